This design comes from an exercise in tuning for small area on the open sky130 flow, not from production work.
RTL that was checked went through simulation tests only; none was proved equivalent to the original.
Runs are listed by start time; runs that overlapped did not see each other's results, and the first one shown may already differ from the original design.
Some runs may be left out. An edit can pass the tests and still lose a function that they never use.
Function not checked in run 1: the RTL went through the layout flow alone.
The clock cells of runs 11 and 13 to 16 come from the design's own scripts or RTL, not from TritonCTS.
The clock port is modelled as an ideal driver, which makes a skipped or thinned clock tree look cheaper than it is; a real chip needs a root buffer or a tree.

### design/flow/design.v
module controller (clk, reset, b0, b1, tc_sec, tc_min, en_sec, en_min, en_hour, 
state,stop_enable_sec,stop_enable_min,stopwatch_tc,stopwatch,add_hour,add_min);
	input clk, reset, b0, b1, tc_sec, tc_min,stopwatch_tc;
	output en_sec, en_min, en_hour,stop_enable_sec,stop_enable_min,stopwatch,add_hour,add_min;
	output [5:0] state;
	reg [5:0] state;
	integer a;
	parameter s0 = 1, s10 = 4, s11 = 6, s12 = 5, s20 = 8, s21 = 10, s22 = 9, s30 = 16, s31 = 18, s32 = 17;
	always @(posedge clk or posedge reset) begin
		if (reset) begin
			state <= s0;
			a <= 0;
		end
		else begin
			if(a == 400) begin
				a <= 0;
				case (state)
					s0: if(!b0) state <= s10; 		 
						else if(!b1) state <= s30;
					s10: if(!b0) state <=s0; 		 
						else if(!b1) state <= s11;
					s11: if(!b1) state <= s12;		 
					s12: if(!b1) state <= s10;		 
					s30: if(!b0) state <= s31;		 
						else if(!b1) state <= s0;
					s31: if(!b0) state <= s32;		 
					s32: if(!b0) state <= s30;		 
						else if(!b1) state <= s0;
				default : state <= s0;
			endcase
			end
			else
				a <= a + 1;
		end
	end 
	assign en_sec = ((state == 4) | (state == 6) | (state == 5)) ? 0 : 1;
	assign en_min = (state == 5) ? 0 : tc_sec;
	assign en_hour = (state == 6) ? 0: tc_min;
	assign add_hour = ((state==6)&(!b0))? 1:0;
	assign add_min = ((state==5)&(!b0))? 1:0;
	assign stopwatch = ((state==16)|(state==17)|(state==18)) ? 1: 0;
	assign stop_enable_sec = ((state==18)& (state!=17)) ? 1 : 0;
	assign stop_enable_min = stopwatch_tc;
endmodule
module count_display_sec(clk, reset, set_outside, set_inside, enable, display, display10, tc, stop_enable_sec, stopwatch_tc,stopwatch);
	parameter N=60, M=6;
	input clk, reset, enable, set_outside, set_inside,stop_enable_sec,stopwatch;
	output [6:0] display, display10;
	output tc,stopwatch_tc;
	reg [M-1:0] bcd,stop_bcd;
	reg [6:0] display, display10;
	integer a,sr, sr10,stop_a,stop_sr,stop_sr10,check,check_return;
	assign tc = (bcd == N-1) & enable;
	assign stopwatch_tc = (stop_bcd == N-1) & stop_enable_sec;
	reg [M-1:0] bcd_v, stop_bcd_v;
	reg [6:0] display_v, display10_v;
	integer a_v, sr_v, sr10_v, stop_a_v, stop_sr_v, stop_sr10_v, check_v, check_return_v;
	always @(posedge clk or posedge reset) begin
		if (reset) begin
			bcd <= 0;
			stop_bcd <= 0;
			a <= 0;
			sr <= 0;
			sr10 <= 0;
			stop_a <= 0;
			stop_sr <= 0;
			stop_sr10 <= 0;
			check <= 0;
			check_return <= 0;
			display <= 7'b000_0001;
			display10 <= 7'b000_0001;
		end
		else begin
			bcd_v = bcd;
			stop_bcd_v = stop_bcd;
			display_v = display;
			display10_v = display10;
			a_v = a;
			sr_v = sr;
			sr10_v = sr10;
			stop_a_v = stop_a;
			stop_sr_v = stop_sr;
			stop_sr10_v = stop_sr10;
			check_v = check;
			check_return_v = check_return;
			if(stopwatch & (check_v==0) &(check_return_v==0))begin
					display_v = 7'b000_0001;
					display10_v = 7'b000_0001;
					check_v=1;
			end
			else if(stopwatch & (check_v==0)&(check_return_v==1))begin
				case (stop_sr_v)
							0:display_v = 7'b000_0001;
							1:display_v = 7'b100_1111;
							2:display_v = 7'b001_0010;
							3:display_v = 7'b000_0110;
							4:display_v = 7'b100_1100;
							5:display_v=  7'b010_0100;
							6:display_v = 7'b010_0000;
							7:display_v = 7'b000_1111;
							8:display_v = 7'b000_0000;
							9:display_v = 7'b000_0100;
							default: display_v = 7'b100_1111;
						endcase
						case (stop_sr10_v)
							0:display10_v = 7'b000_0001;
							1:display10_v = 7'b100_1111;
							2:display10_v = 7'b001_0010;
							3:display10_v = 7'b000_0110;
							4:display10_v = 7'b100_1100;
							5:display10_v = 7'b010_0100;
							default: display10_v = 7'b100_1111;
						endcase
					check_v=1;
			end
			else if((check_v==1) & !stopwatch & !enable)begin
				display_v = 7'b000_0001;
				display10_v = 7'b000_0001;
				check_v=0;
			end
			else if(enable) begin
				if(a_v == 999) begin
					a_v=0;
					if(bcd_v == N-1) begin bcd_v = 0; sr10_v = 0; sr_v = 0; end
					else begin 
						bcd_v = bcd_v + 1;
						if(bcd_v <10) begin sr10_v = 0; sr_v = bcd_v; end
						else if(bcd_v <20) begin sr10_v = 1; sr_v = bcd_v-10; end
						else if(bcd_v <30) begin sr10_v = 2; sr_v = bcd_v-20; end
						else if(bcd_v <40) begin sr10_v = 3; sr_v = bcd_v-30; end
						else if(bcd_v <50) begin sr10_v = 4; sr_v = bcd_v-40; end
						else begin sr10_v = 5; sr_v = bcd_v-50; end
					end
					if(!stopwatch) begin
						case (sr_v)
							0:display_v = 7'b000_0001;
							1:display_v = 7'b100_1111;
							2:display_v = 7'b001_0010;
							3:display_v = 7'b000_0110;
							4:display_v = 7'b100_1100;
							5:display_v=  7'b010_0100;
							6:display_v = 7'b010_0000;
							7:display_v = 7'b000_1111;
							8:display_v = 7'b000_0000;
							9:display_v = 7'b000_0100;
							default: display_v = 7'b100_1111;
						endcase
						case (sr10_v)
							0:display10_v = 7'b000_0001;
							1:display10_v = 7'b100_1111;
							2:display10_v = 7'b001_0010;
							3:display10_v = 7'b000_0110;
							4:display10_v = 7'b100_1100;
							5:display10_v = 7'b010_0100;
							default: display10_v = 7'b100_1111;
						endcase
					end 
				end
				else begin
					a_v= a_v+1;
				end
				if(stop_enable_sec) begin	 
					check_return_v=1;
					if(stop_a_v == 9) begin
						stop_a_v=0;
						if(stop_bcd_v == N-1) begin stop_bcd_v = 0; stop_sr10_v = 0; stop_sr_v = 0; end
						else begin 
							stop_bcd_v = stop_bcd_v + 1;
							if(stop_bcd_v <10) begin stop_sr10_v = 0; stop_sr_v = stop_bcd_v; end
							else if(stop_bcd_v <20) begin stop_sr10_v = 1; stop_sr_v = stop_bcd_v-10; end
							else if(stop_bcd_v <30) begin stop_sr10_v = 2; stop_sr_v = stop_bcd_v-20; end
							else if(stop_bcd_v <40) begin stop_sr10_v = 3; stop_sr_v = stop_bcd_v-30; end
							else if(stop_bcd_v <50) begin stop_sr10_v = 4; stop_sr_v = stop_bcd_v-40; end
							else begin stop_sr10_v = 5; stop_sr_v = stop_bcd_v-50; end
						end
						case (stop_sr_v)
							0:display_v = 7'b000_0001;
							1:display_v = 7'b100_1111;
							2:display_v = 7'b001_0010;
							3:display_v = 7'b000_0110;
							4:display_v = 7'b100_1100;
							5:display_v=  7'b010_0100;
							6:display_v = 7'b010_0000;
							7:display_v = 7'b000_1111;
							8:display_v = 7'b000_0000;
							9:display_v = 7'b000_0100;
							default: display_v = 7'b100_1111;
						endcase
						case (stop_sr10_v)
							0:display10_v = 7'b000_0001;
							1:display10_v = 7'b100_1111;
							2:display10_v = 7'b001_0010;
							3:display10_v = 7'b000_0110;
							4:display10_v = 7'b100_1100;
							5:display10_v = 7'b010_0100;
							default: display10_v = 7'b100_1111;
						endcase
					end else stop_a_v =stop_a_v + 1;	
				end
			end
			bcd <= bcd_v;
			stop_bcd <= stop_bcd_v;
			display <= display_v;
			display10 <= display10_v;
			a <= a_v;
			sr <= sr_v;
			sr10 <= sr10_v;
			stop_a <= stop_a_v;
			stop_sr <= stop_sr_v;
			stop_sr10 <= stop_sr10_v;
			check <= check_v;
			check_return <= check_return_v;
		end
	end
endmodule
module count_display_min (clk, reset, enable ,display, display10, tc,stop_enable_sec,stop_enable_min,stopwatch,add_min);
	parameter N=60, M=6;
	input clk, reset, enable;
	input stop_enable_min,stop_enable_sec,stopwatch,add_min;
	output [6:0] display, display10;
	output tc;
	reg [M-1:0] bcd,stop_bcd;
	reg [6:0] display, display10;
	integer a,mr, mr10, stop_a,stop_mr,stop_mr10,check,check_return;
	assign tc = (bcd == N-1) & enable;
	reg [M-1:0] bcd_v, stop_bcd_v;
	reg [6:0] display_v, display10_v;
	integer a_v, mr_v, mr10_v, stop_a_v, stop_mr_v, stop_mr10_v, check_v, check_return_v;
	always @(posedge clk or posedge reset) begin
		if (reset) begin
			bcd <= 0;
			stop_bcd <= 0;
			a <= 0;
			mr <= 0;
			mr10 <= 0;
			stop_a <= 0;
			stop_mr <= 0;
			stop_mr10 <= 0;
			check <= 0;
			check_return <= 0;
			display <= 7'b000_0001;
			display10 <= 7'b000_0001;
		end
		else begin
			bcd_v = bcd;
			stop_bcd_v = stop_bcd;
			display_v = display;
			display10_v = display10;
			a_v = a;
			mr_v = mr;
			mr10_v = mr10;
			stop_a_v = stop_a;
			stop_mr_v = stop_mr;
			stop_mr10_v = stop_mr10;
			check_v = check;
			check_return_v = check_return;
			if(add_min) begin 
			if(a_v == 999) begin
				a_v=0;
				if(bcd_v == N-1) begin bcd_v = 0; mr10_v = 0; mr_v = 0; end
				else begin 
					bcd_v = bcd_v + 1;
					if(bcd_v <10) begin mr10_v = 0; mr_v = bcd_v; end
					else if(bcd_v <20) begin mr10_v = 1; mr_v = bcd_v-10; end
					else if(bcd_v <30) begin mr10_v = 2; mr_v = bcd_v-20; end
					else if(bcd_v <40) begin mr10_v = 3; mr_v = bcd_v-30; end
					else if(bcd_v <50) begin mr10_v = 4; mr_v = bcd_v-40; end
					else begin mr10_v = 5; mr_v = bcd_v-50; end
				end
				check_v=0;
				case (mr_v)
					0:display_v = 7'b000_0001;
					1:display_v = 7'b100_1111;
					2:display_v = 7'b001_0010;
					3:display_v = 7'b000_0110;
					4:display_v = 7'b100_1100;
					5:display_v=  7'b010_0100;
					6:display_v = 7'b010_0000;
					7:display_v = 7'b000_1111;
					8:display_v = 7'b000_0000;
					9:display_v = 7'b000_0100;
					default: display_v = 7'b100_1111;
				endcase
				case (mr10_v)
					0:display10_v = 7'b000_0001;
					1:display10_v = 7'b100_1111;
					2:display10_v = 7'b001_0010;
					3:display10_v = 7'b000_0110;
					4:display10_v = 7'b100_1100;
					5:display10_v = 7'b010_0100;
					default: display10_v = 7'b100_1111;
				endcase
			end
			else begin
				a_v= a_v+1;
			end
			end
			else if(stopwatch & (check_v==0) & (check_return_v==0))begin
					display_v = 7'b000_0001;
					display10_v = 7'b000_0001;
					check_v=1;
			end
			else if(stopwatch & (check_v==0)&(check_return_v==1))begin
				case (stop_mr_v)
							0:display_v = 7'b000_0001;
							1:display_v = 7'b100_1111;
							2:display_v = 7'b001_0010;
							3:display_v = 7'b000_0110;
							4:display_v = 7'b100_1100;
							5:display_v=  7'b010_0100;
							6:display_v = 7'b010_0000;
							7:display_v = 7'b000_1111;
							8:display_v = 7'b000_0000;
							9:display_v = 7'b000_0100;
							default: display_v = 7'b100_1111;
						endcase
						case (stop_mr10_v)
							0:display10_v = 7'b000_0001;
							1:display10_v = 7'b100_1111;
							2:display10_v = 7'b001_0010;
							3:display10_v = 7'b000_0110;
							4:display10_v = 7'b100_1100;
							5:display10_v = 7'b010_0100;
							default: display10_v = 7'b100_1111;
						endcase
					check_v=1;
			end
			else if((check_v==1) & !stopwatch & !enable)begin
					display_v = 7'b000_0001;
					display10_v = 7'b000_0001;
					check_v=0;
			end
			else if(enable | stop_enable_min) begin
				if(enable) begin
					if(a_v == 999) begin
						a_v=0;
						if(bcd_v == N-1) begin bcd_v = 0; mr10_v = 0; mr_v = 0; end
						else begin 
							bcd_v = bcd_v + 1;
							if(bcd_v <10) begin mr10_v = 0; mr_v = bcd_v; end
							else if(bcd_v <20) begin mr10_v = 1; mr_v = bcd_v-10; end
							else if(bcd_v <30) begin mr10_v = 2; mr_v = bcd_v-20; end
							else if(bcd_v <40) begin mr10_v = 3; mr_v = bcd_v-30; end
							else if(bcd_v <50) begin mr10_v = 4; mr_v = bcd_v-40; end
							else begin mr10_v = 5; mr_v = bcd_v-50; end
						end
						if(!stopwatch) begin
							check_v=0;
							case (mr_v)
								0:display_v = 7'b000_0001;
								1:display_v = 7'b100_1111;
								2:display_v = 7'b001_0010;
								3:display_v = 7'b000_0110;
								4:display_v = 7'b100_1100;
								5:display_v=  7'b010_0100;
								6:display_v = 7'b010_0000;
								7:display_v = 7'b000_1111;
								8:display_v = 7'b000_0000;
								9:display_v = 7'b000_0100;
								default: display_v = 7'b100_1111;
							endcase
							case (mr10_v)
								0:display10_v = 7'b000_0001;
								1:display10_v = 7'b100_1111;
								2:display10_v = 7'b001_0010;
								3:display10_v = 7'b000_0110;
								4:display10_v = 7'b100_1100;
								5:display10_v = 7'b010_0100;
								default: display10_v = 7'b100_1111;
							endcase
						end 
					end
					else begin
						a_v= a_v+1;
					end
				end 
				if(stop_enable_min) begin	 
					check_return_v=1;
					if(stop_a_v == 9) begin
						stop_a_v=0;
						if(stop_bcd_v == N-1) begin stop_bcd_v = 0; stop_mr10_v = 0; stop_mr_v = 0; end
						else begin 
							stop_bcd_v = stop_bcd_v + 1;
							if(stop_bcd_v <10) begin stop_mr10_v = 0; stop_mr_v = stop_bcd_v; end
							else if(stop_bcd_v <20) begin stop_mr10_v = 1; stop_mr_v = stop_bcd_v-10; end
							else if(stop_bcd_v <30) begin stop_mr10_v = 2; stop_mr_v = stop_bcd_v-20; end
							else if(stop_bcd_v <40) begin stop_mr10_v = 3; stop_mr_v = stop_bcd_v-30; end
							else if(stop_bcd_v <50) begin stop_mr10_v = 4; stop_mr_v = stop_bcd_v-40; end
							else begin stop_mr10_v = 5; stop_mr_v = stop_bcd_v-50; end
						end
						case (stop_mr_v)
							0:display_v = 7'b000_0001;
							1:display_v = 7'b100_1111;
							2:display_v = 7'b001_0010;
							3:display_v = 7'b000_0110;
							4:display_v = 7'b100_1100;
							5:display_v=  7'b010_0100;
							6:display_v = 7'b010_0000;
							7:display_v = 7'b000_1111;
							8:display_v = 7'b000_0000;
							9:display_v = 7'b000_0100;
							default: display_v = 7'b100_1111;
						endcase
						case (stop_mr10_v)
							0:display10_v = 7'b000_0001;
							1:display10_v = 7'b100_1111;
							2:display10_v = 7'b001_0010;
							3:display10_v = 7'b000_0110;
							4:display10_v = 7'b100_1100;
							5:display10_v = 7'b010_0100;
							default: display10_v = 7'b100_1111;
						endcase
					end else stop_a_v =stop_a_v + 1;	
				end
			end 
			bcd <= bcd_v;
			stop_bcd <= stop_bcd_v;
			display <= display_v;
			display10 <= display10_v;
			a <= a_v;
			mr <= mr_v;
			mr10 <= mr10_v;
			stop_a <= stop_a_v;
			stop_mr <= stop_mr_v;
			stop_mr10 <= stop_mr10_v;
			check <= check_v;
			check_return <= check_return_v;
		end
	end
endmodule
module count_display_hour (clk, reset, enable, display, display10,stop_enable_sec,stopwatch,add_hour);
	parameter N=24, M=5;
	input clk, reset, enable,stop_enable_sec,add_hour,stopwatch;
	output [6:0] display, display10;
	reg [M-1:0] bcd;
	reg [6:0] display, display10;
	integer a,hr,hr10,check;
	reg [M-1:0] bcd_v;
	reg [6:0] display_v, display10_v;
	integer a_v, hr_v, hr10_v, check_v;
	always @(posedge clk or posedge reset) begin
		if (reset) begin
			bcd <= 0;
			a <= 0;
			hr <= 0;
			hr10 <= 0;
			check <= 0;
			display <= 7'b000_0001;
			display10 <= 7'b000_0001;
		end
		else begin
			bcd_v = bcd;
			display_v = display;
			display10_v = display10;
			a_v = a;
			hr_v = hr;
			hr10_v = hr10;
			check_v = check;
			if(stopwatch & (check_v==0))begin
					display_v = 7'b000_0001;
					display10_v = 7'b000_0001;
					check_v=1;
			end
			else if(add_hour) begin 
			if(a_v == 999) begin
					a_v=0;
					if(bcd_v == N-1) begin bcd_v = 0; hr10_v = 0; hr_v = 0; end
					else begin 
						bcd_v = bcd_v + 1;
						if(bcd_v < 10) begin hr10_v = 0; hr_v = bcd_v; end
						else if(bcd_v < 20) begin hr10_v = 1; hr_v = bcd_v - 10; end
						else begin hr10_v = 2; hr_v = bcd_v - 20; end
					end
					if(!stop_enable_sec)begin
						case (hr_v)
							0:display_v = 7'b000_0001;
							1:display_v = 7'b100_1111;
							2:display_v = 7'b001_0010;
							3:display_v = 7'b000_0110;
							4:display_v = 7'b100_1100;
							5:display_v=  7'b010_0100;
							6:display_v = 7'b010_0000;
							7:display_v = 7'b000_1111;
							8:display_v = 7'b000_0000;
							9:display_v = 7'b000_0100;
							default: display_v = 7'b100_1111;
						endcase
						case (hr10_v)
							0:display10_v = 7'b000_0001;
							1:display10_v = 7'b100_1111;
							2:display10_v = 7'b001_0010;
							default: display10_v = 7'b100_1111;
						endcase
					end
				end
				else
					a_v = a_v + 1;
			end
			else if(enable) begin
				if(a_v == 999) begin
					a_v=0;
					if(bcd_v == N-1) begin bcd_v = 0; hr10_v = 0; hr_v = 0; end
					else begin 
						bcd_v = bcd_v + 1;
						if(bcd_v < 10) begin hr10_v = 0; hr_v = bcd_v; end
						else if(bcd_v < 20) begin hr10_v = 1; hr_v = bcd_v - 10; end
						else begin hr10_v = 2; hr_v = bcd_v - 20; end
					end
					if(!stop_enable_sec)begin
						case (hr_v)
							0:display_v = 7'b000_0001;
							1:display_v = 7'b100_1111;
							2:display_v = 7'b001_0010;
							3:display_v = 7'b000_0110;
							4:display_v = 7'b100_1100;
							5:display_v=  7'b010_0100;
							6:display_v = 7'b010_0000;
							7:display_v = 7'b000_1111;
							8:display_v = 7'b000_0000;
							9:display_v = 7'b000_0100;
							default: display_v = 7'b100_1111;
						endcase
						case (hr10_v)
							0:display10_v = 7'b000_0001;
							1:display10_v = 7'b100_1111;
							2:display10_v = 7'b001_0010;
							default: display10_v = 7'b100_1111;
						endcase
					end
				end
				else
					a_v = a_v + 1;
				if(stop_enable_sec)begin display_v =7'b000_0001; display10_v = 7'b000_0001;end
			end
			bcd <= bcd_v;
			display <= display_v;
			display10 <= display10_v;
			a <= a_v;
			hr <= hr_v;
			hr10 <= hr10_v;
			check <= check_v;
		end
	end
endmodule
module watch_project (clk, reset, set_outside, set_inside, display_sec, display_sec10, display_min, display_min10, display_hour, display_hour10, state );
	input clk, reset, set_outside, set_inside;
	output [6:0] display_sec, display_sec10, display_min, display_min10, display_hour, display_hour10;
	output [5:0] state;
	wire en_sec, en_sec10, en_min, en_min10, en_hour, en_hour10,stop_enable_sec,stopwatch_tc,stopwatch,add_hour,add_min;
	wire tc_sec, tc_min, stop_enable_min;
	count_display_sec #(60,6) u1 (clk, reset, set_outside, set_inside, en_sec, display_sec, display_sec10, tc_sec,stop_enable_sec, stopwatch_tc,stopwatch);
	count_display_min #(60,6) u2 (clk, reset, en_min, display_min, display_min10, tc_min,stop_enable_sec,stopwatch_tc,stopwatch,add_min);
	count_display_hour #(24,5) u3 (clk, reset, en_hour, display_hour, display_hour10,stop_enable_sec,stopwatch,add_hour);
	controller u6 (clk, reset, set_outside, set_inside, tc_sec, tc_min, en_sec, en_min, 
	en_hour, state, stop_enable_sec,stop_enable_min,stopwatch_tc,stopwatch,add_hour,add_min);
endmodule
### design/flow/run.sh
#!/bin/bash
# synth_recipe.tcl (not shown) runs the flow's synth.tcl, then flattens the netlist and writes it again
# the make line also repeats each setting of config.mk as NAME=value (left out here)
make -C /OpenROAD-flow-scripts/flow DESIGN_CONFIG=/design/flow/config.mk WORK_HOME=/design/flow/orfs CLKGATE_MAP_FILE= SYNTH_SCRIPT=/design/flow/synth_recipe.tcl finish
### design/flow/config.mk
export PLATFORM = sky130hd
export DESIGN_NAME = watch_project
export DESIGN_NICKNAME = watch_project
export VERILOG_FILES = /design/flow/design.v
export SDC_FILE = /design/flow/constraint.sdc
export NUM_CORES = 4
export LEC_CHECK = 0
export CAP_MARGIN = 20
export CORE_MARGIN = 2
export CORE_UTILIZATION = 40
export SLEW_MARGIN = 20
### design/flow/constraint.sdc
create_clock -name core_clock -period 20.0 [get_ports {clk}]
set_input_delay 4.0000 -clock core_clock [delete_from_list [all_inputs] [get_ports {clk}]]
set_output_delay 4.0000 -clock core_clock [all_outputs]
set_load 0.01 [all_outputs]
==> flow_summary.json, run 1 <==
{
  "die_w_um": 220,
  "fin_util": 0.452,
  "ctsHoldBuffers": 0,
  "cts_sinks": 289,
  "path_delay_family": "simple AND/OR/NAND/NOR gates",
  "fillers": 4525,
  "finalClockSkew_ns": 0.0211,
  "layout-drive-gt1-share": 0.0527,
  "place.gp.congestion": 0.896,
  "period_share": 0.333,
  "yosys_warnings": 4,
  "clkTransAtPathRegs_ns": 0.06,
  "syn_area_mm2": 0.0186,
  "setup_slack_ns": 13.33,
  "worst_path_max_delay_cell": "clkdlybuf4s50_1",
  "slew_viol_final": 0,
  "cp_cell_sequence": "clkdlybuf4s50_1 > nor2_1 > nand3_1 > nor2_2 > a21oi_2 > nor2_1 > nand2_1 > a2111oi_0 > or3_1 > a221o_1",
  "antenna_found_initial": 0,
  "final_common_cell": "dfrtp_1",
  "worstPathMaxFanout": 18,
  "numCtsBuffers": 37,
  "synth_ff_type": "dfrtp_1",
  "post_drt_wl_per_cell_um": 16.6,
  "layout.cells.non_filler": 2772,
  "dieArea_mm2": 0.0482,
  "grt_max_degree": 138,
  "tritoncts": "built",
  "r2r_setup_slack_ns": 14.86,
  "final_hold_viol_count": 0,
  "start_kind": "input port",
  "ys_seq_elements": 289,
  "synth_edf_count": 0,
  "synth_cells": 2110,
  "place_hpwl_mm": 33.2,
  "die_h_um": 220,
  "cts_buffer_depth": 3,
  "postRouteAntennaNets": 0,
  "io_pins": 52,
  "cpMostUsedCell": "nor2_1",
  "dp.cells": 2704,
  "async_flop_share": 1.00,
  "htreeDepth": 2,
  "rsz0062_at_grt": "no",
  "slew_headroom": 0.287,
  "drv_cap": 0,
  "routed_wirelength_mm": 46.1,
  "cts.repair.resized": 0,
  "grt_usage": 0.195,
  "drt_iter0_drc": 985,
  "synth_cell_types": 97,
  "ys_seq_area_frac": 0.389,
  "status": "no timing/DRC/antenna violations",
  "setup_viol_count_final": 0,
  "avgSynthCellArea_um2": 8.81,
  "tightest_slew_ns": 1.07,
  "firstDrtPassIters": 5,
  "crit_path_end_kind": "register",
  "initial_core_util": 0.402,
  "grt_pass1_wl_mm": 77.5,
  "post_cts_buffers": 0,
  "clock_latency_ns": 0.55,
  "gr-total-overflow": 0,
  "area_growth_pct": 12.4,
  "nets": 2233,
  "final_cell_mix": "dfrtp_1 (282), nand2_1 (266), nor2_1 (152)",
  "critPathKind": "in -> reg",
  "grt_pass1_vias": 15311,
  "rows": 79,
  "worstPathArrival_ns": 7.10,
  "drc": 0,
  "finalCriticalPeriod_ns": 6.67,
  "cts_root_buf": "clkbuf_16",
  "diodes": 0,
  "fp.coreArea_mm2": 0.0463,
  "vias_per_cell": 5.68,
  "tns_ns": 0,
  "clock.fmax_mhz": 150,
  "io_buffer_count": 50,
  "cpPeakStageDelay_ns": 0.65,
  "hold_class": "reg -> reg",
  "preCtsSetupSlack_ns": 12.87,
  "cp_num_buf_inv": 1,
  "vias": 15738,
  "critPathRequiredTime_ns": 20.43
}
-- final cells by class --
type | count | area [µm²] | share of cell area
inverter | 92 | 353 | 0.0169
sequential | 289 | 7240 | 0.346
clock inverter | 13 | 196 | 0.00940
clock buffer | 55 | 1090 | 0.0520
timing repair buffer | 54 | 534 | 0.0256
multi-input combinational | 1662 | 10700 | 0.513
tap | 607 | 759 | 0.0363
-- synth_stat cells (8+ instances only) --
master | number | area, µm²
xor2_1 | 63 | 552
nor3_1 | 47 | 235
o31ai_1 | 19 | 143
a221oi_1 | 9 | 78.8
xnor2_1 | 150 | 1310
and3_1 | 55 | 344
a22o_1 | 10 | 87.6
and2_1 | 17 | 106
o211ai_1 | 15 | 113
ha_1 | 93 | 1160
buf_2 | 8 | 40.0
inv_1 | 86 | 323
dfrtp_1 | 282 | 7060
a31oi_1 | 20 | 125
and4_1 | 19 | 166
o21ai_0 | 131 | 656
nand3_1 | 102 | 510
nand2_1 | 266 | 998
or3_1 | 27 | 169
o2111ai_1 | 11 | 96.3
a21o_1 | 15 | 113
nor2b_1 | 23 | 144
clkbuf_1 | 52 | 195
o22ai_1 | 21 | 131
mux2_2 | 9 | 101
nand2b_1 | 17 | 106
nor4_1 | 49 | 307
mux2i_1 | 15 | 150
a21oi_1 | 88 | 440
a211oi_1 | 16 | 120
nor2_1 | 152 | 571
nand4_1 | 59 | 369
nor3b_1 | 8 | 60.1
-- sequential cells by signal, indices dropped and copies added (netlist names), 32 cells and up --
register and count:
u2.stop_a 32, u3.a 32, u2.a 32, u1.stop_a 32, u6.a 32, u1.a 32
-- worst paths after layout --
kind | start | end | cells after the start
max in group asynchronous | reset | u1.a[12] | 3
setup / recovery | set_outside | u2.display[1] | 10
setup reg to reg | u2.stop_mr[0] | u2.display[1] | 15
hold / removal | u1.stop_a[31] | u1.stop_a[31] | 1
min in group asynchronous | reset | u2.stop_a[7] | 2
hold reg to reg | u1.stop_a[31] | u1.stop_a[31] | 1
-- per-stage QoR --
stage / area [µm²] / hold WS, ns
2_1_floorplan: 18600 / 0.443
4_1_cts: 20900 / 0.470
6_report: 20900 / 0.467
3_5_place_dp: 19600 / 0.459
5_1_grt: 20900 / 0.486
3_3_place_gp: 19600 / 0.459
-- worst reg2reg max path, stage by stage, from the launching register on --
cell	delay, ns
dfrtp_1	0.59
nand3_4	0.17
xnor2_1	0.56
inv_1	0.31
ha_1	0.29
a21oi_1	0.66
o21ai_0	0.19
a21oi_1	0.27
nor4_1	0.12
o21ai_0	0.63
inv_1	0.15
ha_1	0.22
nor2_1	0.15
a2111oi_0	0.09
or3_1	0.34
a221o_1	0.29
-- logic make-up after synthesis --
family                     count (synthesis)  share of synthesized area
adders and majority gates                 94                     0.0631
AOI/OAI and AO/OA                        439                      0.153
and+or+nand+nor                          888                      0.243
xor gates and xnor gates                 216                      0.104
other                                      1                   0.000202
DFF                                      289                      0.389
muxes                                     24                     0.0135
buffers and inverters                    159                     0.0338
-- routing by layer --
| layer | global-route usage | part of all wire |
|---|---|---|
| met2 | 0.316 | 0.46 |
| met3 | 0.0320 | 0.053 |
| met5 | 0 | 0 |
| met1 | 0.266 | 0.46 |
| met4 | 0.0635 | 0.024 |
Power of run 1 is not shown: the default activity estimate is doubtful for this run.
==> run 2, diff against run 1 <==
==> design/flow/design.v (replaced) <==
module watch_project (clk, reset, set_outside, set_inside, display_sec, display_sec10,
                      display_min, display_min10, display_hour, display_hour10, state);
	input clk, reset, set_outside, set_inside;
	output [6:0] display_sec, display_sec10, display_min, display_min10, display_hour, display_hour10;
	output [5:0] state;
	parameter CT = 400;	 
	parameter PT = 999;	 
	parameter ST = 9;	 
	function [6:0] seg;
		input [3:0] d;
		case (d)
			4'd0: seg = 7'b000_0001;
			4'd1: seg = 7'b100_1111;
			4'd2: seg = 7'b001_0010;
			4'd3: seg = 7'b000_0110;
			4'd4: seg = 7'b100_1100;
			4'd5: seg = 7'b010_0100;
			4'd6: seg = 7'b010_0000;
			4'd7: seg = 7'b000_1111;
			4'd8: seg = 7'b000_0000;
			4'd9: seg = 7'b000_0100;
			default: seg = 7'b100_1111;
		endcase
	endfunction
	wire b0 = set_outside, b1 = set_inside;
	reg [8:0] ca;
	reg q4, q2, q1, q0;	 
	assign state = {1'b0, q4, 1'b0, q2, q1, q0};
	wire samp = (ca == CT);
	always @(posedge clk or posedge reset) begin
		if (reset) begin
			ca <= 0;
			{q4, q2, q1, q0} <= 4'b0001;
		end else if (samp) begin
			ca <= 0;
			case ({q4, q2, q1, q0})
				4'b0001: if (!b0) {q4, q2, q1, q0} <= 4'b0100; else if (!b1) {q4, q2, q1, q0} <= 4'b1000;
				4'b0100: if (!b0) {q4, q2, q1, q0} <= 4'b0001; else if (!b1) {q4, q2, q1, q0} <= 4'b0110;
				4'b0110: if (!b1) {q4, q2, q1, q0} <= 4'b0101;
				4'b0101: if (!b1) {q4, q2, q1, q0} <= 4'b0100;
				4'b1000: if (!b0) {q4, q2, q1, q0} <= 4'b1010; else if (!b1) {q4, q2, q1, q0} <= 4'b0001;
				4'b1010: if (!b0) {q4, q2, q1, q0} <= 4'b1001;
				4'b1001: if (!b0) {q4, q2, q1, q0} <= 4'b1000; else if (!b1) {q4, q2, q1, q0} <= 4'b0001;
				default: {q4, q2, q1, q0} <= 4'b0001;
			endcase
		end else
			ca <= ca + 1'b1;
	end
	wire sw = q4;			 
	wire set = q2;			 
	wire run = q4 & q1;		 
	wire st5 = q2 & q0;		 
	wire st6 = q2 & q1;		 
	wire add_min = st5 & !b0;
	wire add_hour = st6 & !b0;
	reg [9:0] as;			 
	reg [3:0] su; reg [2:0] st;	 
	reg [3:0] sa;			 
	reg [3:0] ssu; reg [2:0] sst;	 
	reg cs;
	reg [3:0] dsu; reg [2:0] dst;	 
	wire as_t = (as == PT);
	wire sa_t = (sa == ST);
	wire s59 = (st == 5) & (su == 9);
	wire ss59 = (sst == 5) & (ssu == 9);
	wire [3:0] su_n = (su == 9) ? 4'd0 : su + 1'b1;
	wire [2:0] st_n = (su == 9) ? ((st == 5) ? 3'd0 : st + 1'b1) : st;
	wire [3:0] ssu_n = (ssu == 9) ? 4'd0 : ssu + 1'b1;
	wire [2:0] sst_n = (ssu == 9) ? ((sst == 5) ? 3'd0 : sst + 1'b1) : sst;
	always @(posedge clk or posedge reset) begin
		if (reset) begin
			as <= 0; su <= 0; st <= 0; sa <= 0; ssu <= 0; sst <= 0; cs <= 0; dsu <= 0; dst <= 0;
		end else if (sw & !cs) begin
			cs <= 1'b1;
			dsu <= ssu; dst <= sst;
		end else if (cs & !sw & set) begin
			cs <= 1'b0;
			dsu <= 0; dst <= 0;
		end else if (!set) begin
			if (as_t) begin
				as <= 0;
				su <= su_n; st <= st_n;
				if (!sw) begin dsu <= su_n; dst <= st_n; end
			end else
				as <= as + 1'b1;
			if (run) begin
				if (sa_t) begin
					sa <= 0;
					ssu <= ssu_n; sst <= sst_n;
					dsu <= ssu_n; dst <= sst_n;
				end else
					sa <= sa + 1'b1;
			end
		end
	end
	wire en_min = s59 & !set;
	wire stc = ss59 & run;		 
	wire sm_step = stc & sa_t;	 
	reg [9:0] am;
	reg [3:0] mu; reg [2:0] mt;
	reg [3:0] smu; reg [2:0] smt;
	reg cm;
	reg [3:0] dmu; reg [2:0] dmt;
	wire am_t = (am == PT);
	wire m59 = (mt == 5) & (mu == 9);
	wire [3:0] mu_n = (mu == 9) ? 4'd0 : mu + 1'b1;
	wire [2:0] mt_n = (mu == 9) ? ((mt == 5) ? 3'd0 : mt + 1'b1) : mt;
	wire [3:0] smu_n = (smu == 9) ? 4'd0 : smu + 1'b1;
	wire [2:0] smt_n = (smu == 9) ? ((smt == 5) ? 3'd0 : smt + 1'b1) : smt;
	always @(posedge clk or posedge reset) begin
		if (reset) begin
			am <= 0; mu <= 0; mt <= 0; smu <= 0; smt <= 0; cm <= 0; dmu <= 0; dmt <= 0;
		end else if (add_min) begin
			if (am_t) begin
				am <= 0;
				mu <= mu_n; mt <= mt_n;
				cm <= 1'b0;
				dmu <= mu_n; dmt <= mt_n;
			end else
				am <= am + 1'b1;
		end else if (sw & !cm) begin
			cm <= 1'b1;
			dmu <= smu; dmt <= smt;
		end else if (cm & !sw & !en_min) begin
			cm <= 1'b0;
			dmu <= 0; dmt <= 0;
		end else begin
			if (en_min) begin
				if (am_t) begin
					am <= 0;
					mu <= mu_n; mt <= mt_n;
					if (!sw) begin cm <= 1'b0; dmu <= mu_n; dmt <= mt_n; end
				end else
					am <= am + 1'b1;
			end
			if (sm_step) begin
				smu <= smu_n; smt <= smt_n;
				dmu <= smu_n; dmt <= smt_n;
			end
		end
	end
	wire en_hour = m59 & en_min & !st6;
	reg [9:0] ah;
	reg [3:0] hu; reg [1:0] ht;
	reg ch, zf;			 
	wire ah_t = (ah == PT);
	wire h23 = (ht == 2) & (hu == 3);
	wire [3:0] hu_n = (h23 | (hu == 9)) ? 4'd0 : hu + 1'b1;
	wire [1:0] ht_n = h23 ? 2'd0 : (hu == 9) ? ht + 1'b1 : ht;
	always @(posedge clk or posedge reset) begin
		if (reset) begin
			ah <= 0; hu <= 0; ht <= 0; ch <= 0; zf <= 0;
		end else if (sw & !ch) begin
			ch <= 1'b1;
			zf <= 1'b1;
		end else if (add_hour) begin
			if (ah_t) begin
				ah <= 0;
				hu <= hu_n; ht <= ht_n;
				zf <= 1'b0;
			end else
				ah <= ah + 1'b1;
		end else if (en_hour) begin
			if (ah_t) begin
				ah <= 0;
				hu <= hu_n; ht <= ht_n;
				if (!run) zf <= 1'b0;
			end else
				ah <= ah + 1'b1;
			if (run) zf <= 1'b1;
		end
	end
	assign display_sec = seg(dsu);
	assign display_sec10 = seg({1'b0, dst});
	assign display_min = seg(dmu);
	assign display_min10 = seg({1'b0, dmt});
	assign display_hour = seg(zf ? 4'd0 : hu);
	assign display_hour10 = seg(zf ? 4'd0 : {2'b00, ht});
endmodule
==> flow_summary.json, run 2 <==
{
  "status": "no timing/DRC/antenna violations",
  "finalClockSkew_ns": 0.0107,
  "slew_headroom": 0.342,
  "synth_cell_types": 74,
  "worst_path_max_delay_cell": "clkdlybuf4s50_1",
  "die_h_um": 132,
  "worstPathMaxFanout": 8,
  "r2r_setup_slack_ns": 17.24,
  "ctsHoldBuffers": 0,
  "routed_wirelength_mm": 13.8,
  "layout-drive-gt1-share": 0.0696,
  "diodes": 0,
  "vias": 5178,
  "slew_viol_final": 0,
  "drv_cap": 0,
  "final_common_cell": "dfrtp_1",
  "cpPeakStageDelay_ns": 0.54,
  "ys_top_cells_by_area": "dfrtp_1 (38%), ha_1 (7.7%), nand2_1 (4.6%), nor2_1 (4.5%), o21ai_0 (4.0%)",
  "avgSynthCellArea_um2": 8.92,
  "crit_start": "zf",
  "clock.fmax_mhz": 154,
  "numCtsBuffers": 9,
  "grt_pass1_wl_mm": 23.6,
  "area_growth_pct": 13.4,
  "tritoncts": "built",
  "synth_ff_type": "dfrtp_1",
  "place.gp.congestion": 0.827,
  "cts_root_buf": "clkbuf_16",
  "yosysTopAreaCell": "dfrtp_1",
  "firstDrtPassIters": 4,
  "yosys_warnings": 1,
  "post_cts_buffers": 0,
  "cts_sinks": 99,
  "yosys-top-cells-count": "dfrtp_1 (98), nand2_1 (80), nor2_1 (79)",
  "period_share": 0.325,
  "critPathRequiredTime_ns": 16.00,
  "critPathKind": "reg -> out",
  "final_cell_mix": "dfrtp_1 (98), nand2_1 (80), nor2_1 (79)",
  "synth_cells": 732,
  "clock_latency_ns": 0.36,
  "postRouteAntennaNets": 0,
  "crit_end": "display_hour[6]",
  "crit_path_end_kind": "primary output",
  "clkTransAtPathRegs_ns": 0.07,
  "htreeDepth": 3,
  "rsz0062_at_grt": "no",
  "drc": 0,
  "gr-total-overflow": 0,
  "synth.most_common_cell": "dfrtp_1",
  "io_pins": 52,
  "hold_class": "reg -> reg",
  "final_hold_viol_count": 0,
  "drt_iter0_drc": 277,
  "start_kind": "register",
  "synth_edf_count": 0,
  "setup_viol_count_final": 0,
  "finalCriticalPeriod_ns": 6.51,
  "grt_max_degree": 65,
  "async_flop_share": 1.00,
  "yosysTopAreaCellShare": 0.375,
  "reg2reg_to": "su[0]",
  "dieArea_mm2": 0.0174,
  "rows": 46,
  "ys_seq_elements": 99,
  "cts_buffer_depth": 2,
  "ys_seq_area_frac": 0.380,
  "place_hpwl_mm": 9.97,
  "die_w_um": 132,
  "initial_core_util": 0.410,
  "nets": 801,
  "r2r.worst_path.cells": 4,
  "tns_ns": 0,
  "syn_area_mm2": 0.00653,
  "tightest_slew_ns": 0.983,
  "grt_usage": 0.164,
  "io_buffer_count": 48,
  "fp.coreArea_mm2": 0.0159,
  "vias_per_cell": 5.29,
  "cp_cell_sequence": "inv_1 > nand2_1 > inv_1 > ha_1 > nor2_1 > a21oi_1 > o22ai_1 > nor2_1 > clkdlybuf4s50_1",
  "post_drt_wl_per_cell_um": 14.1,
  "top_regs": "ah (10), am (10), as (10)",
  "timing.rr.start": "q2",
  "cts.repair.resized": 0,
  "antenna_found_initial": 0,
  "grt_pass1_vias": 4931,
  "worstPathArrival_ns": 2.51
}
[run 2: cell count changes after synthesis, sizes merged, moves of 46 or more]
| cell | change |
|---|---|
| nor2 | -74 |
| xnor2 | -126 |
| dfrtp | -184 |
| nand2 | -186 |
| xor2 | -48 |
| nand4 | -49 |
| nor4 | -46 |
| a21oi | -55 |
| and3 | -55 |
| ha | -53 |
| nand3 | -81 |
| inv | -56 |
| o21ai | -81 |
[run 2: layer usage]
metal | wire (µm) | track usage
met1 | 6560 | 0.211
met2 | 6670 | 0.279
met3 | 445 | 0.0365
met4 | 150 | 0.0435
met5 | 0 | 0
[run 2: worst min-delay path by stage]
stage	start	endpoint	cells after the start
2_1_floorplan	ah[9]	ah[9]	1
3_3_place_gp	ah[9]	ah[9]	1
3_5_place_dp	ca[5]	ca[5]	1
4_1_cts	ca[5]	ca[5]	1
5_1_grt	am[8]	am[8]	1
6_report	ca[5]	ca[5]	1
[run 2: logic make-up (layout without fill, tap and decap cells)]
group	after synthesis	count (layout)	share of synthesized area
AOI/OAI and AO/OA	159	159	0.158
xor gates and xnor gates	41	41	0.0550
adders and majority gates	42	42	0.0797
buffers and inverters	74	102	0.0498
DFF	99	99	0.380
muxes	27	27	0.0448
other	1	3	0.000574
and+or+nand+nor	289	289	0.233
[run 2: cell type report]
type | instances | area, µm²
inverters | 36 | 138
well taps | 216 | 270
multi-input cells | 561 | 3730
fillers | 1527 | 8530
flip-flops and latches | 99 | 2480
clock buffers | 9 | 225
repair buffers | 50 | 495
clock inverters | 7 | 67.6
[run 2: critical path, delay by kind of cell, from the launching register on]
kind / cells / cell delay, ns
adder cells (fa/ha/maj): 1 / 0.18
AND/OR/NAND/NOR: 3 / 0.35
flip-flops: 1 / 0.47
buffers and inverters: 3 / 0.90
AO/OA/AOI/OAI: 2 / 0.24
[run 2: stage by stage]
step | std cells | utilization | setup WS (ns) | hold WS (ns) | cell area (µm²)
after floorplan | 734 | - | 13.41 | 0.445 | 6540
after global placement | 962 | 0.446 | 13.81 | 0.474 | 7120
after detailed placement | 962 | 0.446 | 13.77 | 0.479 | 7120
after CTS | 978 | 0.465 | 13.46 | 0.491 | 7410
after global routing | 978 | 0.465 | 13.27 | 0.505 | 7410
final | 978 | 0.465 | 13.49 | 0.490 | 7410
Power of run 2 is not shown: the default activity estimate is doubtful for this run.
==> run 3, diff against run 2 <==
==> design/flow/design.v (replaced) <==
module watch_project (clk, reset, set_outside, set_inside, display_sec, display_sec10,
                      display_min, display_min10, display_hour, display_hour10, state);
	input clk, reset, set_outside, set_inside;
	output [6:0] display_sec, display_sec10, display_min, display_min10, display_hour, display_hour10;
	output [5:0] state;
	parameter [8:0] CA0 = 9'd111;	 
	parameter [9:0] PA0 = 10'd24;	 
	parameter [3:0] SA0 = 4'd6;	 
	localparam [3:0] U0 = 4'd6;	 
	localparam [2:0] T0 = 3'd2;	 
	localparam [1:0] H0 = 2'd1;	 
	function [6:0] segu;		 
		input [3:0] d;
		segu = {(~d[3] & d[0]) | (~d[2] & d[1] & ~d[0]),
			(~d[2] & d[1] & d[0]) | (d[2] & ~d[1] & ~d[0]),
			(~d[2] & ~d[1] & ~d[0]),
			~((d[3] & d[1] & d[0]) | (~d[2] & ~d[1]) | (d[2] & ~d[0])),
			(~d[2] & d[1]) | d[0],
			~((d[3] & d[1]) | (d[2] & ~d[0])),
			~d[3] | (d[2] & ~d[1] & d[0])};
	endfunction
	function [6:0] segt;		 
		input [2:0] d;
		segt = {(~d[2] & d[0]) | (d[2] & d[1] & ~d[0]),
			(d[2] & d[1] & d[0]),
			(~d[1] & ~d[0]),
			(~d[2] & d[0]) | (d[2] & d[1] & ~d[0]),
			(d[2] & d[1]) | d[0],
			(~d[2] & d[0]) | ~d[1],
			~d[2]};
	endfunction
	function [6:0] segh;		 
		input [1:0] d;
		segh = {~d[0], 1'b0, d[1] & d[0], ~d[0], ~d[0], d[1], ~(d[1] & d[0])};
	endfunction
	wire b0 = set_outside, b1 = set_inside;
	reg [8:0] ca;
	reg q4, q2, q1, q0;	 
	assign state = {1'b0, q4, 1'b0, q2, q1, q0};
	wire samp;
	wire [8:0] ca_i;
	assign {samp, ca_i} = ca + 1'b1;
	always @(posedge clk or posedge reset) begin
		if (reset) begin
			ca <= CA0;
			{q4, q2, q1, q0} <= 4'b0001;
		end else begin
			ca <= ca_i | (samp ? CA0 : 9'd0);
			if (samp)
				case ({q4, q2, q1, q0})
					4'b0001: if (!b0) {q4, q2, q1, q0} <= 4'b0100; else if (!b1) {q4, q2, q1, q0} <= 4'b1000;
					4'b0100: if (!b0) {q4, q2, q1, q0} <= 4'b0001; else if (!b1) {q4, q2, q1, q0} <= 4'b0110;
					4'b0110: if (!b1) {q4, q2, q1, q0} <= 4'b0101;
					4'b0101: if (!b1) {q4, q2, q1, q0} <= 4'b0100;
					4'b1000: if (!b0) {q4, q2, q1, q0} <= 4'b1010; else if (!b1) {q4, q2, q1, q0} <= 4'b0001;
					4'b1010: if (!b0) {q4, q2, q1, q0} <= 4'b1001;
					4'b1001: if (!b0) {q4, q2, q1, q0} <= 4'b1000; else if (!b1) {q4, q2, q1, q0} <= 4'b0001;
					default: {q4, q2, q1, q0} <= 4'b0001;
				endcase
		end
	end
	wire sw = q4;			 
	wire set = q2;			 
	wire run = q4 & q1;		 
	wire st5 = q2 & q0;		 
	wire st6 = q2 & q1;		 
	wire add_min = st5 & !b0;
	wire add_hour = st6 & !b0;
	reg cs;
	reg [9:0] as;			 
	reg [3:0] su; reg [2:0] st;	 
	reg [3:0] sa;			 
	reg [3:0] ssu; reg [2:0] sst;	 
	reg [3:0] dsu; reg [2:0] dst;	 
	wire s_first = sw & !cs;	 
	wire s_blank = cs & !sw & set;	 
	wire [9:0] as_i; wire s_tick;
	assign {s_tick, as_i} = as + (!set & !s_first);
	wire [3:0] su_i; wire su_c;
	assign {su_c, su_i} = su + s_tick;
	wire [2:0] st_i; wire st_c;
	assign {st_c, st_i} = st + su_c;
	wire [3:0] su_n = su_i | (su_c ? U0 : 4'd0);
	wire [2:0] st_n = st_i | (st_c ? T0 : 3'd0);
	wire s59 = &{st, su};
	wire [3:0] sa_i; wire sa_c;
	assign {sa_c, sa_i} = sa + run;
	wire [3:0] ssu_i; wire ssu_c;
	assign {ssu_c, ssu_i} = ssu + sa_c;
	wire [2:0] sst_i; wire sst_c;
	assign {sst_c, sst_i} = sst + ssu_c;
	wire [3:0] ssu_n = ssu_i | (ssu_c ? U0 : 4'd0);
	wire [2:0] sst_n = sst_i | (sst_c ? T0 : 3'd0);
	wire ss59 = &{sst, ssu};
	always @(posedge clk or posedge reset) begin
		if (reset) begin
			cs <= 0; as <= PA0; su <= U0; st <= T0; sa <= SA0; ssu <= U0; sst <= T0; dsu <= U0; dst <= T0;
		end else begin
			as <= as_i | (s_tick ? PA0 : 10'd0);
			su <= su_n; st <= st_n;
			sa <= sa_i | (sa_c ? SA0 : 4'd0);
			ssu <= ssu_n; sst <= sst_n;
			if (s_first) begin
				cs <= 1'b1;
				dsu <= ssu; dst <= sst;
			end else if (s_blank) begin
				cs <= 1'b0;
				dsu <= U0; dst <= T0;
			end else if (sa_c) begin
				dsu <= ssu_n; dst <= sst_n;
			end else if (s_tick & !sw) begin
				dsu <= su_n; dst <= st_n;
			end
		end
	end
	wire en_min = s59 & !set;	 
	reg cm;
	reg [9:0] am;
	reg [3:0] mu; reg [2:0] mt;
	reg [3:0] smu; reg [2:0] smt;
	reg [3:0] dmu; reg [2:0] dmt;
	wire m_first = sw & !cm;
	wire m_blank = cm & !sw & !en_min;
	wire [9:0] am_i; wire m_tick;
	assign {m_tick, am_i} = am + (add_min | (en_min & !m_first));
	wire [3:0] mu_i; wire mu_c;
	assign {mu_c, mu_i} = mu + m_tick;
	wire [2:0] mt_i; wire mt_c;
	assign {mt_c, mt_i} = mt + mu_c;
	wire [3:0] mu_n = mu_i | (mu_c ? U0 : 4'd0);
	wire [2:0] mt_n = mt_i | (mt_c ? T0 : 3'd0);
	wire m59 = &{mt, mu};
	wire sm_step = ss59 & sa_c;
	wire [3:0] smu_i; wire smu_c;
	assign {smu_c, smu_i} = smu + sm_step;
	wire [2:0] smt_i; wire smt_c;
	assign {smt_c, smt_i} = smt + smu_c;
	wire [3:0] smu_n = smu_i | (smu_c ? U0 : 4'd0);
	wire [2:0] smt_n = smt_i | (smt_c ? T0 : 3'd0);
	always @(posedge clk or posedge reset) begin
		if (reset) begin
			cm <= 0; am <= PA0; mu <= U0; mt <= T0; smu <= U0; smt <= T0; dmu <= U0; dmt <= T0;
		end else begin
			am <= am_i | (m_tick ? PA0 : 10'd0);
			mu <= mu_n; mt <= mt_n;
			smu <= smu_n; smt <= smt_n;
			if (add_min) begin
				if (m_tick) begin
					cm <= 1'b0;
					dmu <= mu_n; dmt <= mt_n;
				end
			end else if (m_first) begin
				cm <= 1'b1;
				dmu <= smu; dmt <= smt;
			end else if (m_blank) begin
				cm <= 1'b0;
				dmu <= U0; dmt <= T0;
			end else if (sm_step) begin
				dmu <= smu_n; dmt <= smt_n;
			end else if (m_tick & !sw) begin
				cm <= 1'b0;
				dmu <= mu_n; dmt <= mt_n;
			end
		end
	end
	reg ch, zf;			 
	reg [9:0] ah;
	reg [3:0] hu; reg [1:0] ht;
	wire en_hour = m59 & en_min;	 
	wire h_first = sw & !ch;
	wire [9:0] ah_i; wire h_tick;
	assign {h_tick, ah_i} = ah + ((add_hour | en_hour) & !h_first);
	wire [3:0] hu_i; wire hu_c;
	assign {hu_c, hu_i} = hu + h_tick;
	wire h23 = (ht == 2'd3) & (hu == 4'd9);
	always @(posedge clk or posedge reset) begin
		if (reset) begin
			ch <= 0; zf <= 0; ah <= PA0; hu <= U0; ht <= H0;
		end else begin
			ah <= ah_i | (h_tick ? PA0 : 10'd0);
			if (h_tick & h23) begin
				hu <= U0; ht <= H0;
			end else begin
				hu <= hu_i | (hu_c ? U0 : 4'd0);
				ht <= ht + hu_c;
			end
			if (h_first) begin
				ch <= 1'b1;
				zf <= 1'b1;
			end else if (en_hour & run)
				zf <= 1'b1;
			else if (h_tick)
				zf <= 1'b0;
		end
	end
	assign display_sec = segu(dsu);
	assign display_sec10 = segt(dst);
	assign display_min = segu(dmu);
	assign display_min10 = segt(dmt);
	assign display_hour = segu(zf ? U0 : hu);
	assign display_hour10 = segh(zf ? H0 : ht);
endmodule
==> flow_summary.json, run 3 <==
{
  "finalCriticalPeriod_ns": 7.50,
  "async_flop_share": 1.00,
  "drt_iter0_drc": 219,
  "tightest_slew_ns": 0.959,
  "worstPathMaxFanout": 9,
  "critPathRequiredTime_ns": 20.27,
  "clock_latency_ns": 0.35,
  "vias_per_cell": 5.27,
  "routed_wirelength_mm": 10.9,
  "initial_core_util": 0.406,
  "finalClockSkew_ns": 0.00701,
  "htreeDepth": 3,
  "post_drt_wl_per_cell_um": 14.6,
  "die_h_um": 120,
  "fp.coreArea_mm2": 0.0131,
  "hold_class": "reg -> reg",
  "grt_pass1_vias": 3810,
  "drv_cap": 0,
  "gr-total-overflow": 0,
  "top_regs": "ah (10), am (10), as (10)",
  "setup_viol_count_final": 0,
  "critPathKind": "in -> reg",
  "final_hold_viol_count": 0,
  "cpMostUsedCell": "ha_1",
  "nets": 596,
  "cts_root_buf": "clkbuf_16",
  "io_pins": 52,
  "crit_path_end_kind": "register",
  "firstDrtPassIters": 4,
  "cts_sinks": 99,
  "worst_path_max_delay_cell": "clkdlybuf4s50_1",
  "drc": 0,
  "diodes": 0,
  "cts.repair.resized": 0,
  "die_w_um": 120,
  "antenna_found_initial": 0,
  "period_share": 0.375,
  "place_hpwl_mm": 7.68,
  "fin_util": 0.469,
  "cp_cell_sequence": "clkdlybuf4s50_1 > nand3b_1 > o21ai_0 > ha_1 > ha_1 > and4_1 > nand3_1 > inv_1 > ha_1 > ha_1 > and3_1 > ha_1 > ha_1 > xor2_1 > nand2b_1 > o2111ai_1 > a41oi_2",
  "yosysTopAreaCellShare": 0.295,
  "vias": 3923,
  "avgSynthCellArea_um2": 10.1,
  "cts_buffer_depth": 2,
  "yosys-top-cells-count": "dfrtp_1 (63), nand2_1 (43), dfstp_2 (36)",
  "ys_seq_area_frac": 0.472,
  "status": "no timing/DRC/antenna violations",
  "layout-drive-gt1-share": 0.134,
  "slew_viol_final": 0,
  "io_buffer_count": 48,
  "ys_top_cells_by_area": "dfrtp_1 (30%), dfstp_2 (18%), ha_1 (6.6%), xnor2_1 (3.4%), nand2_1 (3.0%)",
  "ctsHoldBuffers": 0,
  "start_kind": "input port",
  "postRouteAntennaNets": 0,
  "synth.most_common_cell": "dfrtp_1",
  "slew_headroom": 0.358,
  "grt_usage": 0.163,
  "area_growth_pct": 15.4,
  "syn_area_mm2": 0.00534,
  "setup_slack_ns": 12.50,
  "final_common_cell": "dfrtp_1",
  "synth_ff_type": "dfrtp_1",
  "synth_cells": 530,
  "fillers": 1247,
  "tritoncts": "built",
  "ys_seq_elements": 99,
  "synth_edf_count": 0,
  "dpl_cell_area_mm2": 0.00590,
  "rows": 42,
  "rsz0062_at_grt": "no",
  "numCtsBuffers": 9,
  "grt_max_degree": 65,
  "final_cell_mix": "dfrtp_1 (63), clkdlybuf4s50_1 (48), nand2_1 (43)",
  "yosys_warnings": 1,
  "yosysTopAreaCell": "dfrtp_1",
  "preCtsSetupSlack_ns": 12.12,
  "post_cts_buffers": 0,
  "clkTransAtPathRegs_ns": 0.07,
  "grt_pass1_wl_mm": 18.8,
  "dieArea_mm2": 0.0143,
  "cpPeakStageDelay_ns": 0.64,
  "clock.fmax_mhz": 133,
  "tns_ns": 0,
  "synth_cell_types": 65,
  "final_area_mm2": 0.00616,
  "place.gp.congestion": 0.827,
  "worstPathArrival_ns": 7.76
}
## run 3: cell count changes after synthesis, sizes merged, moves of 10 or more
| cell | change |
|---|---|
| a21oi | -12 |
| and3 | +15 |
| dfrtp | -35 |
| dfstp | +35 |
| ha | -12 |
| mux2 | -11 |
| nand2 | -38 |
| nor2 | -47 |
| nor3 | -12 |
| nor3b | -10 |
| o21ai | -30 |
| o31ai | -10 |
## run 3: kinds of logic after synthesis
family,after synthesis,synth area share
XOR/XNOR,38,0.0623
other,1,0.000702
AO/OA/AOI/OAI,103,0.134
flip-flops,99,0.472
AND/OR/NAND/NOR,188,0.186
buffers and inverters,59,0.0522
adder cells (fa/ha/maj),28,0.0656
multiplexers,14,0.0272
## run 3: cell type report
cell class / instances / area [µm²] / area share
Sequential cell: 99 / 2520 / 0.409
Tap cell: 176 / 220 / 0.0357
Timing Repair Buffer: 49 / 488 / 0.0792
Multi-Input combinational cell: 374 / 2550 / 0.413
Inverter: 31 / 120 / 0.0195
Clock buffer: 13 / 250 / 0.0406
Clock inverter: 3 / 15.0 / 0.00244
## run 3: critical path: cells and delay by family
| kind | cells | cell delay, ns |
|---|---|---|
| fa+ha+maj | 6 | 1.24 |
| compound gates | 3 | 0.53 |
| buf+inv | 2 | 0.69 |
| simple gates | 5 | 1.09 |
| xor+xnor | 1 | 0.19 |
## run 3: worst paths after layout
check	slack [ns]	cells past startpoint	from	end
min in group asynchronous	4.04	2	reset	ht[1]
worst max-delay path	12.50	17	set_outside	dmt[2]
worst max register to register	15.80	16	q4	dmt[2]
max in group asynchronous	14.75	3	reset	dsu[3]
worst min register to register	0.47	1	ch	ch
worst min-delay path	0.47	1	ch	ch
## run 3: through the flow
step | cells | hold slack, ns
floorplan | 532 | 0.434
global placement | 729 | 0.448
detailed placement | 729 | 0.452
CTS | 745 | 0.472
global route | 745 | 0.489
finish | 745 | 0.467
## run 3: per-layer routing
layer | vias to the layer above | global-route usage | share of wire
met5 | - | 0 | 0
met4 | 0 | 0.0375 | 0.0086
met3 | 8 | 0.0466 | 0.034
met2 | 60 | 0.260 | 0.48
met1 | 1932 | 0.221 | 0.47
li1 | 1923 | - | -
Power of run 3 is not shown: the default activity estimate is doubtful for this run.
==> run 4, diff against run 3 <==
--- a/design/flow/config.mk
+++ b/design/flow/config.mk
@@ -8,4 +8,5 @@
 export CAP_MARGIN = 20
 export CORE_MARGIN = 2
 export CORE_UTILIZATION = 40
+export CTS_BUF_LIST = sky130_fd_sc_hd__clkbuf_4 sky130_fd_sc_hd__clkbuf_8
 export SLEW_MARGIN = 20
==> flow_summary.json, run 4 <==
{
  "tightest_slew_ns": 0.954,
  "avgSynthCellArea_um2": 10.1,
  "numCtsBuffers": 9,
  "grt_pass1_vias": 3818,
  "finalClockSkew_ns": 0.0118,
  "initial_core_util": 0.406,
  "ys_seq_area_frac": 0.472,
  "grt_usage": 0.162,
  "hold_class": "reg -> reg",
  "synth_cell_types": 65,
  "top_regs": "ah (10), am (10), as (10)",
  "synth.most_common_cell": "dfrtp_1",
  "tns_ns": 0,
  "cts_sinks": 99,
  "hold_path.startpoint": "ch",
  "die_h_um": 120,
  "tritoncts": "built",
  "clkTransAtPathRegs_ns": 0.09,
  "fp.coreArea_mm2": 0.0131,
  "status": "no timing/DRC/antenna violations",
  "ctsHoldBuffers": 0,
  "synth_ff_type": "dfrtp_1",
  "place.gp.congestion": 0.827,
  "yosysTopAreaCellShare": 0.295,
  "timing.rr.start": "q4",
  "layout-drive-gt1-share": 0.139,
  "drc": 0,
  "synth_edf_count": 0,
  "slew_headroom": 0.361,
  "final_cell_mix": "dfrtp_1 (63), clkdlybuf4s50_1 (48), nand2_1 (43)",
  "worst_path_max_delay_cell": "clkdlybuf4s50_1",
  "setup_viol_count_final": 0,
  "setup_slack_ns": 12.53,
  "htreeDepth": 3,
  "area_growth_pct": 13.7,
  "cts_buffer_depth": 2,
  "grt_max_degree": 65,
  "rows": 42,
  "drt_iter0_drc": 247,
  "slew_viol_final": 0,
  "routed_wirelength_mm": 10.8,
  "ys_top_cells_by_area": "dfrtp_1 (30%), dfstp_2 (18%), ha_1 (6.6%), xnor2_1 (3.4%), nand2_1 (3.0%)",
  "grt_pass1_wl_mm": 18.6,
  "final_hold_viol_count": 0,
  "io_buffer_count": 48,
  "syn_area_mm2": 0.00534,
  "post_cts_buffers": 0,
  "clock.fmax_mhz": 134,
  "final_common_cell": "dfrtp_1",
  "cts_root_buf": "clkbuf_8",
  "cpPeakStageDelay_ns": 0.63,
  "diodes": 0,
  "nets": 596,
  "ys_seq_elements": 99,
  "antenna_found_initial": 0,
  "preCtsSetupSlack_ns": 12.12,
  "synth_cells": 530,
  "period_share": 0.373,
  "postRouteAntennaNets": 0,
  "yosysTopAreaCell": "dfrtp_1",
  "firstDrtPassIters": 4,
  "cpMostUsedCell": "ha_1",
  "dieArea_mm2": 0.0143,
  "async_flop_share": 1.00,
  "drv_cap": 0,
  "place_hpwl_mm": 7.68,
  "clock_latency_ns": 0.37,
  "vias_per_cell": 5.25,
  "finalCriticalPeriod_ns": 7.47,
  "yosys_warnings": 1,
  "critPathKind": "in -> reg",
  "die_w_um": 120,
  "crit_path_end_kind": "register",
  "post_drt_wl_per_cell_um": 14.5,
  "worstPathMaxFanout": 9,
  "vias": 3911,
  "rsz0062_at_grt": "no",
  "gr-total-overflow": 0,
  "worstPathArrival_ns": 7.77,
  "cts.repair.resized": 0,
  "cp_cell_sequence": "clkdlybuf4s50_1 > nand3b_1 > o21ai_0 > ha_1 > ha_1 > and4_1 > nand3_1 > inv_1 > ha_1 > ha_1 > and3_1 > ha_1 > ha_1 > xor2_1 > nand2b_1 > o2111ai_1 > a41oi_2",
  "crit_start": "set_outside",
  "io_pins": 52,
  "yosys-top-cells-count": "dfrtp_1 (63), nand2_1 (43), dfstp_2 (36)",
  "critPathRequiredTime_ns": 20.30,
  "start_kind": "input port"
}
## run 4: changes by cell type in the layout (fill, tap and decap cells not counted)
cell | before | now
clkbuf_4 | 0 | 3
clkbuf_1 | 3 | 0
clkbuf_16 | 9 | 0
clkbuf_8 | 1 | 10
## run 4: kinds of logic (layout without fill, tap and decap cells)
logic type / Yosys count / count (layout) / share of synthesized area
XOR/XNOR: 38 / 38 / 0.0623
adder cells (fa/ha/maj): 28 / 28 / 0.0656
flip-flops: 99 / 99 / 0.472
AO/OA/AOI/OAI: 103 / 103 / 0.134
multiplexers: 14 / 14 / 0.0272
other: 1 / 3 / 0.000702
AND/OR/NAND/NOR: 188 / 188 / 0.186
buffers and inverters: 59 / 96 / 0.0522
## run 4: area by class of cell
type	instances	area [µm²]
Clock buffer	13	160
Clock inverter	3	15.0
Fill cell	1252	7070
Inverter	31	120
Multi-Input combinational cell	374	2550
Sequential cell	99	2520
Tap cell	176	220
Timing Repair Buffer	49	488
## run 4: final timing paths
kind                                to  slack, ns  depth (start not counted)
worst max register to register  dmt[2]      15.78                         16
worst min register to register      ch       0.47                          1
max in group asynchronous       smu[3]      14.77                          3
worst max-delay path            dmt[2]      12.53                         17
min in group asynchronous        ht[1]       4.01                          2
worst min-delay path                ch       0.47                          1
## run 4: critical path: cells and delay by family
kind	cells	cell delay, ns
compound gates	3	0.53
simple gates	5	1.09
fa+ha+maj	6	1.24
xor+xnor	1	0.20
buf+inv	2	0.68
## run 4: through the flow
stage,utilization,area (µm²),cells,hold slack [ns]
floorplan,-,5350,532,0.434
global placement,0.449,5900,729,0.448
detailed placement,0.449,5900,729,0.452
CTS,0.462,6070,745,0.476
global route,0.462,6070,745,0.494
finish,0.462,6070,745,0.473
## run 4: metal layers
layer  global-route usage  part of all wire
met3               0.0452             0.035
met1                0.218              0.47
met5                    0                 0
met2                0.260              0.48
met4               0.0419             0.011
Power of run 4 is not shown: the default activity estimate is doubtful for this run.
==> run 5, diff against run 4 <==
--- a/design/flow/config.mk
+++ b/design/flow/config.mk
@@ -8,5 +8,5 @@
 export CAP_MARGIN = 20
 export CORE_MARGIN = 2
 export CORE_UTILIZATION = 40
-export CTS_BUF_LIST = sky130_fd_sc_hd__clkbuf_4 sky130_fd_sc_hd__clkbuf_8
+export CTS_BUF_LIST = sky130_fd_sc_hd__clkbuf_8
 export SLEW_MARGIN = 20
==> flow_summary.json, run 5 <==
{
  "status": "no timing/DRC/antenna violations",
  "grt_pass1_vias": 3798,
  "top_regs": "ah (10), am (10), as (10)",
  "fillers": 1251,
  "final_cell_mix": "dfrtp_1 (63), clkdlybuf4s50_1 (48), nand2_1 (43)",
  "period_share": 0.374,
  "clock.fmax_mhz": 134,
  "crit_end": "dmt[2]",
  "path_delay_family": "adder cells",
  "timing.rr.start": "q4",
  "setup_viol_count_final": 0,
  "ctsHoldBuffers": 0,
  "yosysTopAreaCell": "dfrtp_1",
  "ys_top_cells_by_area": "dfrtp_1 (30%), dfstp_2 (18%), ha_1 (6.6%), xnor2_1 (3.4%), nand2_1 (3.0%)",
  "post_cts_buffers": 0,
  "io_buffer_count": 48,
  "tns_ns": 0,
  "preCtsSetupSlack_ns": 12.12,
  "yosys-top-cells-count": "dfrtp_1 (63), nand2_1 (43), dfstp_2 (36)",
  "hold_class": "reg -> reg",
  "firstDrtPassIters": 4,
  "reg2reg_to": "dmt[2]",
  "drv_cap": 0,
  "layout-drive-gt1-share": 0.134,
  "crit_path_end_kind": "register",
  "start_kind": "input port",
  "diodes": 0,
  "cpPeakStageDelay_ns": 0.63,
  "synth_cell_types": 65,
  "routed_wirelength_mm": 10.8,
  "io_pins": 52,
  "sequential_cell_area_mm2": 0.00252,
  "critPathRequiredTime_ns": 20.30,
  "finalCriticalPeriod_ns": 7.49,
  "clock_latency_ns": 0.37,
  "grt_max_degree": 65,
  "rsz0062_at_grt": "no",
  "rows": 42,
  "drt_iter0_drc": 277,
  "antenna_found_initial": 0,
  "worstPathMaxFanout": 9,
  "grt_usage": 0.162,
  "grt_pass1_wl_mm": 18.6,
  "critPathKind": "in -> reg",
  "initial_core_util": 0.406,
  "synth.most_common_cell": "dfrtp_1",
  "dieArea_mm2": 0.0143,
  "numCtsBuffers": 9,
  "cpMostUsedCell": "ha_1",
  "finalClockSkew_ns": 0.0120,
  "die_h_um": 120,
  "vias_per_cell": 5.24,
  "r2r.worst_path.cells": 16,
  "cp_num_buf_inv": 2,
  "r2r_setup_slack_ns": 15.77,
  "place_hpwl_mm": 7.68,
  "final_common_cell": "dfrtp_1",
  "cts.repair.resized": 0,
  "critical_path_depth": 17,
  "setup_slack_ns": 12.51,
  "cp_cell_sequence": "clkdlybuf4s50_1 > nand3b_1 > o21ai_0 > ha_1 > ha_1 > and4_1 > nand3_1 > inv_1 > ha_1 > ha_1 > and3_1 > ha_1 > ha_1 > xor2_1 > nand2b_1 > o2111ai_1 > a41oi_2",
  "post_drt_wl_per_cell_um": 14.5,
  "place.gp.congestion": 0.827,
  "vias": 3907,
  "avgSynthCellArea_um2": 10.1,
  "slew_viol_final": 0,
  "syn_area_mm2": 0.00534,
  "multiInputGateArea_mm2": 0.00255,
  "crit_start": "set_outside",
  "postRouteAntennaNets": 0,
  "final_hold_viol_count": 0,
  "cts_sinks": 99,
  "yosys_warnings": 1,
  "async_flop_share": 1.00,
  "ys_seq_area_frac": 0.472,
  "fp.coreArea_mm2": 0.0131,
  "cts_root_buf": "clkbuf_8",
  "tritoncts": "built",
  "synth_edf_count": 0,
  "clkTransAtPathRegs_ns": 0.09,
  "area_growth_pct": 13.5,
  "synth_cells": 530,
  "gr-total-overflow": 0,
  "yosysTopAreaCellShare": 0.295,
  "worstPathArrival_ns": 7.78,
  "die_w_um": 120,
  "cts_buffer_depth": 2,
  "worst_path_max_delay_cell": "clkdlybuf4s50_1",
  "ys_seq_elements": 99,
  "slew_headroom": 0.362,
  "tightest_slew_ns": 0.954,
  "nets": 596,
  "hold_ws_ns": 0.473,
  "synth_ff_type": "dfrtp_1",
  "htreeDepth": 3,
  "drc": 0
}
[run 5: cell counts after synthesis]
Identical to the previous run, type by type.
[run 5: final cells by class]
cell class | count | share of cell area
sequential | 99 | 0.416
tap | 176 | 0.0363
clock inverter | 6 | 0.00434
multi-input combinational | 374 | 0.420
inverter | 31 | 0.0198
clock buffer | 10 | 0.0227
timing repair buffer | 49 | 0.0805
[run 5: how the worst min path moves through the flow]
| stage | start | to | slack (ns) | cells past startpoint |
|---|---|---|---|---|
| floorplan | as[6] | as[6] | 0.43 | 1 |
| global placement | as[6] | as[6] | 0.45 | 1 |
| detailed placement | ch | ch | 0.45 | 1 |
| CTS | ca[8] | ca[8] | 0.48 | 1 |
| global route | ah[8] | ah[8] | 0.49 | 1 |
| finish | ch | ch | 0.47 | 1 |
[run 5: per-layer routing]
layer	vias to the layer above	global-route usage	wire length [µm]
met4	0	0.0419	120
li1	1922	-	-
met1	1920	0.219	5140
met3	8	0.0452	361
met2	57	0.258	5140
met5	-	0	0
[run 5: kinds of logic after synthesis]
kind of cell	synth area share
compound gates	0.134
xor+xnor	0.0623
fa+ha+maj	0.0656
buf+inv	0.0522
flops	0.472
mux	0.0272
other cells	0.000702
simple gates	0.186
[run 5: metrics by stage]
stage / cells / area, µm² / util
after floorplan: 532 / 5350 / -
after global placement: 729 / 5900 / 0.449
after detailed placement: 729 / 5900 / 0.449
after CTS: 745 / 6060 / 0.461
after global routing: 745 / 6060 / 0.461
final: 745 / 6060 / 0.461
Power of run 5 is not shown: the default activity estimate is doubtful for this run.
==> run 6, diff against run 5 <==
==> design/flow/flow/run.sh (new file) <==
#!/bin/bash
# Own layout flow: the standard ORFS flow (standard.sh) with
#  - an area-oriented ABC script for the synthesis's logic mapping
#    (registers are mapped before ABC, so they are the standard synthesis's)
#  - port buffers of the smallest buffer cell
#  - clock tree of clkbuf_8 without dummy loads
set -euo pipefail
W=$(pwd)
rm -rf "$W/myscripts"
cp -r "$FLOW_HOME/scripts" "$W/myscripts"
cp "$W/flow/abc_area.script" "$W/myscripts/abc_area.script"
export BUFFER_PORTS_ARGS="-buffer_cell sky130_fd_sc_hd__buf_1"
export CTS_ARGS="-sink_clustering_enable -repair_clock_nets -dont_use_dummy_load -buf_list sky130_fd_sc_hd__clkbuf_8"
bash "$W/standard.sh" SCRIPTS_DIR="$W/myscripts" ABC_AREA=1 finish > "$W/flow_make.log" 2>&1
==> design/flow/flow/abc_area.script (new file) <==
strash
&get -n
&deepsyn -T 60
&put
dch -f
amap
topo
==> design/flow/standard.sh (new file) <==
#!/bin/bash
# synth_recipe.tcl (not shown) runs the flow's synth.tcl, then flattens the netlist and writes it again
# the make line also repeats each setting of config.mk as NAME=value (left out here)
make -C /OpenROAD-flow-scripts/flow DESIGN_CONFIG=/design/flow/config.mk WORK_HOME=/design/flow/orfs CLKGATE_MAP_FILE= SYNTH_SCRIPT=/design/flow/synth_recipe.tcl "${@:-finish}"
--- a/design/flow/config.mk
+++ b/design/flow/config.mk
@@ -8,5 +8,4 @@
 export CAP_MARGIN = 20
 export CORE_MARGIN = 2
 export CORE_UTILIZATION = 40
-export CTS_BUF_LIST = sky130_fd_sc_hd__clkbuf_8
 export SLEW_MARGIN = 20
removed: design/flow/run.sh
==> flow_summary.json, run 6 <==
{
  "grt_pass1_vias": 3500,
  "status": "no timing/DRC/antenna violations",
  "yosys-top-cells-count": "clkinv_1 (85), dfrtp_1 (63), nor2_1 (59)",
  "top_regs": "ah (10), am (10), as (10)",
  "synth_cell_types": 35,
  "final_common_cell": "clkinv_1",
  "post_cts_buffers": 0,
  "routed_wirelength_mm": 9.23,
  "rsz0062_at_grt": "no",
  "yosys_warnings": 1,
  "final_cell_mix": "clkinv_1 (84), dfrtp_1 (63), nor2_1 (59)",
  "place.gp.congestion": 0.829,
  "tns_ns": 0,
  "slew_viol_final": 0,
  "finalCriticalPeriod_ns": 8.20,
  "setup_viol_count_final": 0,
  "grt_pass1_wl_mm": 16.0,
  "drv_cap": 0,
  "layout-drive-gt1-share": 0.0825,
  "io_pins": 52,
  "syn_area_mm2": 0.00486,
  "slew_headroom": 0.456,
  "clkTransAtPathRegs_ns": 0.08,
  "initial_core_util": 0.406,
  "htreeDepth": 3,
  "drt_iter0_drc": 233,
  "synth_ff_type": "dfrtp_1",
  "multiInputGateArea_mm2": 0.00195,
  "start_kind": "input port",
  "synth_cells": 521,
  "nets": 604,
  "firstDrtPassIters": 4,
  "critPathRequiredTime_ns": 20.31,
  "fin_util": 0.442,
  "critPathKind": "in -> reg",
  "ys_top_cells_by_area": "dfrtp_1 (32%), dfstp_2 (19%), ha_1 (7.2%), clkinv_1 (6.6%), nor2_1 (4.6%)",
  "vias_per_cell": 5.12,
  "grt_usage": 0.154,
  "worstPathMaxFanout": 8,
  "clock_latency_ns": 0.38,
  "drc": 0,
  "cts_root_buf": "clkbuf_8",
  "place_hpwl_mm": 7.05,
  "sequential_cell_area_mm2": 0.00252,
  "period_share": 0.410,
  "ys_seq_area_frac": 0.519,
  "yosysTopAreaCell": "dfrtp_1",
  "dieArea_mm2": 0.0131,
  "ctsHoldBuffers": 0,
  "die_w_um": 114,
  "worstPathArrival_ns": 8.50,
  "post_drt_wl_per_cell_um": 12.9,
  "synth.most_common_cell": "clkinv_1",
  "crit_path_end_kind": "register",
  "area_growth_pct": 8.67,
  "final_hold_viol_count": 0,
  "cts_buffer_depth": 2,
  "async_flop_share": 1.00,
  "grt_max_degree": 68,
  "tritoncts": "built",
  "postRouteAntennaNets": 0,
  "fp.coreArea_mm2": 0.0120,
  "die_h_um": 114,
  "io_buffer_count": 48,
  "cts.repair.resized": 0,
  "cts_sinks": 99,
  "clock.fmax_mhz": 122,
  "avgSynthCellArea_um2": 9.33,
  "synth_edf_count": 0,
  "diodes": 0,
  "fillers": 1188,
  "tightest_slew_ns": 0.817,
  "gr-total-overflow": 0,
  "vias": 3671,
  "rows": 40,
  "hold_class": "reg -> reg",
  "antenna_found_initial": 0,
  "finalClockSkew_ns": 0.0155,
  "yosysTopAreaCellShare": 0.324,
  "numCtsBuffers": 9,
  "ys_seq_elements": 99
}
## run 6: changes by cell type after synthesis, moves of 15 or more
cell | before | now
a22oi_1 | 1 | 16
and3_1 | 17 | 1
clkinv_1 | 0 | 85
inv_1 | 29 | 0
nand3_1 | 30 | 15
nor2_1 | 32 | 59
nor3_1 | 5 | 26
or2_0 | 0 | 17
xnor2_1 | 21 | 0
xor2_1 | 17 | 0
## run 6: area by class of cell
type	count	share of cell area
inverters	85	0.0606
flip-flops and latches	99	0.477
clock buffers	9	0.0234
well taps	147	0.0348
repair buffers	49	0.0355
multi-input cells	328	0.368
## run 6: metal layers
metal,up-vias,global-route usage,wire length [µm]
met5,-,0,0
met4,0,0.0496,117
met3,9,0.0450,323
met2,55,0.256,4440
met1,1712,0.195,4350
li1,1895,-,-
## run 6: path summary, 6_finish.rpt
kind	from	end	slack [ns]	cells after the start
max	set_outside	dmt[1]	11.80	22
min	am[8]	am[8]	0.46	1
max reg2reg	q2	dmt[1]	14.81	22
min reg2reg	am[8]	am[8]	0.46	1
max in group asynchronous	reset	mu[3]	15.17	3
min in group asynchronous	reset	q1	3.63	2
## run 6: cell families after synthesis
group | Yosys count | share of synthesized area
buffers and inverters | 96 | 0.0826
adder cells (fa/ha/maj) | 28 | 0.0721
AND/OR/NAND/NOR | 171 | 0.158
other | 1 | 0.000771
flip-flops | 99 | 0.519
AO/OA/AOI/OAI | 126 | 0.168
## run 6: per-stage QoR
step / worst slack (ns) / hold WS (ns) / area [µm²] / cells
after detailed placement: 11.37 / 0.453 / 5160 / 708
final: 11.80 / 0.462 / 5280 / 717
after global placement: 11.55 / 0.439 / 5160 / 708
after floorplan: 12.30 / 0.431 / 4870 / 523
after CTS: 11.77 / 0.465 / 5280 / 717
after global routing: 11.05 / 0.481 / 5280 / 717
## run 6: worst max-delay path, cell delays in order
cell and delay, ns:
buf_1 0.17, nor3_1 0.47, nor3_1 0.24, nor2_1 0.22, ha_1 0.21, ha_1 0.18
clkinv_1 0.08, nor3_1 0.25, clkinv_1 0.13, nor3_1 0.26, clkinv_1 0.12, nor3_1 0.25
clkinv_1 0.12, nor3_1 0.35, ha_1 0.24, ha_1 0.18, and3_1 0.17, ha_1 0.18
ha_1 0.24, a31o_1 0.21, o22ai_1 0.17, a21oi_1 0.09
Power of run 6 is not shown: the default activity estimate is doubtful for this run.
==> run 7, diff against run 6 <==
--- a/design/flow/design.v
+++ b/design/flow/design.v
@@ -3,7 +3,8 @@
 	input clk, reset, set_outside, set_inside;
 	output [6:0] display_sec, display_sec10, display_min, display_min10, display_hour, display_hour10;
 	output [5:0] state;
-	parameter [8:0] CA0 = 9'd111;	 
+	parameter [8:0] CA0 = 9'd324;	 
+	parameter [8:0] CA_S = 9'd162;	 
 	parameter [9:0] PA0 = 10'd24;	 
 	parameter [3:0] SA0 = 4'd6;	 
 	localparam [3:0] U0 = 4'd6;	 
@@ -33,19 +34,60 @@
 		input [1:0] d;
 		segh = {~d[0], 1'b0, d[1] & d[0], ~d[0], ~d[0], d[1], ~(d[1] & d[0])};
 	endfunction
+	function [10:0] inc10;
+		input [9:0] a; input ci;
+		integer i; reg c;
+		begin
+			c = ci;
+			for (i = 0; i < 10; i = i + 1) begin inc10[i] = a[i] ^ c; c = c & a[i]; end
+			inc10[10] = c;
+		end
+	endfunction
+	function [9:0] inc9;
+		input [8:0] a; input ci;
+		integer i; reg c;
+		begin
+			c = ci;
+			for (i = 0; i < 9; i = i + 1) begin inc9[i] = a[i] ^ c; c = c & a[i]; end
+			inc9[9] = c;
+		end
+	endfunction
+	function [4:0] inc4;
+		input [3:0] a; input ci;
+		integer i; reg c;
+		begin
+			c = ci;
+			for (i = 0; i < 4; i = i + 1) begin inc4[i] = a[i] ^ c; c = c & a[i]; end
+			inc4[4] = c;
+		end
+	endfunction
+	function [3:0] inc3;
+		input [2:0] a; input ci;
+		integer i; reg c;
+		begin
+			c = ci;
+			for (i = 0; i < 3; i = i + 1) begin inc3[i] = a[i] ^ c; c = c & a[i]; end
+			inc3[3] = c;
+		end
+	endfunction
+	function [1:0] inc2;
+		input [1:0] a; input ci;
+		begin
+			inc2 = {a[1] ^ (ci & a[0]), a[0] ^ ci};
+		end
+	endfunction
 	wire b0 = set_outside, b1 = set_inside;
 	reg [8:0] ca;
 	reg q4, q2, q1, q0;	 
 	assign state = {1'b0, q4, 1'b0, q2, q1, q0};
-	wire samp;
-	wire [8:0] ca_i;
-	assign {samp, ca_i} = ca + 1'b1;
+	wire samp = (ca[6:0] == CA_S[6:0]);	 
+	wire [8:0] ca_i = {ca[7:0], ~(ca[8] ^ ca[3]) ^ samp};
 	always @(posedge clk or posedge reset) begin
 		if (reset) begin
 			ca <= CA0;
 			{q4, q2, q1, q0} <= 4'b0001;
 		end else begin
-			ca <= ca_i | (samp ? CA0 : 9'd0);
+			ca <= ca_i;
 			if (samp)
 				case ({q4, q2, q1, q0})
 					4'b0001: if (!b0) {q4, q2, q1, q0} <= 4'b0100; else if (!b1) {q4, q2, q1, q0} <= 4'b1000;
@@ -75,20 +117,20 @@
 	wire s_first = sw & !cs;	 
 	wire s_blank = cs & !sw & set;	 
 	wire [9:0] as_i; wire s_tick;
-	assign {s_tick, as_i} = as + (!set & !s_first);
+	assign {s_tick, as_i} = inc10(as, (!set & !s_first));
 	wire [3:0] su_i; wire su_c;
-	assign {su_c, su_i} = su + s_tick;
+	assign {su_c, su_i} = inc4(su, s_tick);
 	wire [2:0] st_i; wire st_c;
-	assign {st_c, st_i} = st + su_c;
+	assign {st_c, st_i} = inc3(st, su_c);
 	wire [3:0] su_n = su_i | (su_c ? U0 : 4'd0);
 	wire [2:0] st_n = st_i | (st_c ? T0 : 3'd0);
 	wire s59 = &{st, su};
 	wire [3:0] sa_i; wire sa_c;
-	assign {sa_c, sa_i} = sa + run;
+	assign {sa_c, sa_i} = inc4(sa, run);
 	wire [3:0] ssu_i; wire ssu_c;
-	assign {ssu_c, ssu_i} = ssu + sa_c;
+	assign {ssu_c, ssu_i} = inc4(ssu, sa_c);
 	wire [2:0] sst_i; wire sst_c;
-	assign {sst_c, sst_i} = sst + ssu_c;
+	assign {sst_c, sst_i} = inc3(sst, ssu_c);
 	wire [3:0] ssu_n = ssu_i | (ssu_c ? U0 : 4'd0);
 	wire [2:0] sst_n = sst_i | (sst_c ? T0 : 3'd0);
 	wire ss59 = &{sst, ssu};
@@ -122,19 +164,19 @@
 	wire m_first = sw & !cm;
 	wire m_blank = cm & !sw & !en_min;
 	wire [9:0] am_i; wire m_tick;
-	assign {m_tick, am_i} = am + (add_min | (en_min & !m_first));
+	assign {m_tick, am_i} = inc10(am, (add_min | (en_min & !m_first)));
 	wire [3:0] mu_i; wire mu_c;
-	assign {mu_c, mu_i} = mu + m_tick;
+	assign {mu_c, mu_i} = inc4(mu, m_tick);
 	wire [2:0] mt_i; wire mt_c;
-	assign {mt_c, mt_i} = mt + mu_c;
+	assign {mt_c, mt_i} = inc3(mt, mu_c);
 	wire [3:0] mu_n = mu_i | (mu_c ? U0 : 4'd0);
 	wire [2:0] mt_n = mt_i | (mt_c ? T0 : 3'd0);
 	wire m59 = &{mt, mu};
 	wire sm_step = ss59 & sa_c;
 	wire [3:0] smu_i; wire smu_c;
-	assign {smu_c, smu_i} = smu + sm_step;
+	assign {smu_c, smu_i} = inc4(smu, sm_step);
 	wire [2:0] smt_i; wire smt_c;
-	assign {smt_c, smt_i} = smt + smu_c;
+	assign {smt_c, smt_i} = inc3(smt, smu_c);
 	wire [3:0] smu_n = smu_i | (smu_c ? U0 : 4'd0);
 	wire [2:0] smt_n = smt_i | (smt_c ? T0 : 3'd0);
 	always @(posedge clk or posedge reset) begin
@@ -169,9 +211,9 @@
 	wire en_hour = m59 & en_min;	 
 	wire h_first = sw & !ch;
 	wire [9:0] ah_i; wire h_tick;
-	assign {h_tick, ah_i} = ah + ((add_hour | en_hour) & !h_first);
+	assign {h_tick, ah_i} = inc10(ah, ((add_hour | en_hour) & !h_first));
 	wire [3:0] hu_i; wire hu_c;
-	assign {hu_c, hu_i} = hu + h_tick;
+	assign {hu_c, hu_i} = inc4(hu, h_tick);
 	wire h23 = (ht == 2'd3) & (hu == 4'd9);
 	always @(posedge clk or posedge reset) begin
 		if (reset) begin
@@ -182,7 +224,7 @@
 				hu <= U0; ht <= H0;
 			end else begin
 				hu <= hu_i | (hu_c ? U0 : 4'd0);
-				ht <= ht + hu_c;
+				ht <= inc2(ht, hu_c);
 			end
 			if (h_first) begin
 				ch <= 1'b1;
==> design/flow/flow/abc_area.script (replaced) <==
strash
&get -n
&deepsyn -T 60
&put
dch -f
amap -m
topo
==> flow_summary.json, run 7 <==
{
  "r2r.worst_path.cells": 22,
  "drv_cap": 0,
  "yosys-top-cells-count": "ha_1 (67), dfrtp_1 (66), nor2_1 (45)",
  "die_w_um": 111,
  "wl_met2_mm": 3.93,
  "multiInputGateArea_mm2": 0.00185,
  "avgSynthCellArea_um2": 11.6,
  "nets": 519,
  "finalCriticalPeriod_ns": 8.35,
  "rsz0062_at_grt": "no",
  "yosysTopAreaCell": "dfrtp_1",
  "place_hpwl_mm": 6.21,
  "die_h_um": 111,
  "top_regs": "ah (10), am (10), as (10)",
  "crit_start": "set_outside",
  "gr-total-overflow": 0,
  "crit_end": "dmt[2]",
  "slew_viol_final": 0,
  "critPathKind": "in -> reg",
  "cts_root_buf": "clkbuf_8",
  "clock.fmax_mhz": 120,
  "ys_seq_elements": 99,
  "layout-drive-gt1-share": 0.0987,
  "syn_area_mm2": 0.00459,
  "fp.coreArea_mm2": 0.0113,
  "yosys_warnings": 1,
  "vias": 3027,
  "status": "no timing/DRC/antenna violations",
  "period_share": 0.418,
  "dieArea_mm2": 0.0123,
  "post_drt_wl_per_cell_um": 13.8,
  "ys_seq_area_frac": 0.549,
  "firstDrtPassIters": 4,
  "clock_latency_ns": 0.37,
  "numCtsBuffers": 9,
  "tightest_slew_ns": 0.793,
  "synth_cell_types": 33,
  "async_flop_share": 1.00,
  "worstPathMaxFanout": 5,
  "clkTransAtPathRegs_ns": 0.10,
  "ys_top_cells_by_area": "dfrtp_1 (36%), dfstp_2 (19%), ha_1 (18%), nor2_1 (3.7%), or2_0 (3.3%)",
  "grt_pass1_vias": 3048,
  "initial_core_util": 0.405,
  "critPathRequiredTime_ns": 20.27,
  "final_common_cell": "ha_1",
  "start_kind": "input port",
  "synth_edf_count": 0,
  "htreeDepth": 3,
  "synth.most_common_cell": "ha_1",
  "reg2reg_to": "dst[2]",
  "final_cell_mix": "ha_1 (67), dfrtp_1 (66), buf_1 (48)",
  "tns_ns": 0,
  "post_cts_buffers": 0,
  "rows": 39,
  "routed_wirelength_mm": 8.11,
  "timing.rr.start": "q4",
  "drc": 0,
  "synth_ff_type": "dfrtp_1",
  "slew_headroom": 0.466,
  "antenna_found_initial": 0,
  "vias_per_cell": 5.14,
  "place.gp.congestion": 0.812,
  "sequential_cell_area_mm2": 0.00252,
  "finalClockSkew_ns": 0.0352,
  "grt_max_degree": 55,
  "synth_cells": 397,
  "postRouteAntennaNets": 0,
  "yosysTopAreaCellShare": 0.360,
  "route.met3.wl_um": 310,
  "drt-met1-wl_mm": 3.71,
  "io_pins": 52,
  "r2r_setup_slack_ns": 14.73,
  "diodes": 0,
  "setup_viol_count_final": 0,
  "tritoncts": "built",
  "cts_buffer_depth": 2,
  "final_hold_viol_count": 0,
  "worstPathArrival_ns": 8.62,
  "grt_pass1_wl_mm": 14.0,
  "ctsHoldBuffers": 0,
  "fillers": 1072,
  "drt_iter0_drc": 124,
  "grt_usage": 0.142,
  "cts.repair.resized": 0,
  "io_buffer_count": 48,
  "crit_path_end_kind": "register",
  "highest_layer": "met4",
  "hold_class": "reg -> reg",
  "area_growth_pct": 9.08,
  "cts_sinks": 99
}
-- run 7: changes by cell type after synthesis, moves of 14 or more --
| cell | before | now |
|---|---|---|
| clkinv_1 | 85 | 39 |
| ha_1 | 28 | 67 |
| a21oi_1 | 30 | 6 |
| nand2_1 | 41 | 19 |
| nor3_1 | 26 | 8 |
| nor2_1 | 59 | 45 |
| o21ai_0 | 31 | 17 |
-- run 7: logic make-up after synthesis --
family / after synthesis / share of synthesized area
flops: 99 / 0.549
compound gates: 61 / 0.0922
simple gates: 119 / 0.126
fa+ha+maj: 67 / 0.183
buf+inv: 50 / 0.0499
other cells: 1 / 0.000817
-- run 7: worst max-delay path, cell delays in order --
cell and delay, ns:
buf_1 0.17, nor2b_1 0.09, nand2_1 0.09, clkinv_1 0.09, nor2_1 0.14, clkinv_1 0.12, nor2_1 0.30, nor2_1 0.10
ha_1 0.19, ha_1 0.18, ha_1 0.18, ha_1 0.18, ha_1 0.18, ha_1 0.18, ha_1 0.18, ha_1 0.18
ha_1 0.18, ha_1 0.23, ha_1 0.20, ha_1 0.18, ha_1 0.18, ha_1 0.21, ha_1 0.19, ha_1 0.18
ha_1 0.28, a221o_1 0.29
-- run 7: worst min path at each step --
stage	startpoint	end	slack [ns]	cells past startpoint
3_3_place_gp	ca[7]	ca[8]	0.34	0
5_1_grt	ca[7]	ca[8]	0.39	0
3_5_place_dp	ca[7]	ca[8]	0.34	0
2_1_floorplan	ca[7]	ca[8]	0.33	0
6_report	ca[7]	ca[8]	0.37	0
4_1_cts	ca[7]	ca[8]	0.37	0
-- run 7: layout make-up --
cell class | instances | area share
clock buffers | 9 | 0.0247
inverters | 39 | 0.0295
multi-input cells | 250 | 0.369
flip-flops and latches | 99 | 0.503
well taps | 143 | 0.0357
repair buffers | 49 | 0.0375
-- run 7: stage by stage --
stage	setup slack (ns)	utilization	hold WS (ns)	area (µm²)	std cells
after floorplan	11.80	-	0.333	4600	399
after global placement	11.30	0.431	0.337	4880	580
after detailed placement	11.20	0.431	0.343	4880	580
after CTS	11.62	0.442	0.373	5010	589
after global routing	11.29	0.442	0.389	5010	589
final	11.65	0.442	0.367	5010	589
-- run 7: metal layers --
layer	track usage	up-vias
met4	0.0486	0
met2	0.231	51
met3	0.0470	16
met5	0	-
met1	0.178	1483
li1	-	1477
Power of run 7 is not shown: the default activity estimate is doubtful for this run.
==> run 8, diff against run 7 <==
--- a/design/flow/flow/run.sh
+++ b/design/flow/flow/run.sh
@@ -10,5 +10,5 @@
 cp -r "$FLOW_HOME/scripts" "$W/myscripts"
 cp "$W/flow/abc_area.script" "$W/myscripts/abc_area.script"
 export BUFFER_PORTS_ARGS="-buffer_cell sky130_fd_sc_hd__buf_1"
-export CTS_ARGS="-sink_clustering_enable -repair_clock_nets -dont_use_dummy_load -buf_list sky130_fd_sc_hd__clkbuf_8"
+export CTS_ARGS="-sink_clustering_enable -repair_clock_nets -dont_use_dummy_load -buf_list sky130_fd_sc_hd__clkbuf_16 -sink_clustering_size 50 -sink_clustering_max_diameter 200"
 bash "$W/standard.sh" SCRIPTS_DIR="$W/myscripts" ABC_AREA=1 finish > "$W/flow_make.log" 2>&1
==> flow_summary.json, run 8 <==
{
  "initial_core_util": 0.405,
  "die_w_um": 111,
  "place.gp.congestion": 0.812,
  "drc": 0,
  "hold_path.startpoint": "ca[7]",
  "die_h_um": 111,
  "setup_viol_count_final": 0,
  "yosys-top-cells-count": "ha_1 (67), dfrtp_1 (66), nor2_1 (45)",
  "crit_path_end_kind": "register",
  "post_cts_buffers": 0,
  "diodes": 0,
  "cts.repair.resized": 0,
  "fp.coreArea_mm2": 0.0113,
  "grt_pass1_wl_mm": 14.1,
  "final_cell_mix": "ha_1 (67), dfrtp_1 (66), buf_1 (48)",
  "avgSynthCellArea_um2": 11.6,
  "holdPathEnd": "ca[8]",
  "tritoncts": "built",
  "drt_iter0_drc": 127,
  "timing.rr.start": "q4",
  "area_growth_pct": 11.3,
  "cts_sinks": 99,
  "synth_ff_type": "dfrtp_1",
  "top_regs": "ah (10), am (10), as (10)",
  "critPathKind": "in -> reg",
  "cts_root_buf": "clkbuf_16",
  "drv_cap": 0,
  "final_common_cell": "ha_1",
  "slew_headroom": 0.465,
  "preCtsSetupSlack_ns": 11.20,
  "worst_path_max_delay_cell": "nor2_1",
  "cpMostUsedCell": "ha_1",
  "slew_viol_final": 0,
  "cp_num_buf_inv": 3,
  "setup_slack_ns": 11.62,
  "rsz0062_at_grt": "no",
  "grt_usage": 0.143,
  "fillers": 1064,
  "antenna_found_initial": 0,
  "sequential_cell_area_mm2": 0.00252,
  "dieArea_mm2": 0.0123,
  "io_pins": 52,
  "critPathRequiredTime_ns": 20.23,
  "syn_area_mm2": 0.00459,
  "grt_pass1_vias": 3055,
  "ctsHoldBuffers": 0,
  "path_delay_family": "adder cells",
  "clock_latency_ns": 0.34,
  "numCtsBuffers": 9,
  "synth.most_common_cell": "ha_1",
  "r2r.worst_path.cells": 22,
  "clock.fmax_mhz": 119,
  "grt_max_degree": 55,
  "postRouteAntennaNets": 0,
  "tightest_slew_ns": 0.795,
  "period_share": 0.419,
  "vias": 3022,
  "yosys_warnings": 1,
  "synth_cell_types": 33,
  "yosysTopAreaCell": "dfrtp_1",
  "ys_seq_area_frac": 0.549,
  "async_flop_share": 1.00,
  "nets": 519,
  "cpPeakStageDelay_ns": 0.30,
  "routed_wirelength_mm": 8.16,
  "htreeDepth": 3,
  "synth_edf_count": 0,
  "yosysTopAreaCellShare": 0.360,
  "status": "no timing/DRC/antenna violations",
  "rows": 39,
  "worstPathMaxFanout": 5,
  "layout-drive-gt1-share": 0.0987,
  "final_hold_viol_count": 0,
  "ys_seq_elements": 99,
  "io_buffer_count": 48,
  "firstDrtPassIters": 4,
  "place_hpwl_mm": 6.21,
  "hold_class": "reg -> reg",
  "synth_cells": 397,
  "finalCriticalPeriod_ns": 8.38,
  "worstPathArrival_ns": 8.62,
  "finalClockSkew_ns": 0.0237,
  "post_drt_wl_per_cell_um": 13.9,
  "ys_top_cells_by_area": "dfrtp_1 (36%), dfstp_2 (19%), ha_1 (18%), nor2_1 (3.7%), or2_0 (3.3%)",
  "reg2reg_to": "dst[2]",
  "holdPathStages": 0,
  "multiInputGateArea_mm2": 0.00185,
  "tns_ns": 0,
  "vias_per_cell": 5.13,
  "cts_buffer_depth": 2,
  "clkTransAtPathRegs_ns": 0.07,
  "start_kind": "input port",
  "gr-total-overflow": 0,
  "r2r_setup_slack_ns": 14.74
}
run 8: cell count changes in the layout (fill, tap and decap cells not counted):
cell       previous run  this run
clkbuf_16             0         9
clkbuf_8              9         0
run 8: layout make-up:
class,count,share of cell area
Inverter,39,0.0289
Timing Repair Buffer,49,0.0367
Clock buffer,9,0.0441
Multi-Input combinational cell,250,0.362
Tap cell,143,0.0350
Sequential cell,99,0.493
run 8: worst max-delay path by stage:
stage	start	endpoint	slack [ns]	cells past startpoint
floorplan	set_outside	dmt[2]	11.80	25
global placement	set_outside	dmt[2]	11.30	26
detailed placement	set_outside	dmt[2]	11.20	26
CTS	set_outside	dmt[2]	11.57	26
global route	set_outside	dmt[2]	11.25	26
finish	set_outside	dmt[2]	11.62	26
run 8: cells by family (layout without fill, tap and decap cells):
family          after synthesis  count (layout)  synth area share
flops                        99              99             0.549
buf+inv                      50              97            0.0499
other cells                   1               3          0.000817
compound gates               61              61            0.0922
simple gates                119             119             0.126
fa+ha+maj                    67              67             0.183
run 8: worst reg2reg max path, delay by kind of cell, from the launching register on:
family                   cells  cell delay, ns
adder cells (fa/ha/maj)     17            3.35
AND/OR/NAND/NOR              2            0.64
flip-flops                   1            0.53
AO/OA/AOI/OAI                2            0.31
buffers and inverters        1            0.28
run 8: metrics by stage:
stage / cell area (µm²) / std cells / hold WS, ns / util
after global placement: 4880 / 580 / 0.337 / 0.431
after CTS: 5110 / 589 / 0.367 / 0.451
after detailed placement: 4880 / 580 / 0.343 / 0.431
final: 5110 / 589 / 0.362 / 0.451
after global routing: 5110 / 589 / 0.381 / 0.451
after floorplan: 4600 / 399 / 0.333 / -
run 8: routing by layer:
metal | share of wire | wire length, µm | up-vias | track usage
met3 | 0.037 | 305 | 17 | 0.0454
met5 | 0 | 0 | - | 0
met1 | 0.46 | 3760 | 1478 | 0.178
li1 | - | - | 1477 | -
met4 | 0.022 | 177 | 0 | 0.0510
met2 | 0.48 | 3920 | 50 | 0.234
Power of run 8 is not shown: the default activity estimate is doubtful for this run.
==> run 9, diff against run 8 <==
==> design/flow/design.v (replaced) <==
module watch_project (clk, reset, set_outside, set_inside, display_sec, display_sec10,
                      display_min, display_min10, display_hour, display_hour10, state);
	input clk, reset, set_outside, set_inside;
	output [6:0] display_sec, display_sec10, display_min, display_min10, display_hour, display_hour10;
	output [5:0] state;
	parameter [8:0] CA0 = 9'd324;	 
	parameter [8:0] CA_S = 9'd162;	 
	parameter [9:0] PA0 = 10'd24;	 
	parameter [3:0] SA0 = 4'd6;	 
	localparam [3:0] U0 = 4'd6;	 
	localparam [2:0] T0 = 3'b000;	 
	localparam [1:0] H0 = 2'b00;	 
	function [6:0] segu;		 
		input [3:0] d;
		segu = {(~d[3] & d[0]) | (~d[2] & d[1] & ~d[0]),
			(~d[2] & d[1] & d[0]) | (d[2] & ~d[1] & ~d[0]),
			(~d[2] & ~d[1] & ~d[0]),
			~((d[3] & d[1] & d[0]) | (~d[2] & ~d[1]) | (d[2] & ~d[0])),
			(~d[2] & d[1]) | d[0],
			~((d[3] & d[1]) | (d[2] & ~d[0])),
			~d[3] | (d[2] & ~d[1] & d[0])};
	endfunction
	function [6:0] segt;		 
		input [2:0] d;
		segt = {d[1] ^ d[0],
			d[2] & ~d[1],
			~d[2] & d[1],
			d[1] ^ d[0],
			d[2] | (~d[1] & d[0]),
			d[0],
			~d[2] & ~d[1]};
	endfunction
	function [6:0] segh;		 
		input [1:0] d;
		segh = {~d[1] & d[0], 1'b0, d[1], ~d[1] & d[0], ~d[1] & d[0], d[0], ~d[1]};
	endfunction
	function [10:0] inc10;
		input [9:0] a; input ci;
		integer i; reg c;
		begin
			c = ci;
			for (i = 0; i < 10; i = i + 1) begin inc10[i] = a[i] ^ c; c = c & a[i]; end
			inc10[10] = c;
		end
	endfunction
	function [4:0] inc4;
		input [3:0] a; input ci;
		integer i; reg c;
		begin
			c = ci;
			for (i = 0; i < 4; i = i + 1) begin inc4[i] = a[i] ^ c; c = c & a[i]; end
			inc4[4] = c;
		end
	endfunction
	function [2:0] jstep;
		input [2:0] q; input en;
		jstep = en ? {q[1:0], ~q[2]} : q;
	endfunction
	wire b0 = set_outside, b1 = set_inside;
	reg [8:0] ca;
	reg q4, q2, q1, q0;	 
	assign state = {1'b0, q4, 1'b0, q2, q1, q0};
	wire samp = (ca[6:0] == CA_S[6:0]);	 
	always @(posedge clk or posedge reset) begin
		if (reset) begin
			ca <= CA0;
			{q4, q2, q1, q0} <= 4'b0001;
		end else begin
			ca <= {ca[7:0], ~(ca[8] ^ ca[3]) ^ samp};
			if (samp)
				case ({q4, q2, q1, q0})
					4'b0001: if (!b0) {q4, q2, q1, q0} <= 4'b0100; else if (!b1) {q4, q2, q1, q0} <= 4'b1000;
					4'b0100: if (!b0) {q4, q2, q1, q0} <= 4'b0001; else if (!b1) {q4, q2, q1, q0} <= 4'b0110;
					4'b0110: if (!b1) {q4, q2, q1, q0} <= 4'b0101;
					4'b0101: if (!b1) {q4, q2, q1, q0} <= 4'b0100;
					4'b1000: if (!b0) {q4, q2, q1, q0} <= 4'b1010; else if (!b1) {q4, q2, q1, q0} <= 4'b0001;
					4'b1010: if (!b0) {q4, q2, q1, q0} <= 4'b1001;
					4'b1001: if (!b0) {q4, q2, q1, q0} <= 4'b1000; else if (!b1) {q4, q2, q1, q0} <= 4'b0001;
					default: {q4, q2, q1, q0} <= 4'b0001;
				endcase
		end
	end
	wire sw = q4;			 
	wire set = q2;			 
	wire run = q4 & q1;		 
	wire add_min = q2 & q0 & !b0;	 
	wire add_hour = q2 & q1 & !b0;	 
	reg cs;
	reg [9:0] as;			 
	reg [3:0] su; reg [2:0] st;	 
	reg [3:0] sa;			 
	reg [3:0] ssu; reg [2:0] sst;	 
	reg [3:0] dsu; reg [2:0] dst;	 
	wire s_first = sw & !cs;	 
	wire s_blank = cs & !sw & set;	 
	wire [9:0] as_i; wire s_tick;
	assign {s_tick, as_i} = inc10(as, !set & !s_first);
	wire [3:0] su_i; wire su_c;
	assign {su_c, su_i} = inc4(su, s_tick);
	wire [3:0] su_n = su_i | (su_c ? U0 : 4'd0);
	wire st_c = su_c & st[2] & !st[1];
	wire [2:0] st_n = jstep(st, su_c);
	wire s59 = (&su) & st[2] & !st[1];
	wire [3:0] sa_i; wire sa_c;
	assign {sa_c, sa_i} = inc4(sa, run);
	wire [3:0] ssu_i; wire ssu_c;
	assign {ssu_c, ssu_i} = inc4(ssu, sa_c);
	wire [3:0] ssu_n = ssu_i | (ssu_c ? U0 : 4'd0);
	wire [2:0] sst_n = jstep(sst, ssu_c);
	wire ss59 = (&ssu) & sst[2] & !sst[1];
	always @(posedge clk or posedge reset) begin
		if (reset) begin
			cs <= 0; as <= PA0; su <= U0; st <= T0; sa <= SA0; ssu <= U0; sst <= T0; dsu <= U0; dst <= T0;
		end else begin
			as <= as_i | (s_tick ? PA0 : 10'd0);
			su <= su_n; st <= st_n;
			sa <= sa_i | (sa_c ? SA0 : 4'd0);
			ssu <= ssu_n; sst <= sst_n;
			if (s_first)
				cs <= 1'b1;
			else if (s_blank)
				cs <= 1'b0;
			if (s_blank) begin
				dsu <= U0; dst <= T0;
			end else if (s_first | sa_c) begin
				dsu <= ssu_n; dst <= sst_n;
			end else if (s_tick & !sw) begin
				dsu <= su_n; dst <= st_n;
			end
		end
	end
	wire en_min = s59 & !set;	 
	reg cm;
	reg [9:0] am;
	reg [3:0] mu; reg [2:0] mt;
	reg [3:0] smu; reg [2:0] smt;
	reg [3:0] dmu; reg [2:0] dmt;
	wire m_first = sw & !cm;
	wire m_blank = cm & !sw & !en_min & !add_min;
	wire [9:0] am_i; wire m_tick;
	assign {m_tick, am_i} = inc10(am, add_min | (en_min & !m_first));
	wire [3:0] mu_i; wire mu_c;
	assign {mu_c, mu_i} = inc4(mu, m_tick);
	wire [3:0] mu_n = mu_i | (mu_c ? U0 : 4'd0);
	wire [2:0] mt_n = jstep(mt, mu_c);
	wire m59 = (&mu) & mt[2] & !mt[1];
	wire sm_step = ss59 & sa_c;
	wire [3:0] smu_i; wire smu_c;
	assign {smu_c, smu_i} = inc4(smu, sm_step);
	wire [3:0] smu_n = smu_i | (smu_c ? U0 : 4'd0);
	wire [2:0] smt_n = jstep(smt, smu_c);
	always @(posedge clk or posedge reset) begin
		if (reset) begin
			cm <= 0; am <= PA0; mu <= U0; mt <= T0; smu <= U0; smt <= T0; dmu <= U0; dmt <= T0;
		end else begin
			am <= am_i | (m_tick ? PA0 : 10'd0);
			mu <= mu_n; mt <= mt_n;
			smu <= smu_n; smt <= smt_n;
			if (m_tick & !sw) begin
				cm <= 1'b0;
				dmu <= mu_n; dmt <= mt_n;
			end else if (m_first) begin
				cm <= 1'b1;
				dmu <= smu_n; dmt <= smt_n;
			end else if (m_blank) begin
				cm <= 1'b0;
				dmu <= U0; dmt <= T0;
			end else if (sm_step) begin
				dmu <= smu_n; dmt <= smt_n;
			end
		end
	end
	reg ch, zf;			 
	reg [9:0] ah;
	reg [3:0] hu; reg [1:0] ht;
	wire en_hour = m59 & en_min;	 
	wire h_first = sw & !ch;
	wire [9:0] ah_i; wire h_tick;
	assign {h_tick, ah_i} = inc10(ah, (add_hour | en_hour) & !h_first);
	wire [3:0] hu_i; wire hu_c;
	assign {hu_c, hu_i} = inc4(hu, h_tick);
	wire h23 = ht[1] & (hu == 4'd9);	 
	always @(posedge clk or posedge reset) begin
		if (reset) begin
			ch <= 0; zf <= 0; ah <= PA0; hu <= U0; ht <= H0;
		end else begin
			ah <= ah_i | (h_tick ? PA0 : 10'd0);
			if (h_tick & h23) begin
				hu <= U0; ht <= H0;
			end else begin
				hu <= hu_i | (hu_c ? U0 : 4'd0);
				if (hu_c) ht <= {ht[0], 1'b1};
			end
			if (h_first) begin
				ch <= 1'b1;
				zf <= 1'b1;
			end else if (en_hour & run)
				zf <= 1'b1;
			else if (h_tick)
				zf <= 1'b0;
		end
	end
	assign display_sec = segu(dsu);
	assign display_sec10 = segt(dst);
	assign display_min = segu(dmu);
	assign display_min10 = segt(dmt);
	assign display_hour = segu(zf ? U0 : hu);
	assign display_hour10 = segh(zf ? H0 : ht);
endmodule
--- a/design/flow/flow/run.sh
+++ b/design/flow/flow/run.sh
@@ -10,5 +10,5 @@
 cp -r "$FLOW_HOME/scripts" "$W/myscripts"
 cp "$W/flow/abc_area.script" "$W/myscripts/abc_area.script"
 export BUFFER_PORTS_ARGS="-buffer_cell sky130_fd_sc_hd__buf_1"
-export CTS_ARGS="-sink_clustering_enable -repair_clock_nets -dont_use_dummy_load -buf_list sky130_fd_sc_hd__clkbuf_16 -sink_clustering_size 50 -sink_clustering_max_diameter 200"
+export CTS_ARGS="-sink_clustering_enable -repair_clock_nets -dont_use_dummy_load -buf_list sky130_fd_sc_hd__clkbuf_8"
 bash "$W/standard.sh" SCRIPTS_DIR="$W/myscripts" ABC_AREA=1 finish > "$W/flow_make.log" 2>&1
==> flow_summary.json, run 9 <==
{
  "status": "no timing/DRC/antenna violations",
  "synthXorXnorAreaFrac": 0,
  "syn_area_mm2": 0.00444,
  "hold_class": "reg -> reg",
  "die_h_um": 109,
  "cts_root_buf": "clkbuf_8",
  "final_cell_mix": "dfrtp_1 (73), ha_1 (57), clkinv_1 (49)",
  "finalClockSkew_ns": 0.0239,
  "place.gp.congestion": 0.745,
  "cts_sinks": 99,
  "ctsHoldBuffers": 0,
  "grt_usage": 0.140,
  "worstPathMaxFanout": 7,
  "initial_core_util": 0.410,
  "finalCriticalPeriod_ns": 7.29,
  "route.met3.wl_um": 292,
  "synth_cells": 387,
  "drc": 0,
  "final_hold_viol_count": 0,
  "grt_pass1_vias": 2876,
  "r2r.worst_path.cells": 20,
  "synth_mux_area_frac": 0,
  "clock_latency_ns": 0.35,
  "synthSimpleGateAreaFrac": 0.113,
  "period_share": 0.365,
  "worstPathArrival_ns": 7.51,
  "slew_headroom": 0.376,
  "htreeDepth": 3,
  "avgSynthCellArea_um2": 11.5,
  "highest_layer": "met4",
  "rows": 38,
  "wl_met2_mm": 3.69,
  "crit_path_end_kind": "register",
  "multiInputGateArea_mm2": 0.00165,
  "nets": 497,
  "critPathRequiredTime_ns": 20.22,
  "synth_ff_type": "dfrtp_1",
  "clock.fmax_mhz": 137,
  "async_flop_share": 1.00,
  "cts.repair.resized": 0,
  "layout-drive-gt1-share": 0.0853,
  "ys_seq_elements": 99,
  "drt-met1-wl_mm": 3.52,
  "drv_cap": 0,
  "holdPathStages": 0,
  "drt_iter0_drc": 133,
  "fillers": 1025,
  "gr-total-overflow": 0,
  "synth_fa_ha_area_frac": 0.161,
  "numCtsBuffers": 9,
  "clkTransAtPathRegs_ns": 0.08,
  "start_kind": "input port",
  "vias": 2882,
  "grt_pass1_wl_mm": 13.2,
  "yosysTopAreaCellShare": 0.411,
  "vias_per_cell": 5.02,
  "place_hpwl_mm": 5.59,
  "critPathKind": "in -> reg",
  "post_drt_wl_per_cell_um": 13.2,
  "final_common_cell": "dfrtp_1",
  "ys_seq_area_frac": 0.565,
  "antenna_found_initial": 0,
  "firstDrtPassIters": 4,
  "post_cts_buffers": 0,
  "io_pins": 52,
  "ys_top_cells_by_area": "dfrtp_1 (41%), ha_1 (16%), dfstp_2 (15%), clkinv_1 (4.2%), nor2_1 (3.0%)",
  "yosys-top-cells-count": "dfrtp_1 (73), ha_1 (57), clkinv_1 (50)",
  "dieArea_mm2": 0.0120,
  "rsz0062_at_grt": "no",
  "yosys_warnings": 1,
  "tritoncts": "built",
  "die_w_um": 109,
  "synth_cell_types": 31,
  "grt_max_degree": 70,
  "slew_viol_final": 0,
  "postRouteAntennaNets": 0,
  "synth_top_family_by_area": "adder cells",
  "synth_edf_count": 0,
  "top_regs": "ah (10), am (10), as (10)",
  "io_buffer_count": 48,
  "cts_buffer_depth": 2,
  "synth.most_common_cell": "dfrtp_1",
  "area_growth_pct": 8.96,
  "synth_compound_gate_area_share": 0.0955,
  "fp.coreArea_mm2": 0.0108,
  "sequential_cell_area_mm2": 0.00251,
  "tns_ns": 0,
  "diodes": 0,
  "yosysTopAreaCell": "dfrtp_1",
  "setup_viol_count_final": 0,
  "routed_wirelength_mm": 7.59,
  "tightest_slew_ns": 0.926
}
[run 9: worst max-delay path, stage by stage]
cell and delay (ns):
buf_1 0.17, o32ai_1 0.15, ha_1 0.21, ha_1 0.18
ha_1 0.17, ha_1 0.17, ha_1 0.18, ha_1 0.18
ha_1 0.18, ha_1 0.19, ha_1 0.19, ha_1 0.27
ha_1 0.21, ha_1 0.18, ha_1 0.20, ha_1 0.23
o22ai_1 0.19, o22a_1 0.18, o21ai_0 0.08
[run 9: through the flow]
stage / utilization / cells / area, µm² / setup slack (ns) / hold WS (ns)
global route: 0.446 / 574 / 4840 / 12.47 / 0.372
detailed placement: 0.435 / 565 / 4710 / 12.36 / 0.338
CTS: 0.446 / 574 / 4840 / 12.71 / 0.366
finish: 0.446 / 574 / 4840 / 12.71 / 0.357
floorplan: - / 389 / 4450 / 12.86 / 0.333
global placement: 0.435 / 565 / 4710 / 12.42 / 0.333
[run 9: worst paths after layout]
path	end	slack, ns	start
setup / recovery	dmt[1]	12.71	set_outside
hold / removal	ca[8]	0.36	ca[7]
setup reg to reg	dmt[1]	15.24	q4
hold reg to reg	ca[8]	0.36	ca[7]
max in group asynchronous	su[0]	15.13	reset
min in group asynchronous	zf	3.64	reset
[run 9: area by class of cell]
class,instances,share of cell area
Timing Repair Buffer,49,0.0388
Multi-Input combinational cell,227,0.341
Sequential cell,99,0.519
Inverter,50,0.0391
Clock buffer,9,0.0256
Tap cell,140,0.0362
[run 9: cell families after synthesis]
group,after synthesis
DFF,99
buffers and inverters,63
AOI/OAI and AO/OA,65
other,1
adders and majority gates,57
and+or+nand+nor,102
[run 9: routing by layer]
metal	up-vias	GRT usage
li1	1413	-
met1	1406	0.178
met2	56	0.238
met3	7	0.0344
met4	0	0.0434
met5	-	0
Power of run 9 is not shown: the default activity estimate is doubtful for this run.
==> run 10, diff against run 9 <==
--- a/design/flow/flow/run.sh
+++ b/design/flow/flow/run.sh
@@ -10,5 +10,5 @@
 cp -r "$FLOW_HOME/scripts" "$W/myscripts"
 cp "$W/flow/abc_area.script" "$W/myscripts/abc_area.script"
 export BUFFER_PORTS_ARGS="-buffer_cell sky130_fd_sc_hd__buf_1"
-export CTS_ARGS="-sink_clustering_enable -repair_clock_nets -dont_use_dummy_load -buf_list sky130_fd_sc_hd__clkbuf_8"
+export CTS_ARGS="-sink_clustering_enable -repair_clock_nets -dont_use_dummy_load -buf_list sky130_fd_sc_hd__clkbuf_8 -sink_clustering_size 40 -sink_buffer_max_cap_derate 1.0"
 bash "$W/standard.sh" SCRIPTS_DIR="$W/myscripts" ABC_AREA=1 finish > "$W/flow_make.log" 2>&1
==> flow_summary.json, run 10 <==
{
  "status": "no timing/DRC/antenna violations",
  "vias_per_cell": 5.02,
  "rsz0062_at_grt": "no",
  "grt_max_degree": 70,
  "slew_viol_final": 0,
  "synth_cell_types": 31,
  "synth_fa_ha_area_frac": 0.161,
  "final_common_cell": "dfrtp_1",
  "synth_mux_area_frac": 0,
  "nets": 497,
  "grt_pass1_wl_mm": 13.2,
  "vias": 2882,
  "syn_area_mm2": 0.00444,
  "critPathRequiredTime_ns": 20.22,
  "sequential_cell_area_mm2": 0.00251,
  "dieArea_mm2": 0.0120,
  "drc": 0,
  "ys_top_cells_by_area": "dfrtp_1 (41%), ha_1 (16%), dfstp_2 (15%), clkinv_1 (4.2%), nor2_1 (3.0%)",
  "post_cts_buffers": 0,
  "cts_buffer_depth": 2,
  "ys_seq_area_frac": 0.565,
  "place.gp.congestion": 0.745,
  "antenna_found_initial": 0,
  "cts_sinks": 99,
  "diodes": 0,
  "hold_class": "reg -> reg",
  "hold_path.startpoint": "ca[7]",
  "crit_path_end_kind": "register",
  "r2r.worst_path.cells": 20,
  "die_w_um": 109,
  "grt_pass1_vias": 2876,
  "reg2reg_to": "dmt[1]",
  "numCtsBuffers": 9,
  "gr-total-overflow": 0,
  "firstDrtPassIters": 4,
  "yosys-top-cells-count": "dfrtp_1 (73), ha_1 (57), clkinv_1 (50)",
  "synthXorXnorAreaFrac": 0,
  "yosys_warnings": 1,
  "dp.cells": 565,
  "top_regs": "ah (10), am (10), as (10)",
  "initial_core_util": 0.410,
  "synth_ff_type": "dfrtp_1",
  "htreeDepth": 3,
  "r2r_setup_slack_ns": 15.24,
  "io_buffer_count": 48,
  "avgSynthCellArea_um2": 11.5,
  "fp.coreArea_mm2": 0.0108,
  "synth_cells": 387,
  "finalCriticalPeriod_ns": 7.29,
  "slew_headroom": 0.376,
  "worstPathArrival_ns": 7.51,
  "tns_ns": 0,
  "setup_viol_count_final": 0,
  "final_cell_mix": "dfrtp_1 (73), ha_1 (57), clkinv_1 (49)",
  "tritoncts": "built",
  "fillers": 1025,
  "yosysTopAreaCell": "dfrtp_1",
  "synthSimpleGateAreaFrac": 0.113,
  "area_growth_pct": 8.96,
  "rows": 38,
  "yosysTopAreaCellShare": 0.411,
  "layout.cells.non_filler": 574,
  "multiInputGateArea_mm2": 0.00165,
  "period_share": 0.365,
  "final_hold_viol_count": 0,
  "cts.repair.resized": 0,
  "clkTransAtPathRegs_ns": 0.08,
  "synth_edf_count": 0,
  "routed_wirelength_mm": 7.59,
  "tightest_slew_ns": 0.926,
  "finalClockSkew_ns": 0.0239,
  "die_h_um": 109,
  "start_kind": "input port",
  "clock_latency_ns": 0.35,
  "ys_seq_elements": 99,
  "critPathKind": "in -> reg",
  "postRouteAntennaNets": 0,
  "drt_iter0_drc": 133,
  "synth_compound_gate_area_share": 0.0955,
  "holdPathStages": 0,
  "ctsHoldBuffers": 0,
  "clock.fmax_mhz": 137,
  "place_hpwl_mm": 5.59,
  "layout-drive-gt1-share": 0.0853,
  "grt_usage": 0.140,
  "synth.most_common_cell": "dfrtp_1",
  "io_pins": 52,
  "worstPathMaxFanout": 7,
  "synth_top_family_by_area": "adder cells",
  "drv_cap": 0,
  "timing.rr.start": "q4",
  "post_drt_wl_per_cell_um": 13.2,
  "async_flop_share": 1.00,
  "holdPathEnd": "ca[8]",
  "cts_root_buf": "clkbuf_8"
}
[run 10: cell counts after synthesis]
Identical to the previous run, type by type.
[run 10: cell families (layout without fill, tap and decap cells)]
| group | count (synthesis) | in the layout |
|---|---|---|
| AOI/OAI and AO/OA | 65 | 65 |
| buffers and inverters | 63 | 108 |
| adders and majority gates | 57 | 57 |
| other | 1 | 3 |
| DFF | 99 | 99 |
| and+or+nand+nor | 102 | 102 |
[run 10: worst max path at each step]
| stage | from | endpoint | slack (ns) | depth (start not counted) |
|---|---|---|---|---|
| 3_5_place_dp | set_outside | dmt[1] | 12.36 | 19 |
| 2_1_floorplan | set_outside | hu[1] | 12.86 | 18 |
| 5_1_grt | set_outside | dmt[1] | 12.47 | 19 |
| 6_report | set_outside | dmt[1] | 12.71 | 19 |
| 4_1_cts | set_outside | dmt[1] | 12.71 | 19 |
| 3_3_place_gp | set_outside | hu[1] | 12.42 | 19 |
[run 10: area by class of cell]
class	count	share of cell area
Sequential cell	99	0.519
Inverter	50	0.0391
Tap cell	140	0.0362
Clock buffer	9	0.0256
Multi-Input combinational cell	227	0.341
Timing Repair Buffer	49	0.0388
[run 10: per-stage QoR]
| step | hold WS [ns] | worst slack (ns) | utilization | area, µm² |
|---|---|---|---|---|
| global placement | 0.333 | 12.42 | 0.435 | 4710 |
| global route | 0.372 | 12.47 | 0.446 | 4840 |
| finish | 0.357 | 12.71 | 0.446 | 4840 |
| CTS | 0.366 | 12.71 | 0.446 | 4840 |
| detailed placement | 0.338 | 12.36 | 0.435 | 4710 |
| floorplan | 0.333 | 12.86 | - | 4450 |
[run 10: worst max-delay path: stages]
cell,delay [ns]
buf_1,0.17
o32ai_1,0.15
ha_1,0.21
ha_1,0.18
ha_1,0.17
ha_1,0.17
ha_1,0.18
ha_1,0.18
ha_1,0.18
ha_1,0.19
ha_1,0.19
ha_1,0.27
ha_1,0.21
ha_1,0.18
ha_1,0.20
ha_1,0.23
o22ai_1,0.19
o22a_1,0.18
o21ai_0,0.08
[run 10: layer usage]
metal  track usage  part of all wire
met1         0.178              0.46
met2         0.238              0.49
met3        0.0344             0.038
met4        0.0434             0.011
met5             0                 0
Power of run 10 is not shown: the default activity estimate is doubtful for this run.
==> run 11, diff against run 10 <==
==> design/flow/flow/run.sh (replaced) <==
#!/bin/bash
# Own layout flow: the standard ORFS flow (standard.sh) with
#  - an area-oriented ABC script for the synthesis's logic mapping
#    (registers are mapped before ABC, so they are the standard synthesis's)
#  - port buffers of the smallest buffer cell
#  - the clock tree replaced by MANUAL_CTS_K clock buffers fed by the clock
#    port, each at the centroid of its group of flip-flops
set -euo pipefail
W=$(pwd)
rm -rf "$W/myscripts"
cp -r "$FLOW_HOME/scripts" "$W/myscripts"
cp "$W/flow/abc_area.script" "$W/myscripts/abc_area.script"
grep -q '^log_cmd clock_tree_synthesis {\*}$cts_args$' "$W/myscripts/cts.tcl"
sed -i "s|^log_cmd clock_tree_synthesis {\*}\$cts_args\$|source $W/flow/manual_cts.tcl|" "$W/myscripts/cts.tcl"
export BUFFER_PORTS_ARGS="-buffer_cell sky130_fd_sc_hd__buf_1"
export MANUAL_CTS_BUF="sky130_fd_sc_hd__clkbuf_16"
export MANUAL_CTS_K=4
bash "$W/standard.sh" SCRIPTS_DIR="$W/myscripts" ABC_AREA=1 finish > "$W/flow_make.log" 2>&1
==> design/flow/flow/manual_cts.tcl (new file) <==
# Clock distribution in place of TritonCTS: the flip-flops are split into
# MANUAL_CTS_K groups by position (k-means); each group gets one clock buffer
# at its centroid, driven straight from the clock port (a one-level tree).
set k $::env(MANUAL_CTS_K)
set pins [get_pins -of_objects [get_nets clk] -filter "direction==input"]
set xs {}; set ys {}
foreach p $pins {
  set bb [[[sta::sta_to_db_pin $p] getInst] getBBox]
  lappend xs [expr { ([$bb xMin] + [$bb xMax]) / 2.0 }]
  lappend ys [expr { ([$bb yMin] + [$bb yMax]) / 2.0 }]
}
set n [llength $pins]
# initial centres: spread along the sorted x (then refined by k-means)
set order [lsort -real -indices $xs]
set cx {}; set cy {}
for {set j 0} {$j < $k} {incr j} {
  set i [lindex $order [expr { int(($j + 0.5) * $n / $k) }]]
  lappend cx [lindex $xs $i]; lappend cy [lindex $ys $i]
}
for {set it 0} {$it < 50} {incr it} {
  set grp {}
  for {set i 0} {$i < $n} {incr i} {
    set best 0; set bd 1e30
    for {set j 0} {$j < $k} {incr j} {
      set d [expr { abs([lindex $xs $i] - [lindex $cx $j]) + abs([lindex $ys $i] - [lindex $cy $j]) }]
      if { $d < $bd } { set bd $d; set best $j }
    }
    lappend grp $best
  }
  set ncx {}; set ncy {}
  for {set j 0} {$j < $k} {incr j} {
    set sx 0.0; set sy 0.0; set m 0
    for {set i 0} {$i < $n} {incr i} {
      if { [lindex $grp $i] == $j } {
        set sx [expr { $sx + [lindex $xs $i] }]; set sy [expr { $sy + [lindex $ys $i] }]; incr m
      }
    }
    if { $m > 0 } { lappend ncx [expr { $sx / $m }]; lappend ncy [expr { $sy / $m }] } else {
      lappend ncx [lindex $cx $j]; lappend ncy [lindex $cy $j] }
  }
  set cx $ncx; set cy $ncy
}
set dbu [[ord::get_db_block] getDbUnitsPerMicron]
for {set j 0} {$j < $k} {incr j} {
  set lp {}
  for {set i 0} {$i < $n} {incr i} {
    if { [lindex $grp $i] == $j } { lappend lp [lindex $pins $i] }
  }
  if { [llength $lp] == 0 } { continue }
  set x [expr { [lindex $cx $j] / $dbu }]; set y [expr { [lindex $cy $j] / $dbu }]
  puts "manual_cts: group $j, [llength $lp] flip-flops, buffer at ($x, $y)"
  insert_buffer -buffer_cell $::env(MANUAL_CTS_BUF) -net clk -load_pins $lp \
    -location [list $x $y] -buffer_name clkbuf_$j -net_name clk_$j
}
--- a/design/flow/config.mk
+++ b/design/flow/config.mk
@@ -7,5 +7,6 @@
 export LEC_CHECK = 0
 export CAP_MARGIN = 20
 export CORE_MARGIN = 2
-export CORE_UTILIZATION = 40
+export CORE_UTILIZATION = 75
+export PLACE_DENSITY = 0.85
 export SLEW_MARGIN = 20
==> flow_summary.json, run 11 <==
{
  "status": "no timing/DRC/antenna violations",
  "hold_ws_ns": 0.370,
  "yosys-top-cells-count": "dfrtp_1 (73), ha_1 (57), clkinv_1 (50)",
  "crit_path_end_kind": "register",
  "clock.fmax_mhz": 133,
  "final_common_cell": "dfrtp_1",
  "synthXorXnorAreaFrac": 0,
  "gr-total-overflow": 0,
  "grt_usage": 0.244,
  "antenna_found_initial": 0,
  "synth_cells": 387,
  "synth_top_family_by_area": "adder cells",
  "ys_seq_area_frac": 0.565,
  "cpPeakStageDelay_ns": 0.28,
  "nets": 492,
  "drt_iter0_drc": 130,
  "synth_compound_gate_area_share": 0.0955,
  "post_cts_buffers": 0,
  "synth_edf_count": 0,
  "highest_layer": "met4",
  "period_share": 0.377,
  "avgSynthCellArea_um2": 11.5,
  "preCtsSetupSlack_ns": 12.32,
  "worstPathArrival_ns": 7.58,
  "synth_fa_ha_area_frac": 0.161,
  "cts.repair.resized": 0,
  "firstDrtPassIters": 4,
  "yosysTopAreaCell": "dfrtp_1",
  "ctsHoldBuffers": 0,
  "wl_met2_mm": 3.90,
  "vias": 2938,
  "drt-met1-wl_mm": 3.35,
  "ys_seq_elements": 99,
  "route.met3.wl_um": 296,
  "slew_viol_final": 0,
  "io_pins": 52,
  "fp.coreArea_mm2": 0.00582,
  "io_buffer_count": 48,
  "diodes": 0,
  "slew_headroom": 0.414,
  "cp_cell_sequence": "buf_1 > o32ai_1 > ha_1 > ha_1 > ha_1 > ha_1 > ha_1 > ha_1 > ha_1 > ha_1 > ha_1 > ha_1 > ha_1 > ha_1 > ha_1 > ha_1 > o22ai_1 > o22a_1 > o21ai_0",
  "tns_ns": 0,
  "setup_viol_count_final": 0,
  "clock_latency_ns": 0.16,
  "critPathRequiredTime_ns": 20.03,
  "yosys_warnings": 1,
  "routed_wirelength_mm": 7.67,
  "async_flop_share": 1.00,
  "finalClockSkew_ns": 0.0133,
  "drv_cap": 0,
  "synth_mux_area_frac": 0,
  "dieArea_mm2": 0.00655,
  "place.gp.congestion": 0.812,
  "cp_num_buf_inv": 1,
  "top_regs": "ah (10), am (10), as (10)",
  "r2r.worst_path.cells": 20,
  "r2r_setup_slack_ns": 15.16,
  "final_cell_mix": "dfrtp_1 (73), ha_1 (57), clkinv_1 (49)",
  "tightest_slew_ns": 0.870,
  "holdPathEnd": "ca[8]",
  "hold_class": "reg -> reg",
  "synthSimpleGateAreaFrac": 0.113,
  "grt_pass1_wl_mm": 12.9,
  "grt_max_degree": 71,
  "postRouteAntennaNets": 0,
  "die_w_um": 80.9,
  "post_drt_wl_per_cell_um": 15.2,
  "clkTransAtPathRegs_ns": 0.10,
  "reg2reg_to": "dmt[1]",
  "rsz0062_at_grt": "no",
  "yosysTopAreaCellShare": 0.411,
  "rows": 28,
  "drc": 0,
  "final_hold_viol_count": 0,
  "place_hpwl_mm": 5.69,
  "ys_top_cells_by_area": "dfrtp_1 (41%), ha_1 (16%), dfstp_2 (15%), clkinv_1 (4.2%), nor2_1 (3.0%)",
  "hold_path.startpoint": "ca[7]",
  "synth.most_common_cell": "dfrtp_1",
  "start_kind": "input port",
  "syn_area_mm2": 0.00444,
  "holdPathStages": 0,
  "path_delay_family": "adder cells",
  "critPathKind": "in -> reg",
  "area_growth_pct": 6.60,
  "worst_path_max_delay_cell": "ha_1",
  "finalCriticalPeriod_ns": 7.54,
  "worstPathMaxFanout": 7,
  "initial_core_util": 0.763,
  "die_h_um": 80.9,
  "synth_cell_types": 31,
  "layout-drive-gt1-share": 0.0746,
  "cpMostUsedCell": "ha_1",
  "synth_ff_type": "dfrtp_1",
  "setup_slack_ns": 12.46,
  "timing.rr.start": "q4",
  "vias_per_cell": 5.83,
  "grt_pass1_vias": 2928
}
[run 11: worst max-delay path by stage]
stage | startpoint | endpoint | slack (ns) | cells after the start
2_1_floorplan | set_outside | hu[1] | 12.86 | 18
3_3_place_gp | set_outside | hu[1] | 12.45 | 19
3_5_place_dp | set_outside | dmt[2] | 12.32 | 20
4_1_cts | set_outside | dmt[1] | 12.30 | 19
5_1_grt | set_outside | dmu[1] | 12.14 | 18
6_report | set_outside | dmt[1] | 12.46 | 19
[run 11: per-layer routing]
layer / vias to the layer above / GRT usage
li1: 1405 / -
met1: 1458 / 0.323
met2: 64 / 0.450
met3: 11 / 0.0178
met4: 0 / 0.0458
met5: - / 0
[run 11: final cells by class, without the clock buffers]
cell class              instances  area, µm²
well taps                      75       93.8
inverters                      50        189
repair buffers                 49        188
multi-input cells             227       1650
flip-flops and latches         99       2510
fillers                       364       1080
[run 11: cells by family after synthesis]
| group | after synthesis |
|---|---|
| other | 1 |
| and+or+nand+nor | 102 |
| DFF | 99 |
| AOI/OAI and AO/OA | 65 |
| buffers and inverters | 63 |
| adders and majority gates | 57 |
[run 11: through the flow]
step | instances | cell area (µm²) | utilization
after floorplan | 389 | 4450 | -
after detailed placement | 500 | 4630 | 0.796
final | 504 | 4730 | 0.814
after global routing | 504 | 4730 | 0.814
after CTS | 504 | 4730 | 0.814
after global placement | 500 | 4630 | 0.796
Power of run 11 is not shown: the default activity estimate is doubtful for this run.
==> run 12, diff against run 11 <==
--- a/design/flow/design.v
+++ b/design/flow/design.v
@@ -134,9 +134,9 @@
 	reg [9:0] am;
 	reg [3:0] mu; reg [2:0] mt;
 	reg [3:0] smu; reg [2:0] smt;
-	reg [3:0] dmu; reg [2:0] dmt;
+	reg zm;				 
 	wire m_first = sw & !cm;
-	wire m_blank = cm & !sw & !en_min & !add_min;
+	wire m_blank = cm & !sw & !en_min;	 
 	wire [9:0] am_i; wire m_tick;
 	assign {m_tick, am_i} = inc10(am, add_min | (en_min & !m_first));
 	wire [3:0] mu_i; wire mu_c;
@@ -151,25 +151,24 @@
 	wire [2:0] smt_n = jstep(smt, smu_c);
 	always @(posedge clk or posedge reset) begin
 		if (reset) begin
-			cm <= 0; am <= PA0; mu <= U0; mt <= T0; smu <= U0; smt <= T0; dmu <= U0; dmt <= T0;
+			cm <= 0; zm <= 0; am <= PA0; mu <= U0; mt <= T0; smu <= U0; smt <= T0;
 		end else begin
 			am <= am_i | (m_tick ? PA0 : 10'd0);
 			mu <= mu_n; mt <= mt_n;
 			smu <= smu_n; smt <= smt_n;
 			if (m_tick & !sw) begin
 				cm <= 1'b0;
-				dmu <= mu_n; dmt <= mt_n;
-			end else if (m_first) begin
+				zm <= 1'b0;
+			end else if (m_first)
 				cm <= 1'b1;
-				dmu <= smu_n; dmt <= smt_n;
-			end else if (m_blank) begin
+			else if (m_blank) begin
 				cm <= 1'b0;
-				dmu <= U0; dmt <= T0;
-			end else if (sm_step) begin
-				dmu <= smu_n; dmt <= smt_n;
+				zm <= 1'b1;
 			end
 		end
 	end
+	wire [3:0] dmu = cm ? smu : zm ? U0 : mu;
+	wire [2:0] dmt = cm ? smt : zm ? T0 : mt;
 	reg ch, zf;			 
 	reg [9:0] ah;
 	reg [3:0] hu; reg [1:0] ht;
==> design/flow/flow/run.sh (replaced) <==
#!/bin/bash
# Own layout flow: the standard ORFS flow (standard.sh) with
#  - an area-oriented ABC script for the synthesis's logic mapping
#    (registers are mapped before ABC, so they are the standard synthesis's)
#  - port buffers of the smallest buffer cell
#  - clock tree of clkbuf_8 without dummy loads
set -euo pipefail
W=$(pwd)
rm -rf "$W/myscripts"
cp -r "$FLOW_HOME/scripts" "$W/myscripts"
cp "$W/flow/abc_area.script" "$W/myscripts/abc_area.script"
export BUFFER_PORTS_ARGS="-buffer_cell sky130_fd_sc_hd__buf_1"
export CTS_ARGS="-sink_clustering_enable -repair_clock_nets -dont_use_dummy_load -buf_list sky130_fd_sc_hd__clkbuf_8"
bash "$W/standard.sh" SCRIPTS_DIR="$W/myscripts" ABC_AREA=1 finish > "$W/flow_make.log" 2>&1
--- a/design/flow/config.mk
+++ b/design/flow/config.mk
@@ -7,6 +7,5 @@
 export LEC_CHECK = 0
 export CAP_MARGIN = 20
 export CORE_MARGIN = 2
-export CORE_UTILIZATION = 75
-export PLACE_DENSITY = 0.85
+export CORE_UTILIZATION = 40
 export SLEW_MARGIN = 20
removed: design/flow/flow/manual_cts.tcl
==> flow_summary.json, run 12 <==
{
  "avgSynthCellArea_um2": 11.4,
  "numCtsBuffers": 9,
  "status": "no timing/DRC/antenna violations",
  "rows": 37,
  "layout-drive-gt1-share": 0.0835,
  "grt_max_degree": 54,
  "htreeDepth": 3,
  "synth_ff_type": "dfrtp_1",
  "grt_pass1_wl_mm": 12.2,
  "grt_pass1_vias": 2588,
  "synth_cell_types": 31,
  "fillers": 979,
  "worstPathMaxFanout": 5,
  "crit_path_end_kind": "register",
  "rsz0062_at_grt": "no",
  "synth_edf_count": 0,
  "finalClockSkew_ns": 0.0268,
  "final_cell_mix": "dfrtp_1 (69), ha_1 (56), buf_1 (48)",
  "cts_sinks": 93,
  "synth.most_common_cell": "dfrtp_1",
  "slew_viol_final": 0,
  "diodes": 0,
  "firstDrtPassIters": 4,
  "critPathKind": "in -> reg",
  "routed_wirelength_mm": 7.12,
  "slew_headroom": 0.464,
  "fin_util": 0.450,
  "cts_buffer_depth": 2,
  "place_hpwl_mm": 5.37,
  "top_regs": "ah (10), am (10), as (10)",
  "postRouteAntennaNets": 0,
  "yosysTopAreaCell": "dfrtp_1",
  "final_hold_viol_count": 0,
  "vias": 2785,
  "yosysTopAreaCellShare": 0.409,
  "tritoncts": "built",
  "setup_viol_count_final": 0,
  "post_drt_wl_per_cell_um": 12.8,
  "die_h_um": 107,
  "cts.repair.resized": 0,
  "post_cts_buffers": 0,
  "ys_seq_area_frac": 0.558,
  "period_share": 0.362,
  "area_growth_pct": 9.48,
  "final_area_mm2": 0.00462,
  "clock_latency_ns": 0.36,
  "tns_ns": 0,
  "async_flop_share": 1.00,
  "antenna_found_initial": 0,
  "grt_usage": 0.136,
  "start_kind": "input port",
  "vias_per_cell": 5.02,
  "synth_cells": 371,
  "drv_cap": 0,
  "clkTransAtPathRegs_ns": 0.09,
  "drt_iter0_drc": 158,
  "io_pins": 52,
  "drc": 0,
  "worstPathArrival_ns": 7.52,
  "yosys-top-cells-count": "dfrtp_1 (69), ha_1 (56), clkinv_1 (43)",
  "ys_seq_elements": 93,
  "die_w_um": 107,
  "clock.fmax_mhz": 138,
  "ctsHoldBuffers": 0,
  "nets": 481,
  "yosys_warnings": 1,
  "hold_class": "reg -> reg",
  "fp.coreArea_mm2": 0.0103,
  "dieArea_mm2": 0.0114,
  "finalCriticalPeriod_ns": 7.24,
  "final_common_cell": "dfrtp_1",
  "initial_core_util": 0.411,
  "tightest_slew_ns": 0.797,
  "gr-total-overflow": 0,
  "critPathRequiredTime_ns": 20.28,
  "io_buffer_count": 48,
  "place.gp.congestion": 0.787,
  "cts_root_buf": "clkbuf_8",
  "ys_top_cells_by_area": "dfrtp_1 (41%), ha_1 (17%), dfstp_2 (15%), clkinv_1 (3.8%), nor2_1 (3.6%)",
  "dpl_cell_area_mm2": 0.00450,
  "syn_area_mm2": 0.00422
}
[run 12: final cells by class]
class,instances,area (µm²),share of cell area
clock buffers,9,124,0.0268
flip-flops and latches,93,2360,0.510
well taps,136,170,0.0368
repair buffers,49,188,0.0406
inverters,43,163,0.0352
multi-input cells,225,1620,0.351
[run 12: metrics by stage]
step / worst slack, ns / cells / hold slack, ns
6_report: 12.76 / 555 / 0.356
3_5_place_dp: 12.37 / 546 / 0.341
3_3_place_gp: 12.53 / 546 / 0.335
5_1_grt: 12.59 / 555 / 0.369
4_1_cts: 12.74 / 555 / 0.358
2_1_floorplan: 12.80 / 373 / 0.333
[run 12: critical path, stage by stage]
cell	delay, ns
buf_1	0.13
nor2_1	0.10
a22oi_1	0.19
nor2_1	0.07
ha_1	0.18
ha_1	0.17
ha_1	0.18
ha_1	0.18
ha_1	0.19
ha_1	0.18
ha_1	0.19
ha_1	0.18
ha_1	0.18
ha_1	0.23
ha_1	0.21
ha_1	0.19
ha_1	0.18
ha_1	0.22
or3_1	0.38
[run 12: worst paths after layout]
check / startpoint / end / slack (ns) / cells past startpoint
worst max-delay path: set_outside / hu[2] / 12.76 / 19
worst min-delay path: ca[7] / ca[8] / 0.36 / 0
worst max register to register: q4 / hu[2] / 15.73 / 18
worst min register to register: ca[7] / ca[8] / 0.36 / 0
max in group asynchronous: reset / sst[0] / 15.21 / 3
min in group asynchronous: reset / am[2] / 3.70 / 2
[run 12: per-layer routing]
layer | GRT usage | part of all wire
met1 | 0.189 | 0.48
met4 | 0.0473 | 0.014
met2 | 0.211 | 0.46
met5 | 0 | 0
met3 | 0.0304 | 0.042
[run 12: cells by family (layout without fill, tap and decap cells)]
| family | Yosys count | count (layout) | synth area share |
|---|---|---|---|
| and+or+nand+nor | 102 | 102 | 0.115 |
| DFF | 93 | 93 | 0.558 |
| AOI/OAI and AO/OA | 64 | 64 | 0.101 |
| adders and majority gates | 56 | 56 | 0.166 |
| buffers and inverters | 55 | 101 | 0.0595 |
| other | 1 | 3 | 0.000888 |
Power of run 12 is not shown: the default activity estimate is doubtful for this run.
==> run 13, diff against run 12 <==
==> design/flow/flow/run.sh (replaced) <==
#!/bin/bash
# Own layout flow: the standard ORFS flow (standard.sh) with
#  - an area-oriented ABC script for the synthesis's logic mapping
#    (registers are mapped before ABC, so they are the standard synthesis's)
#  - port buffers of the smallest buffer cell
#  - the clock tree replaced by MANUAL_CTS_K clock buffers fed by the clock
#    port, each at the centroid of its group of flip-flops
set -euo pipefail
W=$(pwd)
rm -rf "$W/myscripts"
cp -r "$FLOW_HOME/scripts" "$W/myscripts"
cp "$W/flow/abc_area.script" "$W/myscripts/abc_area.script"
grep -q '^log_cmd clock_tree_synthesis {\*}$cts_args$' "$W/myscripts/cts.tcl"
sed -i "s|^log_cmd clock_tree_synthesis {\*}\$cts_args\$|source $W/flow/manual_cts.tcl|" "$W/myscripts/cts.tcl"
export BUFFER_PORTS_ARGS="-buffer_cell sky130_fd_sc_hd__buf_1"
export MANUAL_CTS_BUF="sky130_fd_sc_hd__buf_12"
export MANUAL_CTS_K=4
export MANUAL_CTS_ROOT="sky130_fd_sc_hd__buf_12"
bash "$W/standard.sh" SCRIPTS_DIR="$W/myscripts" ABC_AREA=1 finish > "$W/flow_make.log" 2>&1
==> design/flow/flow/manual_cts.tcl (new file) <==
# Clock distribution in place of TritonCTS: the flip-flops are split into
# MANUAL_CTS_K groups by position (k-means); each group gets one clock buffer
# at its centroid, driven straight from the clock port (a one-level tree).
set k $::env(MANUAL_CTS_K)
set pins [get_pins -of_objects [get_nets clk] -filter "direction==input"]
set xs {}; set ys {}
foreach p $pins {
  set bb [[[sta::sta_to_db_pin $p] getInst] getBBox]
  lappend xs [expr { ([$bb xMin] + [$bb xMax]) / 2.0 }]
  lappend ys [expr { ([$bb yMin] + [$bb yMax]) / 2.0 }]
}
set n [llength $pins]
# initial centres: spread along the sorted x (then refined by k-means)
set order [lsort -real -indices $xs]
set cx {}; set cy {}
for {set j 0} {$j < $k} {incr j} {
  set i [lindex $order [expr { int(($j + 0.5) * $n / $k) }]]
  lappend cx [lindex $xs $i]; lappend cy [lindex $ys $i]
}
for {set it 0} {$it < 50} {incr it} {
  set grp {}
  for {set i 0} {$i < $n} {incr i} {
    set best 0; set bd 1e30
    for {set j 0} {$j < $k} {incr j} {
      set d [expr { abs([lindex $xs $i] - [lindex $cx $j]) + abs([lindex $ys $i] - [lindex $cy $j]) }]
      if { $d < $bd } { set bd $d; set best $j }
    }
    lappend grp $best
  }
  set ncx {}; set ncy {}
  for {set j 0} {$j < $k} {incr j} {
    set sx 0.0; set sy 0.0; set m 0
    for {set i 0} {$i < $n} {incr i} {
      if { [lindex $grp $i] == $j } {
        set sx [expr { $sx + [lindex $xs $i] }]; set sy [expr { $sy + [lindex $ys $i] }]; incr m
      }
    }
    if { $m > 0 } { lappend ncx [expr { $sx / $m }]; lappend ncy [expr { $sy / $m }] } else {
      lappend ncx [lindex $cx $j]; lappend ncy [lindex $cy $j] }
  }
  set cx $ncx; set cy $ncy
}
set dbu [[ord::get_db_block] getDbUnitsPerMicron]
for {set j 0} {$j < $k} {incr j} {
  set lp {}
  for {set i 0} {$i < $n} {incr i} {
    if { [lindex $grp $i] == $j } { lappend lp [lindex $pins $i] }
  }
  if { [llength $lp] == 0 } { continue }
  set x [expr { [lindex $cx $j] / $dbu }]; set y [expr { [lindex $cy $j] / $dbu }]
  puts "manual_cts: group $j, [llength $lp] flip-flops, buffer at ($x, $y)"
  insert_buffer -buffer_cell $::env(MANUAL_CTS_BUF) -net clk -load_pins $lp \
    -location [list $x $y] -buffer_name clkbuf_$j -net_name clk_$j
}
# more than 4 groups: one root buffer between the clock port and the group buffers
if { $k > 4 } {
  set lp [get_pins -of_objects [get_nets clk] -filter "direction==input"]
  set sx 0.0; set sy 0.0
  for {set j 0} {$j < $k} {incr j} {
    set sx [expr { $sx + [lindex $cx $j] }]; set sy [expr { $sy + [lindex $cy $j] }]
  }
  set x [expr { $sx / $k / $dbu }]; set y [expr { $sy / $k / $dbu }]
  puts "manual_cts: root buffer at ($x, $y) for [llength $lp] group buffers"
  insert_buffer -buffer_cell $::env(MANUAL_CTS_ROOT) -net clk -load_pins $lp \
    -location [list $x $y] -buffer_name clkbuf_root -net_name clk_root
}
--- a/design/flow/config.mk
+++ b/design/flow/config.mk
@@ -7,5 +7,6 @@
 export LEC_CHECK = 0
 export CAP_MARGIN = 20
 export CORE_MARGIN = 2
-export CORE_UTILIZATION = 40
+export CORE_UTILIZATION = 75
+export PLACE_DENSITY = 0.85
 export SLEW_MARGIN = 20
==> flow_summary.json, run 13 <==
{
  "routed_wirelength_mm": 7.35,
  "cp_num_buf_inv": 1,
  "final_hold_viol_count": 0,
  "setup_viol_count_final": 0,
  "ys_seq_area_frac": 0.558,
  "io_buffer_count": 48,
  "vias_per_cell": 5.89,
  "synth_cells": 371,
  "worstPathMaxFanout": 5,
  "firstDrtPassIters": 4,
  "crit_path_end_kind": "register",
  "die_h_um": 79.0,
  "critPathRequiredTime_ns": 20.08,
  "yosysTopAreaCell": "dfrtp_1",
  "slew_headroom": 0.449,
  "cpMostUsedCell": "ha_1",
  "synth.most_common_cell": "dfrtp_1",
  "yosys_warnings": 1,
  "hold_class": "reg -> reg",
  "final_cell_mix": "dfrtp_1 (69), ha_1 (56), buf_1 (48)",
  "final_area_mm2": 0.00450,
  "postRouteAntennaNets": 0,
  "antenna_found_initial": 0,
  "path_delay_family": "adder cells",
  "fp.coreArea_mm2": 0.00547,
  "vias": 2864,
  "post_cts_buffers": 0,
  "worstPathArrival_ns": 7.50,
  "drt_iter0_drc": 164,
  "hold_ws_ns": 0.353,
  "layout-drive-gt1-share": 0.0725,
  "synth_edf_count": 0,
  "diodes": 0,
  "avgSynthCellArea_um2": 11.4,
  "syn_area_mm2": 0.00422,
  "ctsHoldBuffers": 0,
  "critPathKind": "in -> reg",
  "cp_cell_sequence": "buf_1 > nor2_1 > a22oi_1 > nor2_1 > ha_1 > ha_1 > ha_1 > ha_1 > ha_1 > ha_1 > ha_1 > ha_1 > ha_1 > ha_1 > ha_1 > ha_1 > ha_1 > ha_1 > or3_1",
  "start_kind": "input port",
  "cpPeakStageDelay_ns": 0.38,
  "tns_ns": 0,
  "finalCriticalPeriod_ns": 7.41,
  "gr-total-overflow": 0,
  "grt_usage": 0.246,
  "synth_cell_types": 31,
  "initial_core_util": 0.772,
  "area_growth_pct": 6.64,
  "grt_pass1_vias": 2765,
  "grt_max_degree": 94,
  "clock_latency_ns": 0.15,
  "place.gp.congestion": 0.846,
  "period_share": 0.371,
  "post_drt_wl_per_cell_um": 15.1,
  "dp.cells": 482,
  "tightest_slew_ns": 0.818,
  "cts.repair.resized": 0,
  "status": "no timing/DRC/antenna violations",
  "nets": 476,
  "yosysTopAreaCellShare": 0.409,
  "multiInputGateArea_mm2": 0.00162,
  "drv_cap": 0,
  "clkTransAtPathRegs_ns": 0.12,
  "yosys-top-cells-count": "dfrtp_1 (69), ha_1 (56), clkinv_1 (43)",
  "io_pins": 52,
  "async_flop_share": 1.00,
  "dpl_cell_area_mm2": 0.00442,
  "die_w_um": 79.0,
  "rows": 27,
  "sequential_cell_area_mm2": 0.00236,
  "ys_top_cells_by_area": "dfrtp_1 (41%), ha_1 (17%), dfstp_2 (15%), clkinv_1 (3.8%), nor2_1 (3.6%)",
  "dieArea_mm2": 0.00625,
  "synth_ff_type": "dfrtp_1",
  "fillers": 340,
  "finalClockSkew_ns": 0.0426,
  "worst_path_max_delay_cell": "or3_1",
  "slew_viol_final": 0,
  "drc": 0,
  "grt_pass1_wl_mm": 12.4,
  "clock.fmax_mhz": 135,
  "layout.cells.non_filler": 486,
  "ys_seq_elements": 93,
  "top_regs": "ah (10), am (10), as (10)",
  "rsz0062_at_grt": "no",
  "place_hpwl_mm": 5.52,
  "final_common_cell": "dfrtp_1"
}
## run 13: changes by cell type in the layout (fill, tap and decap cells not counted), sizes merged
cell    delta
clkbuf     -9
buf        +4
## run 13: kinds of logic after synthesis
family                   synth area share
AND/OR/NAND/NOR                     0.115
flip-flops                          0.558
AO/OA/AOI/OAI                       0.101
adder cells (fa/ha/maj)             0.166
buffers and inverters              0.0595
other                            0.000888
## run 13: cell type report, without the clock buffers
class,instances,area share
inverter,43,0.0361
multi-input combinational,225,0.360
sequential,93,0.523
tap,72,0.0200
timing repair buffer,49,0.0425
## run 13: stage by stage
stage               setup WS (ns)  utilization
floorplan                   12.80            -
global placement            12.53        0.808
detailed placement          12.40        0.808
CTS                         12.39        0.822
global route                12.39        0.823
finish                      12.59        0.823
## run 13: worst paths after layout
kind                             startpoint    end  slack, ns  cells past startpoint
worst min-delay path                  ca[7]  ca[8]       0.35                      0
worst min register to register        ca[7]  ca[8]       0.35                      0
max in group asynchronous             reset  ca[0]      15.39                      3
worst max register to register           q4  hu[2]      15.77                     18
worst max-delay path            set_outside  hu[2]      12.59                     19
min in group asynchronous             reset  ah[9]       4.03                      3
## run 13: worst register-to-register path, stage by stage, from the launching register on
cell	delay [ns]
dfrtp_1	0.50
clkinv_1	0.36
nor2_1	0.25
nor2_1	0.06
ha_1	0.19
ha_1	0.18
ha_1	0.19
ha_1	0.18
ha_1	0.18
ha_1	0.18
ha_1	0.18
ha_1	0.18
ha_1	0.18
ha_1	0.23
ha_1	0.20
ha_1	0.19
ha_1	0.19
ha_1	0.22
or3_1	0.38
## run 13: layer usage
metal / GRT usage / vias up / routed length, µm
met5: 0 / - / 0
met4: 0.0207 / 0 / 91
met3: 0.0170 / 12 / 278
met2: 0.454 / 77 / 3800
met1: 0.337 / 1415 / 3180
li1: - / 1360 / -
Power of run 13 is not shown: the default activity estimate is doubtful for this run.
==> run 14, diff against run 13 <==
==> design/flow/flow/run.sh (replaced) <==
#!/bin/bash
# Own layout flow: the standard ORFS flow (standard.sh) with
#  - no half-adder cell mapping and an area-oriented ABC script for the
#    synthesis's logic mapping
#    (registers are mapped before ABC, so they are the standard synthesis's)
#  - port buffers of the smallest buffer cell
#  - the clock tree replaced by MANUAL_CTS_K clock buffers fed by the clock
#    port, each at the centroid of its group of flip-flops
set -euo pipefail
W=$(pwd)
rm -rf "$W/myscripts"
cp -r "$FLOW_HOME/scripts" "$W/myscripts"
cp "$W/flow/abc_area.script" "$W/myscripts/abc_area.script"
grep -q '^log_cmd clock_tree_synthesis {\*}$cts_args$' "$W/myscripts/cts.tcl"
sed -i "s|^log_cmd clock_tree_synthesis {\*}\$cts_args\$|source $W/flow/manual_cts.tcl|" "$W/myscripts/cts.tcl"
export BUFFER_PORTS_ARGS="-buffer_cell sky130_fd_sc_hd__buf_1"
export MANUAL_CTS_BUF="sky130_fd_sc_hd__clkbuf_16"
export MANUAL_CTS_K=4
export MANUAL_CTS_ROOT="sky130_fd_sc_hd__clkbuf_16"
bash "$W/standard.sh" SCRIPTS_DIR="$W/myscripts" ABC_AREA=1 ADDER_MAP_FILE= finish > "$W/flow_make.log" 2>&1
==> flow_summary.json, run 14 <==
{
  "status": "no timing/DRC/antenna violations",
  "synth.most_common_cell": "nor2_1",
  "critPathKind": "in -> reg",
  "holdPathEnd": "ca[8]",
  "dieArea_mm2": 0.00615,
  "synth_cells": 459,
  "die_h_um": 78.4,
  "area_growth_pct": 7.14,
  "clock_latency_ns": 0.16,
  "async_flop_share": 1.00,
  "yosysTopAreaCell": "dfrtp_1",
  "crit_path_end_kind": "register",
  "hold_class": "reg -> reg",
  "vias_per_cell": 5.76,
  "antenna_found_initial": 0,
  "io_pins": 52,
  "timing.rr.start": "su[2]",
  "firstDrtPassIters": 4,
  "cp_num_buf_inv": 2,
  "slew_headroom": 0.447,
  "postRouteAntennaNets": 0,
  "avgSynthCellArea_um2": 9.05,
  "io_buffer_count": 48,
  "yosys_warnings": 1,
  "post_drt_wl_per_cell_um": 13.8,
  "layout-drive-gt1-share": 0.0598,
  "fp.coreArea_mm2": 0.00544,
  "tightest_slew_ns": 0.822,
  "setup_viol_count_final": 0,
  "r2r.worst_path.cells": 15,
  "vias": 3307,
  "worstPathArrival_ns": 6.71,
  "critical_path_depth": 14,
  "drt_iter0_drc": 178,
  "yosysTopAreaCellShare": 0.416,
  "drc": 0,
  "post_cts_buffers": 0,
  "final_cell_mix": "nor2_1 (118), dfrtp_1 (69), clkinv_1 (56)",
  "syn_area_mm2": 0.00415,
  "cts.repair.resized": 0,
  "reg2reg_to": "ht[1]",
  "synth_edf_count": 0,
  "slew_viol_final": 0,
  "final_common_cell": "nor2_1",
  "final_hold_viol_count": 0,
  "ys_top_cells_by_area": "dfrtp_1 (42%), dfstp_2 (15%), nor2_1 (11%), clkinv_1 (5.2%), and3_1 (3.6%)",
  "cpMostUsedCell": "and3_1",
  "clkTransAtPathRegs_ns": 0.10,
  "hold_path.startpoint": "ca[7]",
  "rsz0062_at_grt": "no",
  "die_w_um": 78.4,
  "rows": 27,
  "worst_path_max_delay_cell": "nor2_1",
  "grt_usage": 0.266,
  "ys_seq_area_frac": 0.568,
  "ctsHoldBuffers": 0,
  "top_regs": "ah (10), am (10), as (10)",
  "gr-total-overflow": 0,
  "nets": 508,
  "yosys-top-cells-count": "nor2_1 (118), dfrtp_1 (69), clkinv_1 (57)",
  "synth_cell_types": 31,
  "tns_ns": 0,
  "grt_max_degree": 59,
  "grt_pass1_vias": 3113,
  "diodes": 0,
  "cp_cell_sequence": "buf_1 > nor2_1 > a21oi_1 > nor2_1 > and2_0 > and3_1 > and3_1 > and3_1 > and3_1 > nand2_1 > nor2_1 > clkinv_1 > o31ai_1 > o22ai_1",
  "ys_seq_elements": 93,
  "routed_wirelength_mm": 7.93,
  "drv_cap": 0,
  "start_kind": "input port",
  "clock.fmax_mhz": 150,
  "path_delay_family": "simple AND/OR/NAND/NOR gates",
  "r2r_setup_slack_ns": 16.05,
  "initial_core_util": 0.764,
  "finalCriticalPeriod_ns": 6.69,
  "grt_pass1_wl_mm": 13.5,
  "period_share": 0.334,
  "holdPathStages": 0,
  "synth_ff_type": "dfrtp_1",
  "place.gp.congestion": 0.824,
  "place_hpwl_mm": 6.06,
  "critPathRequiredTime_ns": 20.02,
  "worstPathMaxFanout": 6,
  "cpPeakStageDelay_ns": 0.34,
  "finalClockSkew_ns": 0.0223
}
[run 14: cell families (layout without fill, tap and decap cells)]
group	count (synthesis)	count (layout)	synth area share
AND/OR/NAND/NOR	196	196	0.209
AO/OA/AOI/OAI	100	100	0.149
flip-flops	93	93	0.568
buffers and inverters	69	110	0.0732
other	1	3	0.000903
[run 14: final cells by class, without the clock buffers]
type / instances / area [µm²]
fillers: 345 / 990
inverters: 57 / 215
well taps: 72 / 90.1
flip-flops and latches: 93 / 2360
repair buffers: 49 / 188
multi-input cells: 299 / 1500
[run 14: worst max-delay path by stage]
stage          endpoint        start  slack (ns)
6_report          ht[1]  set_outside       13.31
5_1_grt           ht[1]  set_outside       13.04
4_1_cts           ht[1]  set_outside       13.19
3_5_place_dp      ht[1]  set_outside       13.20
3_3_place_gp      ht[1]  set_outside       13.43
2_1_floorplan     ht[1]  set_outside       13.80
[run 14: worst register-to-register path: stages, from the launching register on]
cell	delay, ns
dfstp_2	0.56
nand3_1	0.11
nand4b_1	0.31
nor3_1	0.41
a21oi_1	0.09
nor2_1	0.16
and2_0	0.20
and3_1	0.22
and3_1	0.20
and3_1	0.21
and3_1	0.21
nand2_1	0.13
nor2_1	0.34
clkinv_1	0.21
o31ai_1	0.32
o22ai_1	0.13
[run 14: metal layers]
metal,track usage,part of all wire,up-vias
met5,0,0,-
met4,0.0368,0.013,0
met3,0.0103,0.034,10
met2,0.489,0.50,73
met1,0.366,0.45,1592
li1,-,-,1632
[run 14: through the flow]
stage	hold WS, ns	utilization	worst slack, ns	instances	area (µm²)
2_1_floorplan	0.333	-	13.80	461	4160
5_1_grt	0.370	0.818	13.04	574	4450
4_1_cts	0.339	0.818	13.19	574	4450
6_report	0.363	0.818	13.31	574	4450
3_5_place_dp	0.339	0.800	13.20	570	4350
3_3_place_gp	0.336	0.800	13.43	570	4350
Power of run 14 is not shown: the default activity estimate is doubtful for this run.
==> run 15, diff against run 14 <==
--- a/design/flow/design.v
+++ b/design/flow/design.v
@@ -7,19 +7,9 @@
 	parameter [8:0] CA_S = 9'd162;	 
 	parameter [9:0] PA0 = 10'd24;	 
 	parameter [3:0] SA0 = 4'd6;	 
-	localparam [3:0] U0 = 4'd6;	 
+	localparam [3:0] U0 = 4'd0;	 
 	localparam [2:0] T0 = 3'b000;	 
 	localparam [1:0] H0 = 2'b00;	 
-	function [6:0] segu;		 
-		input [3:0] d;
-		segu = {(~d[3] & d[0]) | (~d[2] & d[1] & ~d[0]),
-			(~d[2] & d[1] & d[0]) | (d[2] & ~d[1] & ~d[0]),
-			(~d[2] & ~d[1] & ~d[0]),
-			~((d[3] & d[1] & d[0]) | (~d[2] & ~d[1]) | (d[2] & ~d[0])),
-			(~d[2] & d[1]) | d[0],
-			~((d[3] & d[1]) | (d[2] & ~d[0])),
-			~d[3] | (d[2] & ~d[1] & d[0])};
-	endfunction
 	function [6:0] segt;		 
 		input [2:0] d;
 		segt = {d[1] ^ d[0],
@@ -55,6 +45,24 @@
 	function [2:0] jstep;
 		input [2:0] q; input en;
 		jstep = en ? {q[1:0], ~q[2]} : q;
+	endfunction
+	function [6:0] segu;		 
+		input [3:0] d;
+		segu = {(~d[3] & ~d[2] & ~d[1] & d[0]) | (d[2] & ~d[1] & ~d[0]),
+			(d[2] & ~d[1] & d[0]) | (d[2] & d[1] & ~d[0]),
+			(~d[2] & d[1] & ~d[0]),
+			(~d[3] & ~d[2] & ~d[1] & d[0]) | (d[2] & ~d[1] & ~d[0]) | (d[2] & d[1] & d[0]),
+			(d[2] & ~d[1]) | d[0],
+			(~d[3] & ~d[2] & d[0]) | (~d[2] & d[1]) | (d[1] & d[0]),
+			(~d[3] & ~d[2] & ~d[1]) | (d[2] & d[1] & d[0])};
+	endfunction
+	function [4:0] ustep;
+		input [3:0] u; input en;
+		reg [4:0] t;
+		begin
+			t = inc4(u, en);
+			ustep = (en & u[3] & u[0]) ? 5'b10000 : {1'b0, t[3:0]};
+		end
 	endfunction
 	wire b0 = set_outside, b1 = set_inside;
 	reg [8:0] ca;
@@ -95,19 +103,17 @@
 	wire s_blank = cs & !sw & set;	 
 	wire [9:0] as_i; wire s_tick;
 	assign {s_tick, as_i} = inc10(as, !set & !s_first);
-	wire [3:0] su_i; wire su_c;
-	assign {su_c, su_i} = inc4(su, s_tick);
-	wire [3:0] su_n = su_i | (su_c ? U0 : 4'd0);
+	wire [3:0] su_n; wire su_c;
+	assign {su_c, su_n} = ustep(su, s_tick);
 	wire st_c = su_c & st[2] & !st[1];
 	wire [2:0] st_n = jstep(st, su_c);
-	wire s59 = (&su) & st[2] & !st[1];
+	wire s59 = su[3] & su[0] & st[2] & !st[1];
 	wire [3:0] sa_i; wire sa_c;
 	assign {sa_c, sa_i} = inc4(sa, run);
-	wire [3:0] ssu_i; wire ssu_c;
-	assign {ssu_c, ssu_i} = inc4(ssu, sa_c);
-	wire [3:0] ssu_n = ssu_i | (ssu_c ? U0 : 4'd0);
+	wire [3:0] ssu_n; wire ssu_c;
+	assign {ssu_c, ssu_n} = ustep(ssu, sa_c);
 	wire [2:0] sst_n = jstep(sst, ssu_c);
-	wire ss59 = (&ssu) & sst[2] & !sst[1];
+	wire ss59 = ssu[3] & ssu[0] & sst[2] & !sst[1];
 	always @(posedge clk or posedge reset) begin
 		if (reset) begin
 			cs <= 0; as <= PA0; su <= U0; st <= T0; sa <= SA0; ssu <= U0; sst <= T0; dsu <= U0; dst <= T0;
@@ -139,15 +145,13 @@
 	wire m_blank = cm & !sw & !en_min;	 
 	wire [9:0] am_i; wire m_tick;
 	assign {m_tick, am_i} = inc10(am, add_min | (en_min & !m_first));
-	wire [3:0] mu_i; wire mu_c;
-	assign {mu_c, mu_i} = inc4(mu, m_tick);
-	wire [3:0] mu_n = mu_i | (mu_c ? U0 : 4'd0);
+	wire [3:0] mu_n; wire mu_c;
+	assign {mu_c, mu_n} = ustep(mu, m_tick);
 	wire [2:0] mt_n = jstep(mt, mu_c);
-	wire m59 = (&mu) & mt[2] & !mt[1];
+	wire m59 = mu[3] & mu[0] & mt[2] & !mt[1];
 	wire sm_step = ss59 & sa_c;
-	wire [3:0] smu_i; wire smu_c;
-	assign {smu_c, smu_i} = inc4(smu, sm_step);
-	wire [3:0] smu_n = smu_i | (smu_c ? U0 : 4'd0);
+	wire [3:0] smu_n; wire smu_c;
+	assign {smu_c, smu_n} = ustep(smu, sm_step);
 	wire [2:0] smt_n = jstep(smt, smu_c);
 	always @(posedge clk or posedge reset) begin
 		if (reset) begin
@@ -176,9 +180,9 @@
 	wire h_first = sw & !ch;
 	wire [9:0] ah_i; wire h_tick;
 	assign {h_tick, ah_i} = inc10(ah, (add_hour | en_hour) & !h_first);
-	wire [3:0] hu_i; wire hu_c;
-	assign {hu_c, hu_i} = inc4(hu, h_tick);
-	wire h23 = ht[1] & (hu == 4'd9);	 
+	wire [3:0] hu_n; wire hu_c;
+	assign {hu_c, hu_n} = ustep(hu, h_tick);
+	wire h23 = ht[1] & (hu == 4'd3);
 	always @(posedge clk or posedge reset) begin
 		if (reset) begin
 			ch <= 0; zf <= 0; ah <= PA0; hu <= U0; ht <= H0;
@@ -187,7 +191,7 @@
 			if (h_tick & h23) begin
 				hu <= U0; ht <= H0;
 			end else begin
-				hu <= hu_i | (hu_c ? U0 : 4'd0);
+				hu <= hu_n;
 				if (hu_c) ht <= {ht[0], 1'b1};
 			end
 			if (h_first) begin
==> flow_summary.json, run 15 <==
{
  "slew_viol_final": 0,
  "antenna_found_initial": 0,
  "final_hold_viol_count": 0,
  "worstPathMaxFanout": 6,
  "final_cell_mix": "nor2_1 (126), dfrtp_1 (81), clkinv_1 (50)",
  "clock.fmax_mhz": 149,
  "grt_usage": 0.281,
  "ctsHoldBuffers": 0,
  "nets": 505,
  "syn_area_mm2": 0.00413,
  "post_cts_buffers": 0,
  "rows": 27,
  "worstPathArrival_ns": 6.74,
  "final_common_cell": "nor2_1",
  "initial_core_util": 0.764,
  "critPathRequiredTime_ns": 20.05,
  "gr-total-overflow": 0,
  "io_buffer_count": 48,
  "yosys-top-cells-count": "nor2_1 (126), dfrtp_1 (81), clkinv_1 (51)",
  "avgSynthCellArea_um2": 9.05,
  "dieArea_mm2": 0.00611,
  "ys_top_cells_by_area": "dfrtp_1 (49%), nor2_1 (11%), dfstp_2 (7.6%), clkinv_1 (4.6%), o21ai_0 (3.4%)",
  "firstDrtPassIters": 4,
  "setup_slack_ns": 13.31,
  "diodes": 0,
  "vias": 3277,
  "fillers": 351,
  "grt_pass1_vias": 3166,
  "synth.most_common_cell": "nor2_1",
  "slew_headroom": 0.422,
  "die_w_um": 78.2,
  "tightest_slew_ns": 0.858,
  "drt_iter0_drc": 171,
  "place_hpwl_mm": 5.95,
  "hold_class": "reg -> reg",
  "fp.coreArea_mm2": 0.00541,
  "top_regs": "ah (10), am (10), as (10)",
  "synth_ff_type": "dfrtp_1",
  "yosysTopAreaCellShare": 0.491,
  "die_h_um": 78.2,
  "async_flop_share": 1.00,
  "area_growth_pct": 7.18,
  "post_drt_wl_per_cell_um": 14.4,
  "critPathKind": "in -> reg",
  "synth_cells": 456,
  "start_kind": "input port",
  "place.gp.congestion": 0.787,
  "drv_cap": 0,
  "clock_latency_ns": 0.16,
  "ys_seq_area_frac": 0.567,
  "hold_ws_ns": 0.366,
  "cts.repair.resized": 0,
  "sequential_cell_area_mm2": 0.00234,
  "ys_seq_elements": 93,
  "tns_ns": 0,
  "grt_max_degree": 70,
  "yosys_warnings": 1,
  "finalCriticalPeriod_ns": 6.69,
  "routed_wirelength_mm": 8.23,
  "clkTransAtPathRegs_ns": 0.10,
  "drc": 0,
  "synth_cell_types": 35,
  "multiInputGateArea_mm2": 0.00151,
  "status": "no timing/DRC/antenna violations",
  "yosysTopAreaCell": "dfrtp_1",
  "layout-drive-gt1-share": 0.0361,
  "preCtsSetupSlack_ns": 13.18,
  "io_pins": 52,
  "finalClockSkew_ns": 0.0249,
  "setup_viol_count_final": 0,
  "grt_pass1_wl_mm": 14.1,
  "period_share": 0.335,
  "crit_path_end_kind": "register",
  "synth_edf_count": 0,
  "rsz0062_at_grt": "no",
  "postRouteAntennaNets": 0,
  "vias_per_cell": 5.74
}
## run 15: cell type report, without the clock buffers
| type | count | area share |
|---|---|---|
| Sequential cell | 93 | 0.529 |
| Multi-Input combinational cell | 302 | 0.342 |
| Inverter | 51 | 0.0436 |
| Timing Repair Buffer | 49 | 0.0424 |
| Tap cell | 72 | 0.0204 |
## run 15: worst max-delay path: stages
cell	delay, ns
buf_1	0.17
o21ai_0	0.17
o21a_1	0.22
nor2_1	0.14
and2_0	0.20
and3_1	0.21
and3_1	0.20
and3_1	0.21
and3_1	0.21
nand2_1	0.14
nor2_1	0.16
clkinv_1	0.12
nor2_1	0.21
clkinv_1	0.14
o221a_1	0.26
## run 15: path summary, 6_finish.rpt
kind / startpoint / endpoint / slack, ns / cells past startpoint
worst max-delay path: set_outside / ht[1] / 13.31 / 15
worst min-delay path: ca[7] / ca[8] / 0.37 / 0
worst max register to register: q4 / dsu[2] / 16.36 / 17
worst min register to register: ca[7] / ca[8] / 0.37 / 0
max in group asynchronous: reset / sst[0] / 15.01 / 3
min in group asynchronous: reset / as[7] / 3.79 / 2
## run 15: kinds of logic after synthesis
family / share of synthesized area
AOI/OAI and AO/OA: 0.151
buffers and inverters: 0.0682
DFF: 0.567
other: 0.000908
and+or+nand+nor: 0.212
## run 15: metal layers
| layer | part of all wire | GRT usage |
|---|---|---|
| met5 | 0 | 0 |
| met4 | 0.013 | 0.0474 |
| met2 | 0.52 | 0.522 |
| met1 | 0.42 | 0.371 |
| met3 | 0.040 | 0.0230 |
## run 15: per-stage QoR
step / instance area, µm² / util / std cells
2_1_floorplan: 4140 / - / 458
6_report: 4420 / 0.819 / 571
3_5_place_dp: 4320 / 0.800 / 567
3_3_place_gp: 4320 / 0.800 / 567
4_1_cts: 4420 / 0.819 / 571
5_1_grt: 4420 / 0.819 / 571
Power of run 15 is not shown: the default activity estimate is doubtful for this run.
==> run 16, diff against run 15 <==
--- a/design/flow/design.v
+++ b/design/flow/design.v
@@ -6,7 +6,7 @@
 	parameter [8:0] CA0 = 9'd324;	 
 	parameter [8:0] CA_S = 9'd162;	 
 	parameter [9:0] PA0 = 10'd24;	 
-	parameter [3:0] SA0 = 4'd6;	 
+	parameter [3:0] SA0 = 4'd0;	 
 	localparam [3:0] U0 = 4'd0;	 
 	localparam [2:0] T0 = 3'b000;	 
 	localparam [1:0] H0 = 2'b00;	 
@@ -108,8 +108,8 @@
 	wire st_c = su_c & st[2] & !st[1];
 	wire [2:0] st_n = jstep(st, su_c);
 	wire s59 = su[3] & su[0] & st[2] & !st[1];
-	wire [3:0] sa_i; wire sa_c;
-	assign {sa_c, sa_i} = inc4(sa, run);
+	wire [3:0] sa_n; wire sa_c;
+	assign {sa_c, sa_n} = ustep(sa, run);
 	wire [3:0] ssu_n; wire ssu_c;
 	assign {ssu_c, ssu_n} = ustep(ssu, sa_c);
 	wire [2:0] sst_n = jstep(sst, ssu_c);
@@ -120,7 +120,7 @@
 		end else begin
 			as <= as_i | (s_tick ? PA0 : 10'd0);
 			su <= su_n; st <= st_n;
-			sa <= sa_i | (sa_c ? SA0 : 4'd0);
+			sa <= sa_n;
 			ssu <= ssu_n; sst <= sst_n;
 			if (s_first)
 				cs <= 1'b1;
==> flow_summary.json, run 16 <==
{
  "status": "no timing/DRC/antenna violations",
  "cpPeakStageDelay_ns": 0.27,
  "ys_seq_area_frac": 0.572,
  "grt_usage": 0.298,
  "synthXorXnorAreaFrac": 0,
  "preCtsSetupSlack_ns": 13.32,
  "rows": 26,
  "synth_cell_types": 29,
  "critPathRequiredTime_ns": 20.04,
  "ys_seq_elements": 93,
  "final_cell_mix": "nor2_1 (122), dfrtp_1 (83), buf_1 (48)",
  "place.gp.congestion": 0.881,
  "route.met3.wl_um": 321,
  "fillers": 288,
  "yosysTopAreaCellShare": 0.507,
  "finalCriticalPeriod_ns": 6.68,
  "dieArea_mm2": 0.00607,
  "yosys_warnings": 1,
  "synth_cells": 447,
  "cp_num_buf_inv": 3,
  "synth_edf_count": 0,
  "highest_layer": "met4",
  "diodes": 0,
  "wl_met2_mm": 4.54,
  "post_cts_buffers": 0,
  "area_growth_pct": 7.46,
  "crit_path_end_kind": "register",
  "clock.fmax_mhz": 150,
  "setup_viol_count_final": 0,
  "setup_slack_ns": 13.32,
  "nets": 497,
  "cp_cell_sequence": "buf_1 > clkinv_1 > a31oi_1 > nor2_1 > and2_0 > and3_1 > and3_1 > and3_1 > and3_1 > nand2_1 > nor2_1 > clkinv_1 > nor3_1 > nand2b_1 > o22ai_1",
  "io_pins": 52,
  "die_w_um": 77.9,
  "path_delay_family": "simple AND/OR/NAND/NOR gates",
  "slew_headroom": 0.331,
  "worstPathArrival_ns": 6.72,
  "synth_top_family_by_area": "simple AND/OR/NAND/NOR gates",
  "avgSynthCellArea_um2": 9.16,
  "fp.coreArea_mm2": 0.00517,
  "rsz0062_at_grt": "no",
  "layout-drive-gt1-share": 0.0346,
  "synth_fa_ha_area_frac": 0,
  "synth_compound_gate_area_share": 0.142,
  "clkTransAtPathRegs_ns": 0.08,
  "final_hold_viol_count": 0,
  "grt_max_degree": 94,
  "ys_top_cells_by_area": "dfrtp_1 (51%), nor2_1 (11%), dfstp_2 (6.4%), clkinv_1 (4.2%), and3_1 (4.0%)",
  "die_h_um": 77.9,
  "yosys-top-cells-count": "nor2_1 (122), dfrtp_1 (83), clkinv_1 (46)",
  "start_kind": "input port",
  "drc": 0,
  "firstDrtPassIters": 5,
  "ctsHoldBuffers": 0,
  "cts.repair.resized": 0,
  "grt_pass1_vias": 3310,
  "synth_ff_type": "dfrtp_1",
  "async_flop_share": 1.00,
  "tightest_slew_ns": 0.993,
  "post_drt_wl_per_cell_um": 15.4,
  "tns_ns": 0,
  "clock_latency_ns": 0.16,
  "antenna_found_initial": 0,
  "grt_pass1_wl_mm": 14.8,
  "top_regs": "ah (10), am (10), as (10)",
  "gr-total-overflow": 0,
  "vias": 3362,
  "drt-met1-wl_mm": 3.49,
  "io_buffer_count": 48,
  "synth.most_common_cell": "nor2_1",
  "routed_wirelength_mm": 8.63,
  "initial_core_util": 0.791,
  "synthSimpleGateAreaFrac": 0.222,
  "final_common_cell": "nor2_1",
  "cpMostUsedCell": "and3_1",
  "drt_iter0_drc": 236,
  "finalClockSkew_ns": 0.0164,
  "postRouteAntennaNets": 0,
  "place_hpwl_mm": 6.16,
  "slew_viol_final": 0,
  "syn_area_mm2": 0.00409,
  "vias_per_cell": 5.99,
  "hold_class": "reg -> reg",
  "critPathKind": "in -> reg",
  "yosysTopAreaCell": "dfrtp_1",
  "period_share": 0.334,
  "worst_path_max_delay_cell": "nor3_1",
  "drv_cap": 0,
  "synth_mux_area_frac": 0,
  "worstPathMaxFanout": 6
}
-- run 16: cell count changes after synthesis, sizes merged, moves of 4 or more --
| cell | previous run | this run |
|---|---|---|
| nor3 | 10 | 18 |
| clkinv | 51 | 46 |
| nand2 | 21 | 16 |
| o21a | 9 | 4 |
| and3 | 22 | 26 |
| nor2 | 126 | 122 |
-- run 16: worst paths after layout --
path	start	endpoint	slack, ns	depth (start not counted)
min in group asynchronous	reset	as[9]	4.05	3
worst max-delay path	set_outside	ht[1]	13.32	15
worst min register to register	ca[7]	ca[8]	0.36	0
worst max register to register	q2	ht[1]	16.11	16
max in group asynchronous	reset	q1	15.44	3
worst min-delay path	ca[7]	ca[8]	0.36	0
-- run 16: layout make-up, without the clock buffers --
cell class / instances / area, µm² / share of cell area
timing repair buffer: 50 / 199 / 0.0452
tap: 70 / 87.6 / 0.0199
sequential: 93 / 2340 / 0.532
multi-input combinational: 298 / 1500 / 0.341
inverter: 46 / 174 / 0.0395
-- run 16: logic make-up (layout without fill, tap and decap cells) --
logic type             Yosys count  after routing
other                            1              3
AND/OR/NAND/NOR                204            204
buffers and inverters           58            100
AO/OA/AOI/OAI                   91             91
flip-flops                      93             93
-- run 16: per-layer routing --
layer | up-vias | GRT usage
met5 | - | 0
met4 | 0 | 0.0982
met3 | 31 | 0.0198
met2 | 116 | 0.537
met1 | 1628 | 0.386
li1 | 1587 | -
-- run 16: through the flow --
stage               utilization  std cells  hold WS, ns  area [µm²]
floorplan                     -        449        0.333        4100
detailed placement        0.830        557        0.342        4300
finish                    0.851        561        0.359        4400
CTS                       0.850        561        0.343        4400
global placement          0.830        557        0.347        4300
global route              0.851        561        0.384        4400
Power of run 16 is not shown: the default activity estimate is doubtful for this run.

## separate check: timing with driven ports
The flow's constraints put no driver on any port. The routed layouts listed below were extracted and timed again, unchanged, in two steps.
Step 1 (the two cells are an assumption about what drives the block):
set clk [get_ports {clk}]
set_driving_cell -lib_cell sky130_fd_sc_hd__clkbuf_16 $clk
set_driving_cell -lib_cell sky130_fd_sc_hd__buf_2 [delete_from_list [all_inputs] $clk]
Step 2 adds t to the input delays and takes it off the output delays; t is the mean of the earliest and latest rising clock arrival at the registers after step 1. Input paths then give back, and output paths get back, about the clock's delay inside the block.
a / b / c = ideal / step 1 / step 2; a / b = the first two.
run | t, ns | slack for setup (ns) | worst setup path at the end
run 1 | 0.593 | 13.330 / 13.330 / 12.737 | input to register
run 2 | 0.394 | 13.492 / 13.451 / 13.736 | input to register
run 3 | 0.380 | 12.503 / 12.518 / 12.139 | input to register
run 4 | 0.402 | 12.533 / 12.549 / 12.147 | input to register
run 5 | 0.401 | 12.514 / 12.530 / 12.129 | input to register
run 6 | 0.405 | 11.805 / 11.816 / 11.411 | input to register
run 7 | 0.387 | 11.649 / 11.645 / 11.258 | input to register
run 8 | 0.372 | 11.618 / 11.620 / 11.248 | input to register
run 9 | 0.374 | 12.709 / 12.702 / 12.328 | input to register
run 10 | 0.374 | 12.709 / 12.702 / 12.328 | input to register
run 11 | 0.232 | 12.456 / 12.504 / 12.272 | input to register
run 12 | 0.374 | 12.755 / 12.754 / 12.379 | input to register
run 13 | 0.208 | 12.585 / 12.640 / 12.433 | input to register
run 14 | 0.223 | 13.314 / 13.369 / 13.145 | input to register
run 15 | 0.227 | 13.308 / 13.339 / 13.112 | input to register
run 16 | 0.221 | 13.319 / 13.360 / 13.139 | input to register
After both steps setup and hold are still met in every run listed. The setup slack of run 1, which loses most, moves by 0.000 ns with the drivers and by -0.593 ns with both steps.
